Background: an optimization exercise with open tools, aiming at small area. Do not read the settings as production practice. Only simulation tests tie the RTL to the original design; equivalence was not proved. Runs are listed by start time; runs that overlapped did not see each other's results, and the first one shown may already differ from the original design. Not every run is shown, and edits may drop behaviour that the tests do not exercise. Power is estimated from default activity; no workload was simulated. No driver is modelled on the clock port, so clocking that relies on it looks cheaper here than on a real chip.

**design/flow/config.mk**
```make
export PLATFORM = sky130hd
export DESIGN_NAME = sobel
export DESIGN_NICKNAME = sobel
export VERILOG_FILES = /design/flow/design.v
export SDC_FILE = /design/flow/constraint.sdc
export NUM_CORES = 4
export LEC_CHECK = 0
export CAP_MARGIN = 20
export CORE_MARGIN = 2
export CORE_UTILIZATION = 45
export SLEW_MARGIN = 20
```
**design/flow/constraint.sdc**
```tcl
create_clock -name core_clock -period 8.0 [get_ports {clk}]
set_input_delay 1.6000 -clock core_clock [delete_from_list [all_inputs] [get_ports {clk}]]
set_output_delay 1.6000 -clock core_clock [all_outputs]
set_load 0.01 [all_outputs]
```
**design/flow/design.v**
```verilog
module line_chain
#(
parameter N = 259
)
(
	input              clk,
	input              en,
	input  [7:0]       din,
	output [8*N-1:0]   q
);
reg [8*N-1:0] sr;
always @(posedge clk)
	if(en)
		sr <= {sr[8*N-9:0], din};
assign q = sr;
endmodule
module matrix_3x3
(
	input clk,
	input rst_n,
	input v0,               
	input v1,               
	input v2,               
	input [7:0] din,
	output [7:0] ta, output [7:0] tb, output [7:0] tc,
	output [7:0] ua, output [7:0] ub, output [7:0] uc,
	output [7:0] ra, output [7:0] rb, output [7:0] rc
);
reg [7:0] yr, y1, y2;
always @(posedge clk) begin
	yr <= din;
	y1 <= yr;
	y2 <= y1;
end
wire [8*256-1:0] l;
line_chain #(.N(256)) u_chain (
	.clk (clk),
	.en  (v2),
	.din (y2),
	.q   (l)
);
reg [6:0] col;
reg [3:0] row;
always @(posedge clk or negedge rst_n)
	if(!rst_n) begin
		col <= 7'd0;
		row <= 4'd0;
	end
	else if(v0) begin
		col <= col + 1'b1;
		if(col == 7'h7f)
			row <= row + 1'b1;
	end
wire c0 = (col == 7'd0);
wire c1 = (col == 7'd1);
wire r0 = (row == 4'd0);
wire r1 = (row == 4'd1);
wire [7:0] l125 = l[8*125 +: 8];
wire [7:0] l126 = l[8*126 +: 8];
wire [7:0] l127 = l[8*127 +: 8];
wire [7:0] l253 = l[8*253 +: 8];
wire [7:0] l254 = l[8*254 +: 8];
wire [7:0] l255 = l[8*255 +: 8];
wire [7:0] hu_c = v1 ? (v2 ? l125 : l126) : (v2 ? l126 : l127);
wire [7:0] hu_b = v2 ? l126 : l127;
wire [7:0] hu_a = l127;
wire [7:0] ht_c = v1 ? (v2 ? l253 : l254) : (v2 ? l254 : l255);
wire [7:0] ht_b = v2 ? l254 : l255;
wire [7:0] ht_a = l255;
wire [7:0] su_c = r0 ? yr : hu_c;
wire [7:0] su_b = r0 ? y1 : hu_b;
wire [7:0] su_a = r0 ? y2 : hu_a;
wire [7:0] st_c = r0 ? yr : r1 ? hu_c : ht_c;
wire [7:0] st_b = r0 ? y1 : r1 ? hu_b : ht_b;
wire [7:0] st_a = r0 ? y2 : r1 ? hu_a : ht_a;
wire ka = c0 | (c1 & v1);
assign rc = yr;
assign rb = c0 ? yr : y1;
assign ra = ka ? rb : y2;
assign uc = su_c;
assign ub = c0 ? su_c : su_b;
assign ua = ka ? ub : su_a;
assign tc = st_c;
assign tb = c0 ? st_c : st_b;
assign ta = ka ? tb : st_a;
endmodule
module rgb_to_ycbcr(
	input  [15:0] rgb565,
	output [7:0]  o_y_8b
);
wire [7:0] R0 = {rgb565[15:11], rgb565[13:11]};
wire [7:0] G0 = {rgb565[10: 5], rgb565[ 6: 5]};
wire [7:0] B0 = {rgb565[ 4: 0], rgb565[ 2: 0]};
wire [15:0] Y = R0 * 16'd77 + G0 * 16'd150 + B0 * 16'd29;
assign o_y_8b = Y[15:8];
endmodule
module sobel
#(
parameter U_COL = 128,
parameter U_ROW = 16,
parameter value = 120
)
(
	input clk,
	input rst_n,
	input cmos_frame_vsync,
	input cmos_frame_hsync,
	input cmos_frame_valid,
	input [15:0]cmos_frame_data,
	output sobel_vsync,
	output sobel_hsync,
	output sobel_de,
	output [15:0] sobel_data
);
wire [7:0] y;
rgb_to_ycbcr u0_rgb_to_ycbcr (
	.rgb565 (cmos_frame_data),
	.o_y_8b (y)
);
reg [6:0] de_r, hs_r, vs_r;
always @(posedge clk or negedge rst_n)
	if(!rst_n) begin
		de_r <= 7'd0;
		hs_r <= 7'd0;
		vs_r <= 7'd0;
	end
	else begin
		de_r <= {de_r[5:0], cmos_frame_valid};
		hs_r <= {hs_r[5:0], cmos_frame_hsync};
		vs_r <= {vs_r[5:0], cmos_frame_vsync};
	end
wire [7:0] ta, tb, tc, ua, ub, uc, ra, rb, rc;
matrix_3x3 u_matrix_3x3 (
	.clk   (clk),
	.rst_n (rst_n),
	.v0    (de_r[0]),
	.v1    (de_r[1]),
	.v2    (de_r[2]),
	.din   (y),
	.ta(ta), .tb(tb), .tc(tc),
	.ua(ua), .ub(ub), .uc(uc),
	.ra(ra), .rb(rb), .rc(rc)
);
wire [9:0] Gx1 = ta + {ua, 1'b0} + ra;
wire [9:0] Gx3 = tc + {uc, 1'b0} + rc;
wire [9:0] Gy1 = ta + {tb, 1'b0} + tc;
wire [9:0] Gy3 = ra + {rb, 1'b0} + rc;
wire [9:0] Gx = (Gx1 > Gx3) ? (Gx1 - Gx3) : (Gx3 - Gx1);
wire [9:0] Gy = (Gy1 > Gy3) ? (Gy1 - Gy3) : (Gy3 - Gy1);
wire [10:0] G = Gx + Gy;
wire edge_bit = (G > value);
reg [6:1] e_r;
always @(posedge clk)
	e_r <= {e_r[5:1], edge_bit};
assign sobel_de    = de_r[6];
assign sobel_hsync = hs_r[6];
assign sobel_vsync = vs_r[6];
assign sobel_data  = e_r[6] ? 16'h0000 : 16'hffff;
endmodule
```
**design/flow/run.sh**
```bash
#!/bin/bash
# synth_recipe.tcl (not shown) runs the flow's synth.tcl, then flattens the netlist and writes it again
# the make line also repeats each setting of config.mk as NAME=value (left out here)
make -C /OpenROAD-flow-scripts/flow DESIGN_CONFIG=/design/flow/config.mk WORK_HOME=/design/flow/orfs CLKGATE_MAP_FILE= SYNTH_SCRIPT=/design/flow/synth_recipe.tcl finish
```
==> flow_summary.rst, run 1 <==
.. list-table::
   :header-rows: 1

   * - Metric
     - Value
   * - Result of the run
     - complete, no violations
   * - Die span in y
     - about 400 µm
   * - First-pass GRT wire length
     - between 150 and 200 mm
   * - Largest driver fanout on the critical path
     - 29
   * - Routability-driven placement congestion ratio
     - 0.824
   * - Maximum number of pins on one net before global-route repair
     - 200
   * - Post-CTS Setup Bufs
     - 0
   * - Die Span X
     - between 400 and 500 µm
   * - Required time at the worst-slack endpoint
     - around 8.7 ns
   * - Number of H-tree levels
     - 4
   * - Vias
     - 27,955
   * - Data arrival, critical path
     - around 8.0 ns
   * - Gate count of the mapped netlist
     - approximately 3,300
   * - Total half-perimeter wirelength after legalization and detailed placement
     - 51.4 mm
   * - Clock transition at the registers of the reported paths
     - 0.07 ns
   * - Synth Register Bits
     - roughly 2,100
   * - Top Ports
     - 40
   * - Portion of synthesized cell area occupied by the leading cell type
     - approximately 85%
   * - Root Driver
     - sky130_fd_sc_hd__clkbuf_16
   * - Hold buffer count at cts
     - 0
   * - Overall Global Routing Usage
     - approximately an eighth
   * - Setup violators final
     - 0
   * - Count of pins over their slew limit
     - 0
   * - Worst-Margin Slew
     - 1.04 ns
   * - Post-synth top cells
     - 2,048 x sky130_fd_sc_hd__edfxtp_1, 206 x sky130_fd_sc_hd__inv_1, 197 x sky130_fd_sc_hd__ha_1
   * - Floorplan Core Area
     - 0.160 mm²
   * - Post-DR vias/cell
     - between 4 and 5
   * - Worst clock skew
     - approximately 0.03 ns
   * - Buffers plus inverters on the worst setup path
     - 4
   * - Share of cells above drive strength 1
     - just over 9%
   * - Worst Slack Setup Final
     - approximately 0.66 ns
   * - Portion of the clock cycle consumed by the worst path in the final layout
     - a little over 90%
   * - Cell taking the most area after synthesis
     - sky130_fd_sc_hd__edfxtp_1
   * - Crit path max-delay cell type
     - sky130_fd_sc_hd__dfrtp_1
   * - Max transition margin
     - a little under a third
   * - Most common cell in the netlist
     - sky130_fd_sc_hd__edfxtp_1
   * - Antenna violations before repair
     - 2
   * - Cell variety after synth
     - 65
   * - Netlist area before placement
     - a little over 0.07 mm²
   * - Sequential element share of the synthesized area
     - roughly 87%
   * - Post-Place Worst Slack
     - between 0.6 and 0.7 ns
   * - Setup TNS
     - 0 ns
   * - Min-delay worst type
     - reg -> reg
   * - Maximum clock rate
     - around 0.14 GHz
   * - Leading register cell type out of synthesis
     - sky130_fd_sc_hd__edfxtp_1
   * - Family with the most delay on the worst path
     - compound AO/OA/AOI/OAI gates
   * - Via count of the first global-routing pass
     - around 28,000
   * - Latest clock arrival within the worst-skew pair
     - roughly 0.8 ns
   * - Final routed DRC violation total
     - 0
   * - Top cells by area, synth
     - sky130_fd_sc_hd__edfxtp_1 85%, sky130_fd_sc_hd__ha_1 3.4%, sky130_fd_sc_hd__fa_1 1.8%, sky130_fd_sc_hd__dfrtp_1 1.1%, sky130_fd_sc_hd__inv_1 1.1%
   * - Detailed router's first-iteration violation count
     - approximately 2,600
   * - Max capacitance violation total
     - 0
   * - Startpoint type of the worst setup path
     - register
   * - Die outline area
     - roughly 0.16 mm²
   * - Nets
     - between 3,000 and 4,000
   * - Syn-to-layout area delta
     - 12.9%
   * - Number of buffers on the longest clock path
     - 3
   * - Fraction of registers with async set or reset after synthesis
     - under 10%
   * - Final critical-path required period
     - between 7 and 8 ns
   * - Number of nets produced by synthesis
     - 3,592
   * - Setup repair after global routing missed its margin
     - false
   * - Total iterations of the first detailed-routing run
     - 5
   * - Number of cells upsized or downsized after cts
     - 0
   * - Quantity of I/O buffers inserted on ports
     - 39
   * - Slowest cell delay on critical path
     - 0.41 ns
   * - Final Hold Viols
     - 0
   * - Antenna violation net count after detailed routing
     - 0
   * - Synth Area per Inst
     - ~22 µm²
   * - Average wire length per cell after detail routing
     - roughly 17 µm
   * - Number of flops mapped to enable cells by yosys
     - approximately 2,000
   * - Number of clock buffers inserted by TritonCTS
     - about 200
   * - Critical Path Most Common Cell
     - sky130_fd_sc_hd__ha_1
   * - Rows
     - ~150
   * - Initial core utilization
     - 45.2%
   * - Crit path capture type
     - register
   * - Yosys warning total
     - 3
   * - Wire length reported by the detailed router
     - slightly below 100 mm
   * - Number of clock sinks
     - about 2,100
   * - Total overflow reported by the global router
     - 0
   * - Critical path start-end classification
     - reg -> reg
   * - CTS tree
     - built
[metal layers]
metal / GRT usage, % / vias up / wire length [µm]
li1: - / 13101 / -
met1: 19.2 / 14311 / 51200
met2: 15.4 / 367 / 39100
met3: 2.67 / 176 / 3960
met4: 3.89 / 0 / 2060
met5: 0 / - / 0
[cells in the final DEF, fill, tap and decap left out, drive strengths merged, types with 4 or more instances in the layout]
| cell | synthesis | final |
|---|---|---|
| a31oi | 9 | 9 |
| or3 | 5 | 5 |
| xor2 | 38 | 38 |
| o21a | 8 | 8 |
| nand2b | 8 | 8 |
| ha | 197 | 197 |
| nand4 | 9 | 9 |
| dfxtp | 30 | 30 |
| clkdlybuf4s50 | 0 | 38 |
| mux4 | 4 | 4 |
| dfrtp | 32 | 32 |
| mux2i | 74 | 74 |
| clkbuf | 13 | 248 |
| edfxtp | 2048 | 2048 |
| nor2b | 20 | 20 |
| o21bai | 17 | 17 |
| a211oi | 28 | 28 |
| nand3 | 10 | 10 |
| clkinv | 0 | 92 |
| xnor2 | 56 | 56 |
| inv | 207 | 214 |
| and3 | 10 | 10 |
| buf | 38 | 39 |
| a21o | 45 | 45 |
| nor3 | 11 | 11 |
| fa | 66 | 66 |
| nor2 | 61 | 61 |
| bufinv | 0 | 10 |
| mux2 | 6 | 6 |
| nand2 | 70 | 70 |
| o21ai | 37 | 37 |
| a21boi | 4 | 4 |
| clkinvlp | 0 | 5 |
| a21oi | 108 | 108 |
| and2 | 5 | 5 |
[metrics by stage]
stage / hold slack (ns) / utilization (%) / instance area (µm²) / std cells
2_1_floorplan: 0.310 / - / 72400 / 3308
3_3_place_gp: 0.313 / 47.1 / 75300 / 5420
3_5_place_dp: 0.313 / 47.1 / 75300 / 5420
4_1_cts: 0.327 / 51.0 / 81600 / 5782
5_1_grt: 0.330 / 51.0 / 81600 / 5782
6_report: 0.327 / 51.0 / 81700 / 5783
[flip-flops by register name, summed over array words and instances (netlist names)]
| signal | cells |
|---|---|
| u_matrix_3x3.u_chain.sr | 2048 |
| u_matrix_3x3.y1 | 8 |
| u_matrix_3x3.y2 | 8 |
| u_matrix_3x3.yr | 8 |
| de_r | 7 |
| hs_r | 7 |
| u_matrix_3x3.col | 7 |
| vs_r | 7 |
| e_r | 6 |
| u_matrix_3x3.row | 4 |
[worst reg2reg max path, delay by kind of cell, from the launching register on]
family | cells | cell delay [ns]
AO/OA/AOI/OAI | 11 | 1.96
adder cells (fa/ha/maj) | 6 | 1.76
AND/OR/NAND/NOR | 7 | 1.04
multiplexers | 4 | 0.82
XOR/XNOR | 3 | 0.69
buffers and inverters | 4 | 0.55
flip-flops | 1 | 0.41
[path summary, 6_finish.rpt]
path / from / end / cells past startpoint / slack, ns
max: u_matrix_3x3.row[1] / e_r[1] / 35 / 0.66
min: e_r[3] / e_r[4] / 0 / 0.33
max reg2reg: u_matrix_3x3.row[1] / e_r[1] / 35 / 0.66
min reg2reg: e_r[3] / e_r[4] / 0 / 0.33
max in group asynchronous: rst_n / de_r[2] / 1 / 6.52
min in group asynchronous: rst_n / hs_r[6] / 1 / 0.87
[final cells by class]
class	instances	area [µm²]
diodes	1	2.50
clock buffers	248	5170
clock inverters	114	1120
fillers	12418	78400
inverters	207	777
multi-input cells	940	8350
flip-flops and latches	2110	62900
well taps	2086	2610
repair buffers	77	719
[kinds of logic (layout without fill, tap and decap cells)]
logic type               after synthesis  after routing  synth area share (%)
flip-flops                          2110           2110                  87.0
AO/OA/AOI/OAI                        281            281                  2.45
adder cells (fa/ha/maj)              263            263                  5.24
buffers and inverters                258            646                  1.50
AND/OR/NAND/NOR                      218            218                  1.42
XOR/XNOR                              94             94                  1.14
multiplexers                          84             84                  1.25
other                                  0              1                     0
Power of run 1 is not shown: default switching activity piles up to over one toggle a cycle in this logic, so the estimate is an artifact.
==> run 2: changes to the inputs <==
--- a/design/flow/config.mk
+++ b/design/flow/config.mk
@@ -7,5 +7,7 @@
 export LEC_CHECK = 0
 export CAP_MARGIN = 20
 export CORE_MARGIN = 2
-export CORE_UTILIZATION = 45
+export CORE_UTILIZATION = 55
+export CTS_BUF_LIST = sky130_fd_sc_hd__clkbuf_4 sky130_fd_sc_hd__clkbuf_8
+export CTS_CLUSTER_SIZE = 16
 export SLEW_MARGIN = 20
==> run 2 against run 1 <==
Net effect:
- still clean
- synthesized area unchanged
- cell count shrank 1.9%
- clock-buffer cell count up 206
- fmax down 3.3%
- final area down 0.37%
- highest routed layer unchanged
- sequential share of layout area is 0.28 points higher
- synthesized cell count stayed put
- global-route usage rose by 4.2 points
- clock skew is 0.049 ns higher
==> flow_summary.rst, run 2 <==
.. list-table::
   :header-rows: 1

   * - Metric
     - Value
   * - Die span in y
     - 367 µm
   * - Antenna violation net count after detailed routing
     - 0
   * - Number of nets produced by synthesis
     - 3,592
   * - Routability-driven placement congestion ratio
     - 0.836
   * - Syn-to-layout area delta
     - 12.5%
   * - Proportion of synthesized area in mux cells
     - between 1 and 1.5%
   * - Final routed DRC violation total
     - 0
   * - Latest clock arrival within the worst-skew pair
     - roughly 0.99 ns
   * - Post-DR vias/cell
     - approximately 5
   * - Critical Path Most Common Cell
     - sky130_fd_sc_hd__a21oi_2
   * - Worst-Margin Slew
     - between 1 and 1.5 ns
   * - Number of H-tree levels
     - 5
   * - Max capacitance violation total
     - 0
   * - Average wire length per cell after detail routing
     - 18.8 µm
   * - Setup violators final
     - 0
   * - Total half-perimeter wirelength after legalization and detailed placement
     - 56.9 mm
   * - FF/Latch Area
     - approximately 0.063 mm²
   * - Reg2Reg Setup Slack
     - a little over 0.4 ns
   * - Fraction of registers with async set or reset after synthesis
     - 1.52%
   * - Top Ports
     - 40
   * - Multi-input logic area
     - 0.00835 mm²
   * - Synth Register Bits
     - 2,110
   * - Post-layout instance count excluding filler cells
     - roughly 5,700
   * - Adder and majority gate portion of the synthesized area
     - under 10%
   * - Depth of the worst hold-timing path
     - 0
   * - Max transition margin
     - 29.5%
   * - Quantity of I/O buffers inserted on ports
     - 39
   * - R2R Path Start
     - u_matrix_3x3.row[1]
   * - Worst Slack Setup Final
     - between 0.4 and 0.5 ns
   * - Setup repair after global routing missed its margin
     - false
   * - Min-delay worst type
     - reg -> reg
   * - Largest family of logic cells by synthesized area
     - adder cells
   * - Most common cell in the netlist
     - sky130_fd_sc_hd__edfxtp_1
   * - Count of placed standard cells including taps
     - between 5,000 and 6,000
   * - Hold path start
     - e_r[2]
   * - R2R cell count
     - 34
   * - Crit path max-delay cell type
     - sky130_fd_sc_hd__fa_1
   * - Count of pins over their slew limit
     - 0
   * - Simple-Gate Fraction of Synth Area
     - 1.42%
   * - First-pass GRT wire length
     - ~170 mm
   * - Leading register cell type out of synthesis
     - sky130_fd_sc_hd__edfxtp_1
   * - Result of the run
     - complete, no violations
   * - Sequential element share of the synthesized area
     - a little under 90%
   * - Antenna violations before repair
     - 5
   * - Startpoint type of the worst setup path
     - register
   * - CTS tree
     - built
   * - Worst clock skew
     - between 0.07 and 0.08 ns
   * - Top cells by area, synth
     - sky130_fd_sc_hd__edfxtp_1 85%, sky130_fd_sc_hd__ha_1 3.4%, sky130_fd_sc_hd__fa_1 1.8%, sky130_fd_sc_hd__dfrtp_1 1.1%, sky130_fd_sc_hd__inv_1 1.1%
   * - Crit path capture type
     - register
   * - Critical path start-end classification
     - reg -> reg
   * - Via count of the first global-routing pass
     - 30,095
   * - Gate count of the mapped netlist
     - about 3,300
   * - Clock transition at the registers of the reported paths
     - approximately 0.08 ns
   * - Final Hold Viols
     - 0
   * - Commonest non-fill, non-tap cells in the layout
     - 2,048 x sky130_fd_sc_hd__edfxtp_1, 354 x sky130_fd_sc_hd__clkbuf_8, 206 x sky130_fd_sc_hd__inv_1, 196 x sky130_fd_sc_hd__ha_1, 102 x sky130_fd_sc_hd__a21oi_1
   * - Data arrival, critical path
     - between 8 and 9 ns
   * - Post-Place Worst Slack
     - 0.439 ns
   * - Max reg flops
     - roughly 2,000
   * - Die Span X
     - around 370 µm
   * - Required time at the worst-slack endpoint
     - 8.82 ns
   * - End-of-flow core utilization
     - between 60% and 70%
   * - Rows
     - 133
   * - Share of cells above drive strength 1
     - approximately 15%
   * - Setup TNS
     - 0 ns
   * - Synthesized-area fraction occupied by xor and xnor cells
     - 1.14%
   * - Overall Global Routing Usage
     - between 10% and 20%
   * - Initial core utilization
     - between 50% and 60%
   * - Netlist area before placement
     - slightly above 0.07 mm²
   * - Post-synthesis compound-gate area fraction
     - 2.45%
   * - Vias
     - just under 30,000
   * - Total overflow reported by the global router
     - 0
   * - Number of clock sinks
     - 2,110
   * - Die outline area
     - 0.134 mm²
   * - Number of buffers on the longest clock path
     - 4
   * - Wire length reported by the detailed router
     - between 100 and 150 mm
   * - Slowest cell delay on critical path
     - between 0.5 and 0.6 ns
   * - Number of flops mapped to enable cells by yosys
     - between 2,000 and 2,500
   * - Nets
     - approximately 4,000
   * - Cell variety after synth
     - 65
   * - Root Driver
     - sky130_fd_sc_hd__clkbuf_8
   * - Commonest non-fill, non-tap cell in the layout
     - sky130_fd_sc_hd__edfxtp_1
   * - Total iterations of the first detailed-routing run
     - 5
   * - Post-synth top cells
     - 2,048 x sky130_fd_sc_hd__edfxtp_1, 206 x sky130_fd_sc_hd__inv_1, 197 x sky130_fd_sc_hd__ha_1
   * - Maximum number of pins on one net before global-route repair
     - 204
   * - Largest driver fanout on the critical path
     - 29
   * - Cell taking the most area after synthesis
     - sky130_fd_sc_hd__edfxtp_1
   * - Maximum clock rate
     - 0.132 GHz
   * - Detailed router's first-iteration violation count
     - ~2,300
   * - Portion of the clock cycle consumed by the worst path in the final layout
     - a little over nine tenths
   * - Floorplan Core Area
     - between 0.1 and 0.15 mm²
   * - Reg-to-reg endpoint
     - e_r[1]
   * - Synth Area per Inst
     - 21.9 µm²
   * - Hold Path Sink
     - e_r[3]
   * - Register with the most flip-flops
     - u_matrix_3x3.u_chain.sr
   * - Yosys warning total
     - 3
   * - Number of clock buffers inserted by TritonCTS
     - between 300 and 400
   * - Portion of synthesized cell area occupied by the leading cell type
     - a little under nine tenths
   * - # fillers
     - roughly 9,000
   * - Final critical-path required period
     - between 7 and 8 ns
## run 2: cell types whose count changed in the layout (fill, tap and decap cells not counted), sizes merged
| cell | before | now |
|---|---|---|
| diode | 1 | 4 |
| bufinv | 10 | 5 |
| inv | 214 | 209 |
| buf | 39 | 40 |
| clkinv | 92 | 116 |
| clkinvlp | 5 | 4 |
| clkbuf | 248 | 454 |
## run 2: how the worst max path moves through the flow
| stage | slack (ns) | startpoint | cells after the start | to |
|---|---|---|---|---|
| 3_3_place_gp | 0.61 | u_matrix_3x3.row[1] | 32 | e_r[1] |
| 4_1_cts | 0.38 | u_matrix_3x3.row[0] | 31 | e_r[1] |
| 2_1_floorplan | -13.04 | de_r[2] | 33 | e_r[1] |
| 3_5_place_dp | 0.44 | de_r[2] | 30 | e_r[1] |
| 6_report | 0.41 | u_matrix_3x3.row[1] | 34 | e_r[1] |
| 5_1_grt | 0.03 | u_matrix_3x3.row[1] | 36 | e_r[1] |
## run 2: per-stage QoR
stage                     hold WS [ns]  instance area [µm²]
final                            0.342                81400
after global routing             0.335                81400
after CTS                        0.332                81300
after detailed placement         0.336                75000
after global placement           0.329                75000
after floorplan                  0.310                72400
## run 2: repair_timing
action / 4_1_cts / 5_1_grt
resized for setup: 0 / 3
setup buffers: 0 / 1
setup endpoints to repair: 0 / 1
hold buffers: 0 / 0
## run 2: per-layer routing
| layer | GRT usage [%] | share of wire [%] | up-vias |
|---|---|---|---|
| met2 | 22.1 | 43 | 577 |
| met3 | 3.39 | 3.8 | 237 |
| li1 | - | - | 13445 |
| met4 | 6.90 | 3.0 | 0 |
| met1 | 24.7 | 50 | 14875 |
| met5 | 0 | 0 | - |
## run 2: final cells by class
cell class | count | area share, %
Clock buffer | 454 | 6.91
Multi-Input combinational cell | 940 | 10.3
Timing Repair Buffer | 78 | 0.984
Antenna cell | 4 | 0.0123
Tap cell | 1755 | 2.70
Sequential cell | 2110 | 77.3
Inverter | 207 | 0.955
Clock inverter | 127 | 0.844
## run 2: worst max-delay path: cells and delay by family, from the launching register on
| family | cells | cell delay [ns] |
|---|---|---|
| AO/OA/AOI/OAI | 12 | 2.32 |
| XOR/XNOR | 3 | 0.71 |
| adder cells (fa/ha/maj) | 6 | 1.93 |
| buffers and inverters | 4 | 0.70 |
| flip-flops | 1 | 0.40 |
| multiplexers | 2 | 0.51 |
| AND/OR/NAND/NOR | 7 | 0.86 |
## run 2: kinds of logic (layout without fill, tap and decap cells)
kind of cell | count (synthesis) | after routing
muxes | 84 | 84
DFF | 2110 | 2110
and+or+nand+nor | 218 | 218
xor gates and xnor gates | 94 | 94
buffers and inverters | 258 | 866
AOI/OAI and AO/OA | 281 | 281
adders and majority gates | 263 | 263
other | 0 | 4
Power of run 2 is left out for the same reason.
==> run 3: changes to the inputs <==
==> design/flow/config.mk (replaced) <==
export PLATFORM = sky130hd
export DESIGN_NAME = sobel
export DESIGN_NICKNAME = sobel
export VERILOG_FILES = /design/flow/design.v
export SDC_FILE = /design/flow/constraint.sdc
export NUM_CORES = 4
export LEC_CHECK = 0
export CAP_MARGIN = 20
export CORE_MARGIN = 2
export CORE_UTILIZATION = 45
export CTS_BUF_LIST = sky130_fd_sc_hd__clkbuf_8
export CTS_CLUSTER_SIZE = 24
export SLEW_MARGIN = 20
==> run 3 against run 2 <==
Net effect:
- cell count grew 5.5%
- critical path depth grew 2
- utilization shrank 11 points
- synthesized cell count is the same
- final area is essentially flat
- first-iteration DRC count grew 5.0%
- global-route usage shrank 3.9 points
- largest cell class unchanged
==> flow_summary.rst, run 3 <==
.. list-table::
   :header-rows: 1

   * - Metric
     - Value
   * - Final routed DRC violation total
     - 0
   * - Post-synthesis compound-gate area fraction
     - under 10%
   * - Number of flops mapped to enable cells by yosys
     - approximately 2,000
   * - Post-route standard cell area excluding fillers
     - approximately 0.081 mm²
   * - Dpl cell area
     - between 0.07 and 0.08 mm²
   * - Netlist area before placement
     - ~0.072 mm²
   * - Synth Register Bits
     - 2,110
   * - Cell variety after synth
     - between 60 and 70
   * - Depth of the worst hold-timing path
     - 0
   * - Synthesized-area fraction occupied by xor and xnor cells
     - ~1.1%
   * - Result of the run
     - complete, no violations
   * - Post-DR vias/cell
     - roughly 4.8
   * - Syn-to-layout area delta
     - 12.4%
   * - Maximum number of pins on one net before global-route repair
     - 200
   * - CTS tree
     - built
   * - Average wire length per cell after detail routing
     - 16.5 µm
   * - Routability-driven placement congestion ratio
     - roughly 0.82
   * - Die span in y
     - a little over 400 µm
   * - Largest family of logic cells by synthesized area
     - adder cells
   * - Count of pins over their slew limit
     - 0
   * - Wire length reported by the detailed router
     - around 99 mm
   * - Sequential element share of the synthesized area
     - 87.0%
   * - Worst clock skew
     - about 0.07 ns
   * - Final critical-path required period
     - roughly 7.4 ns
   * - Register with the most flip-flops
     - u_matrix_3x3.u_chain.sr
   * - First-pass GRT wire length
     - between 150 and 200 mm
   * - # fillers
     - 12,579
   * - Yosys warning total
     - 3
   * - Overall Global Routing Usage
     - roughly 12%
   * - Top cells by area, synth
     - sky130_fd_sc_hd__edfxtp_1 85%, sky130_fd_sc_hd__ha_1 3.4%, sky130_fd_sc_hd__fa_1 1.8%, sky130_fd_sc_hd__dfrtp_1 1.1%, sky130_fd_sc_hd__inv_1 1.1%
   * - R2R Path Start
     - u_matrix_3x3.row[1]
   * - Total iterations of the first detailed-routing run
     - 6
   * - Commonest non-fill, non-tap cells in the layout
     - 2,048 x sky130_fd_sc_hd__edfxtp_1, 355 x sky130_fd_sc_hd__clkbuf_8, 313 x sky130_fd_sc_hd__inv_1, 196 x sky130_fd_sc_hd__ha_1, 102 x sky130_fd_sc_hd__a21oi_1
   * - Simple-Gate Fraction of Synth Area
     - about 1.4%
   * - Nets
     - slightly below 4,000
   * - Setup violators final
     - 0
   * - Root Driver
     - sky130_fd_sc_hd__clkbuf_8
   * - Setup repair after global routing missed its margin
     - false
   * - Reg2Reg Setup Slack
     - 0.64 ns
   * - Latest clock arrival within the worst-skew pair
     - approximately 0.95 ns
   * - Via count of the first global-routing pass
     - 28,764
   * - Clock transition at the registers of the reported paths
     - ~0.070 ns
   * - Total half-perimeter wirelength after legalization and detailed placement
     - around 51 mm
   * - Synth Area per Inst
     - 21.9 µm²
   * - Number of buffers on the longest clock path
     - 4
   * - Maximum clock rate
     - roughly 0.14 GHz
   * - Tightest hold margin
     - just over 0.3 ns
   * - Gate count of the mapped netlist
     - approximately 3,300
   * - Setup TNS
     - 0 ns
   * - Number of nets produced by synthesis
     - 3,592
   * - Required time at the worst-slack endpoint
     - between 8 and 9 ns
   * - Initial core utilization
     - 45.2%
   * - Worst-Margin Slew
     - 1.03 ns
   * - Largest driver fanout on the critical path
     - 29
   * - Data arrival, critical path
     - around 8 ns
   * - Detailed router's first-iteration violation count
     - ~2,400
   * - Floorplan Core Area
     - roughly 0.16 mm²
   * - Adder and majority gate portion of the synthesized area
     - about 5.2%
   * - Multi-input logic area
     - roughly 0.0083 mm²
   * - Slowest cell delay on critical path
     - between 0.4 and 0.5 ns
   * - Die outline area
     - approximately 0.16 mm²
   * - Total overflow reported by the global router
     - 0
   * - Critical Path Most Common Cell
     - sky130_fd_sc_hd__ha_1
   * - Leading register cell type out of synthesis
     - sky130_fd_sc_hd__edfxtp_1
   * - Hold Path Sink
     - e_r[5]
   * - Max capacitance violation total
     - 0
   * - Vias
     - approximately 29,000
   * - Top Ports
     - 40
   * - Portion of the clock cycle consumed by the worst path in the final layout
     - 92.0%
   * - Number of H-tree levels
     - 5
   * - FF/Latch Area
     - between 0.06 and 0.07 mm²
   * - Most common cell in the netlist
     - sky130_fd_sc_hd__edfxtp_1
   * - Stages on the worst setup path
     - 36
   * - Rows
     - between 100 and 150
   * - Critical path start-end classification
     - reg -> reg
   * - Final Hold Viols
     - 0
   * - Reg-to-reg endpoint
     - e_r[1]
   * - Hold path start
     - e_r[4]
   * - Fraction of registers with async set or reset after synthesis
     - under 10%
   * - Antenna violation net count after detailed routing
     - 0
   * - Antenna violations before repair
     - 2
   * - Post-synth top cells
     - 2,048 x sky130_fd_sc_hd__edfxtp_1, 206 x sky130_fd_sc_hd__inv_1, 197 x sky130_fd_sc_hd__ha_1
   * - Die Span X
     - 405 µm
   * - Cell taking the most area after synthesis
     - sky130_fd_sc_hd__edfxtp_1
   * - Quantity of I/O buffers inserted on ports
     - 39
   * - Startpoint type of the worst setup path
     - register
   * - Max reg flops
     - a little over 2,000
   * - Family with the most delay on the worst path
     - compound AO/OA/AOI/OAI gates
   * - Number of clock sinks
     - about 2,100
   * - R2R cell count
     - 36
   * - Portion of synthesized cell area occupied by the leading cell type
     - between 80% and 90%
   * - Proportion of synthesized area in mux cells
     - under 10%
   * - Max transition margin
     - between 30% and 40%
   * - Min-delay worst type
     - reg -> reg
   * - Share of cells above drive strength 1
     - 11.8%
   * - Buffers plus inverters on the worst setup path
     - 4
   * - Crit path capture type
     - register
   * - Commonest non-fill, non-tap cell in the layout
     - sky130_fd_sc_hd__edfxtp_1
   * - Number of clock buffers inserted by TritonCTS
     - between 300 and 400
   * - Crit path max-delay cell type
     - sky130_fd_sc_hd__fa_1
==> run 3: cell types whose count changed in the layout (fill, tap and decap cells not counted), sizes merged <==
| cell | change |
|---|---|
| buf | -1 |
| bufinv | +2 |
| clkbuf | -99 |
| clkinv | -28 |
| diode | -2 |
| inv | +108 |
==> run 3: metal layers <==
layer	GRT usage (%)	routed length, µm	vias to the layer above
li1	-	-	13413
met1	19.4	51900	14469
met2	15.4	40000	475
met3	2.96	4260	226
met4	5.08	2580	0
met5	0	0	-
==> run 3: logic make-up (layout without fill, tap and decap cells) <==
family	after synthesis	after routing
multiplexers	84	84
XOR/XNOR	94	94
buffers and inverters	258	848
other	0	2
flip-flops	2110	2110
adder cells (fa/ha/maj)	263	263
AND/OR/NAND/NOR	218	218
AO/OA/AOI/OAI	281	281
==> run 3: final cells by class <==
class | instances | area share [%]
diodes | 2 | 0.00616
clock buffers | 355 | 6.01
clock inverters | 209 | 1.27
inverters | 207 | 0.956
multi-input cells | 940 | 10.3
flip-flops and latches | 2110 | 77.4
well taps | 2086 | 3.21
repair buffers | 77 | 0.881
==> run 3: worst max-delay path by stage <==
stage                  end           startpoint
floorplan           e_r[1]              de_r[2]
global placement    e_r[1]  u_matrix_3x3.row[1]
detailed placement  e_r[1]  u_matrix_3x3.row[1]
CTS                 e_r[1]  u_matrix_3x3.row[1]
global route        e_r[1]              de_r[2]
finish              e_r[1]  u_matrix_3x3.row[1]
==> run 3: timing repair <==
action                                  4_1_cts  5_1_grt
resized for setup                             0        1
hold buffers                                  0        0
setup buffers                                 0        0
endpoints found under the setup margin        0        1
==> run 3: through the flow <==
step	setup WS, ns	util [%]	std cells
finish	0.640	50.8	5986
global route	0.0168	50.8	5985
CTS	0.652	50.8	5984
floorplan	-13.04	-	3308
global placement	0.802	47.1	5420
detailed placement	0.669	47.1	5420
Power of run 3 is left out for the same reason.
==> run 4: changes to the inputs <==
==> design/flow/design.v (replaced) <==
module line_chain
#(
parameter N = 259
)
(
	input              clk,
	input              en,
	input  [7:0]       din,
	output [8*N-1:0]   q
);
reg [8*N-1:0] sr;
always @(posedge clk)
	if(en)
		sr <= {sr[8*N-9:0], din};
assign q = sr;
endmodule
module matrix_3x3
(
	input clk,
	input rst_n,
	input valid,            
	input [7:0] din,
	output      col0,
	output [7:0] ta, output [7:0] tb, output [7:0] tc,
	output [7:0] ua, output [7:0] uc,
	output [7:0] ra, output [7:0] rb, output [7:0] rc
);
reg [7:0] yr;
always @(posedge clk)
	yr <= din;
wire [8*256-1:0] l;
line_chain #(.N(256)) u_chain (
	.clk (clk),
	.en  (valid),
	.din (yr),
	.q   (l)
);
reg [6:0] col_cnt;
reg [3:0] row_cnt;
always @(posedge clk or negedge rst_n)
	if(!rst_n) begin
		col_cnt <= 7'd0;
		row_cnt <= 4'd0;
	end
	else if(valid) begin
		col_cnt <= col_cnt + 1'b1;
		if(col_cnt == 7'h7f)
			row_cnt <= row_cnt + 1'b1;
	end
assign col0 = (col_cnt == 7'd0);
wire row0  = (row_cnt == 4'd0);
wire row01 = (row_cnt[3:1] == 3'd0);
wire [7:0] src_r = yr;
wire [7:0] src_u = row0  ? yr    : l[8*127 +: 8];
wire [7:0] src_t = row01 ? src_u : l[8*255 +: 8];
reg [7:0] b_r, a_r, b_u, a_u, b_t, a_t;
always @(posedge clk) begin
	b_r <= src_r;
	b_u <= src_u;
	b_t <= src_t;
	a_r <= col0 ? src_r : b_r;
	a_u <= col0 ? src_u : b_u;
	a_t <= col0 ? src_t : b_t;
end
assign rc = src_r;
assign rb = b_r;
assign ra = a_r;
assign uc = src_u;
assign ua = a_u;
assign tc = src_t;
assign tb = b_t;
assign ta = a_t;
endmodule
module rgb_to_ycbcr(
	input  [15:0] rgb565,
	output [7:0]  o_y_8b
);
wire n1 = rgb565[11] ^ rgb565[13];
wire n2 = rgb565[11] & rgb565[13];
wire n3 = rgb565[12] ^ rgb565[13] ^ rgb565[14];
wire n4 = (rgb565[12] & rgb565[13]) | (rgb565[12] & rgb565[14]) | (rgb565[13] & rgb565[14]);
wire n5 = rgb565[11] ^ rgb565[13] ^ rgb565[15];
wire n6 = (rgb565[11] & rgb565[13]) | (rgb565[11] & rgb565[15]) | (rgb565[13] & rgb565[15]);
wire n7 = rgb565[5] ^ rgb565[6];
wire n8 = rgb565[5] & rgb565[6];
wire n9 = rgb565[12] ^ rgb565[14] ^ rgb565[6];
wire n10 = (rgb565[12] & rgb565[14]) | (rgb565[12] & rgb565[6]) | (rgb565[14] & rgb565[6]);
wire n11 = rgb565[7] ^ rgb565[9] ^ rgb565[10];
wire n12 = (rgb565[7] & rgb565[9]) | (rgb565[7] & rgb565[10]) | (rgb565[9] & rgb565[10]);
wire n13 = rgb565[14] ^ rgb565[15] ^ rgb565[5];
wire n14 = (rgb565[14] & rgb565[15]) | (rgb565[14] & rgb565[5]) | (rgb565[15] & rgb565[5]);
wire n15 = rgb565[8] ^ rgb565[10] ^ rgb565[1];
wire n16 = (rgb565[8] & rgb565[10]) | (rgb565[8] & rgb565[1]) | (rgb565[10] & rgb565[1]);
wire n17 = rgb565[3] ^ rgb565[4];
wire n18 = rgb565[3] & rgb565[4];
wire n19 = rgb565[12] ^ rgb565[15] ^ rgb565[6];
wire n20 = (rgb565[12] & rgb565[15]) | (rgb565[12] & rgb565[6]) | (rgb565[15] & rgb565[6]);
wire n21 = rgb565[9] ^ rgb565[2] ^ rgb565[3];
wire n22 = (rgb565[9] & rgb565[2]) | (rgb565[9] & rgb565[3]) | (rgb565[2] & rgb565[3]);
wire n23 = rgb565[4] ^ n2;
wire n24 = rgb565[4] & n2;
wire n25 = rgb565[13] ^ rgb565[7];
wire n26 = rgb565[13] & rgb565[7];
wire n27 = rgb565[11] ^ rgb565[13] ^ rgb565[5];
wire n28 = (rgb565[11] & rgb565[13]) | (rgb565[11] & rgb565[5]) | (rgb565[13] & rgb565[5]);
wire n29 = rgb565[12] ^ rgb565[5];
wire n30 = rgb565[12] & rgb565[5];
wire n31 = rgb565[11] ^ rgb565[13];
wire n32 = rgb565[11] & rgb565[13];
wire n33 = rgb565[11] ^ rgb565[12];
wire n34 = rgb565[11] & rgb565[12];
wire n35 = rgb565[5] ^ rgb565[6] ^ rgb565[7];
wire n36 = (rgb565[5] & rgb565[6]) | (rgb565[5] & rgb565[7]) | (rgb565[6] & rgb565[7]);
wire n37 = rgb565[8] ^ rgb565[3];
wire n38 = rgb565[8] & rgb565[3];
wire n39 = rgb565[8] ^ rgb565[9] ^ rgb565[4];
wire n40 = (rgb565[8] & rgb565[9]) | (rgb565[8] & rgb565[4]) | (rgb565[9] & rgb565[4]);
wire n41 = n4 ^ n5 ^ n7;
wire n42 = (n4 & n5) | (n4 & n7) | (n5 & n7);
wire n43 = rgb565[0] ^ rgb565[3] ^ n6;
wire n44 = (rgb565[0] & rgb565[3]) | (rgb565[0] & n6) | (rgb565[3] & n6);
wire n45 = n8 ^ n9 ^ n11;
wire n46 = (n8 & n9) | (n8 & n11) | (n9 & n11);
wire n47 = n1 ^ n10 ^ n12;
wire n48 = (n1 & n10) | (n1 & n12) | (n10 & n12);
wire n49 = n13 ^ n15 ^ n17;
wire n50 = (n13 & n15) | (n13 & n17) | (n15 & n17);
wire n51 = n14 ^ n16 ^ n18;
wire n52 = (n14 & n16) | (n14 & n18) | (n16 & n18);
wire n53 = n19 ^ n21 ^ n23;
wire n54 = (n19 & n21) | (n19 & n23) | (n21 & n23);
wire n55 = rgb565[10] ^ rgb565[4] ^ n20;
wire n56 = (rgb565[10] & rgb565[4]) | (rgb565[10] & n20) | (rgb565[4] & n20);
wire n57 = n22 ^ n24 ^ n25;
wire n58 = (n22 & n24) | (n22 & n25) | (n24 & n25);
wire n59 = rgb565[14] ^ rgb565[8];
wire n60 = rgb565[14] & rgb565[8];
wire n61 = rgb565[6] ^ rgb565[0];
wire n62 = rgb565[6] & rgb565[0];
wire n63 = rgb565[6] ^ rgb565[1] ^ n28;
wire n64 = (rgb565[6] & rgb565[1]) | (rgb565[6] & n28) | (rgb565[1] & n28);
wire n65 = rgb565[6] ^ rgb565[2] ^ n30;
wire n66 = (rgb565[6] & rgb565[2]) | (rgb565[6] & n30) | (rgb565[2] & n30);
wire n67 = rgb565[5] ^ rgb565[7] ^ n32;
wire n68 = (rgb565[5] & rgb565[7]) | (rgb565[5] & n32) | (rgb565[7] & n32);
wire n69 = n3 ^ n34 ^ n35;
wire n70 = (n3 & n34) | (n3 & n35) | (n34 & n35);
wire n71 = n36 ^ n38 ^ n39;
wire n72 = (n36 & n38) | (n36 & n39) | (n38 & n39);
wire n73 = n40 ^ n42 ^ n43;
wire n74 = (n40 & n42) | (n40 & n43) | (n42 & n43);
wire n75 = n44 ^ n46 ^ n47;
wire n76 = (n44 & n46) | (n44 & n47) | (n46 & n47);
wire n77 = n48 ^ n50 ^ n51;
wire n78 = (n48 & n50) | (n48 & n51) | (n50 & n51);
wire n79 = n52 ^ n54 ^ n55;
wire n80 = (n52 & n54) | (n52 & n55) | (n54 & n55);
wire n81 = n26 ^ n56 ^ n58;
wire n82 = (n26 & n56) | (n26 & n58) | (n56 & n58);
wire n83 = rgb565[15] ^ rgb565[9];
wire n84 = rgb565[15] & rgb565[9];
wire n85 = rgb565[12] ^ rgb565[5];
wire n86 = rgb565[12] & rgb565[5];
wire n87 = rgb565[2] ^ n27 ^ n61;
wire n88 = (rgb565[2] & n27) | (rgb565[2] & n61) | (n27 & n61);
wire n89 = n29 ^ n62 ^ n63;
wire n90 = (n29 & n62) | (n29 & n63) | (n62 & n63);
wire n91 = n31 ^ n64 ^ n65;
wire n92 = (n31 & n64) | (n31 & n65) | (n64 & n65);
wire n93 = n33 ^ n66 ^ n67;
wire n94 = (n33 & n66) | (n33 & n67) | (n66 & n67);
wire n95 = n37 ^ n68 ^ n69;
wire n96 = (n37 & n68) | (n37 & n69) | (n68 & n69);
wire n97 = n41 ^ n70 ^ n71;
wire n98 = (n41 & n70) | (n41 & n71) | (n70 & n71);
wire n99 = n45 ^ n72 ^ n73;
wire n100 = (n45 & n72) | (n45 & n73) | (n72 & n73);
wire n101 = n49 ^ n74 ^ n75;
wire n102 = (n49 & n74) | (n49 & n75) | (n74 & n75);
wire n103 = n53 ^ n76 ^ n77;
wire n104 = (n53 & n76) | (n53 & n77) | (n76 & n77);
wire n105 = n57 ^ n78 ^ n79;
wire n106 = (n57 & n78) | (n57 & n79) | (n78 & n79);
wire n107 = n59 ^ n80 ^ n81;
wire n108 = (n59 & n80) | (n59 & n81) | (n80 & n81);
wire n109 = n60 ^ n82 ^ n83;
wire n110 = (n60 & n82) | (n60 & n83) | (n82 & n83);
wire n111 = rgb565[10] ^ n84;
wire n112 = rgb565[10] & n84;
wire n113 = rgb565[11] & rgb565[0];
wire n114 = (rgb565[1] & n85) | (rgb565[1] & n113) | (n85 & n113);
wire n115 = (n86 & n87) | (n86 & n114) | (n87 & n114);
wire n116 = (n88 & n89) | (n88 & n115) | (n89 & n115);
wire n117 = (n90 & n91) | (n90 & n116) | (n91 & n116);
wire n118 = (n92 & n93) | (n92 & n117) | (n93 & n117);
wire n119 = (n94 & n95) | (n94 & n118) | (n95 & n118);
wire n120 = (n96 & n97) | (n96 & n119) | (n97 & n119);
wire n121 = n98 ^ n99 ^ n120;
wire n122 = (n98 & n99) | (n98 & n120) | (n99 & n120);
wire n123 = n100 ^ n101 ^ n122;
wire n124 = (n100 & n101) | (n100 & n122) | (n101 & n122);
wire n125 = n102 ^ n103 ^ n124;
wire n126 = (n102 & n103) | (n102 & n124) | (n103 & n124);
wire n127 = n104 ^ n105 ^ n126;
wire n128 = (n104 & n105) | (n104 & n126) | (n105 & n126);
wire n129 = n106 ^ n107 ^ n128;
wire n130 = (n106 & n107) | (n106 & n128) | (n107 & n128);
wire n131 = n108 ^ n109 ^ n130;
wire n132 = (n108 & n109) | (n108 & n130) | (n109 & n130);
wire n133 = n110 ^ n111 ^ n132;
wire n134 = (n110 & n111) | (n110 & n132) | (n111 & n132);
wire n135 = n112 ^ n134;
wire n136 = n112 & n134;
assign o_y_8b = {n135, n133, n131, n129, n127, n125, n123, n121};
endmodule
module sobel
#(
parameter U_COL = 128,
parameter U_ROW = 16,
parameter value = 120
)
(
	input clk,
	input rst_n,
	input cmos_frame_vsync,
	input cmos_frame_hsync,
	input cmos_frame_valid,
	input [15:0]cmos_frame_data,
	output sobel_vsync,
	output sobel_hsync,
	output sobel_de,
	output [15:0] sobel_data
);
wire [7:0] y;
rgb_to_ycbcr u0_rgb_to_ycbcr (
	.rgb565 (cmos_frame_data),
	.o_y_8b (y)
);
reg [6:0] de_r, hs_r, vs_r;
always @(posedge clk or negedge rst_n)
	if(!rst_n) begin
		de_r <= 7'd0;
		hs_r <= 7'd0;
		vs_r <= 7'd0;
	end
	else begin
		de_r <= {de_r[5:0], cmos_frame_valid};
		hs_r <= {hs_r[5:0], cmos_frame_hsync};
		vs_r <= {vs_r[5:0], cmos_frame_vsync};
	end
wire [7:0] ta, tb, tc, ua, uc, ra, rb, rc;
wire       col0;
matrix_3x3 u_matrix_3x3 (
	.clk   (clk),
	.rst_n (rst_n),
	.valid (de_r[0]),
	.din   (y),
	.col0  (col0),
	.ta(ta), .tb(tb), .tc(tc),
	.ua(ua), .uc(uc),
	.ra(ra), .rb(rb), .rc(rc)
);
wire [8:0] dx, d1, e1, e2, f;
rca #(8) u_dx (.a(ua), .b(~uc), .ci(1'b1), .s(dx));
rca #(8) u_d1 (.a(tb), .b(~rb), .ci(1'b1), .s(d1));
rca #(8) u_e1 (.a(ta), .b(~rc), .ci(1'b1), .s(e1));
rca #(8) u_e2 (.a(ra), .b(~tc), .ci(1'b1), .s(e2));
rca #(8) u_f  (.a(tc), .b(~rc), .ci(1'b1), .s(f));
wire [9:0] w1, w2;
rca #(9) u_w1 (.a(dx), .b(d1),  .ci(1'b0), .s(w1));
rca #(9) u_w2 (.a(dx), .b(~d1), .ci(1'b0), .s(w2));
wire [10:0] p, q;
rca #(10) u_p (.a(w1), .b({1'b0, e1}), .ci(1'b0), .s(p));
rca #(10) u_q (.a(w2), .b({1'b0, e2}), .ci(1'b0), .s(q));
wire p_small = (p >= 11'd708) && (p <= 11'd828);
wire q_small = (q >= 11'd707) && (q <= 11'd827);
wire f_small = (f >= 9'd226) && (f <= 9'd286);
wire edge_bit = col0 ? ~f_small : ~(p_small & q_small);
reg [6:1] e_r;
always @(posedge clk)
	e_r <= {e_r[5:1], edge_bit};
assign sobel_de    = de_r[6];
assign sobel_hsync = hs_r[6];
assign sobel_vsync = vs_r[6];
assign sobel_data  = e_r[6] ? 16'h0000 : 16'hffff;
endmodule
module rca
#(
parameter N = 8
)
(
	input  [N-1:0] a,
	input  [N-1:0] b,
	input          ci,
	output [N:0]   s
);
wire [N:0] c;
assign c[0] = ci;
genvar i;
generate for (i = 0; i < N; i = i + 1) begin : g
	assign s[i]   = a[i] ^ b[i] ^ c[i];
	assign c[i+1] = (a[i] & b[i]) | (a[i] & c[i]) | (b[i] & c[i]);
end endgenerate
assign s[N] = c[N];
endmodule
--- a/design/flow/config.mk
+++ b/design/flow/config.mk
@@ -8,6 +8,4 @@
 export CAP_MARGIN = 20
 export CORE_MARGIN = 2
 export CORE_UTILIZATION = 45
-export CTS_BUF_LIST = sky130_fd_sc_hd__clkbuf_8
-export CTS_CLUSTER_SIZE = 24
 export SLEW_MARGIN = 20
==> run 4 against run 3 <==
Net effect:
- via count shrank 19%
- final area is 4.9% lower
- sequential cell count is 32 higher
- clock-buffer cell count decreased by 114
- non-clock buffer count shrank 16
- hold slack improved by 0.024 ns
- sequential share of layout area grew 4.8 points
- global-route usage down 1.1 points
==> flow_summary.rst, run 4 <==
.. list-table::
   :header-rows: 1

   * - Metric
     - Value
   * - Hold buffer count at cts
     - 0
   * - VDD IR max
     - between 0.0006 and 0.0007 V
   * - Clock transition at the registers of the reported paths
     - 0.06 ns
   * - Critical path start-end classification
     - reg -> reg
   * - Met3 Use GR
     - approximately 2.7%
   * - Setup TNS
     - 0 ns
   * - Number of cells upsized or downsized after cts
     - 0
   * - Netlist area before placement
     - slightly below 0.07 mm²
   * - Static leakage power
     - about 27 nW
   * - Total half-perimeter wirelength after legalization and detailed placement
     - between 30 and 40 mm
   * - Min-delay worst type
     - reg -> reg
   * - # fillers
     - ~11,000
   * - Synth Register Bits
     - approximately 2,100
   * - Vias
     - approximately 23,000
   * - Cell taking the most area after synthesis
     - sky130_fd_sc_hd__edfxtp_1
   * - Wire length reported by the detailed router
     - 84.0 mm
   * - Largest driver fanout on the critical path
     - 8
   * - Gate count of the mapped netlist
     - 2,599
   * - Total iterations of the first detailed-routing run
     - 5
   * - Top cells by area, synth
     - sky130_fd_sc_hd__edfxtp_1 91%, sky130_fd_sc_hd__fa_1 3.4%, sky130_fd_sc_hd__dfxtp_1 1.8%, sky130_fd_sc_hd__dfrtp_1 1.2%, sky130_fd_sc_hd__inv_1 0.85%
   * - Antenna violation net count after detailed routing
     - 0
   * - Cell variety after synth
     - 43
   * - Post-route standard cell area excluding fillers
     - 0.0773 mm²
   * - Dpl cell area
     - ~0.071 mm²
   * - Max transition margin
     - about a quarter
   * - Max capacitance violation total
     - 0
   * - Overall Global Routing Usage
     - a little over a tenth
   * - Routability-driven placement congestion ratio
     - approximately 0.73
   * - Busiest metal layer after global routing
     - met1
   * - Detailed router's first-iteration violation count
     - 1,767
   * - Number of H-tree levels
     - 4
   * - Nets
     - ~3,000
   * - Number of flops mapped to enable cells by yosys
     - between 2,000 and 2,500
   * - Synth Area per Inst
     - between 20 and 30 µm²
   * - Commonest non-fill, non-tap cell in the layout
     - sky130_fd_sc_hd__edfxtp_1
   * - Total power density per cell area
     - about 360 mW/mm²
   * - Quantity of I/O buffers inserted on ports
     - 39
   * - Rows
     - around 140
   * - R2R Path Start
     - u_matrix_3x3.row_cnt[1]
   * - Portion of synthesized cell area occupied by the leading cell type
     - between 90% and 100%
   * - Final critical-path required period
     - between 7 and 8 ns
   * - Final routed DRC violation total
     - 0
   * - Post-synth top cells
     - 2,048 x sky130_fd_sc_hd__edfxtp_1, 153 x sky130_fd_sc_hd__inv_1, 115 x sky130_fd_sc_hd__fa_1
   * - Maximum clock rate
     - 0.142 GHz
   * - Setup repair after global routing missed its margin
     - false
   * - Number of clock buffers inserted by TritonCTS
     - about 190
   * - Initial core utilization
     - a little under half
   * - Required time at the worst-slack endpoint
     - between 8 and 9 ns
   * - CTS tree
     - built
   * - Worst clock skew
     - between 0.03 and 0.04 ns
   * - Portion of the clock cycle consumed by the worst path in the final layout
     - between 80% and 90%
   * - Register with the most flip-flops
     - u_matrix_3x3.u_chain.sr
   * - Data arrival, critical path
     - between 7 and 8 ns
   * - First-pass GRT wire length
     - 133 mm
   * - Die span in y
     - 392 µm
   * - Max reg flops
     - 2,048
   * - Total overflow reported by the global router
     - 0
   * - Post-DR vias/cell
     - 4.61
   * - Number of clock sinks
     - 2,142
   * - Floorplan Core Area
     - between 0.1 and 0.15 mm²
   * - Number of nets produced by synthesis
     - 2,763
   * - Count of pins over their slew limit
     - 0
   * - Average wire length per cell after detail routing
     - between 15 and 20 µm
   * - Die Span X
     - ~390 µm
   * - Latest clock arrival within the worst-skew pair
     - approximately 0.80 ns
   * - Number of buffers on the longest clock path
     - 3
   * - Top Ports
     - 40
   * - Leading register cell type out of synthesis
     - sky130_fd_sc_hd__edfxtp_1
   * - Sequential element share of the synthesized area
     - between 90% and 100%
   * - Maximum number of pins on one net before global-route repair
     - around 210
   * - Post-CTS Setup Bufs
     - 0
   * - CP Launch Point
     - u_matrix_3x3.row_cnt[1]
   * - Syn-to-layout area delta
     - 13.9%
   * - Yosys warning total
     - 3
   * - Worst-Margin Slew
     - approximately 1.1 ns
   * - Inserted Diodes
     - 0
   * - Startpoint type of the worst setup path
     - register
   * - Via count of the first global-routing pass
     - between 20,000 and 25,000
   * - Most common cell in the netlist
     - sky130_fd_sc_hd__edfxtp_1
   * - Final Hold Viols
     - 0
   * - Share of cells above drive strength 1
     - a little over a tenth
   * - Global routing met2 resource utilization
     - 14.7%
   * - Die outline area
     - roughly 0.15 mm²
   * - Result of the run
     - complete, no violations
   * - Hold path start
     - e_r[2]
   * - Crit path capture type
     - register
   * - Antenna violations before repair
     - 5
   * - Fraction of registers with async set or reset after synthesis
     - under 10%
   * - Root Driver
     - sky130_fd_sc_hd__clkbuf_16
   * - GRT met1 Usage
     - ~17%
   * - Commonest non-fill, non-tap cells in the layout
     - 2,048 x sky130_fd_sc_hd__edfxtp_1, 194 x sky130_fd_sc_hd__clkbuf_16, 153 x sky130_fd_sc_hd__inv_1, 115 x sky130_fd_sc_hd__fa_1, 62 x sky130_fd_sc_hd__dfxtp_1
   * - Setup violators final
     - 0
## run 4: changes by cell type in the layout (fill, tap and decap cells not counted), sizes merged, moves of 45 or more
cell	delta
fa	+49
nor2	-54
a21oi	-105
ha	-169
xnor2	-49
inv	-154
clkbuf	-114
mux2i	-66
a21o	-45
## run 4: worst max-delay path: stages, from the launching register on
cell and delay [ns]:
sky130_fd_sc_hd__dfrtp_1 0.43, sky130_fd_sc_hd__inv_1 0.11, sky130_fd_sc_hd__ha_1 0.15, sky130_fd_sc_hd__nor3b_2 0.15
sky130_fd_sc_hd__buf_4 0.28, sky130_fd_sc_hd__mux2i_1 0.15, sky130_fd_sc_hd__inv_1 0.12, sky130_fd_sc_hd__ha_1 0.15
sky130_fd_sc_hd__inv_1 0.05, sky130_fd_sc_hd__fa_1 0.45, sky130_fd_sc_hd__fa_1 0.47, sky130_fd_sc_hd__fa_1 0.56
sky130_fd_sc_hd__fa_1 0.42, sky130_fd_sc_hd__inv_1 0.08, sky130_fd_sc_hd__fa_1 0.16, sky130_fd_sc_hd__inv_1 0.05
sky130_fd_sc_hd__fa_1 0.39, sky130_fd_sc_hd__fa_1 0.47, sky130_fd_sc_hd__fa_1 0.45, sky130_fd_sc_hd__fa_1 0.49
sky130_fd_sc_hd__fa_1 0.53, sky130_fd_sc_hd__or4b_1 0.52, sky130_fd_sc_hd__o21ai_0 0.10, sky130_fd_sc_hd__a41oi_1 0.15
## run 4: area by class of cell
class	instances	area, µm²	share of cell area (%)
flip-flops and latches	2142	63500	82.2
clock buffers	241	5110	6.61
multi-input cells	282	3590	4.64
well taps	2016	2520	3.26
clock inverters	116	1240	1.61
repair buffers	61	701	0.907
inverters	153	574	0.743
## run 4: power by group
| part | switching, W | internal [W] |
|---|---|---|
| clock | 0.00385 | 0.00520 |
| combinational | 0.00298 | 0.00241 |
| sequential | 0.000355 | 0.0132 |
| total | 0.00719 | 0.0208 |
## run 4: stage by stage
stage                     utilization, %  hold WS (ns)  power [W]  cells  worst slack, ns
after floorplan                        -         0.310     0.0179   2599            -7.94
after global placement              47.3         0.330     0.0190   4653            0.443
after detailed placement            47.3         0.330     0.0193   4653            0.486
after CTS                           51.6         0.344     0.0285   5010            0.862
after global routing                51.6         0.350     0.0298   5011            0.548
final                               51.6         0.335     0.0280   5011            0.942
## run 4: worst paths after layout
path	cells past startpoint	to	slack [ns]
worst min register to register	0	e_r[3]	0.34
worst max-delay path	23	e_r[1]	0.94
max in group asynchronous	2	de_r[0]	6.43
min in group asynchronous	2	hs_r[2]	1.22
worst min-delay path	0	e_r[3]	0.34
worst max register to register	23	e_r[1]	0.94
## run 4: logic make-up after synthesis
| logic type | count (synthesis) | synth area share (%) |
|---|---|---|
| AO/OA/AOI/OAI | 49 | 0.478 |
| XOR/XNOR | 11 | 0.142 |
| adder cells (fa/ha/maj) | 143 | 3.91 |
| buffers and inverters | 175 | 1.07 |
| flip-flops | 2142 | 93.6 |
| multiplexers | 9 | 0.214 |
| AND/OR/NAND/NOR | 70 | 0.546 |
## run 4: metal layers
metal	wire length [µm]	share of wire (%)
met1	43100	51
met5	0	0
met2	35400	42
met3	3540	4.2
met4	2010	2.4
==> run 5: changes to the inputs <==
--- a/design/flow/config.mk
+++ b/design/flow/config.mk
@@ -8,4 +8,7 @@
 export CAP_MARGIN = 20
 export CORE_MARGIN = 2
 export CORE_UTILIZATION = 45
+export CTS_BUF_LIST = sky130_fd_sc_hd__clkbuf_16
+export CTS_CLUSTER_DIAMETER = 100
+export CTS_CLUSTER_SIZE = 30
 export SLEW_MARGIN = 20
==> run 5 against run 4 <==
Net effect:
- wire length is 4.3% lower
- die area stayed put
- sequential power hardly changed
- sequential share of layout area is 4.4 points higher
- combinational power hardly changed
- synthesized area stayed put
- worst setup slack better by 0.064 ns
- final area is 5.1% lower
- cell count is 4.1% lower
- utilization is 2.6 points lower
- critical endpoint unchanged
- largest cell class unchanged
==> flow_summary.rst, run 5 <==
.. list-table::
   :header-rows: 1

   * - Metric
     - Value
   * - Die Span X
     - around 390 µm
   * - Total power density per cell area
     - between 300 and 400 mW/mm²
   * - Data arrival, critical path
     - around 7.6 ns
   * - Syn-to-layout area delta
     - 8.07%
   * - Wire length reported by the detailed router
     - 80.4 mm
   * - Final Hold Viols
     - 0
   * - Root Driver
     - sky130_fd_sc_hd__clkbuf_16
   * - Total iterations of the first detailed-routing run
     - 5
   * - Critical Path Most Common Cell
     - sky130_fd_sc_hd__fa_1
   * - Largest driver fanout on the critical path
     - 8
   * - Antenna violations before repair
     - 4
   * - Post-CTS Setup Bufs
     - 0
   * - Setup violators final
     - 0
   * - Number of H-tree levels
     - 3
   * - Max reg flops
     - just over 2,000
   * - Crit path max-delay cell type
     - sky130_fd_sc_hd__fa_1
   * - Inserted Diodes
     - 0
   * - Floorplan Core Area
     - roughly 0.15 mm²
   * - Total overflow reported by the global router
     - 0
   * - Antenna violation net count after detailed routing
     - 0
   * - Number of flops mapped to enable cells by yosys
     - 2,048
   * - Die span in y
     - ~390 µm
   * - Post-DR vias/cell
     - approximately 4.6
   * - Portion of the clock cycle consumed by the worst path in the final layout
     - 87.4%
   * - Clock transition at the registers of the reported paths
     - ~0.11 ns
   * - Top Ports
     - 40
   * - Routability-driven placement congestion ratio
     - between 0.7 and 0.8
   * - Commonest non-fill, non-tap cells in the layout
     - 2,048 x sky130_fd_sc_hd__edfxtp_1, 215 x sky130_fd_sc_hd__inv_1, 115 x sky130_fd_sc_hd__fa_1, 83 x sky130_fd_sc_hd__clkbuf_16, 62 x sky130_fd_sc_hd__dfxtp_1
   * - Netlist area before placement
     - slightly below 0.07 mm²
   * - Most common cell in the netlist
     - sky130_fd_sc_hd__edfxtp_1
   * - Overall Global Routing Usage
     - roughly a tenth
   * - Detailed router's first-iteration violation count
     - roughly 1,900
   * - Total half-perimeter wirelength after legalization and detailed placement
     - around 40 mm
   * - Register with the most flip-flops
     - u_matrix_3x3.u_chain.sr
   * - Maximum clock rate
     - between 0.1 and 0.15 GHz
   * - Final critical-path required period
     - 6.99 ns
   * - CTS tree
     - built
   * - Commonest non-fill, non-tap cell in the layout
     - sky130_fd_sc_hd__edfxtp_1
   * - Setup TNS
     - 0 ns
   * - Synth Register Bits
     - 2,142
   * - Required time at the worst-slack endpoint
     - ~8.6 ns
   * - Synth Area per Inst
     - around 26 µm²
   * - Setup repair after global routing missed its margin
     - false
   * - Via count of the first global-routing pass
     - about 22,000
   * - Maximum number of pins on one net before global-route repair
     - between 200 and 250
   * - Share of cells above drive strength 1
     - 4.84%
   * - Startpoint type of the worst setup path
     - register
   * - Critical Path, Cell by Cell
     - inv_1 > ha_1 > nor3b_2 > buf_4 > mux2i_1 > inv_1 > ha_1 > inv_1 > fa_1 > fa_1 > fa_1 > fa_1 > inv_1 > fa_1 > inv_1 > fa_1 > fa_1 > fa_1 > fa_1 > fa_1 > or4b_1 > o21ai_0 > a41oi_1
   * - Number of cells upsized or downsized after cts
     - 0
   * - Rows
     - ~140
   * - # fillers
     - ~12,000
   * - Number of clock sinks
     - 2,142
   * - Die outline area
     - around 0.15 mm²
   * - Dpl cell area
     - ~0.071 mm²
   * - Average wire length per cell after detail routing
     - 16.7 µm
   * - Cell taking the most area after synthesis
     - sky130_fd_sc_hd__edfxtp_1
   * - Initial core utilization
     - 45.3%
   * - Count of pins over their slew limit
     - 0
   * - Vias
     - between 20,000 and 25,000
   * - Worst-Margin Slew
     - around 1.1 ns
   * - Portion of synthesized cell area occupied by the leading cell type
     - 90.6%
   * - Crit path capture type
     - register
   * - Quantity of I/O buffers inserted on ports
     - 39
   * - Static leakage power
     - 24.9 nW
   * - Worst clock skew
     - 0.0453 ns
   * - Sequential element share of the synthesized area
     - 93.6%
   * - Result of the run
     - complete, no violations
   * - Leading register cell type out of synthesis
     - sky130_fd_sc_hd__edfxtp_1
   * - Latest clock arrival within the worst-skew pair
     - between 0.7 and 0.8 ns
   * - VDD IR max
     - ~0.00068 V
   * - Max capacitance violation total
     - 0
   * - End-of-flow core utilization
     - about half
   * - Final routed DRC violation total
     - 0
   * - Max transition margin
     - a little over a quarter
   * - Slowest cell delay on critical path
     - approximately 0.56 ns
   * - Fraction of registers with async set or reset after synthesis
     - under 10%
   * - Min-delay worst type
     - reg -> reg
   * - Post-synth top cells
     - 2,048 x sky130_fd_sc_hd__edfxtp_1, 153 x sky130_fd_sc_hd__inv_1, 115 x sky130_fd_sc_hd__fa_1
   * - Top cells by area, synth
     - sky130_fd_sc_hd__edfxtp_1 91%, sky130_fd_sc_hd__fa_1 3.4%, sky130_fd_sc_hd__dfxtp_1 1.8%, sky130_fd_sc_hd__dfrtp_1 1.2%, sky130_fd_sc_hd__inv_1 0.85%
   * - Critical path start-end classification
     - reg -> reg
   * - Nets
     - roughly 2,900
   * - Number of nets produced by synthesis
     - 2,763
   * - First-pass GRT wire length
     - 126 mm
   * - Post-route standard cell area excluding fillers
     - about 0.073 mm²
   * - Yosys warning total
     - 3
   * - Cell variety after synth
     - 43
   * - Number of clock buffers inserted by TritonCTS
     - between 80 and 90
   * - Gate count of the mapped netlist
     - 2,599
   * - Number of buffers on the longest clock path
     - 3
   * - Hold buffer count at cts
     - 0
==> run 5: cell counts after synthesis <==
No cell type changed its count.
==> run 5: where the power goes <==
| part | total (W) | internal, W | switching, W | leakage, nW |
|---|---|---|---|---|
| logic | 0.00538 | 0.00241 | 0.00298 | 2.53 |
| clock network | 0.00495 | 0.00194 | 0.00301 | 1.40 |
| registers | 0.0135 | 0.0132 | 0.000352 | 21.0 |
| total | 0.0238 | 0.0175 | 0.00634 | 24.9 |
==> run 5: layout make-up <==
class	instances	area [µm²]	area share, %
clock buffer	83	2080	2.83
clock inverter	68	328	0.447
inverter	153	574	0.783
multi-input combinational	282	3590	4.89
sequential	2142	63500	86.6
tap	2016	2520	3.44
timing repair buffer	61	701	0.955
==> run 5: metrics by stage <==
step / hold slack, ns / setup WS [ns] / power [W] / cells
5_1_grt: 0.326 / 0.600 / 0.0256 / 4805
3_3_place_gp: 0.330 / 0.443 / 0.0190 / 4653
2_1_floorplan: 0.310 / -7.94 / 0.0179 / 2599
4_1_cts: 0.333 / 0.909 / 0.0243 / 4804
6_report: 0.330 / 1.01 / 0.0238 / 4805
3_5_place_dp: 0.330 / 0.486 / 0.0193 / 4653
==> run 5: cells by family after synthesis <==
logic type | synth area share (%)
compound gates | 0.478
fa+ha+maj | 3.91
buf+inv | 1.07
flops | 93.6
xor+xnor | 0.142
mux | 0.214
simple gates | 0.546
==> run 5: layer usage <==
metal / track usage, % / vias to the layer above / wire length (µm) / part of all wire (%)
met4: 2.80 / 0 / 1820 / 2.3
li1: - / 10173 / - / -
met5: 0 / - / 0 / 0
met2: 14.3 / 205 / 34200 / 42
met1: 16.6 / 11712 / 42200 / 52
met3: 1.96 / 107 / 2290 / 2.8
==> run 5: final timing paths <==
| path | start | endpoint | slack (ns) | cells after the start |
|---|---|---|---|---|
| max in group asynchronous | rst_n | de_r[0] | 6.36 | 2 |
| min in group asynchronous | rst_n | u_matrix_3x3.col_cnt[5] | 1.30 | 2 |
| worst max-delay path | u_matrix_3x3.row_cnt[1] | e_r[1] | 1.01 | 23 |
| worst min-delay path | e_r[2] | e_r[3] | 0.33 | 0 |
| worst max register to register | u_matrix_3x3.row_cnt[1] | e_r[1] | 1.01 | 23 |
| worst min register to register | e_r[2] | e_r[3] | 0.33 | 0 |
==> run 5: critical path: cells and delay by family (launching register included) <==
family	cells	cell delay [ns]
buffers and inverters	6	0.67
AO/OA/AOI/OAI	2	0.25
flip-flops	1	0.45
adder cells (fa/ha/maj)	12	4.68
AND/OR/NAND/NOR	2	0.66
multiplexers	1	0.15
==> run 6: changes to the inputs <==
--- a/design/flow/config.mk
+++ b/design/flow/config.mk
@@ -7,7 +7,7 @@
 export LEC_CHECK = 0
 export CAP_MARGIN = 20
 export CORE_MARGIN = 2
-export CORE_UTILIZATION = 45
+export CORE_UTILIZATION = 60
 export CTS_BUF_LIST = sky130_fd_sc_hd__clkbuf_16
 export CTS_CLUSTER_DIAMETER = 100
 export CTS_CLUSTER_SIZE = 30
==> run 6 against run 5 <==
Net effect:
- critical path type unchanged
- wire length decreased by 3.7%
- register-to-register slack got worse by 0.09 ns
- synthesized area unchanged
- still clean
- global-route usage increased by 3.1 points
- sequential share of layout area increased by 0.97 points
==> flow_summary.rst, run 6 <==
.. list-table::
   :header-rows: 1

   * - Metric
     - Value
   * - Result of the run
     - complete, no violations
   * - VDD IR max
     - 0.000611 V
   * - Synth Register Bits
     - about 2,100
   * - Crit path capture type
     - register
   * - Gate count of the mapped netlist
     - 2,599
   * - Total iterations of the first detailed-routing run
     - 5
   * - Routability-driven placement congestion ratio
     - 0.736
   * - Maximum clock rate
     - ~0.14 GHz
   * - Hold Path Sink
     - e_r[6]
   * - Max transition margin
     - 25.6%
   * - Static leakage power
     - 24.6 nW
   * - Final critical-path required period
     - between 7 and 8 ns
   * - R2R Path Start
     - u_matrix_3x3.row_cnt[1]
   * - Floorplan Core Area
     - approximately 0.11 mm²
   * - Final Hold Viols
     - 0
   * - Sequential element share of the synthesized area
     - between 90% and 100%
   * - Reg-to-reg endpoint
     - e_r[1]
   * - Count of pins over their slew limit
     - 0
   * - Antenna violation net count after detailed routing
     - 0
   * - Inserted Diodes
     - 0
   * - FF/Latch Area
     - ~0.064 mm²
   * - Worst Slack Setup Final
     - 0.918 ns
   * - Most common cell in the netlist
     - sky130_fd_sc_hd__edfxtp_1
   * - Post-DR vias/cell
     - 5.18
   * - R2R cell count
     - 25
   * - Number of buffers on the longest clock path
     - 3
   * - Hold path start
     - e_r[5]
   * - Portion of the clock cycle consumed by the worst path in the final layout
     - approximately 89%
   * - Leading register cell type out of synthesis
     - sky130_fd_sc_hd__edfxtp_1
   * - Die outline area
     - about 0.12 mm²
   * - Multi-input logic area
     - between 0.003 and 0.004 mm²
   * - Quantity of I/O buffers inserted on ports
     - 39
   * - Via count of the first global-routing pass
     - 21,584
   * - Register with the most flip-flops
     - u_matrix_3x3.u_chain.sr
   * - Number of cells upsized or downsized after cts
     - 0
   * - Overall Global Routing Usage
     - around 13%
   * - Detailed router's first-iteration violation count
     - approximately 2,100
   * - Top Ports
     - 40
   * - CTS tree
     - built
   * - Post-route standard cell area excluding fillers
     - 0.0725 mm²
   * - Die span in y
     - 340 µm
   * - Critical path start-end classification
     - reg -> reg
   * - Total half-perimeter wirelength after legalization and detailed placement
     - roughly 37 mm
   * - Worst clock skew
     - around 0.043 ns
   * - Setup repair after global routing missed its margin
     - false
   * - Final routed DRC violation total
     - 0
   * - Max reg flops
     - approximately 2,000
   * - Yosys warning total
     - 3
   * - # fillers
     - approximately 7,300
   * - Portion of synthesized cell area occupied by the leading cell type
     - between 90% and 100%
   * - Power consumption
     - about 0.024 W
   * - Hold buffer count at cts
     - 0
   * - End-of-flow core utilization
     - between 60 and 70%
   * - Largest driver fanout on the critical path
     - 8
   * - Cell variety after synth
     - 43
   * - Initial core utilization
     - 60.4%
   * - Netlist area before placement
     - 0.0679 mm²
   * - Max capacitance violation total
     - 0
   * - Commonest non-fill, non-tap cell in the layout
     - sky130_fd_sc_hd__edfxtp_1
   * - Clock transition at the registers of the reported paths
     - around 0.12 ns
   * - Root Driver
     - sky130_fd_sc_hd__clkbuf_16
   * - Number of H-tree levels
     - 3
   * - Cell taking the most area after synthesis
     - sky130_fd_sc_hd__edfxtp_1
   * - Nets
     - between 2,000 and 3,000
   * - Setup violators final
     - 0
   * - Startpoint type of the worst setup path
     - register
   * - Data arrival, critical path
     - ~7.6 ns
   * - Wire length reported by the detailed router
     - a little under 80 mm
   * - Post-synth top cells
     - 2,048 x sky130_fd_sc_hd__edfxtp_1, 153 x sky130_fd_sc_hd__inv_1, 115 x sky130_fd_sc_hd__fa_1
   * - Total overflow reported by the global router
     - 0
   * - First-pass GRT wire length
     - 123 mm
   * - Reg2Reg Setup Slack
     - a little over 0.9 ns
   * - Number of clock buffers inserted by TritonCTS
     - 81
   * - Post-Place Worst Slack
     - approximately 0.46 ns
   * - Fraction of registers with async set or reset after synthesis
     - around 1.5%
   * - Worst-Margin Slew
     - 1.12 ns
   * - Min-delay worst type
     - reg -> reg
   * - Rows
     - about 120
   * - Dpl cell area
     - roughly 0.07 mm²
   * - Average wire length per cell after detail routing
     - roughly 18 µm
   * - Number of flops mapped to enable cells by yosys
     - a little over 2,000
   * - Latest clock arrival within the worst-skew pair
     - ~0.7 ns
   * - Commonest non-fill, non-tap cells in the layout
     - 2,048 x sky130_fd_sc_hd__edfxtp_1, 171 x sky130_fd_sc_hd__inv_1, 115 x sky130_fd_sc_hd__fa_1, 84 x sky130_fd_sc_hd__clkbuf_16, 62 x sky130_fd_sc_hd__dfxtp_1
   * - Top cells by area, synth
     - sky130_fd_sc_hd__edfxtp_1 91%, sky130_fd_sc_hd__fa_1 3.4%, sky130_fd_sc_hd__dfxtp_1 1.8%, sky130_fd_sc_hd__dfrtp_1 1.2%, sky130_fd_sc_hd__inv_1 0.85%
   * - Number of clock sinks
     - approximately 2,100
   * - Maximum number of pins on one net before global-route repair
     - 223
   * - Required time at the worst-slack endpoint
     - roughly 8.5 ns
   * - Number of nets produced by synthesis
     - about 2,800
   * - Share of cells above drive strength 1
     - around 5%
   * - Synth Area per Inst
     - roughly 26 µm²
   * - Setup TNS
     - 0 ns
   * - Post-CTS Setup Bufs
     - 0
   * - Antenna violations before repair
     - 2
   * - Syn-to-layout area delta
     - 6.88%
   * - Total power density per cell area
     - 325 mW/mm²
   * - Vias
     - about 22,000
   * - Depth of the worst hold-timing path
     - 0
   * - Die Span X
     - 340 µm
==> run 6: how the worst max path moves through the flow <==
stage,to,start,depth (start not counted)
6_report,e_r[1],u_matrix_3x3.row_cnt[1],25
5_1_grt,e_r[1],u_matrix_3x3.row_cnt[1],25
4_1_cts,e_r[1],u_matrix_3x3.row_cnt[1],25
3_5_place_dp,u_matrix_3x3.yr[6],cmos_frame_data[5],18
3_3_place_gp,u_matrix_3x3.yr[6],cmos_frame_data[5],18
2_1_floorplan,u_matrix_3x3.row_cnt[3],de_r[0],5
==> run 6: through the flow <==
step / instances / hold WS (ns)
3_3_place_gp: 4138 / 0.320
3_5_place_dp: 4138 / 0.320
6_report: 4248 / 0.342
4_1_cts: 4247 / 0.347
2_1_floorplan: 2599 / 0.310
5_1_grt: 4248 / 0.356
==> run 6: where the power goes <==
| part | internal, W | switching [W] | total (W) |
|---|---|---|---|
| clock | 0.00193 | 0.00294 | 0.00487 |
| sequential | 0.0132 | 0.000327 | 0.0135 |
| combinational | 0.00236 | 0.00289 | 0.00524 |
==> run 6: kinds of logic (layout without fill, tap and decap cells) <==
group / count (synthesis) / in the layout / share of synthesized area (%)
buffers and inverters: 175 / 324 / 1.07
AOI/OAI and AO/OA: 49 / 49 / 0.478
and+or+nand+nor: 70 / 70 / 0.546
muxes: 9 / 9 / 0.214
adders and majority gates: 143 / 143 / 3.91
DFF: 2142 / 2142 / 93.6
xor gates and xnor gates: 11 / 11 / 0.142
==> run 6: cell type report <==
type                       count  area share, %
inverter                     153          0.792
tap                         1500           2.59
multi-input combinational    282           4.95
sequential                  2142           87.6
timing repair buffer          62          0.942
clock inverter                25          0.214
clock buffer                  84           2.90
==> run 6: critical path: stages (launching register included) <==
cell	delay, ns
sky130_fd_sc_hd__dfrtp_1	0.45
sky130_fd_sc_hd__inv_1	0.10
sky130_fd_sc_hd__ha_1	0.13
sky130_fd_sc_hd__nor3b_2	0.16
sky130_fd_sc_hd__buf_4	0.28
sky130_fd_sc_hd__mux2i_1	0.16
sky130_fd_sc_hd__inv_1	0.11
sky130_fd_sc_hd__ha_1	0.15
sky130_fd_sc_hd__inv_1	0.06
sky130_fd_sc_hd__fa_1	0.46
sky130_fd_sc_hd__fa_1	0.59
sky130_fd_sc_hd__inv_1	0.07
sky130_fd_sc_hd__fa_1	0.54
sky130_fd_sc_hd__inv_1	0.05
sky130_fd_sc_hd__fa_1	0.44
sky130_fd_sc_hd__fa_1	0.45
sky130_fd_sc_hd__fa_1	0.39
sky130_fd_sc_hd__fa_1	0.38
sky130_fd_sc_hd__inv_1	0.08
sky130_fd_sc_hd__fa_1	0.16
sky130_fd_sc_hd__inv_1	0.05
sky130_fd_sc_hd__fa_1	0.43
sky130_fd_sc_hd__fa_1	0.37
sky130_fd_sc_hd__ha_1	0.27
sky130_fd_sc_hd__nor4bb_1	0.40
sky130_fd_sc_hd__a41oi_1	0.17
==> run 6: layer usage <==
metal  global-route usage, %  share of wire, %
met2                    18.1                42
met1                    23.0                53
met4                    3.57               2.3
met3                    2.30               2.6
met5                       0                 0
==> run 7: changes to the inputs <==
==> design/flow/flow/run.sh (new file) <==
#!/bin/bash
# The standard layout, with two changes: the clock tree is built without
# dummy loads, and the port buffers are the smallest buffer cell.
set -euo pipefail
export CTS_ARGS="-sink_clustering_enable -repair_clock_nets -sink_clustering_size 30 -sink_clustering_max_diameter 100 -buf_list sky130_fd_sc_hd__clkbuf_16 -dont_use_dummy_load"
export BUFFER_PORTS_ARGS="-buffer_cell sky130_fd_sc_hd__buf_1"
bash standard.sh > standard_make.log 2>&1
==> design/flow/standard.sh (new file) <==
#!/bin/bash
# synth_recipe.tcl (not shown) runs the flow's synth.tcl, then flattens the netlist and writes it again
# the make line also repeats each setting of config.mk as NAME=value (left out here)
make -C /OpenROAD-flow-scripts/flow DESIGN_CONFIG=/design/flow/config.mk WORK_HOME=/design/flow/orfs CLKGATE_MAP_FILE= SYNTH_SCRIPT=/design/flow/synth_recipe.tcl "${@:-finish}"
removed: design/flow/run.sh
==> run 7 against run 6 <==
Net effect:
- synthesized cell count unchanged
- first-iteration DRC count increased by 3.2%
- utilization decreased by 0.40 points
- non-clock buffer count increased by 1
- power decreased by 0.37%
- via count increased by 0.41%
- highest routed layer unchanged
- clock-buffer cell count decreased by 2
- synthesized area unchanged
- register-to-register slack about the same
- sequential share of layout area increased by 0.55 points
- wire length increased by 0.21%
==> flow_summary.rst, run 7 <==
.. list-table::
   :header-rows: 1

   * - Metric
     - Value
   * - Result of the run
     - complete, no violations
   * - Total overflow reported by the global router
     - 0
   * - Min-delay worst type
     - reg -> reg
   * - Top Ports
     - 40
   * - Gate count of the mapped netlist
     - 2,599
   * - Total half-perimeter wirelength after legalization and detailed placement
     - approximately 37 mm
   * - Startpoint type of the worst setup path
     - register
   * - Max capacitance violation total
     - 0
   * - Antenna violation net count after detailed routing
     - 0
   * - Worst clock skew
     - about 0.056 ns
   * - Fraction of registers with async set or reset after synthesis
     - under 10%
   * - Synthesized-area fraction occupied by xor and xnor cells
     - less than 1%
   * - Total iterations of the first detailed-routing run
     - 5
   * - Die Span X
     - approximately 340 µm
   * - Number of buffers on the longest clock path
     - 3
   * - Leading register cell type out of synthesis
     - sky130_fd_sc_hd__edfxtp_1
   * - Total power density per cell area
     - between 300 and 400 mW/mm²
   * - Die outline area
     - between 0.1 and 0.15 mm²
   * - Final critical-path required period
     - 7.09 ns
   * - Synth Area per Inst
     - ~26 µm²
   * - Wire length reported by the detailed router
     - 77.7 mm
   * - Portion of the clock cycle consumed by the worst path in the final layout
     - 88.6%
   * - Detailed router's first-iteration violation count
     - around 2,100
   * - FF/Latch Area
     - between 0.06 and 0.07 mm²
   * - Multi-input logic area
     - 0.00359 mm²
   * - Overall Global Routing Usage
     - 13.4%
   * - Max transition margin
     - between 20% and 30%
   * - Commonest non-fill, non-tap cell in the layout
     - sky130_fd_sc_hd__edfxtp_1
   * - Floorplan Core Area
     - between 0.1 and 0.15 mm²
   * - Largest family of logic cells by synthesized area
     - adder cells
   * - Via count of the first global-routing pass
     - between 20,000 and 25,000
   * - # fillers
     - 7,271
   * - Post-Place Worst Slack
     - 0.826 ns
   * - Post-CTS Setup Bufs
     - 0
   * - Required time at the worst-slack endpoint
     - between 8 and 9 ns
   * - Setup repair after global routing missed its margin
     - false
   * - Rows
     - about 120
   * - Largest driver fanout on the critical path
     - 8
   * - Proportion of synthesized area in mux cells
     - less than 1%
   * - Worst-Margin Slew
     - between 1 and 1.5 ns
   * - Worst Slack Setup Final
     - 0.911 ns
   * - Final Hold Viols
     - 0
   * - Post-synth top cells
     - 2,048 x sky130_fd_sc_hd__edfxtp_1, 153 x sky130_fd_sc_hd__inv_1, 115 x sky130_fd_sc_hd__fa_1
   * - Inserted Diodes
     - 0
   * - Nets
     - between 2,000 and 3,000
   * - Die span in y
     - about 340 µm
   * - Setup TNS
     - 0 ns
   * - Cell variety after synth
     - 43
   * - Latest clock arrival within the worst-skew pair
     - about 0.67 ns
   * - Simple-Gate Fraction of Synth Area
     - less than 1%
   * - Antenna violations before repair
     - 7
   * - Post-synthesis compound-gate area fraction
     - less than 1%
   * - Share of cells above drive strength 1
     - ~4.8%
   * - Portion of synthesized cell area occupied by the leading cell type
     - approximately 91%
   * - Number of cells upsized or downsized after cts
     - 0
   * - Commonest non-fill, non-tap cells in the layout
     - 2,048 x sky130_fd_sc_hd__edfxtp_1, 153 x sky130_fd_sc_hd__inv_1, 115 x sky130_fd_sc_hd__fa_1, 82 x sky130_fd_sc_hd__clkbuf_16, 62 x sky130_fd_sc_hd__dfxtp_1
   * - Critical path start-end classification
     - reg -> reg
   * - Adder and majority gate portion of the synthesized area
     - under 10%
   * - Clock transition at the registers of the reported paths
     - roughly 0.11 ns
   * - Maximum number of pins on one net before global-route repair
     - ~210
   * - Crit path capture type
     - register
   * - Average wire length per cell after detail routing
     - ~18 µm
   * - Max reg flops
     - 2,048
   * - Number of flops mapped to enable cells by yosys
     - between 2,000 and 2,500
   * - Cell taking the most area after synthesis
     - sky130_fd_sc_hd__edfxtp_1
   * - Vias
     - between 20,000 and 25,000
   * - Count of pins over their slew limit
     - 0
   * - First-pass GRT wire length
     - between 100 and 150 mm
   * - Number of clock buffers inserted by TritonCTS
     - around 80
   * - Netlist area before placement
     - slightly below 0.07 mm²
   * - Sequential element share of the synthesized area
     - a little over nine tenths
   * - Number of nets produced by synthesis
     - about 2,800
   * - Initial core utilization
     - between 60% and 70%
   * - Most common cell in the netlist
     - sky130_fd_sc_hd__edfxtp_1
   * - VDD IR max
     - 0.000909 V
   * - Number of H-tree levels
     - 3
   * - Number of clock sinks
     - 2,142
   * - CTS tree
     - built
   * - Top cells by area, synth
     - sky130_fd_sc_hd__edfxtp_1 91%, sky130_fd_sc_hd__fa_1 3.4%, sky130_fd_sc_hd__dfxtp_1 1.8%, sky130_fd_sc_hd__dfrtp_1 1.2%, sky130_fd_sc_hd__inv_1 0.85%
   * - Register with the most flip-flops
     - u_matrix_3x3.u_chain.sr
   * - Setup violators final
     - 0
   * - Routability-driven placement congestion ratio
     - around 0.73
   * - Maximum clock rate
     - 0.141 GHz
   * - Final routed DRC violation total
     - 0
   * - Post-DR vias/cell
     - 5.24
   * - Static leakage power
     - approximately 24 nW
   * - Data arrival, critical path
     - between 7 and 8 ns
   * - Syn-to-layout area delta
     - 6.21%
   * - Hold buffer count at cts
     - 0
   * - Synth Register Bits
     - between 2,000 and 2,500
   * - Root Driver
     - sky130_fd_sc_hd__clkbuf_16
   * - Quantity of I/O buffers inserted on ports
     - 39
   * - Yosys warning total
     - 3
==> run 7: cell counts after synthesis <==
No cell type changed its count.
==> run 7: final timing paths <==
| kind | startpoint | end | slack [ns] | depth (start not counted) |
|---|---|---|---|---|
| max in group asynchronous | rst_n | de_r[0] | 6.46 | 1 |
| min in group asynchronous | rst_n | vs_r[1] | 0.99 | 1 |
| hold reg to reg | e_r[3] | e_r[4] | 0.29 | 0 |
| setup / recovery | u_matrix_3x3.row_cnt[1] | e_r[1] | 0.91 | 23 |
| hold / removal | e_r[3] | e_r[4] | 0.29 | 0 |
| setup reg to reg | u_matrix_3x3.row_cnt[1] | e_r[1] | 0.91 | 23 |
==> run 7: critical path, cell delays in order (launching register included) <==
cell	delay, ns
sky130_fd_sc_hd__dfrtp_1	0.45
sky130_fd_sc_hd__inv_1	0.10
sky130_fd_sc_hd__ha_1	0.15
sky130_fd_sc_hd__nor3b_2	0.23
sky130_fd_sc_hd__buf_4	0.29
sky130_fd_sc_hd__mux2i_1	0.14
sky130_fd_sc_hd__inv_1	0.11
sky130_fd_sc_hd__ha_1	0.14
sky130_fd_sc_hd__inv_1	0.05
sky130_fd_sc_hd__fa_1	0.45
sky130_fd_sc_hd__fa_1	0.47
sky130_fd_sc_hd__fa_1	0.57
sky130_fd_sc_hd__fa_1	0.42
sky130_fd_sc_hd__inv_1	0.07
sky130_fd_sc_hd__fa_1	0.16
sky130_fd_sc_hd__inv_1	0.05
sky130_fd_sc_hd__fa_1	0.39
sky130_fd_sc_hd__fa_1	0.48
sky130_fd_sc_hd__fa_1	0.46
sky130_fd_sc_hd__fa_1	0.49
sky130_fd_sc_hd__fa_1	0.51
sky130_fd_sc_hd__or4b_1	0.52
sky130_fd_sc_hd__o21ai_0	0.10
sky130_fd_sc_hd__a41oi_1	0.13
==> run 7: cell families after synthesis <==
logic type               count (synthesis)
AND/OR/NAND/NOR                         70
XOR/XNOR                                11
AO/OA/AOI/OAI                           49
flip-flops                            2142
buffers and inverters                  175
adder cells (fa/ha/maj)                143
multiplexers                             9
==> run 7: layout make-up <==
class / instances / area share, %
Tap cell: 1500 / 2.60
Sequential cell: 2142 / 88.2
Multi-Input combinational cell: 282 / 4.98
Inverter: 153 / 0.797
Timing Repair Buffer: 63 / 0.604
Clock buffer: 82 / 2.85
==> run 7: power breakdown <==
group	internal, W	leakage (nW)	switching (W)
clock	0.00185	1.01	0.00287
combinational	0.00235	2.43	0.00295
sequential	0.0132	21.0	0.000326
==> run 7: layer usage <==
layer / track usage [%] / up-vias / wire [µm]
met2: 17.9 / 187 / 32400
met5: 0 / - / 0
li1: - / 10123 / -
met4: 3.75 / 0 / 1830
met1: 23.1 / 11679 / 41100
met3: 2.39 / 114 / 2350
==> run 7: stage by stage <==
stage,hold WS [ns],util [%],area [µm²],total power [W],cells
CTS,0.296,64.1,72000,0.0239,4221
finish,0.294,64.2,72100,0.0235,4222
floorplan,0.310,-,67900,0.0179,2599
detailed placement,0.314,62.3,70000,0.0191,4139
global placement,0.320,62.3,70000,0.0188,4139
global route,0.303,64.2,72100,0.0252,4222
==> run 8: changes to the inputs <==
==> design/flow/run.sh (new file) <==
#!/bin/bash
# synth_recipe.tcl (not shown) runs the flow's synth.tcl, then flattens the netlist and writes it again
# the make line also repeats each setting of config.mk as NAME=value (left out here)
make -C /OpenROAD-flow-scripts/flow DESIGN_CONFIG=/design/flow/config.mk WORK_HOME=/design/flow/orfs CLKGATE_MAP_FILE= SYNTH_SCRIPT=/design/flow/synth_recipe.tcl finish
--- a/design/flow/config.mk
+++ b/design/flow/config.mk
@@ -9,6 +9,6 @@
 export CORE_MARGIN = 2
 export CORE_UTILIZATION = 60
 export CTS_BUF_LIST = sky130_fd_sc_hd__clkbuf_16
-export CTS_CLUSTER_DIAMETER = 100
-export CTS_CLUSTER_SIZE = 30
+export CTS_CLUSTER_DIAMETER = 60
+export CTS_CLUSTER_SIZE = 40
 export SLEW_MARGIN = 20
removed: design/flow/flow/run.sh
removed: design/flow/standard.sh
==> run 8 against run 7 <==
Net effect:
- via count is 2.0% higher
- sequential share of layout area shrank 3.2 points
- clock power increased by 51%
- highest routed layer unchanged
- still clean on timing, DRC and antenna
- synthesized area is the same
- first-iteration DRC count shrank 6.3%
- global-route usage increased by 0.56 points
==> flow_summary.rst, run 8 <==
.. list-table::
   :header-rows: 1

   * - Metric
     - Value
   * - Result of the run
     - complete, no violations
   * - Top Ports
     - 40
   * - FF/Latch Area
     - 0.0635 mm²
   * - Setup repair after global routing missed its margin
     - false
   * - Floorplan Core Area
     - around 0.11 mm²
   * - Post-synth top cells
     - 2,048 x sky130_fd_sc_hd__edfxtp_1, 153 x sky130_fd_sc_hd__inv_1, 115 x sky130_fd_sc_hd__fa_1
   * - Count of pins over their slew limit
     - 0
   * - Max capacitance violation total
     - 0
   * - Number of nets produced by synthesis
     - around 2,800
   * - Simple-Gate Fraction of Synth Area
     - less than 1%
   * - Hold path start
     - e_r[3]
   * - Max reg flops
     - 2,048
   * - Required time at the worst-slack endpoint
     - around 8.6 ns
   * - Worst-Margin Slew
     - between 1 and 1.5 ns
   * - Number of cells upsized or downsized after cts
     - 0
   * - Average wire length per cell after detail routing
     - between 15 and 20 µm
   * - Final critical-path required period
     - 7.04 ns
   * - Commonest non-fill, non-tap cell in the layout
     - sky130_fd_sc_hd__edfxtp_1
   * - Antenna violation net count after detailed routing
     - 0
   * - Post-DR vias/cell
     - 5.14
   * - Detailed router's first-iteration violation count
     - between 2,000 and 2,500
   * - Portion of the clock cycle consumed by the worst path in the final layout
     - 88.0%
   * - Maximum clock rate
     - about 0.14 GHz
   * - Inserted Diodes
     - 0
   * - Total power density per cell area
     - 346 mW/mm²
   * - Number of clock buffers inserted by TritonCTS
     - roughly 130
   * - First-pass GRT wire length
     - roughly 130 mm
   * - Nets
     - 2,939
   * - Register with the most flip-flops
     - u_matrix_3x3.u_chain.sr
   * - Total half-perimeter wirelength after legalization and detailed placement
     - 37.1 mm
   * - Most common cell in the netlist
     - sky130_fd_sc_hd__edfxtp_1
   * - Maximum number of pins on one net before global-route repair
     - 223
   * - Number of H-tree levels
     - 4
   * - Largest driver fanout on the critical path
     - 8
   * - Hold buffer count at cts
     - 0
   * - Crit path capture type
     - register
   * - Static leakage power
     - roughly 26 nW
   * - Wire length reported by the detailed router
     - between 70 and 80 mm
   * - Family with the most delay on the worst path
     - adder cells
   * - Top cells by area, synth
     - sky130_fd_sc_hd__edfxtp_1 91%, sky130_fd_sc_hd__fa_1 3.4%, sky130_fd_sc_hd__dfxtp_1 1.8%, sky130_fd_sc_hd__dfrtp_1 1.2%, sky130_fd_sc_hd__inv_1 0.85%
   * - Busiest metal layer after global routing
     - met1
   * - GRT met1 Usage
     - about a quarter
   * - Data arrival, critical path
     - 7.60 ns
   * - Root Driver
     - sky130_fd_sc_hd__clkbuf_16
   * - Setup TNS
     - 0 ns
   * - Crit path max-delay cell type
     - sky130_fd_sc_hd__fa_1
   * - Setup violators final
     - 0
   * - Synthesized-area fraction occupied by xor and xnor cells
     - less than 1%
   * - Post-CTS Setup Bufs
     - 0
   * - Die outline area
     - roughly 0.12 mm²
   * - Cell variety after synth
     - 43
   * - Met3 Use GR
     - slightly below 3%
   * - Syn-to-layout area delta
     - 10.2%
   * - Yosys warning total
     - 3
   * - R2R Path Start
     - u_matrix_3x3.row_cnt[1]
   * - Tightest hold margin
     - approximately 0.33 ns
   * - Antenna violations before repair
     - 2
   * - Post-Place Worst Slack
     - between 0.4 and 0.5 ns
   * - Number of buffers on the longest clock path
     - 3
   * - Critical path start-end classification
     - reg -> reg
   * - Routability-driven placement congestion ratio
     - about 0.74
   * - Total iterations of the first detailed-routing run
     - 5
   * - Total overflow reported by the global router
     - 0
   * - Gate count of the mapped netlist
     - roughly 2,600
   * - Quantity of I/O buffers inserted on ports
     - 39
   * - Portion of synthesized cell area occupied by the leading cell type
     - 90.6%
   * - Worst Slack Setup Final
     - 0.960 ns
   * - Min-delay worst type
     - reg -> reg
   * - Share of cells above drive strength 1
     - 9.29%
   * - Vias
     - between 20,000 and 25,000
   * - Netlist area before placement
     - slightly below 0.07 mm²
   * - Final Hold Viols
     - 0
   * - Number of clock sinks
     - about 2,100
   * - Commonest non-fill, non-tap cells in the layout
     - 2,048 x sky130_fd_sc_hd__edfxtp_1, 166 x sky130_fd_sc_hd__inv_1, 140 x sky130_fd_sc_hd__clkbuf_16, 115 x sky130_fd_sc_hd__fa_1, 62 x sky130_fd_sc_hd__dfxtp_1
   * - Rows
     - ~120
   * - Die span in y
     - around 340 µm
   * - Cell taking the most area after synthesis
     - sky130_fd_sc_hd__edfxtp_1
   * - Overall Global Routing Usage
     - ~14%
   * - Global routing met2 resource utilization
     - 18.8%
   * - Final routed DRC violation total
     - 0
   * - Startpoint type of the worst setup path
     - register
   * - Largest family of logic cells by synthesized area
     - adder cells
   * - Latest clock arrival within the worst-skew pair
     - 0.74 ns
   * - Fraction of registers with async set or reset after synthesis
     - 1.49%
   * - Max transition margin
     - around 30%
   * - VDD IR max
     - a little over 0.0006 V
   * - CTS tree
     - built
   * - Synth Register Bits
     - 2,142
   * - Proportion of synthesized area in mux cells
     - 0.214%
   * - # fillers
     - between 7,000 and 8,000
   * - Buffers plus inverters on the worst setup path
     - 8
   * - Clock transition at the registers of the reported paths
     - approximately 0.08 ns
   * - Leading register cell type out of synthesis
     - sky130_fd_sc_hd__edfxtp_1
   * - Slowest cell delay on critical path
     - around 0.60 ns
   * - Critical Path Most Common Cell
     - sky130_fd_sc_hd__fa_1
   * - Via count of the first global-routing pass
     - 22,405
   * - Synth Area per Inst
     - between 20 and 30 µm²
   * - Post-synthesis compound-gate area fraction
     - less than 1%
   * - Number of flops mapped to enable cells by yosys
     - 2,048
   * - Die Span X
     - 340 µm
   * - Initial core utilization
     - 60.4%
   * - Worst clock skew
     - between 0.03 and 0.04 ns
   * - Multi-input logic area
     - 0.00359 mm²
   * - CP Launch Point
     - u_matrix_3x3.row_cnt[1]
   * - Adder and majority gate portion of the synthesized area
     - 3.91%
   * - Sequential element share of the synthesized area
     - a little over nine tenths
run 8: cell count changes in the layout (fill, tap and decap cells not counted), moves of 8 or more:
cell	delta
sky130_fd_sc_hd__inv_1	+13
sky130_fd_sc_hd__clkinv_2	+19
sky130_fd_sc_hd__clkinv_1	+11
sky130_fd_sc_hd__buf_1	-38
sky130_fd_sc_hd__bufinv_16	+8
sky130_fd_sc_hd__clkdlybuf4s50_1	+39
sky130_fd_sc_hd__clkinv_8	+11
sky130_fd_sc_hd__clkinvlp_4	+13
sky130_fd_sc_hd__inv_6	+16
sky130_fd_sc_hd__clkbuf_16	+58
run 8: layout make-up:
cell class / count / area share [%]
Sequential cell: 2142 / 85.0
Multi-Input combinational cell: 282 / 4.80
Clock buffer: 140 / 4.69
Tap cell: 1500 / 2.51
Clock inverter: 105 / 1.34
Timing Repair Buffer: 62 / 0.914
Inverter: 153 / 0.768
run 8: logic make-up after synthesis:
logic type	Yosys count
flip-flops	2142
buffers and inverters	175
multiplexers	9
XOR/XNOR	11
adder cells (fa/ha/maj)	143
AND/OR/NAND/NOR	70
AO/OA/AOI/OAI	49
run 8: stage by stage:
stage	power (W)	utilization (%)	area (µm²)	std cells
3_3_place_gp	0.0191	62.5	70200	4138
6_report	0.0259	66.6	74800	4384
4_1_cts	0.0264	66.5	74700	4383
2_1_floorplan	0.0179	-	67900	2599
5_1_grt	0.0278	66.6	74800	4384
3_5_place_dp	0.0191	62.5	70200	4138
run 8: where the power goes:
part	internal, W	switching (W)
registers	0.0132	0.000332
logic	0.00237	0.00290
clock network	0.00356	0.00355
run 8: routing by layer:
layer	wire length, µm	share of wire [%]
met5	0	0
met4	1670	2.1
met3	2850	3.6
met2	33900	43
met1	41300	52
run 8: worst paths after layout:
path	endpoint	slack [ns]	depth (start not counted)
worst min register to register	e_r[4]	0.33	0
min in group asynchronous	vs_r[0]	1.26	2
max in group asynchronous	de_r[0]	6.42	2
worst min-delay path	e_r[4]	0.33	0
worst max-delay path	e_r[1]	0.96	25
worst max register to register	e_r[1]	0.96	25
==> run 9: changes to the inputs <==
==> design/flow/design.v (replaced) <==
module line_chain
#(
parameter N = 259
)
(
	input              clk,
	input              en,
	input  [7:0]       din,
	output [8*N-1:0]   q
);
reg [8*N-1:0] sr;
always @(posedge clk)
	if(en)
		sr <= {sr[8*N-9:0], din};
assign q = sr;
endmodule
module matrix_3x3
(
	input clk,
	input rst_n,
	input valid,            
	input [7:0] din,
	output      col0,
	output [7:0] ta_n, output [7:0] tb_n, output [7:0] tc,
	output [7:0] ua_n, output [7:0] uc,
	output [7:0] ra, output [7:0] rb, output [7:0] rc
);
reg [7:0] yr;
always @(posedge clk)
	yr <= din;
wire [8*256-1:0] l;
line_chain #(.N(256)) u_chain (
	.clk (clk),
	.en  (valid),
	.din (yr),
	.q   (l)
);
reg [6:0] col_cnt;
reg [3:0] row_cnt;
always @(posedge clk or negedge rst_n)
	if(!rst_n) begin
		col_cnt <= 7'd0;
		row_cnt <= 4'd0;
	end
	else if(valid) begin
		col_cnt <= col_cnt + 1'b1;
		if(col_cnt == 7'h7f)
			row_cnt <= row_cnt + 1'b1;
	end
assign col0 = (col_cnt == 7'd0);
wire row0  = (row_cnt == 4'd0);
wire row01 = (row_cnt[3:1] == 3'd0);
wire [7:0] src_r = yr;
wire [7:0] src_u = row0  ? yr    : l[8*127 +: 8];
wire [7:0] src_t = row01 ? src_u : l[8*255 +: 8];
reg [7:0] b_r, a_r, b_u, a_u_n, b_t_n, a_t_n;
always @(posedge clk) begin
	b_r   <= src_r;
	b_u   <= src_u;
	b_t_n <= ~src_t;
	a_r   <= col0 ? src_r : b_r;
	a_u_n <= col0 ? ~src_u : ~b_u;
	a_t_n <= col0 ? ~src_t : b_t_n;
end
assign rc   = src_r;
assign rb   = b_r;
assign ra   = a_r;
assign uc   = src_u;
assign ua_n = a_u_n;
assign tc   = src_t;
assign tb_n = b_t_n;
assign ta_n = a_t_n;
endmodule
module rgb_to_ycbcr(
	input  [15:0] rgb565,
	output [7:0]  o_y_8b
);
wire n1 = ~rgb565[11] ^ ~rgb565[13] ^ ~rgb565[14];
wire n2 = (~rgb565[11] & ~rgb565[13]) | (~rgb565[11] & ~rgb565[14]) | (~rgb565[13] & ~rgb565[14]);
wire n3 = ~rgb565[12] ^ ~rgb565[15] ^ ~rgb565[6];
wire n4 = (~rgb565[12] & ~rgb565[15]) | (~rgb565[12] & ~rgb565[6]) | (~rgb565[15] & ~rgb565[6]);
wire n5 = rgb565[11] ^ ~rgb565[13] ^ rgb565[14];
wire n6 = (rgb565[11] & ~rgb565[13]) | (rgb565[11] & rgb565[14]) | (~rgb565[13] & rgb565[14]);
wire n7 = rgb565[5] ^ rgb565[8];
wire n8 = rgb565[5] & rgb565[8];
wire n9 = rgb565[12] ^ rgb565[15] ^ rgb565[6];
wire n10 = (rgb565[12] & rgb565[15]) | (rgb565[12] & rgb565[6]) | (rgb565[15] & rgb565[6]);
wire n11 = rgb565[11] ^ rgb565[13];
wire n12 = rgb565[11] & rgb565[13];
wire n13 = ~rgb565[11] ^ rgb565[13];
wire n14 = ~rgb565[11] & rgb565[13];
wire n15 = ~rgb565[12] ^ ~rgb565[6];
wire n16 = ~rgb565[12] & ~rgb565[6];
wire n17 = ~rgb565[11] ^ ~rgb565[13] ^ rgb565[14];
wire n18 = (~rgb565[11] & ~rgb565[13]) | (~rgb565[11] & rgb565[14]) | (~rgb565[13] & rgb565[14]);
wire n19 = ~rgb565[12] ^ rgb565[15] ^ ~rgb565[7];
wire n20 = (~rgb565[12] & rgb565[15]) | (~rgb565[12] & ~rgb565[7]) | (rgb565[15] & ~rgb565[7]);
wire n21 = ~rgb565[5] ^ ~rgb565[8] ^ ~rgb565[10];
wire n22 = (~rgb565[5] & ~rgb565[8]) | (~rgb565[5] & ~rgb565[10]) | (~rgb565[8] & ~rgb565[10]);
wire n23 = rgb565[0] ^ ~rgb565[3];
wire n24 = rgb565[0] & ~rgb565[3];
wire n25 = rgb565[7] ^ ~rgb565[9] ^ rgb565[1];
wire n26 = (rgb565[7] & ~rgb565[9]) | (rgb565[7] & rgb565[1]) | (~rgb565[9] & rgb565[1]);
wire n27 = ~rgb565[4] ^ n2 ^ n3;
wire n28 = (~rgb565[4] & n2) | (~rgb565[4] & n3) | (n2 & n3);
wire n29 = ~(~rgb565[10] ^ rgb565[2]);
wire n30 = ~rgb565[10] | rgb565[2];
wire n31 = n4 ^ n5 ^ n7;
wire n32 = (n4 & n5) | (n4 & n7) | (n5 & n7);
wire n33 = rgb565[7] ^ rgb565[9] ^ rgb565[3];
wire n34 = (rgb565[7] & rgb565[9]) | (rgb565[7] & rgb565[3]) | (rgb565[9] & rgb565[3]);
wire n35 = n6 ^ n8 ^ n9;
wire n36 = (n6 & n8) | (n6 & n9) | (n8 & n9);
wire n37 = rgb565[13] ^ rgb565[14] ^ rgb565[8];
wire n38 = (rgb565[13] & rgb565[14]) | (rgb565[13] & rgb565[8]) | (rgb565[14] & rgb565[8]);
wire n39 = rgb565[10] ^ rgb565[4] ^ n10;
wire n40 = (rgb565[10] & rgb565[4]) | (rgb565[10] & n10) | (rgb565[4] & n10);
wire n41 = rgb565[15] ^ rgb565[9];
wire n42 = rgb565[15] & rgb565[9];
wire n43 = rgb565[12] ^ ~rgb565[5];
wire n44 = rgb565[12] & ~rgb565[5];
wire n45 = ~rgb565[6] ^ rgb565[0] ^ rgb565[2];
wire n46 = (~rgb565[6] & rgb565[0]) | (~rgb565[6] & rgb565[2]) | (rgb565[0] & rgb565[2]);
wire n47 = ~(rgb565[12] ^ rgb565[1]);
wire n48 = rgb565[12] | rgb565[1];
wire n49 = ~(~rgb565[5] ^ rgb565[2]);
wire n50 = ~rgb565[5] | rgb565[2];
wire n51 = ~(~rgb565[7] ^ n14);
wire n52 = ~rgb565[7] | n14;
wire n53 = ~rgb565[8] ^ rgb565[3] ^ n16;
wire n54 = (~rgb565[8] & rgb565[3]) | (~rgb565[8] & n16) | (rgb565[3] & n16);
wire n55 = ~rgb565[9] ^ rgb565[4] ^ n18;
wire n56 = (~rgb565[9] & rgb565[4]) | (~rgb565[9] & n18) | (rgb565[4] & n18);
wire n57 = n1 ^ n20 ^ n21;
wire n58 = (n1 & n20) | (n1 & n21) | (n20 & n21);
wire n59 = n22 ^ n24 ^ n25;
wire n60 = (n22 & n24) | (n22 & n25) | (n24 & n25);
wire n61 = n26 ^ n28 ^ n29;
wire n62 = (n26 & n28) | (n26 & n29) | (n28 & n29);
wire n63 = n30 ^ n32 ^ n33;
wire n64 = (n30 & n32) | (n30 & n33) | (n32 & n33);
wire n65 = n34 ^ n36 ^ n37;
wire n66 = (n34 & n36) | (n34 & n37) | (n36 & n37);
wire n67 = ~(n38 ^ n40);
wire n68 = n38 | n40;
wire n69 = ~rgb565[10];
wire n70 = ~rgb565[1];
wire n71 = n11 ^ n44 ^ n45;
wire n72 = (n11 & n44) | (n11 & n45) | (n44 & n45);
wire n73 = n12 ^ n46 ^ n47;
wire n74 = (n12 & n46) | (n12 & n47) | (n46 & n47);
wire n75 = n13 ^ n48 ^ n49;
wire n76 = (n13 & n48) | (n13 & n49) | (n48 & n49);
wire n77 = n15 ^ n50 ^ n51;
wire n78 = (n15 & n50) | (n15 & n51) | (n50 & n51);
wire n79 = n17 ^ n52 ^ n53;
wire n80 = (n17 & n52) | (n17 & n53) | (n52 & n53);
wire n81 = n19 ^ n54 ^ n55;
wire n82 = (n19 & n54) | (n19 & n55) | (n54 & n55);
wire n83 = n23 ^ n56 ^ n57;
wire n84 = (n23 & n56) | (n23 & n57) | (n56 & n57);
wire n85 = n27 ^ n58 ^ n59;
wire n86 = (n27 & n58) | (n27 & n59) | (n58 & n59);
wire n87 = n31 ^ n60 ^ n61;
wire n88 = (n31 & n60) | (n31 & n61) | (n60 & n61);
wire n89 = n35 ^ n62 ^ n63;
wire n90 = (n35 & n62) | (n35 & n63) | (n62 & n63);
wire n91 = n39 ^ n64 ^ n65;
wire n92 = (n39 & n64) | (n39 & n65) | (n64 & n65);
wire n93 = n41 ^ n66 ^ n67;
wire n94 = (n41 & n66) | (n41 & n67) | (n66 & n67);
wire n95 = n42 ^ n68 ^ n69;
wire n96 = (n42 & n68) | (n42 & n69) | (n68 & n69);
wire n97 = ~rgb565[10];
wire n98 = rgb565[11] & rgb565[0];
wire n99 = (n43 & n70) | (n43 & n98) | (n70 & n98);
wire n100 = (rgb565[1] & n71) | (rgb565[1] & n99) | (n71 & n99);
wire n101 = (n72 & n73) | (n72 & n100) | (n73 & n100);
wire n102 = (n74 & n75) | (n74 & n101) | (n75 & n101);
wire n103 = (n76 & n77) | (n76 & n102) | (n77 & n102);
wire n104 = (n78 & n79) | (n78 & n103) | (n79 & n103);
wire n105 = (n80 & n81) | (n80 & n104) | (n81 & n104);
wire n106 = n82 ^ n83 ^ n105;
wire n107 = (n82 & n83) | (n82 & n105) | (n83 & n105);
wire n108 = n84 ^ n85 ^ n107;
wire n109 = (n84 & n85) | (n84 & n107) | (n85 & n107);
wire n110 = n86 ^ n87 ^ n109;
wire n111 = (n86 & n87) | (n86 & n109) | (n87 & n109);
wire n112 = n88 ^ n89 ^ n111;
wire n113 = (n88 & n89) | (n88 & n111) | (n89 & n111);
wire n114 = n90 ^ n91 ^ n113;
wire n115 = (n90 & n91) | (n90 & n113) | (n91 & n113);
wire n116 = n92 ^ n93 ^ n115;
wire n117 = (n92 & n93) | (n92 & n115) | (n93 & n115);
wire n118 = n94 ^ n95 ^ n117;
wire n119 = (n94 & n95) | (n94 & n117) | (n95 & n117);
wire n120 = n96 ^ n97 ^ n119;
assign o_y_8b = {n120, n118, n116, n114, n112, n110, n108, n106};
endmodule
module sobel
#(
parameter U_COL = 128,
parameter U_ROW = 16,
parameter value = 120
)
(
	input clk,
	input rst_n,
	input cmos_frame_vsync,
	input cmos_frame_hsync,
	input cmos_frame_valid,
	input [15:0]cmos_frame_data,
	output sobel_vsync,
	output sobel_hsync,
	output sobel_de,
	output [15:0] sobel_data
);
wire [7:0] y;
rgb_to_ycbcr u0_rgb_to_ycbcr (
	.rgb565 (cmos_frame_data),
	.o_y_8b (y)
);
reg [6:0] de_r, hs_r, vs_r;
always @(posedge clk or negedge rst_n)
	if(!rst_n) begin
		de_r <= 7'd0;
		hs_r <= 7'd0;
		vs_r <= 7'd0;
	end
	else begin
		de_r <= {de_r[5:0], cmos_frame_valid};
		hs_r <= {hs_r[5:0], cmos_frame_hsync};
		vs_r <= {vs_r[5:0], cmos_frame_vsync};
	end
wire [7:0] ta_n, tb_n, tc, ua_n, uc, ra, rb, rc;
wire       col0;
matrix_3x3 u_matrix_3x3 (
	.clk   (clk),
	.rst_n (rst_n),
	.valid (de_r[0]),
	.din   (y),
	.col0  (col0),
	.ta_n(ta_n), .tb_n(tb_n), .tc(tc),
	.ua_n(ua_n), .uc(uc),
	.ra(ra), .rb(rb), .rc(rc)
);
wire [8:0] dx, d1, e1, e2;
rca #(8) u_dx (.a(uc), .b(ua_n), .ci(1'b1), .s(dx));
rca #(8) u_d1 (.a(rb), .b(tb_n), .ci(1'b1), .s(d1));
rca #(8) u_e1 (.a(rc), .b(col0 ? ~tc : ta_n), .ci(1'b1), .s(e1));
rca #(8) u_e2 (.a(ra), .b(~tc), .ci(1'b1), .s(e2));
wire [9:0] w1, w2;
rca #(9) u_w1 (.a(d1), .b(dx),  .ci(1'b0), .s(w1));
rca #(9) u_w2 (.a(d1), .b(~dx), .ci(1'b0), .s(w2));
wire [10:0] p, q;
rca #(10) u_p (.a(w1), .b({1'b0, e1}), .ci(1'b0), .s(p));
rca #(10) u_q (.a(w2), .b({1'b0, e2}), .ci(1'b0), .s(q));
wire p_small = (p >= 11'd708) && (p <= 11'd828);
wire q_small = (q >= 11'd707) && (q <= 11'd827);
wire c_small = (e1 >= 9'd226) && (e1 <= 9'd286);
wire edge_bit = col0 ? ~c_small : ~(p_small & q_small);
reg [6:1] e_r;
always @(posedge clk)
	e_r <= {e_r[5:1], edge_bit};
assign sobel_de    = de_r[6];
assign sobel_hsync = hs_r[6];
assign sobel_vsync = vs_r[6];
assign sobel_data  = e_r[6] ? 16'h0000 : 16'hffff;
endmodule
module rca
#(
parameter N = 8
)
(
	input  [N-1:0] a,
	input  [N-1:0] b,
	input          ci,
	output [N:0]   s
);
wire [N:0] c;
assign c[0] = ci;
genvar i;
generate for (i = 0; i < N; i = i + 1) begin : g
	assign s[i]   = a[i] ^ b[i] ^ c[i];
	assign c[i+1] = (a[i] & b[i]) | (a[i] & c[i]) | (b[i] & c[i]);
end endgenerate
assign s[N] = c[N];
endmodule
--- a/design/flow/config.mk
+++ b/design/flow/config.mk
@@ -9,6 +9,6 @@
 export CORE_MARGIN = 2
 export CORE_UTILIZATION = 60
 export CTS_BUF_LIST = sky130_fd_sc_hd__clkbuf_16
-export CTS_CLUSTER_DIAMETER = 60
-export CTS_CLUSTER_SIZE = 40
+export CTS_CLUSTER_DIAMETER = 100
+export CTS_CLUSTER_SIZE = 30
 export SLEW_MARGIN = 20
==> run 9 against run 8 <==
Net effect:
- die area shrank 0.51%
- worst setup slack got worse by 0.20 ns
- sequential share of layout area rose by 3.0 points
- via count fell by 2.6%
- hold slack improved by 0.0093 ns
- synthesized area down 0.52%
- sequential cell count did not move
- global-route usage shrank 0.56 points
==> flow_summary.rst, run 9 <==
.. list-table::
   :header-rows: 1

   * - Metric
     - Value
   * - Result of the run
     - complete, no violations
   * - Post-route standard cell area excluding fillers
     - 0.0723 mm²
   * - Count of pins over their slew limit
     - 0
   * - Rows
     - between 100 and 150
   * - Average wire length per cell after detail routing
     - 18.4 µm
   * - Via count of the first global-routing pass
     - 21,240
   * - Slowest cell delay on critical path
     - 0.61 ns
   * - Detailed router's first-iteration violation count
     - between 1,500 and 2,000
   * - Share of cells above drive strength 1
     - about 5.3%
   * - Startpoint type of the worst setup path
     - register
   * - Critical path start-end classification
     - reg -> reg
   * - VDD IR max
     - roughly 0.00065 V
   * - Gate count of the mapped netlist
     - approximately 2,500
   * - Initial core utilization
     - 60.3%
   * - Total power density per cell area
     - approximately 330 mW/mm²
   * - Crit path capture type
     - register
   * - Number of clock buffers inserted by TritonCTS
     - about 80
   * - Required time at the worst-slack endpoint
     - 8.56 ns
   * - Die outline area
     - roughly 0.12 mm²
   * - Synth Area per Inst
     - approximately 26 µm²
   * - Fraction of registers with async set or reset after synthesis
     - roughly 1.5%
   * - Synth Register Bits
     - 2,142
   * - Sequential element share of the synthesized area
     - a little over nine tenths
   * - Die Span X
     - roughly 340 µm
   * - Static leakage power
     - between 20 and 25 nW
   * - Buffers plus inverters on the worst setup path
     - 3
   * - Final Hold Viols
     - 0
   * - First-pass GRT wire length
     - roughly 120 mm
   * - Maximum number of pins on one net before global-route repair
     - approximately 210
   * - Clock transition at the registers of the reported paths
     - approximately 0.11 ns
   * - Syn-to-layout area delta
     - 7.03%
   * - CTS tree
     - built
   * - Final routed DRC violation total
     - 0
   * - Post-DR vias/cell
     - 5.21
   * - Die span in y
     - 339 µm
   * - Dpl cell area
     - ~0.070 mm²
   * - Register with the most flip-flops
     - u_matrix_3x3.u_chain.sr
   * - Antenna violations before repair
     - 1
   * - Critical Path Most Common Cell
     - sky130_fd_sc_hd__fa_1
   * - Post-synth top cells
     - 2,048 x sky130_fd_sc_hd__edfxtp_1, 133 x sky130_fd_sc_hd__inv_1, 101 x sky130_fd_sc_hd__fa_1
   * - Commonest non-fill, non-tap cells in the layout
     - 2,048 x sky130_fd_sc_hd__edfxtp_1, 170 x sky130_fd_sc_hd__inv_1, 101 x sky130_fd_sc_hd__fa_1, 82 x sky130_fd_sc_hd__clkbuf_16, 62 x sky130_fd_sc_hd__dfxtp_1
   * - Inserted Diodes
     - 0
   * - Worst-Margin Slew
     - roughly 1.1 ns
   * - Cell variety after synth
     - 39
   * - Max capacitance violation total
     - 0
   * - Quantity of I/O buffers inserted on ports
     - 39
   * - Number of cells upsized or downsized after cts
     - 0
   * - Overall Global Routing Usage
     - about 13%
   * - Wire length reported by the detailed router
     - between 70 and 80 mm
   * - Total half-perimeter wirelength after legalization and detailed placement
     - roughly 37 mm
   * - Final critical-path required period
     - ~7.2 ns
   * - Data arrival, critical path
     - between 7 and 8 ns
   * - Setup repair after global routing missed its margin
     - false
   * - Number of flops mapped to enable cells by yosys
     - roughly 2,000
   * - Post-Place Worst Slack
     - 0.621 ns
   * - Cell taking the most area after synthesis
     - sky130_fd_sc_hd__edfxtp_1
   * - Max transition margin
     - around 27%
   * - Setup violators final
     - 0
   * - Total iterations of the first detailed-routing run
     - 5
   * - Number of H-tree levels
     - 3
   * - Yosys warning total
     - 3
   * - Hold buffer count at cts
     - 0
   * - Largest driver fanout on the critical path
     - 8
   * - Netlist area before placement
     - just under 0.07 mm²
   * - Max reg flops
     - around 2,000
   * - Worst Slack Setup Final
     - 0.761 ns
   * - Number of nets produced by synthesis
     - around 2,700
   * - Post-CTS Setup Bufs
     - 0
   * - Routability-driven placement congestion ratio
     - approximately 0.75
   * - Total overflow reported by the global router
     - 0
   * - Most common cell in the netlist
     - sky130_fd_sc_hd__edfxtp_1
   * - Nets
     - between 2,000 and 3,000
   * - Top cells by area, synth
     - sky130_fd_sc_hd__edfxtp_1 91%, sky130_fd_sc_hd__fa_1 3.0%, sky130_fd_sc_hd__dfxtp_1 1.8%, sky130_fd_sc_hd__dfrtp_1 1.2%, sky130_fd_sc_hd__inv_1 0.74%
   * - Maximum clock rate
     - ~0.14 GHz
   * - Worst clock skew
     - 0.0272 ns
   * - Family with the most delay on the worst path
     - adder cells
   * - Floorplan Core Area
     - approximately 0.11 mm²
   * - Top Ports
     - 40
   * - Portion of the clock cycle consumed by the worst path in the final layout
     - between 90% and 100%
   * - Setup TNS
     - 0 ns
   * - Number of buffers on the longest clock path
     - 3
   * - Number of clock sinks
     - approximately 2,100
   * - Min-delay worst type
     - reg -> reg
   * - Root Driver
     - sky130_fd_sc_hd__clkbuf_16
   * - Portion of synthesized cell area occupied by the leading cell type
     - 91.1%
   * - Latest clock arrival within the worst-skew pair
     - between 0.6 and 0.7 ns
   * - Leading register cell type out of synthesis
     - sky130_fd_sc_hd__edfxtp_1
   * - Crit path max-delay cell type
     - sky130_fd_sc_hd__fa_1
   * - Antenna violation net count after detailed routing
     - 0
   * - Vias
     - roughly 22,000
   * - Critical Path, Cell by Cell
     - inv_1 > ha_1 > nor3b_4 > buf_4 > mux2_2 > inv_1 > ha_1 > fa_1 > fa_1 > fa_1 > fa_1 > fa_1 > fa_1 > fa_1 > fa_1 > fa_1 > fa_1 > ha_1 > nor4bb_1 > o21a_1 > a31oi_1
   * - Commonest non-fill, non-tap cell in the layout
     - sky130_fd_sc_hd__edfxtp_1
## run 9: cell type report
| type | count | area (µm²) |
|---|---|---|
| clock buffers | 82 | 2050 |
| clock inverters | 45 | 284 |
| fillers | 7227 | 39800 |
| inverters | 133 | 499 |
| multi-input cells | 254 | 3330 |
| flip-flops and latches | 2142 | 63500 |
| well taps | 1500 | 1880 |
| repair buffers | 60 | 661 |
## run 9: power breakdown
group	total, W	switching [W]	internal (W)
clock network	0.00492	0.00295	0.00197
registers	0.0135	0.000318	0.0132
logic	0.00528	0.00292	0.00236
total	0.0237	0.00619	0.0175
## run 9: per-layer routing
metal  up-vias  GRT usage (%)  share of wire, %
li1      10023              -                 -
met1     11622           22.9                53
met2       213           18.1                42
met3       109           2.39               2.9
met4         0           3.71               2.4
met5         -              0                 0
## run 9: logic make-up after synthesis
group | count (synthesis) | synth area share (%)
XOR/XNOR | 11 | 0.143
multiplexers | 39 | 0.636
AO/OA/AOI/OAI | 28 | 0.248
adder cells (fa/ha/maj) | 129 | 3.51
buffers and inverters | 152 | 0.932
AND/OR/NAND/NOR | 47 | 0.397
flip-flops | 2142 | 94.1
## run 9: worst paths after layout
path                                          from  endpoint  slack [ns]  cells after the start
setup / recovery           u_matrix_3x3.row_cnt[1]    e_r[1]        0.76                     21
hold / removal                              e_r[4]    e_r[5]        0.34                      0
setup reg to reg           u_matrix_3x3.row_cnt[1]    e_r[1]        0.76                     21
hold reg to reg                             e_r[4]    e_r[5]        0.34                      0
max in group asynchronous                    rst_n   de_r[0]        6.34                      2
min in group asynchronous                    rst_n   hs_r[1]        1.32                      2
## run 9: metrics by stage
step / power, W / instances / hold WS [ns] / utilization (%)
3_5_place_dp: 0.0191 / 4089 / 0.312 / 62.4
2_1_floorplan: 0.0178 / 2548 / 0.310 / -
6_report: 0.0237 / 4216 / 0.337 / 64.5
5_1_grt: 0.0254 / 4216 / 0.341 / 64.5
4_1_cts: 0.0241 / 4216 / 0.337 / 64.5
3_3_place_gp: 0.0190 / 4089 / 0.317 / 62.4
==> run 10: changes to the inputs <==
==> design/flow/flow/run.sh (new file) <==
#!/bin/bash
# The standard layout, with two changes: the clock tree is built without
# dummy loads, and the port buffers are the smallest buffer cell.
set -euo pipefail
export CTS_ARGS="-sink_clustering_enable -repair_clock_nets -sink_clustering_size 30 -sink_clustering_max_diameter 100 -buf_list sky130_fd_sc_hd__clkbuf_16 -dont_use_dummy_load"
export BUFFER_PORTS_ARGS="-buffer_cell sky130_fd_sc_hd__buf_1"
bash standard.sh > standard_make.log 2>&1
==> design/flow/standard.sh (new file) <==
#!/bin/bash
# synth_recipe.tcl (not shown) runs the flow's synth.tcl, then flattens the netlist and writes it again
# the make line also repeats each setting of config.mk as NAME=value (left out here)
make -C /OpenROAD-flow-scripts/flow DESIGN_CONFIG=/design/flow/config.mk WORK_HOME=/design/flow/orfs CLKGATE_MAP_FILE= SYNTH_SCRIPT=/design/flow/synth_recipe.tcl "${@:-finish}"
removed: design/flow/run.sh
==> run 10 against run 9 <==
Net effect:
- still clean on timing, DRC and antenna
- via count shrank 0.22%
- fmax up 0.47%
- combinational power is 0.8% higher
- final area down 0.72%
- clock skew up 0.027 ns
- utilization decreased by 0.46 points
- worst setup slack gained 0.034 ns
- largest power group unchanged
==> flow_summary.rst, run 10 <==
.. list-table::
   :header-rows: 1

   * - Metric
     - Value
   * - R2R Path Start
     - u_matrix_3x3.row_cnt[1]
   * - Setup violators final
     - 0
   * - Latest clock arrival within the worst-skew pair
     - 0.67 ns
   * - Result of the run
     - complete, no violations
   * - Commonest non-fill, non-tap cells in the layout
     - 2,048 x sky130_fd_sc_hd__edfxtp_1, 133 x sky130_fd_sc_hd__inv_1, 101 x sky130_fd_sc_hd__fa_1, 82 x sky130_fd_sc_hd__clkbuf_16, 62 x sky130_fd_sc_hd__dfxtp_1
   * - Reg2Reg Setup Slack
     - about 0.79 ns
   * - Startpoint type of the worst setup path
     - register
   * - Number of H-tree levels
     - 3
   * - Floorplan Core Area
     - about 0.11 mm²
   * - Gate count of the mapped netlist
     - about 2,500
   * - Final routed DRC violation total
     - 0
   * - CP Launch Point
     - u_matrix_3x3.row_cnt[1]
   * - Data arrival, critical path
     - 7.69 ns
   * - Static leakage power
     - ~24 nW
   * - Synth Area per Inst
     - 26.5 µm²
   * - Overall Global Routing Usage
     - a little over an eighth
   * - Post-CTS Setup Bufs
     - 0
   * - Maximum clock rate
     - around 0.14 GHz
   * - Number of flops mapped to enable cells by yosys
     - slightly above 2,000
   * - Portion of synthesized cell area occupied by the leading cell type
     - 91.1%
   * - Synth Register Bits
     - ~2,100
   * - Largest driver fanout on the critical path
     - 8
   * - Rows
     - ~120
   * - Die span in y
     - approximately 340 µm
   * - Total iterations of the first detailed-routing run
     - 5
   * - Post-DR vias/cell
     - between 5 and 6
   * - Die Span X
     - between 300 and 400 µm
   * - Number of buffers on the longest clock path
     - 3
   * - Fraction of registers with async set or reset after synthesis
     - roughly 1.5%
   * - Worst-Margin Slew
     - approximately 1.1 ns
   * - Top Ports
     - 40
   * - First-pass GRT wire length
     - ~120 mm
   * - Worst clock skew
     - between 0.05 and 0.06 ns
   * - Reg-to-reg endpoint
     - e_r[1]
   * - Antenna violation net count after detailed routing
     - 0
   * - Most common cell in the netlist
     - sky130_fd_sc_hd__edfxtp_1
   * - FF/Latch Area
     - 0.0635 mm²
   * - Nets
     - around 2,800
   * - # fillers
     - approximately 7,300
   * - Average wire length per cell after detail routing
     - between 15 and 20 µm
   * - Root Driver
     - sky130_fd_sc_hd__clkbuf_16
   * - Netlist area before placement
     - 0.0675 mm²
   * - R2R cell count
     - 21
   * - Min-delay worst type
     - reg -> reg
   * - Total power density per cell area
     - around 330 mW/mm²
   * - Wire length reported by the detailed router
     - about 80 mm
   * - Critical path start-end classification
     - reg -> reg
   * - Syn-to-layout area delta
     - 6.26%
   * - Routability-driven placement congestion ratio
     - about 0.73
   * - VDD IR max
     - around 0.00053 V
   * - Total half-perimeter wirelength after legalization and detailed placement
     - 38.2 mm
   * - Max capacitance violation total
     - 0
   * - Number of clock sinks
     - 2,142
   * - Max transition margin
     - about a quarter
   * - Setup TNS
     - 0 ns
   * - Cell variety after synth
     - 39
   * - Tightest hold margin
     - 0.336 ns
   * - Multi-input logic area
     - approximately 0.0033 mm²
   * - Sequential element share of the synthesized area
     - ~94%
   * - CP endpoint
     - e_r[1]
   * - Count of pins over their slew limit
     - 0
   * - Final critical-path required period
     - roughly 7 ns
   * - Inserted Diodes
     - 0
   * - Critical Path Most Common Cell
     - sky130_fd_sc_hd__fa_1
   * - Number of clock buffers inserted by TritonCTS
     - between 80 and 90
   * - Slowest cell delay on critical path
     - 0.61 ns
   * - Initial core utilization
     - around three fifths
   * - Detailed router's first-iteration violation count
     - approximately 2,000
   * - Portion of the clock cycle consumed by the worst path in the final layout
     - 90.1%
   * - Maximum number of pins on one net before global-route repair
     - roughly 210
   * - Antenna violations before repair
     - 2
   * - CTS tree
     - built
   * - Commonest non-fill, non-tap cell in the layout
     - sky130_fd_sc_hd__edfxtp_1
   * - Family with the most delay on the worst path
     - adder cells
   * - Setup repair after global routing missed its margin
     - false
   * - Critical Path, Cell by Cell
     - inv_1 > ha_1 > nor3b_4 > buf_4 > mux2_2 > inv_1 > ha_1 > fa_1 > fa_1 > fa_1 > fa_1 > fa_1 > fa_1 > fa_1 > fa_1 > fa_1 > fa_1 > ha_1 > nor4bb_1 > o21a_1 > a31oi_1
   * - Required time at the worst-slack endpoint
     - approximately 8.5 ns
   * - Top cells by area, synth
     - sky130_fd_sc_hd__edfxtp_1 91%, sky130_fd_sc_hd__fa_1 3.0%, sky130_fd_sc_hd__dfxtp_1 1.8%, sky130_fd_sc_hd__dfrtp_1 1.2%, sky130_fd_sc_hd__inv_1 0.74%
   * - Number of nets produced by synthesis
     - ~2,700
   * - Hold buffer count at cts
     - 0
   * - Share of cells above drive strength 1
     - 5.09%
   * - Yosys warning total
     - 3
   * - Via count of the first global-routing pass
     - 21,340
   * - Register with the most flip-flops
     - u_matrix_3x3.u_chain.sr
   * - Total overflow reported by the global router
     - 0
   * - Leading register cell type out of synthesis
     - sky130_fd_sc_hd__edfxtp_1
   * - Buffers plus inverters on the worst setup path
     - 3
   * - End-of-flow core utilization
     - 64.0%
   * - Quantity of I/O buffers inserted on ports
     - 39
   * - Crit path capture type
     - register
   * - Stages on the worst setup path
     - 21
   * - Vias
     - about 22,000
   * - Crit path max-delay cell type
     - sky130_fd_sc_hd__fa_1
   * - Number of cells upsized or downsized after cts
     - 0
   * - Cell taking the most area after synthesis
     - sky130_fd_sc_hd__edfxtp_1
   * - Clock transition at the registers of the reported paths
     - around 0.11 ns
   * - Final Hold Viols
     - 0
   * - Max reg flops
     - ~2,000
   * - Post-synth top cells
     - 2,048 x sky130_fd_sc_hd__edfxtp_1, 133 x sky130_fd_sc_hd__inv_1, 101 x sky130_fd_sc_hd__fa_1
   * - Die outline area
     - between 0.1 and 0.15 mm²
-- run 10: changes by cell type in the layout (fill, tap and decap cells not counted), sizes merged --
cell | previous run | this run
clkinv | 1 | 0
bufinv | 2 | 0
clkbuf | 82 | 83
inv | 175 | 133
clkdlybuf4s50 | 39 | 0
buf | 21 | 59
-- run 10: worst reg2reg max path, delay by kind of cell (launching register included) --
| family | cells | cell delay (ns) |
|---|---|---|
| AO/OA/AOI/OAI | 2 | 0.24 |
| AND/OR/NAND/NOR | 2 | 0.46 |
| multiplexers | 1 | 0.26 |
| adder cells (fa/ha/maj) | 13 | 5.30 |
| buffers and inverters | 3 | 0.31 |
| flip-flops | 1 | 0.46 |
-- run 10: kinds of logic (layout without fill, tap and decap cells) --
kind of cell	Yosys count	after routing	share of synthesized area (%)
compound gates	28	28	0.248
xor+xnor	11	11	0.143
fa+ha+maj	129	129	3.51
buf+inv	152	275	0.932
flops	2142	2142	94.1
mux	39	39	0.636
simple gates	47	47	0.397
-- run 10: how the worst min path moves through the flow --
stage | start | to | cells past startpoint
after floorplan | e_r[1] | e_r[2] | 0
after global placement | e_r[5] | e_r[6] | 0
after detailed placement | e_r[4] | e_r[5] | 0
after CTS | e_r[5] | e_r[6] | 0
after global routing | e_r[4] | e_r[5] | 0
final | e_r[5] | e_r[6] | 0
-- run 10: layout make-up --
| class | count | area share, % |
|---|---|---|
| Sequential cell | 2142 | 88.6 |
| Timing Repair Buffer | 60 | 0.593 |
| Clock buffer | 82 | 2.86 |
| Multi-Input combinational cell | 254 | 4.65 |
| Tap cell | 1500 | 2.62 |
| Inverter | 133 | 0.696 |
-- run 10: layer usage --
metal	vias up	track usage [%]	wire [µm]
li1	9984	-	-
met1	11613	23.3	41900
met2	219	18.6	33200
met3	103	2.29	2250
met4	0	3.61	1730
met5	-	0	0
-- run 10: power breakdown --
group,switching (W),leakage (nW),total (W),internal [W]
logic,0.00297,2.24,0.00532,0.00234
clock network,0.00287,1.01,0.00472,0.00185
registers,0.000319,21.0,0.0135,0.0132
-- run 10: per-stage QoR --
step	cell area, µm²	cells	total power [W]	setup WS (ns)
after floorplan	67500	2548	0.0178	-7.99
after global placement	69700	4088	0.0192	0.875
after detailed placement	69700	4088	0.0192	0.778
after CTS	71700	4170	0.0240	0.696
after global routing	71700	4171	0.0253	0.337
final	71700	4171	0.0235	0.795
==> run 11: changes to the inputs <==
==> design/flow/flow/run.sh (replaced) <==
#!/bin/bash
# The standard layout, with two changes: the clock tree is built without
# dummy loads, and the port buffers are the smallest buffer cell.
set -euo pipefail
export CTS_ARGS="-sink_clustering_enable -repair_clock_nets -sink_clustering_size 32 -sink_clustering_max_diameter 130 -buf_list sky130_fd_sc_hd__clkbuf_16 -dont_use_dummy_load"
export BUFFER_PORTS_ARGS="-buffer_cell sky130_fd_sc_hd__buf_1"
bash standard.sh > standard_make.log 2>&1
==> run 11 against run 10 <==
Net effect:
- still clean on timing, DRC and antenna
- synthesized area unchanged
- die area unchanged
- utilization decreased by 0.11 points
- final area decreased by 0.17%
- non-clock buffer count did not move
- clock power decreased by 3%
- power fell by 0.62%
- clock-buffer cell count fell by 5
- largest power group unchanged
==> flow_summary.rst, run 11 <==
.. list-table::
   :header-rows: 1

   * - Metric
     - Value
   * - Gate count of the mapped netlist
     - 2,548
   * - Total overflow reported by the global router
     - 0
   * - Rows
     - 123
   * - Synth Register Bits
     - around 2,100
   * - Power consumption
     - about 0.023 W
   * - End-of-flow core utilization
     - 63.9%
   * - Number of buffers on the longest clock path
     - 3
   * - Hold buffer count at cts
     - 0
   * - Commonest non-fill, non-tap cell in the layout
     - sky130_fd_sc_hd__edfxtp_1
   * - FF/Latch Area
     - ~0.064 mm²
   * - First-pass GRT wire length
     - 123 mm
   * - Critical path start-end classification
     - reg -> reg
   * - Max transition margin
     - around 22%
   * - Cell variety after synth
     - 39
   * - Via count of the first global-routing pass
     - about 21,000
   * - Quantity of I/O buffers inserted on ports
     - 39
   * - Worst Slack Setup Final
     - 0.809 ns
   * - Fraction of registers with async set or reset after synthesis
     - 1.49%
   * - Final critical-path required period
     - between 7 and 8 ns
   * - Vias
     - about 22,000
   * - Antenna violation net count after detailed routing
     - 0
   * - Leading register cell type out of synthesis
     - sky130_fd_sc_hd__edfxtp_1
   * - Net switching component of the power
     - approximately 0.006 W
   * - Hold Path Sink
     - e_r[6]
   * - Setup violators final
     - 0
   * - Share of cells above drive strength 1
     - between 4 and 5%
   * - Nets
     - about 2,800
   * - Latest clock arrival within the worst-skew pair
     - between 0.6 and 0.7 ns
   * - Most common cell in the netlist
     - sky130_fd_sc_hd__edfxtp_1
   * - Initial core utilization
     - around 60%
   * - Busiest metal layer after global routing
     - met1
   * - Max capacitance violation total
     - 0
   * - Number of flops mapped to enable cells by yosys
     - between 2,000 and 2,500
   * - Multi-input logic area
     - 0.00333 mm²
   * - Maximum clock rate
     - between 0.1 and 0.15 GHz
   * - Static leakage power
     - ~24 nW
   * - Count of pins over their slew limit
     - 0
   * - Detailed router's first-iteration violation count
     - just over 2,000
   * - Proportion of power drawn by flip-flops and latches
     - between 50 and 60%
   * - Root Driver
     - sky130_fd_sc_hd__clkbuf_16
   * - Post-synth top cells
     - 2,048 x sky130_fd_sc_hd__edfxtp_1, 133 x sky130_fd_sc_hd__inv_1, 101 x sky130_fd_sc_hd__fa_1
   * - Post-Place Worst Slack
     - ~0.8 ns
   * - Total power density per cell area
     - 326 mW/mm²
   * - Number of clock sinks
     - ~2,100
   * - Worst-Margin Slew
     - ~1.2 ns
   * - Top cells by area, synth
     - sky130_fd_sc_hd__edfxtp_1 91%, sky130_fd_sc_hd__fa_1 3.0%, sky130_fd_sc_hd__dfxtp_1 1.8%, sky130_fd_sc_hd__dfrtp_1 1.2%, sky130_fd_sc_hd__inv_1 0.74%
   * - Data arrival, critical path
     - between 7 and 8 ns
   * - Total half-perimeter wirelength after legalization and detailed placement
     - approximately 38 mm
   * - Number of clock buffers inserted by TritonCTS
     - 77
   * - Combinational share of power
     - 22.8%
   * - Reg-to-reg endpoint
     - e_r[1]
   * - Startpoint type of the worst setup path
     - register
   * - Maximum number of pins on one net before global-route repair
     - 212
   * - Total iterations of the first detailed-routing run
     - 5
   * - Dpl cell area
     - ~0.07 mm²
   * - Switching share of total power
     - a little over a quarter
   * - Cell taking the most area after synthesis
     - sky130_fd_sc_hd__edfxtp_1
   * - Die Span X
     - approximately 340 µm
   * - Floorplan Core Area
     - between 0.1 and 0.15 mm²
   * - # fillers
     - ~7,300
   * - Portion of the clock cycle consumed by the worst path in the final layout
     - ~90%
   * - R2R Path Start
     - u_matrix_3x3.row_cnt[1]
   * - Number of H-tree levels
     - 3
   * - Number of cells upsized or downsized after cts
     - 0
   * - Clock transition at the registers of the reported paths
     - 0.12 ns
   * - Setup TNS
     - 0 ns
   * - Clock Power Share
     - around a fifth
   * - Final routed DRC violation total
     - 0
   * - Post-DR vias/cell
     - between 5 and 6
   * - Routability-driven placement congestion ratio
     - around 0.73
   * - Largest driver fanout on the critical path
     - 8
   * - Syn-to-layout area delta
     - 6.08%
   * - Worst clock skew
     - ~0.055 ns
   * - Average wire length per cell after detail routing
     - 18.9 µm
   * - Cell internal power dissipation
     - approximately 0.017 W
   * - Yosys warning total
     - 3
   * - Final Hold Viols
     - 0
   * - Setup repair after global routing missed its margin
     - false
   * - Die outline area
     - roughly 0.12 mm²
   * - Min-delay worst type
     - reg -> reg
   * - Met3 Use GR
     - under 10%
   * - Result of the run
     - complete, no violations
   * - Global routing met2 resource utilization
     - a little under a fifth
   * - Netlist area before placement
     - about 0.068 mm²
   * - Required time at the worst-slack endpoint
     - between 8 and 9 ns
   * - Die span in y
     - ~340 µm
   * - Number of nets produced by synthesis
     - between 2,000 and 3,000
   * - GRT met1 Usage
     - 23.3%
   * - Max reg flops
     - ~2,000
   * - Synth Area per Inst
     - 26.5 µm²
   * - CTS tree
     - built
   * - Crit path capture type
     - register
   * - Depth of the worst hold-timing path
     - 0
   * - Hold path start
     - e_r[5]
   * - Register with the most flip-flops
     - u_matrix_3x3.u_chain.sr
   * - Wire length reported by the detailed router
     - 78.8 mm
   * - Sequential element share of the synthesized area
     - 94.1%
   * - Antenna violations before repair
     - 2
   * - Post-route standard cell area excluding fillers
     - 0.0716 mm²
   * - R2R cell count
     - 21
   * - Overall Global Routing Usage
     - around 14%
   * - Commonest non-fill, non-tap cells in the layout
     - 2,048 x sky130_fd_sc_hd__edfxtp_1, 133 x sky130_fd_sc_hd__inv_1, 101 x sky130_fd_sc_hd__fa_1, 77 x sky130_fd_sc_hd__clkbuf_16, 62 x sky130_fd_sc_hd__dfxtp_1
   * - VDD IR max
     - 0.000527 V
   * - Top Ports
     - 40
   * - Portion of synthesized cell area occupied by the leading cell type
     - between 90% and 100%
   * - Reg2Reg Setup Slack
     - 0.81 ns
   * - Post-CTS Setup Bufs
     - 0
[run 11: worst max path at each step]
stage	slack (ns)	depth (start not counted)	start	endpoint
5_1_grt	0.38	21	u_matrix_3x3.row_cnt[1]	e_r[1]
2_1_floorplan	-7.99	4	de_r[0]	u_matrix_3x3.row_cnt[1]
3_5_place_dp	0.78	21	u_matrix_3x3.row_cnt[1]	e_r[1]
6_report	0.81	21	u_matrix_3x3.row_cnt[1]	e_r[1]
3_3_place_gp	0.88	21	u_matrix_3x3.row_cnt[1]	e_r[1]
4_1_cts	0.72	21	u_matrix_3x3.row_cnt[1]	e_r[1]
[run 11: kinds of logic after synthesis]
family                     share of synthesized area [%]
adders and majority gates                           3.51
xor gates and xnor gates                           0.143
and+or+nand+nor                                    0.397
muxes                                              0.636
DFF                                                 94.1
AOI/OAI and AO/OA                                  0.248
buffers and inverters                              0.932
[run 11: area by class of cell]
cell class                      count  area share (%)
Clock buffer                       77            2.69
Tap cell                         1500            2.62
Timing Repair Buffer               60           0.594
Inverter                          133           0.697
Multi-Input combinational cell    254            4.65
Antenna cell                        1         0.00349
Sequential cell                  2142            88.7
[run 11: power groups by stage]
stage / registers, W / logic [W] / clock network [W]
after global routing: 0.0136 / 0.00639 / 0.00518
after detailed placement: 0.0137 / 0.00546 / 0
after CTS: 0.0135 / 0.00551 / 0.00483
final: 0.0135 / 0.00532 / 0.00457
after global placement: 0.0137 / 0.00547 / 0
after floorplan: 0.0140 / 0.00387 / 0
[run 11: metal layers]
layer	up-vias	share of wire (%)
met1	11589	54
li1	9967	-
met2	206	42
met4	0	2.1
met5	-	0
met3	105	2.7
[run 11: stage by stage]
stage / std cells / hold slack (ns)
final: 4167 / 0.337
after global routing: 4166 / 0.343
after CTS: 4165 / 0.340
after detailed placement: 4088 / 0.314
after global placement: 4088 / 0.314
after floorplan: 2548 / 0.310
[run 11: critical path, stage by stage, from the launching register on]
cell                       delay [ns]
sky130_fd_sc_hd__dfrtp_1         0.46
sky130_fd_sc_hd__inv_1           0.06
sky130_fd_sc_hd__ha_1            0.18
sky130_fd_sc_hd__nor3b_4         0.15
sky130_fd_sc_hd__buf_4           0.18
sky130_fd_sc_hd__mux2_2          0.26
sky130_fd_sc_hd__inv_1           0.06
sky130_fd_sc_hd__ha_1            0.20
sky130_fd_sc_hd__fa_1            0.46
sky130_fd_sc_hd__fa_1            0.46
sky130_fd_sc_hd__fa_1            0.46
sky130_fd_sc_hd__fa_1            0.46
sky130_fd_sc_hd__fa_1            0.47
sky130_fd_sc_hd__fa_1            0.46
sky130_fd_sc_hd__fa_1            0.61
sky130_fd_sc_hd__fa_1            0.45
sky130_fd_sc_hd__fa_1            0.42
sky130_fd_sc_hd__fa_1            0.37
sky130_fd_sc_hd__ha_1            0.28
sky130_fd_sc_hd__nor4bb_1        0.31
sky130_fd_sc_hd__o21a_1          0.17
sky130_fd_sc_hd__a31oi_1         0.08
==> run 12: changes to the inputs <==
==> design/flow/flow/run.sh (replaced) <==
#!/bin/bash
# The standard layout, with three changes:
#  - after the standard synthesis, flow/fa_polarity.py picks the polarity of
#    each full-adder cell so that fewer inverters are needed between them
#    (registers and every other cell are left as synthesis made them);
#  - the clock tree is built without dummy loads, from clkbuf_16 cells
#    driving clusters of up to 32 flip-flops;
#  - the port buffers are the smallest buffer cell.
set -euo pipefail
export CTS_ARGS="-sink_clustering_enable -repair_clock_nets -sink_clustering_size 32 -sink_clustering_max_diameter 130 -buf_list sky130_fd_sc_hd__clkbuf_16 -dont_use_dummy_load"
export BUFFER_PORTS_ARGS="-buffer_cell sky130_fd_sc_hd__buf_1"
R=orfs/results/${FLOW_PLATFORM}/sobel/base
bash standard.sh synth > synth_make.log 2>&1
cp $R/1_2_yosys.v yosys_standard.v
python3 flow/fa_polarity.py yosys_standard.v $R/1_2_yosys.v > fa_polarity.log 2>&1
rm -f $R/1_synth.odb $R/1_synth.sdc
bash standard.sh > layout_make.log 2>&1
==> design/flow/flow/fa_polarity.py (new file) <==
#!/usr/bin/env python3
"""Remove inverters around full-adder cells of a Yosys netlist.

A full adder is self-dual: fa(~a, ~b, ~c) = (~cout, ~sum). Yosys's adder
extraction leaves inverters between fa cells whose polarity it picks cell by
cell. This script gives every fa cell a polarity (as is, or with all its
inputs and outputs complemented) so that the fewest inverters remain, then
rewrites the netlist: all inv cells are removed and one inverter is added per
net that some load needs complemented. The logic function is unchanged; only
inv and fa cells are touched.

usage: fa_polarity.py in.v out.v
"""
import re, sys, random

src = open(sys.argv[1]).read()
m = re.search(r'^(module .*?;\n)(.*?)^endmodule', src, re.S | re.M)
head, body = m.group(1), m.group(2)

ident = r'(?:\\\S+\s|[A-Za-z_][A-Za-z0-9_$]*(?:\s*\[\d+\])?)'
cell_re = re.compile(r'^\s*(sky130_fd_sc_hd__\w+)\s+(' + ident + r')\s*\((.*?)\);\s*$', re.S | re.M)
pin_re = re.compile(r'\.(\w+)\(\s*(.*?)\s*\)(?=\s*,|\s*$)', re.S)

decls = []
cells = []
pos = 0
for cm in cell_re.finditer(body):
    decls.append(body[pos:cm.start()])
    pos = cm.end()
    pins = {}
    for pm in pin_re.finditer(cm.group(3)):
        pins[pm.group(1)] = pm.group(2).strip()
    cells.append([cm.group(1), cm.group(2).strip(), pins])
tail = body[pos:]
other = "".join(decls) + tail
if re.search(r'\bassign\b', other):
    sys.exit("netlist has assign statements; not handled")

OUTPINS = {'X', 'Y', 'Q', 'Q_N', 'SUM', 'COUT', 'HI', 'LO'}
def is_inv(t): return re.match(r'sky130_fd_sc_hd__inv_\d+$', t) is not None
def is_fa(t): return t == 'sky130_fd_sc_hd__fa_1'

# inverter output net -> input net
inv_of = {}
for t, n, p in cells:
    if is_inv(t):
        inv_of[p['Y']] = p['A']

ports = set()
for line in head.splitlines() + other.splitlines():
    mm = re.match(r'\s*(input|output)\s*(\[\d+:\d+\])?\s*(.*);', line)
    if mm:
        for nm in mm.group(3).split(','):
            nm = nm.strip()
            if mm.group(2):
                hi, lo = map(int, mm.group(2)[1:-1].split(':'))
                for i in range(min(hi, lo), max(hi, lo) + 1):
                    ports.add(f"{nm}[{i}]")
            else:
                ports.add(nm)

def root(net):
    par = 0
    seen = 0
    while net in inv_of and seen < 100:
        net = inv_of[net]; par ^= 1; seen += 1
    return net, par

# loads: list of (cell index, pin, root, parity)
fa_idx = [i for i, c in enumerate(cells) if is_fa(c[0])]
fa_set = set(fa_idx)
drv_fa = {}
for i in fa_idx:
    for pin in ('SUM', 'COUT'):
        if pin in cells[i][2]:
            drv_fa[cells[i][2][pin]] = i
loads = {}   # root -> list of (cell idx or None, pin, parity)
for i, (t, n, p) in enumerate(cells):
    if is_inv(t):
        continue
    for pin, net in p.items():
        if pin in OUTPINS or net == '' or net.startswith("1'b"):
            continue
        r, par = root(net)
        loads.setdefault(r, []).append((i, pin, par))
# inverter outputs that reach ports must stay as they are
for pnet in ports:
    if pnet in inv_of:
        r, par = root(pnet)
        loads.setdefault(r, []).append((None, pnet, par))

x = {i: 0 for i in fa_idx}
for i in fa_idx:
    for pin in ('SUM', 'COUT'):
        if cells[i][2].get(pin) in ports:
            fa_idx.remove(i); fa_set.discard(i); del x[i]
            break
def cost_root(r):
    xd = x.get(drv_fa.get(r, -1), 0)
    need = False
    for i, pin, par in loads.get(r, []):
        q = par ^ xd ^ (x[i] if i in fa_set else 0)
        if q:
            need = True
            break
    return 1 if need else 0
roots = list(loads.keys())
def total():
    return sum(cost_root(r) for r in roots)
# roots touched by each fa
touch = {i: set() for i in fa_idx}
for r in roots:
    if r in drv_fa:
        touch[drv_fa[r]].add(r)
    for i, pin, par in loads[r]:
        if i in fa_set:
            touch[i].add(r)

before = total()
best = dict(x); best_cost = before
random.seed(1)
for restart in range(30):
    if restart:
        for i in fa_idx:
            x[i] = random.randint(0, 1)
    improved = True
    while improved:
        improved = False
        for i in fa_idx:
            c0 = sum(cost_root(r) for r in touch[i])
            x[i] ^= 1
            c1 = sum(cost_root(r) for r in touch[i])
            if c1 < c0:
                improved = True
            else:
                x[i] ^= 1
    c = total()
    if c < best_cost:
        best_cost = c; best = dict(x)
x = best
after = total()
old_inv = sum(1 for c in cells if is_inv(c[0]))
print(f"fa cells {len(fa_idx)}, flipped {sum(x.values())}, inverters {old_inv} -> {after}", file=sys.stderr)
if after >= old_inv:
    open(sys.argv[2], 'w').write(src)
    sys.exit(0)

# rewrite
newcells = []
newwires = []
k = 0
invnet = {}
def inv_net(r):
    global k
    if r not in invnet:
        k += 1
        nn = f"fapol_n{k}"
        invnet[r] = nn
        newwires.append(nn)
        newcells.append(('sky130_fd_sc_hd__inv_1', f"fapol_inv{k}", {'A': r, 'Y': nn}))
    return invnet[r]
for i, (t, n, p) in enumerate(cells):
    if is_inv(t):
        continue
    np_ = dict(p)
    for pin, net in p.items():
        if pin in OUTPINS or net == '' or net.startswith("1'b"):
            continue
        r, par = root(net)
        xd = x.get(drv_fa.get(r, -1), 0)
        q = par ^ xd ^ (x[i] if i in fa_set else 0)
        np_[pin] = inv_net(r) if q else r
    newcells.append((t, n, np_))
# ports driven through inverters
for pnet in sorted(ports):
    if pnet in inv_of:
        r, par = root(pnet)
        xd = x.get(drv_fa.get(r, -1), 0)
        q = par ^ xd
        k += 1
        if q:
            newcells.append(('sky130_fd_sc_hd__inv_1', f"fapol_inv{k}", {'A': r, 'Y': pnet}))
        else:
            newcells.append(('sky130_fd_sc_hd__buf_1', f"fapol_buf{k}", {'A': r, 'X': pnet}))

def fmt(t, n, p):
    pins = ",\n".join(f"    .{a}({b}{' ' if b.startswith(chr(92)) else ''})" for a, b in p.items())
    return f"  {t} {n} (\n{pins}\n  );\n"
out = head
out += "".join(f"  wire {w};\n" for w in newwires)
out += "".join(decls)  # declarations (wire lists) in original order
out += "".join(fmt(*c) for c in newcells)
out += tail + "endmodule\n"
open(sys.argv[2], 'w').write(out)
==> run 12 against run 11 <==
Net effect:
- first-iteration DRC count grew 7.9%
- clock power about the same
- non-clock buffer count rose by 1
- power fell by 0.82%
- utilization up 0.41 points
- wire length is 1.5% lower
- sequential power is essentially flat
- critical endpoint unchanged
==> flow_summary.rst, run 12 <==
.. list-table::
   :header-rows: 1

   * - Metric
     - Value
   * - Result of the run
     - complete, no violations
   * - Worst clock skew
     - around 0.032 ns
   * - Portion of the clock cycle consumed by the worst path in the final layout
     - approximately nine tenths
   * - Total half-perimeter wirelength after legalization and detailed placement
     - 37.1 mm
   * - Die span in y
     - 339 µm
   * - Final critical-path required period
     - just over 7 ns
   * - Total power density per cell area
     - roughly 320 mW/mm²
   * - Required time at the worst-slack endpoint
     - between 8 and 9 ns
   * - Post-CTS Setup Bufs
     - 0
   * - Commonest non-fill, non-tap cell in the layout
     - sky130_fd_sc_hd__edfxtp_1
   * - Root Driver
     - sky130_fd_sc_hd__clkbuf_16
   * - Yosys warning total
     - 3
   * - Data arrival, critical path
     - between 7 and 8 ns
   * - Overall Global Routing Usage
     - a little over an eighth
   * - Inserted Diodes
     - 0
   * - CTS tree
     - built
   * - Number of clock sinks
     - ~2,100
   * - Startpoint type of the worst setup path
     - register
   * - Antenna violation net count after detailed routing
     - 0
   * - Post-DR vias/cell
     - approximately 5.3
   * - Max transition margin
     - between 30% and 40%
   * - Hold buffer count at cts
     - 0
   * - Max reg flops
     - around 2,000
   * - Number of H-tree levels
     - 3
   * - Clock transition at the registers of the reported paths
     - around 0.11 ns
   * - Floorplan Core Area
     - between 0.1 and 0.15 mm²
   * - Largest driver fanout on the critical path
     - 4
   * - Number of clock buffers inserted by TritonCTS
     - 76
   * - Average wire length per cell after detail routing
     - between 15 and 20 µm
   * - Quantity of I/O buffers inserted on ports
     - 39
   * - Rows
     - 122
   * - Nets
     - 2,762
   * - Worst-Margin Slew
     - roughly 0.92 ns
   * - FF/Latch Area
     - 0.0635 mm²
   * - Maximum clock rate
     - approximately 0.14 GHz
   * - Via count of the first global-routing pass
     - about 21,000
   * - VDD IR max
     - about 0.00083 V
   * - Detailed router's first-iteration violation count
     - 2,179
   * - Gate count of the mapped netlist
     - between 2,000 and 2,500
   * - Hold path start
     - e_r[4]
   * - R2R Path Start
     - u_matrix_3x3.row_cnt[0]
   * - Critical path start-end classification
     - reg -> reg
   * - Antenna violations before repair
     - 2
   * - Setup violators final
     - 0
   * - First-pass GRT wire length
     - 121 mm
   * - Routability-driven placement congestion ratio
     - about 0.77
   * - Total overflow reported by the global router
     - 0
   * - Crit path capture type
     - register
   * - Final Hold Viols
     - 0
   * - Number of buffers on the longest clock path
     - 3
   * - Commonest non-fill, non-tap cells in the layout
     - 2,048 x sky130_fd_sc_hd__edfxtp_1, 101 x sky130_fd_sc_hd__fa_1, 77 x sky130_fd_sc_hd__inv_1, 76 x sky130_fd_sc_hd__clkbuf_16, 62 x sky130_fd_sc_hd__dfxtp_1
   * - Latest clock arrival within the worst-skew pair
     - between 0.6 and 0.7 ns
   * - Static leakage power
     - about 24 nW
   * - Setup TNS
     - 0 ns
   * - Vias
     - between 20,000 and 25,000
   * - Final routed DRC violation total
     - 0
   * - Min-delay worst type
     - reg -> reg
   * - Die Span X
     - between 300 and 400 µm
   * - Count of pins over their slew limit
     - 0
   * - Netlist area before placement
     - 0.0673 mm²
   * - # fillers
     - ~7,100
   * - Top Ports
     - 40
   * - CP Launch Point
     - u_matrix_3x3.row_cnt[0]
   * - Number of cells upsized or downsized after cts
     - 0
   * - Setup repair after global routing missed its margin
     - false
   * - Register with the most flip-flops
     - u_matrix_3x3.u_chain.sr
   * - Total iterations of the first detailed-routing run
     - 4
   * - End-of-flow core utilization
     - between 60% and 70%
   * - Die outline area
     - 0.115 mm²
   * - Share of cells above drive strength 1
     - 5.02%
   * - Maximum number of pins on one net before global-route repair
     - roughly 230
   * - Initial core utilization
     - 60.6%
   * - Max capacitance violation total
     - 0
   * - Multi-input logic area
     - 0.00333 mm²
   * - Wire length reported by the detailed router
     - just under 80 mm
   * - Synth Area per Inst
     - ~27 µm²
   * - Syn-to-layout area delta
     - 6.08%
   * - Number of nets produced by synthesis
     - 2,642
[run 12: final cells by class]
class                           instances  share of cell area (%)
Clock buffer                           76                    2.66
Sequential cell                      2142                    89.0
Timing Repair Buffer                   61                   0.635
Multi-Input combinational cell        254                    4.67
Tap cell                             1488                    2.61
Inverter                               77                   0.405
[run 12: per-layer routing]
metal  global-route usage, %  vias up  wire (µm)
li1                        -     9851          -
met1                    22.9    11391      41100
met2                    18.1      226      32500
met3                    2.14      100       2190
met4                    3.60        0       1820
met5                       0        -          0
[run 12: worst max-delay path, stage by stage (launching register included)]
cell and delay (ns):
sky130_fd_sc_hd__dfrtp_1 0.44, sky130_fd_sc_hd__inv_1 0.09, sky130_fd_sc_hd__ha_1 0.16, sky130_fd_sc_hd__nor3b_4 0.21, sky130_fd_sc_hd__mux2_2 0.39, sky130_fd_sc_hd__inv_1 0.08, sky130_fd_sc_hd__ha_1 0.14, sky130_fd_sc_hd__inv_1 0.05
sky130_fd_sc_hd__fa_1 0.44, sky130_fd_sc_hd__fa_1 0.46, sky130_fd_sc_hd__fa_1 0.46, sky130_fd_sc_hd__fa_1 0.46, sky130_fd_sc_hd__fa_1 0.46, sky130_fd_sc_hd__fa_1 0.47, sky130_fd_sc_hd__fa_1 0.59, sky130_fd_sc_hd__inv_1 0.07
sky130_fd_sc_hd__fa_1 0.40, sky130_fd_sc_hd__fa_1 0.47, sky130_fd_sc_hd__fa_1 0.44, sky130_fd_sc_hd__ha_1 0.28, sky130_fd_sc_hd__nor4bb_1 0.34, sky130_fd_sc_hd__o21a_1 0.17, sky130_fd_sc_hd__a31oi_1 0.07
[run 12: report_power, final]
group	leakage (nW)	switching, W	internal, W
registers	21.0	0.000341	0.0132
logic	1.96	0.00280	0.00233
clock network	0.937	0.00283	0.00173
[run 12: through the flow]
stage | setup slack, ns | hold slack [ns] | cells | power [W] | instance area (µm²)
4_1_cts | 0.631 | 0.350 | 4096 | 0.0236 | 71300
5_1_grt | 0.331 | 0.353 | 4098 | 0.0248 | 71400
3_3_place_gp | 0.748 | 0.328 | 4020 | 0.0189 | 69400
3_5_place_dp | 0.648 | 0.324 | 4020 | 0.0189 | 69400
2_1_floorplan | -7.99 | 0.310 | 2492 | 0.0178 | 67300
6_report | 0.725 | 0.346 | 4098 | 0.0232 | 71400
[run 12: final timing paths]
path	end	slack [ns]	depth (start not counted)
max	e_r[1]	0.73	22
min	e_r[5]	0.35	0
max reg2reg	e_r[1]	0.73	22
min reg2reg	e_r[5]	0.35	0
max in group asynchronous	de_r[0]	6.32	1
min in group asynchronous	vs_r[6]	1.04	1
==> run 13: changes to the inputs <==
--- a/design/flow/flow/run.sh
+++ b/design/flow/flow/run.sh
@@ -7,7 +7,7 @@
 #    driving clusters of up to 32 flip-flops;
 #  - the port buffers are the smallest buffer cell.
 set -euo pipefail
-export CTS_ARGS="-sink_clustering_enable -repair_clock_nets -sink_clustering_size 32 -sink_clustering_max_diameter 130 -buf_list sky130_fd_sc_hd__clkbuf_16 -dont_use_dummy_load"
+export CTS_ARGS="-sink_clustering_enable -repair_clock_nets -sink_clustering_size 28 -sink_clustering_max_diameter 160 -buf_list sky130_fd_sc_hd__clkbuf_16 -dont_use_dummy_load"
 export BUFFER_PORTS_ARGS="-buffer_cell sky130_fd_sc_hd__buf_1"
 R=orfs/results/${FLOW_PLATFORM}/sobel/base
 bash standard.sh synth > synth_make.log 2>&1
==> run 13 against run 12 <==
Net effect:
- critical path type unchanged
- global-route usage increased by 0.15 points
- utilization up 0.23 points
- worst setup slack gained 0.014 ns
- clock power rose by 6.2%
- critical endpoint unchanged
- first-iteration DRC count rose by 1.6%
- hold slack worse by 0.0023 ns
- final area up 0.35%
- wire length up 0.52%
- fmax is 0.19% higher
- still clean
- sequential power hardly changed
- clock-buffer cell count rose by 10
- sequential share of layout area decreased by 0.31 points
==> flow_summary.rst, run 13 <==
.. list-table::
   :header-rows: 1

   * - Metric
     - Value
   * - Number of clock buffers inserted by TritonCTS
     - 86
   * - Root Driver
     - sky130_fd_sc_hd__clkbuf_16
   * - Number of buffers on the longest clock path
     - 3
   * - Count of pins over their slew limit
     - 0
   * - Detailed router's first-iteration violation count
     - about 2,200
   * - Antenna violation net count after detailed routing
     - 0
   * - Floorplan Core Area
     - between 0.1 and 0.15 mm²
   * - Die Span X
     - 339 µm
   * - Total overflow reported by the global router
     - 0
   * - Dpl cell area
     - a little under 0.07 mm²
   * - Crit path capture type
     - register
   * - Nets
     - 2,772
   * - Setup violators final
     - 0
   * - Latest clock arrival within the worst-skew pair
     - between 0.6 and 0.7 ns
   * - Top Ports
     - 40
   * - R2R Path Start
     - u_matrix_3x3.row_cnt[1]
   * - Setup TNS
     - 0 ns
   * - Yosys warning total
     - 3
   * - CTS tree
     - built
   * - Busiest metal layer after global routing
     - met1
   * - Hold buffer count at cts
     - 0
   * - Final routed DRC violation total
     - 0
   * - Total power density per cell area
     - roughly 330 mW/mm²
   * - Static leakage power
     - roughly 24 nW
   * - Commonest non-fill, non-tap cells in the layout
     - 2,048 x sky130_fd_sc_hd__edfxtp_1, 101 x sky130_fd_sc_hd__fa_1, 86 x sky130_fd_sc_hd__clkbuf_16, 77 x sky130_fd_sc_hd__inv_1, 62 x sky130_fd_sc_hd__dfxtp_1
   * - Result of the run
     - complete, no violations
   * - Max transition margin
     - 38.3%
   * - Required time at the worst-slack endpoint
     - around 8.5 ns
   * - Number of cells upsized or downsized after cts
     - 0
   * - Number of H-tree levels
     - 3
   * - Overall Global Routing Usage
     - a little over an eighth
   * - Hold path start
     - e_r[5]
   * - Post-route standard cell area excluding fillers
     - roughly 0.072 mm²
   * - Clock transition at the registers of the reported paths
     - 0.11 ns
   * - Worst-Margin Slew
     - between 0.9 and 1 ns
   * - VDD IR max
     - about 0.00084 V
   * - Critical path start-end classification
     - reg -> reg
   * - Reg-to-reg endpoint
     - e_r[1]
   * - Die outline area
     - between 0.1 and 0.15 mm²
   * - Hold Path Sink
     - e_r[6]
   * - Reg2Reg Setup Slack
     - between 0.7 and 0.8 ns
   * - Share of cells above drive strength 1
     - 5.38%
   * - Worst clock skew
     - roughly 0.063 ns
   * - Total half-perimeter wirelength after legalization and detailed placement
     - 37.1 mm
   * - Quantity of I/O buffers inserted on ports
     - 39
   * - Final critical-path required period
     - 7.26 ns
   * - Setup repair after global routing missed its margin
     - false
   * - Average wire length per cell after detail routing
     - between 15 and 20 µm
   * - Vias
     - between 20,000 and 25,000
   * - Register with the most flip-flops
     - u_matrix_3x3.u_chain.sr
   * - Maximum number of pins on one net before global-route repair
     - around 230
   * - Total iterations of the first detailed-routing run
     - 5
   * - Syn-to-layout area delta
     - 6.45%
   * - Post-CTS Setup Bufs
     - 0
   * - First-pass GRT wire length
     - approximately 120 mm
   * - Post-DR vias/cell
     - approximately 5.3
   * - Max capacitance violation total
     - 0
   * - Initial core utilization
     - 60.6%
   * - Antenna violations before repair
     - 2
   * - Routability-driven placement congestion ratio
     - about 0.77
   * - Rows
     - around 120
   * - Startpoint type of the worst setup path
     - register
   * - Met3 Use GR
     - under 10%
   * - Number of nets produced by synthesis
     - approximately 2,600
   * - Synth Area per Inst
     - between 20 and 30 µm²
   * - Wire length reported by the detailed router
     - around 80 mm
   * - Commonest non-fill, non-tap cell in the layout
     - sky130_fd_sc_hd__edfxtp_1
   * - Tightest hold margin
     - ~0.34 ns
   * - Gate count of the mapped netlist
     - approximately 2,500
   * - Via count of the first global-routing pass
     - around 21,000
   * - Post-layout instance count excluding filler cells
     - between 4,000 and 5,000
   * - # fillers
     - ~7,100
   * - Number of clock sinks
     - about 2,100
   * - Max reg flops
     - around 2,000
   * - Count of placed standard cells including taps
     - around 4,000
   * - Depth of the worst hold-timing path
     - 0
   * - Maximum clock rate
     - 0.138 GHz
   * - R2R cell count
     - 22
   * - Data arrival, critical path
     - slightly below 8 ns
   * - Min-delay worst type
     - reg -> reg
   * - End-of-flow core utilization
     - ~65%
   * - GRT met1 Usage
     - roughly a quarter
   * - Netlist area before placement
     - slightly below 0.07 mm²
   * - Largest driver fanout on the critical path
     - 5
   * - Die span in y
     - 339 µm
   * - Portion of the clock cycle consumed by the worst path in the final layout
     - between 90% and 100%
   * - Global routing met2 resource utilization
     - 18.1%
   * - Final Hold Viols
     - 0
-- run 13: layer usage --
layer	part of all wire, %	vias up	wire length [µm]
met5	0	-	0
met1	53	11531	41000
met3	3.4	96	2640
met2	42	270	32600
met4	2.2	0	1740
li1	-	9877	-
-- run 13: how the worst max path moves through the flow --
stage,from,end,cells past startpoint
3_5_place_dp,u_matrix_3x3.row_cnt[1],e_r[1],22
5_1_grt,u_matrix_3x3.row_cnt[0],e_r[1],22
3_3_place_gp,u_matrix_3x3.row_cnt[1],e_r[1],22
2_1_floorplan,de_r[0],u_matrix_3x3.row_cnt[1],4
6_report,u_matrix_3x3.row_cnt[1],e_r[1],22
4_1_cts,u_matrix_3x3.row_cnt[1],e_r[1],22
-- run 13: worst max-delay path: stages (launching register included) --
cell and delay [ns]:
sky130_fd_sc_hd__dfrtp_1 0.46, sky130_fd_sc_hd__inv_1 0.08, sky130_fd_sc_hd__ha_1 0.15, sky130_fd_sc_hd__nor3b_4 0.21, sky130_fd_sc_hd__mux2_2 0.39, sky130_fd_sc_hd__inv_1 0.08, sky130_fd_sc_hd__ha_1 0.14, sky130_fd_sc_hd__inv_1 0.05
sky130_fd_sc_hd__fa_1 0.44, sky130_fd_sc_hd__fa_1 0.46, sky130_fd_sc_hd__fa_1 0.46, sky130_fd_sc_hd__fa_1 0.46, sky130_fd_sc_hd__fa_1 0.46, sky130_fd_sc_hd__fa_1 0.47, sky130_fd_sc_hd__fa_1 0.59, sky130_fd_sc_hd__inv_1 0.07
sky130_fd_sc_hd__fa_1 0.40, sky130_fd_sc_hd__fa_1 0.47, sky130_fd_sc_hd__fa_1 0.44, sky130_fd_sc_hd__ha_1 0.28, sky130_fd_sc_hd__nor4bb_1 0.33, sky130_fd_sc_hd__o21a_1 0.17, sky130_fd_sc_hd__a31oi_1 0.07
-- run 13: final cells by class --
class	count	area, µm²	area share [%]
flip-flops and latches	2142	63500	88.7
clock buffers	86	2150	3.00
repair buffers	61	453	0.632
well taps	1488	1860	2.60
multi-input cells	254	3330	4.65
inverters	77	289	0.403
diodes	1	2.50	0.00349
-- run 13: stage by stage --
| step | power, W | worst slack [ns] |
|---|---|---|
| 2_1_floorplan | 0.0178 | -7.99 |
| 6_report | 0.0235 | 0.739 |
| 3_5_place_dp | 0.0189 | 0.648 |
| 5_1_grt | 0.0251 | 0.334 |
| 4_1_cts | 0.0239 | 0.639 |
| 3_3_place_gp | 0.0189 | 0.748 |
-- run 13: where the power goes --
part | switching (W) | leakage, nW | internal [W]
clock | 0.00289 | 1.06 | 0.00194
sequential | 0.000341 | 21.0 | 0.0132
combinational | 0.00282 | 1.96 | 0.00234
total | 0.00605 | 24.0 | 0.0174
==> run 14: changes to the inputs <==
--- a/design/flow/flow/run.sh
+++ b/design/flow/flow/run.sh
@@ -7,7 +7,7 @@
 #    driving clusters of up to 32 flip-flops;
 #  - the port buffers are the smallest buffer cell.
 set -euo pipefail
-export CTS_ARGS="-sink_clustering_enable -repair_clock_nets -sink_clustering_size 28 -sink_clustering_max_diameter 160 -buf_list sky130_fd_sc_hd__clkbuf_16 -dont_use_dummy_load"
+export CTS_ARGS="-sink_clustering_enable -repair_clock_nets -sink_clustering_size 16 -sink_clustering_max_diameter 60 -buf_list sky130_fd_sc_hd__clkbuf_8 -dont_use_dummy_load"
 export BUFFER_PORTS_ARGS="-buffer_cell sky130_fd_sc_hd__buf_1"
 R=orfs/results/${FLOW_PLATFORM}/sobel/base
 bash standard.sh synth > synth_make.log 2>&1
==> run 14 against run 13 <==
Net effect:
- cell count up 1.7%
- still clean on timing, DRC and antenna
- clock power down 3%
- register-to-register slack worse by 0.05 ns
- sequential cell count unchanged
- sequential power about the same
- clock skew up 0.021 ns
- global-route usage up 0.36 points
- fmax down 0.75%
==> flow_summary.rst, run 14 <==
.. list-table::
   :header-rows: 1

   * - Metric
     - Value
   * - Portion of the clock cycle consumed by the worst path in the final layout
     - between 90% and 100%
   * - Total power density per cell area
     - approximately 330 mW/mm²
   * - Post-route standard cell area excluding fillers
     - about 0.072 mm²
   * - Hold path start
     - u_matrix_3x3.yr[0]
   * - Hold buffer count at cts
     - 0
   * - Critical path start-end classification
     - reg -> reg
   * - CP Launch Point
     - u_matrix_3x3.row_cnt[1]
   * - Post-CTS Setup Bufs
     - 0
   * - Final routed DRC violation total
     - 0
   * - Maximum clock rate
     - approximately 0.14 GHz
   * - Total half-perimeter wirelength after legalization and detailed placement
     - approximately 37 mm
   * - Die span in y
     - 339 µm
   * - Max reg flops
     - 2,048
   * - Max capacitance violation total
     - 0
   * - Final Hold Viols
     - 0
   * - First-pass GRT wire length
     - about 120 mm
   * - Required time at the worst-slack endpoint
     - 8.64 ns
   * - Cell internal power dissipation
     - 0.0172 W
   * - Startpoint type of the worst setup path
     - register
   * - Post-Place Worst Slack
     - around 0.65 ns
   * - Clock transition at the registers of the reported paths
     - 0.09 ns
   * - Quantity of I/O buffers inserted on ports
     - 39
   * - Total overflow reported by the global router
     - 0
   * - # fillers
     - between 7,000 and 8,000
   * - Register with the most flip-flops
     - u_matrix_3x3.u_chain.sr
   * - Proportion of power drawn by flip-flops and latches
     - about 58%
   * - Wire length reported by the detailed router
     - around 80 mm
   * - Total iterations of the first detailed-routing run
     - 4
   * - Via count of the first global-routing pass
     - 21,895
   * - Switching share of total power
     - 26.2%
   * - Share of cells above drive strength 1
     - a little under 8%
   * - Vias
     - between 20,000 and 25,000
   * - Syn-to-layout area delta
     - 6.43%
   * - Clock Power Share
     - between 20% and 30%
   * - CTS tree
     - built
   * - Post-DR vias/cell
     - 5.28
   * - Combinational share of power
     - between 20% and 30%
   * - Setup violators final
     - 0
   * - Root Driver
     - sky130_fd_sc_hd__clkbuf_8
   * - Yosys warning total
     - 3
   * - Setup repair after global routing missed its margin
     - false
   * - CP endpoint
     - e_r[1]
   * - Result of the run
     - complete, no violations
   * - Data arrival, critical path
     - about 8.0 ns
   * - Die Span X
     - roughly 340 µm
   * - Worst clock skew
     - approximately 0.084 ns
   * - Commonest non-fill, non-tap cell in the layout
     - sky130_fd_sc_hd__edfxtp_1
   * - Worst-Margin Slew
     - between 0.9 and 1 ns
   * - Floorplan Core Area
     - around 0.11 mm²
   * - R2R cell count
     - 22
   * - Worst Slack Setup Final
     - 0.684 ns
   * - Gate count of the mapped netlist
     - ~2,500
   * - Dpl cell area
     - about 0.07 mm²
   * - Number of H-tree levels
     - 4
   * - Synth Area per Inst
     - about 27 µm²
   * - Reg-to-reg endpoint
     - e_r[1]
   * - Maximum number of pins on one net before global-route repair
     - between 200 and 250
   * - Tightest hold margin
     - around 0.31 ns
   * - End-of-flow core utilization
     - between 60% and 70%
   * - Initial core utilization
     - 60.6%
   * - Commonest non-fill, non-tap cells in the layout
     - 2,048 x sky130_fd_sc_hd__edfxtp_1, 155 x sky130_fd_sc_hd__clkbuf_8, 101 x sky130_fd_sc_hd__fa_1, 77 x sky130_fd_sc_hd__inv_1, 62 x sky130_fd_sc_hd__dfxtp_1
   * - Latest clock arrival within the worst-skew pair
     - around 0.83 ns
   * - Largest driver fanout on the critical path
     - 5
   * - Setup TNS
     - 0 ns
   * - Number of nets produced by synthesis
     - between 2,000 and 3,000
   * - Number of cells upsized or downsized after cts
     - 0
   * - Net switching component of the power
     - around 0.006 W
   * - Rows
     - about 120
   * - Number of buffers on the longest clock path
     - 3
   * - Antenna violation net count after detailed routing
     - 0
   * - Nets
     - about 2,800
   * - Number of clock sinks
     - about 2,100
   * - Overall Global Routing Usage
     - between 10% and 20%
   * - Top Ports
     - 40
   * - Routability-driven placement congestion ratio
     - 0.775
   * - Antenna violations before repair
     - 3
   * - Static leakage power
     - between 20 and 25 nW
   * - Die outline area
     - 0.115 mm²
   * - Number of clock buffers inserted by TritonCTS
     - 155
   * - Detailed router's first-iteration violation count
     - 2,084
   * - Crit path capture type
     - register
   * - Average wire length per cell after detail routing
     - roughly 19 µm
   * - VDD IR max
     - about 0.00084 V
   * - Reg2Reg Setup Slack
     - ~0.68 ns
   * - Count of pins over their slew limit
     - 0
   * - Netlist area before placement
     - approximately 0.067 mm²
   * - Min-delay worst type
     - reg -> reg
   * - Final critical-path required period
     - 7.32 ns
   * - R2R Path Start
     - u_matrix_3x3.row_cnt[1]
   * - Max transition margin
     - between 30% and 40%
==> run 14: worst min-delay path by stage <==
stage,end,slack (ns),depth (start not counted)
floorplan,e_r[2],0.31,0
global placement,e_r[6],0.33,0
detailed placement,e_r[5],0.32,0
CTS,u_matrix_3x3.b_r[0],0.30,0
global route,u_matrix_3x3.b_r[0],0.31,0
finish,u_matrix_3x3.b_r[0],0.31,0
==> run 14: routing by layer <==
layer  vias up  share of wire [%]  track usage, %  routed length (µm)
li1       9993                  -               -                   -
met1     11565                 52            23.2               41700
met2       345                 41            18.3               32700
met3       155                3.9            2.65                3110
met4         0                2.6            5.19                2110
met5         -                  0               0                   0
==> run 14: cell type report <==
type / count / area (µm²) / share of cell area [%]
antenna: 1 / 2.50 / 0.00349
clock buffer: 155 / 2130 / 2.98
inverter: 77 / 289 / 0.404
multi-input combinational: 254 / 3330 / 4.65
sequential: 2142 / 63500 / 88.7
tap: 1488 / 1860 / 2.60
timing repair buffer: 61 / 453 / 0.632
==> run 14: critical path: stages (launching register included) <==
cell and delay, ns:
sky130_fd_sc_hd__dfrtp_1 0.45, sky130_fd_sc_hd__inv_1 0.08, sky130_fd_sc_hd__ha_1 0.15, sky130_fd_sc_hd__nor3b_4 0.21
sky130_fd_sc_hd__mux2_2 0.39, sky130_fd_sc_hd__inv_1 0.08, sky130_fd_sc_hd__ha_1 0.14, sky130_fd_sc_hd__inv_1 0.05
sky130_fd_sc_hd__fa_1 0.44, sky130_fd_sc_hd__fa_1 0.46, sky130_fd_sc_hd__fa_1 0.46, sky130_fd_sc_hd__fa_1 0.46
sky130_fd_sc_hd__fa_1 0.46, sky130_fd_sc_hd__fa_1 0.47, sky130_fd_sc_hd__fa_1 0.59, sky130_fd_sc_hd__inv_1 0.07
sky130_fd_sc_hd__fa_1 0.40, sky130_fd_sc_hd__fa_1 0.47, sky130_fd_sc_hd__fa_1 0.44, sky130_fd_sc_hd__ha_1 0.28
sky130_fd_sc_hd__nor4bb_1 0.34, sky130_fd_sc_hd__o21a_1 0.17, sky130_fd_sc_hd__a31oi_1 0.07
==> run 14: stage by stage <==
stage          instances  power [W]
5_1_grt             4178     0.0250
2_1_floorplan       2492     0.0178
6_report            4178     0.0233
4_1_cts             4175     0.0238
3_5_place_dp        4020     0.0189
3_3_place_gp        4020     0.0189
==> run 14: power groups by stage <==
stage | Clock, W | Combinational, W | Sequential (W)
2_1_floorplan | 0 | 0.00382 | 0.0140
3_3_place_gp | 0 | 0.00517 | 0.0137
3_5_place_dp | 0 | 0.00520 | 0.0137
4_1_cts | 0.00499 | 0.00526 | 0.0135
5_1_grt | 0.00535 | 0.00608 | 0.0136
6_report | 0.00470 | 0.00515 | 0.0135
==> run 15: changes to the inputs <==
--- a/design/flow/flow/run.sh
+++ b/design/flow/flow/run.sh
@@ -7,7 +7,7 @@
 #    driving clusters of up to 32 flip-flops;
 #  - the port buffers are the smallest buffer cell.
 set -euo pipefail
-export CTS_ARGS="-sink_clustering_enable -repair_clock_nets -sink_clustering_size 16 -sink_clustering_max_diameter 60 -buf_list sky130_fd_sc_hd__clkbuf_8 -dont_use_dummy_load"
+export CTS_ARGS="-sink_clustering_enable -repair_clock_nets -sink_clustering_size 32 -sink_clustering_max_diameter 130 -buf_list \"sky130_fd_sc_hd__clkbuf_8 sky130_fd_sc_hd__clkbuf_16\" -root_buf sky130_fd_sc_hd__clkbuf_16 -dont_use_dummy_load"
 export BUFFER_PORTS_ARGS="-buffer_cell sky130_fd_sc_hd__buf_1"
 R=orfs/results/${FLOW_PLATFORM}/sobel/base
 bash standard.sh synth > synth_make.log 2>&1
==> run 15 against run 14 <==
Net effect:
- cell count down 1.9%
- combinational power about the same
- synthesized area unchanged
- synthesized cell count unchanged
- wire length down 2.6%
- sequential power about the same
- utilization down 0.21 points
- clock skew down 0.052 ns
- register-to-register slack better by 0.04 ns
- critical path depth unchanged
- global-route usage down 0.50 points
- final area down 0.33%
- highest routed layer unchanged
==> flow_summary.rst, run 15 <==
.. list-table::
   :header-rows: 1

   * - Metric
     - Value
   * - Top Ports
     - 40
   * - Commonest non-fill, non-tap cells in the layout
     - 2,048 x sky130_fd_sc_hd__edfxtp_1, 101 x sky130_fd_sc_hd__fa_1, 77 x sky130_fd_sc_hd__inv_1, 76 x sky130_fd_sc_hd__clkbuf_16, 62 x sky130_fd_sc_hd__dfxtp_1
   * - CP Launch Point
     - u_matrix_3x3.row_cnt[0]
   * - Post-DR vias/cell
     - ~5.3
   * - Rows
     - ~120
   * - Average wire length per cell after detail routing
     - ~19 µm
   * - Synth Area per Inst
     - between 20 and 30 µm²
   * - First-pass GRT wire length
     - roughly 120 mm
   * - Reg-to-reg endpoint
     - e_r[1]
   * - Floorplan Core Area
     - about 0.11 mm²
   * - Number of nets produced by synthesis
     - around 2,600
   * - Latest clock arrival within the worst-skew pair
     - approximately 0.65 ns
   * - R2R cell count
     - 22
   * - Syn-to-layout area delta
     - 6.08%
   * - Number of clock buffers inserted by TritonCTS
     - between 70 and 80
   * - Post-CTS Setup Bufs
     - 0
   * - Crit path capture type
     - register
   * - Stages on the worst setup path
     - 22
   * - Count of pins over their slew limit
     - 0
   * - Worst-Margin Slew
     - between 0.9 and 1 ns
   * - Initial core utilization
     - 60.6%
   * - Netlist area before placement
     - 0.0673 mm²
   * - CP endpoint
     - e_r[1]
   * - Result of the run
     - complete, no violations
   * - Number of H-tree levels
     - 3
   * - Crit path max-delay cell type
     - sky130_fd_sc_hd__fa_1
   * - Clock transition at the registers of the reported paths
     - around 0.11 ns
   * - Die outline area
     - ~0.11 mm²
   * - Static leakage power
     - ~24 nW
   * - Yosys warning total
     - 3
   * - CTS tree
     - built
   * - Detailed router's first-iteration violation count
     - around 2,200
   * - Number of clock sinks
     - between 2,000 and 2,500
   * - Critical path start-end classification
     - reg -> reg
   * - End-of-flow core utilization
     - around 64%
   * - Wire length reported by the detailed router
     - between 70 and 80 mm
   * - Worst clock skew
     - approximately 0.032 ns
   * - Vias
     - roughly 22,000
   * - Setup violators final
     - 0
   * - Critical Path Most Common Cell
     - sky130_fd_sc_hd__fa_1
   * - Routability-driven placement congestion ratio
     - between 0.7 and 0.8
   * - Overall Global Routing Usage
     - between 10% and 20%
   * - Total power density per cell area
     - about 320 mW/mm²
   * - Die Span X
     - 339 µm
   * - Clock Power Share
     - roughly a fifth
   * - Critical Path, Cell by Cell
     - inv_1 > ha_1 > nor3b_4 > mux2_2 > inv_1 > ha_1 > inv_1 > fa_1 > fa_1 > fa_1 > fa_1 > fa_1 > fa_1 > fa_1 > inv_1 > fa_1 > fa_1 > fa_1 > ha_1 > nor4bb_1 > o21a_1 > a31oi_1
   * - Die span in y
     - ~340 µm
   * - Family with the most delay on the worst path
     - adder cells
   * - Buffers plus inverters on the worst setup path
     - 4
   * - Slowest cell delay on critical path
     - a little under 0.6 ns
   * - Inserted Diodes
     - 0
   * - Multi-input logic area
     - 0.00333 mm²
   * - Combinational share of power
     - 22.1%
   * - Gate count of the mapped netlist
     - between 2,000 and 2,500
   * - Final critical-path required period
     - 7.27 ns
   * - Required time at the worst-slack endpoint
     - 8.51 ns
   * - Share of cells above drive strength 1
     - 5.02%
   * - Final Hold Viols
     - 0
   * - Tightest hold margin
     - 0.346 ns
   * - Max capacitance violation total
     - 0
   * - Setup TNS
     - 0 ns
   * - Register with the most flip-flops
     - u_matrix_3x3.u_chain.sr
   * - Root Driver
     - sky130_fd_sc_hd__clkbuf_16
   * - Net switching component of the power
     - roughly 0.0060 W
   * - Via count of the first global-routing pass
     - 20,964
   * - Proportion of power drawn by flip-flops and latches
     - a little under 60%
   * - Nets
     - ~2,800
   * - Max reg flops
     - approximately 2,000
   * - Reg2Reg Setup Slack
     - around 0.73 ns
   * - Startpoint type of the worst setup path
     - register
   * - Antenna violations before repair
     - 2
   * - FF/Latch Area
     - ~0.064 mm²
   * - # fillers
     - just over 7,000
   * - Total iterations of the first detailed-routing run
     - 4
   * - R2R Path Start
     - u_matrix_3x3.row_cnt[0]
   * - Portion of the clock cycle consumed by the worst path in the final layout
     - approximately nine tenths
   * - Max transition margin
     - just under 40%
   * - Min-delay worst type
     - reg -> reg
   * - Total overflow reported by the global router
     - 0
   * - Data arrival, critical path
     - just under 8 ns
   * - Hold buffer count at cts
     - 0
   * - Quantity of I/O buffers inserted on ports
     - 39
   * - Maximum clock rate
     - 0.137 GHz
   * - Total half-perimeter wirelength after legalization and detailed placement
     - 37.1 mm
   * - Largest driver fanout on the critical path
     - 4
   * - VDD IR max
     - around 0.00083 V
   * - Final routed DRC violation total
     - 0
   * - Setup repair after global routing missed its margin
     - false
   * - Number of cells upsized or downsized after cts
     - 0
   * - Worst Slack Setup Final
     - slightly above 0.7 ns
   * - Commonest non-fill, non-tap cell in the layout
     - sky130_fd_sc_hd__edfxtp_1
   * - Cell internal power dissipation
     - roughly 0.017 W
   * - Number of buffers on the longest clock path
     - 3
   * - Maximum number of pins on one net before global-route repair
     - 231
   * - Switching share of total power
     - 25.7%
   * - Post-Place Worst Slack
     - about 0.65 ns
   * - Antenna violation net count after detailed routing
     - 0
## run 15: through the flow
| stage | area [µm²] | power, W | cells |
|---|---|---|---|
| finish | 71400 | 0.0232 | 4098 |
| global route | 71400 | 0.0248 | 4098 |
| CTS | 71300 | 0.0236 | 4096 |
| detailed placement | 69400 | 0.0189 | 4020 |
| global placement | 69400 | 0.0189 | 4020 |
| floorplan | 67300 | 0.0178 | 2492 |
## run 15: how the worst min path moves through the flow
stage	startpoint	endpoint	cells after the start
floorplan	e_r[1]	e_r[2]	0
global route	e_r[3]	e_r[4]	0
detailed placement	e_r[4]	e_r[5]	0
CTS	e_r[4]	e_r[5]	0
finish	e_r[4]	e_r[5]	0
global placement	e_r[5]	e_r[6]	0
## run 15: routing by layer
layer  vias to the layer above  global-route usage, %  routed length, µm
met5                         -                      0                  0
met4                         0                   3.60               1820
met3                       100                   2.14               2190
met2                       226                   18.1              32500
met1                     11391                   22.9              41100
li1                       9851                      -                  -
## run 15: cell type report
| type | instances | area share (%) |
|---|---|---|
| tap | 1488 | 2.61 |
| timing repair buffer | 61 | 0.635 |
| clock buffer | 76 | 2.66 |
| multi-input combinational | 254 | 4.67 |
| sequential | 2142 | 89.0 |
| inverter | 77 | 0.405 |
## run 15: worst register-to-register path, delay by kind of cell, from the launching register on
family,cells,cell delay [ns]
and+or+nand+nor,2,0.55
DFF,1,0.44
buffers and inverters,4,0.29
muxes,1,0.39
adders and majority gates,13,5.23
AOI/OAI and AO/OA,2,0.24
## run 15: power by group through the flow
stage | clock network, W | registers [W] | logic, W
4_1_cts | 0.00481 | 0.0135 | 0.00526
3_3_place_gp | 0 | 0.0137 | 0.00517
3_5_place_dp | 0 | 0.0137 | 0.00520
5_1_grt | 0.00514 | 0.0136 | 0.00608
6_report | 0.00455 | 0.0135 | 0.00513
2_1_floorplan | 0 | 0.0140 | 0.00382
==> run 16: changes to the inputs <==
--- a/design/flow/flow/run.sh
+++ b/design/flow/flow/run.sh
@@ -7,7 +7,7 @@
 #    driving clusters of up to 32 flip-flops;
 #  - the port buffers are the smallest buffer cell.
 set -euo pipefail
-export CTS_ARGS="-sink_clustering_enable -repair_clock_nets -sink_clustering_size 32 -sink_clustering_max_diameter 130 -buf_list \"sky130_fd_sc_hd__clkbuf_8 sky130_fd_sc_hd__clkbuf_16\" -root_buf sky130_fd_sc_hd__clkbuf_16 -dont_use_dummy_load"
+export CTS_ARGS="-sink_clustering_enable -repair_clock_nets -sink_clustering_size 20 -sink_clustering_max_diameter 80 -buf_list sky130_fd_sc_hd__clkbuf_8 -dont_use_dummy_load"
 export BUFFER_PORTS_ARGS="-buffer_cell sky130_fd_sc_hd__buf_1"
 R=orfs/results/${FLOW_PLATFORM}/sobel/base
 bash standard.sh synth > synth_make.log 2>&1
==> run 16 against run 15 <==
Net effect:
- still clean
- hold slack got worse by 0.0083 ns
- first-iteration DRC count decreased by 5.7%
- synthesized cell count unchanged
- clock-buffer cell count increased by 42
- synthesized area unchanged
- highest routed layer unchanged
==> flow_summary.rst, run 16 <==
.. list-table::
   :header-rows: 1

   * - Metric
     - Value
   * - Result of the run
     - complete, no violations
   * - Crit path max-delay cell type
     - sky130_fd_sc_hd__fa_1
   * - Reg2Reg Setup Slack
     - a little under 0.7 ns
   * - Root Driver
     - sky130_fd_sc_hd__clkbuf_8
   * - Worst clock skew
     - ~0.12 ns
   * - Floorplan Core Area
     - approximately 0.11 mm²
   * - Die span in y
     - roughly 340 µm
   * - Detailed router's first-iteration violation count
     - 2,054
   * - Critical Path, Cell by Cell
     - inv_1 > ha_1 > nor3b_4 > mux2_2 > inv_1 > ha_1 > inv_1 > fa_1 > fa_1 > fa_1 > fa_1 > fa_1 > fa_1 > fa_1 > inv_1 > fa_1 > fa_1 > fa_1 > ha_1 > nor4bb_1 > o21a_1 > a31oi_1
   * - Top Ports
     - 40
   * - Number of buffers on the longest clock path
     - 3
   * - Crit path capture type
     - register
   * - Number of nets produced by synthesis
     - 2,642
   * - Cell internal power dissipation
     - 0.0168 W
   * - Total iterations of the first detailed-routing run
     - 5
   * - Post-layout instance count excluding filler cells
     - between 4,000 and 5,000
   * - Die outline area
     - around 0.11 mm²
   * - Routability-driven placement congestion ratio
     - between 0.7 and 0.8
   * - Proportion of power drawn by flip-flops and latches
     - 59.1%
   * - Max capacitance violation total
     - 0
   * - Average wire length per cell after detail routing
     - around 19 µm
   * - Switching share of total power
     - between 20% and 30%
   * - Initial core utilization
     - 60.6%
   * - Vias
     - roughly 22,000
   * - Setup TNS
     - 0 ns
   * - Net switching component of the power
     - about 0.006 W
   * - Number of cells upsized or downsized after cts
     - 0
   * - Netlist area before placement
     - 0.0673 mm²
   * - Antenna violation net count after detailed routing
     - 0
   * - Syn-to-layout area delta
     - 5.67%
   * - Die Span X
     - about 340 µm
   * - Share of cells above drive strength 1
     - 6.52%
   * - Max reg flops
     - 2,048
   * - Max transition margin
     - about two fifths
   * - Maximum number of pins on one net before global-route repair
     - 231
   * - Total power density per cell area
     - approximately 320 mW/mm²
   * - Commonest non-fill, non-tap cell in the layout
     - sky130_fd_sc_hd__edfxtp_1
   * - Startpoint type of the worst setup path
     - register
   * - Number of clock buffers inserted by TritonCTS
     - ~120
   * - FF/Latch Area
     - roughly 0.064 mm²
   * - Clock transition at the registers of the reported paths
     - between 0.1 and 0.15 ns
   * - Setup repair after global routing missed its margin
     - false
   * - Clock Power Share
     - 18.3%
   * - Final routed DRC violation total
     - 0
   * - Buffers plus inverters on the worst setup path
     - 4
   * - Rows
     - 122
   * - Count of pins over their slew limit
     - 0
   * - Slowest cell delay on critical path
     - 0.59 ns
   * - Overall Global Routing Usage
     - 13.6%
   * - Final critical-path required period
     - approximately 7.3 ns
   * - Total half-perimeter wirelength after legalization and detailed placement
     - approximately 37 mm
   * - Via count of the first global-routing pass
     - 21,522
   * - Latest clock arrival within the worst-skew pair
     - roughly 0.79 ns
   * - # fillers
     - ~7,100
   * - First-pass GRT wire length
     - about 120 mm
   * - Gate count of the mapped netlist
     - 2,492
   * - Data arrival, critical path
     - around 8 ns
   * - Number of clock sinks
     - 2,142
   * - Nets
     - 2,804
   * - Synth Area per Inst
     - around 27 µm²
   * - Critical path start-end classification
     - reg -> reg
   * - Hold buffer count at cts
     - 0
   * - Quantity of I/O buffers inserted on ports
     - 39
   * - Maximum clock rate
     - between 0.1 and 0.15 GHz
   * - Largest driver fanout on the critical path
     - 4
   * - Wire length reported by the detailed router
     - between 70 and 80 mm
   * - Total overflow reported by the global router
     - 0
   * - Yosys warning total
     - 3
   * - Portion of the clock cycle consumed by the worst path in the final layout
     - 91.5%
   * - VDD IR max
     - ~0.00084 V
   * - Final Hold Viols
     - 0
   * - Count of placed standard cells including taps
     - about 4,000
   * - Min-delay worst type
     - reg -> reg
   * - Post-CTS Setup Bufs
     - 0
   * - Critical Path Most Common Cell
     - sky130_fd_sc_hd__fa_1
   * - CTS tree
     - built
   * - Static leakage power
     - 23.8 nW
   * - Combinational share of power
     - 22.6%
   * - Post-DR vias/cell
     - ~5.3
   * - Multi-input logic area
     - 0.00333 mm²
   * - Number of H-tree levels
     - 3
   * - Antenna violations before repair
     - 2
   * - Commonest non-fill, non-tap cells in the layout
     - 2,048 x sky130_fd_sc_hd__edfxtp_1, 118 x sky130_fd_sc_hd__clkbuf_8, 101 x sky130_fd_sc_hd__fa_1, 77 x sky130_fd_sc_hd__inv_1, 62 x sky130_fd_sc_hd__dfxtp_1
   * - Setup violators final
     - 0
   * - Family with the most delay on the worst path
     - adder cells
   * - Required time at the worst-slack endpoint
     - 8.58 ns
   * - Worst-Margin Slew
     - slightly above 0.9 ns
   * - Register with the most flip-flops
     - u_matrix_3x3.u_chain.sr
-- run 16: cell types whose count changed in the layout (fill, tap and decap cells not counted) --
| cell | before | now |
|---|---|---|
| sky130_fd_sc_hd__clkbuf_16 | 76 | 0 |
| sky130_fd_sc_hd__clkbuf_8 | 0 | 118 |
| sky130_fd_sc_hd__diode_2 | 0 | 1 |
-- run 16: power groups by stage --
stage               sequential [W]  clock [W]  combinational (W)
CTS                         0.0135    0.00445            0.00526
global placement            0.0137          0            0.00517
detailed placement          0.0137          0            0.00520
finish                      0.0135    0.00417            0.00516
global route                0.0136    0.00479            0.00608
floorplan                   0.0140          0            0.00382
-- run 16: area by class of cell --
cell class                      instances  share of cell area [%]
Antenna cell                            1                 0.00352
Clock buffer                          118                    2.28
Inverter                               77                   0.406
Multi-Input combinational cell        254                    4.69
Sequential cell                      2142                    89.4
Tap cell                             1488                    2.62
Timing Repair Buffer                   61                   0.637
-- run 16: metal layers --
metal  routed length [µm]  track usage [%]  vias to the layer above
met5                    0                0                        -
met4                 1950             3.99                        0
met3                 2730             2.46                      134
met2                32600             18.1                      288
met1                41200             23.3                    11455
li1                     -                -                     9917
-- run 16: through the flow --
step	setup slack [ns]	instance area, µm²	power, W	utilization [%]	hold slack, ns
final	0.678	71100	0.0228	64.1	0.338
after global routing	0.272	71100	0.0245	64.1	0.343
after CTS	0.574	71100	0.0232	64.0	0.342
after detailed placement	0.648	69400	0.0189	62.6	0.324
after global placement	0.748	69400	0.0189	62.6	0.328
after floorplan	-7.99	67300	0.0178	-	0.310
-- run 16: final timing paths --
kind,start,endpoint,cells past startpoint
min reg2reg,e_r[4],e_r[5],0
max reg2reg,u_matrix_3x3.row_cnt[0],e_r[1],22
max in group asynchronous,rst_n,de_r[0],1
max,u_matrix_3x3.row_cnt[0],e_r[1],22
min,e_r[4],e_r[5],0
min in group asynchronous,rst_n,de_r[6],1
==> run 17: changes to the inputs <==
--- a/design/flow/flow/run.sh
+++ b/design/flow/flow/run.sh
@@ -7,7 +7,7 @@
 #    driving clusters of up to 32 flip-flops;
 #  - the port buffers are the smallest buffer cell.
 set -euo pipefail
-export CTS_ARGS="-sink_clustering_enable -repair_clock_nets -sink_clustering_size 20 -sink_clustering_max_diameter 80 -buf_list sky130_fd_sc_hd__clkbuf_8 -dont_use_dummy_load"
+export CTS_ARGS="-sink_clustering_enable -repair_clock_nets -sink_clustering_size 12 -sink_clustering_max_diameter 50 -buf_list sky130_fd_sc_hd__clkbuf_4 -dont_use_dummy_load"
 export BUFFER_PORTS_ARGS="-buffer_cell sky130_fd_sc_hd__buf_1"
 R=orfs/results/${FLOW_PLATFORM}/sobel/base
 bash standard.sh synth > synth_make.log 2>&1
==> run 17 against run 16 <==
Net effect:
- power shrank 0.44%
- critical endpoint unchanged
- register-to-register slack is essentially flat
- fmax is essentially flat
- synthesized area is the same
- sequential share of layout area grew 0.12 points
- largest cell class unchanged
- first-iteration DRC count shrank 1.7%
- utilization shrank 0.086 points
- largest power group unchanged
- worst setup slack lost 0.0072 ns
- cell count grew 2.2%
==> flow_summary.rst, run 17 <==
.. list-table::
   :header-rows: 1

   * - Metric
     - Value
   * - Die outline area
     - between 0.1 and 0.15 mm²
   * - Total power density per cell area
     - about 320 mW/mm²
   * - Setup TNS
     - 0 ns
   * - Final Hold Viols
     - 0
   * - Antenna violation net count after detailed routing
     - 0
   * - Wire length reported by the detailed router
     - 79.9 mm
   * - Synth Area per Inst
     - around 27 µm²
   * - Worst-Margin Slew
     - 0.917 ns
   * - Post-CTS Setup Bufs
     - 0
   * - Post-Place Worst Slack
     - roughly 0.65 ns
   * - Number of buffers on the longest clock path
     - 3
   * - Worst Slack Setup Final
     - ~0.67 ns
   * - VDD IR max
     - 0.000829 V
   * - Post-DR vias/cell
     - around 5.3
   * - Total overflow reported by the global router
     - 0
   * - Number of cells upsized or downsized after cts
     - 0
   * - Detailed router's first-iteration violation count
     - slightly above 2,000
   * - Worst clock skew
     - around 0.13 ns
   * - Commonest non-fill, non-tap cell in the layout
     - sky130_fd_sc_hd__edfxtp_1
   * - Count of placed standard cells including taps
     - about 4,000
   * - Commonest non-fill, non-tap cells in the layout
     - 2,048 x sky130_fd_sc_hd__edfxtp_1, 201 x sky130_fd_sc_hd__clkbuf_4, 101 x sky130_fd_sc_hd__fa_1, 77 x sky130_fd_sc_hd__inv_1, 62 x sky130_fd_sc_hd__dfxtp_1
   * - Dpl cell area
     - ~0.07 mm²
   * - Critical Path Most Common Cell
     - sky130_fd_sc_hd__fa_1
   * - Reg2Reg Setup Slack
     - roughly 0.67 ns
   * - Data arrival, critical path
     - 8.20 ns
   * - Critical Path, Cell by Cell
     - inv_1 > ha_1 > nor3b_4 > mux2_2 > inv_1 > ha_1 > inv_1 > fa_1 > fa_1 > fa_1 > fa_1 > fa_1 > fa_1 > fa_1 > inv_1 > fa_1 > fa_1 > fa_1 > ha_1 > nor4bb_1 > o21a_1 > a31oi_1
   * - Via count of the first global-routing pass
     - roughly 22,000
   * - Register with the most flip-flops
     - u_matrix_3x3.u_chain.sr
   * - Rows
     - roughly 120
   * - Final critical-path required period
     - between 7 and 8 ns
   * - Gate count of the mapped netlist
     - around 2,500
   * - Die Span X
     - roughly 340 µm
   * - Routability-driven placement congestion ratio
     - between 0.7 and 0.8
   * - First-pass GRT wire length
     - approximately 130 mm
   * - Startpoint type of the worst setup path
     - register
   * - Family with the most delay on the worst path
     - adder cells
   * - Antenna violations before repair
     - 3
   * - Critical path start-end classification
     - reg -> reg
   * - Largest driver fanout on the critical path
     - 4
   * - Die span in y
     - between 300 and 400 µm
   * - Static leakage power
     - approximately 24 nW
   * - Required time at the worst-slack endpoint
     - roughly 8.9 ns
   * - Setup violators final
     - 0
   * - Result of the run
     - complete, no violations
   * - Number of clock sinks
     - approximately 2,100
   * - Initial core utilization
     - 60.6%
   * - Floorplan Core Area
     - 0.111 mm²
   * - Number of H-tree levels
     - 4
   * - Top Ports
     - 40
   * - Total iterations of the first detailed-routing run
     - 5
   * - Overall Global Routing Usage
     - 14.1%
   * - Vias
     - 22,343
   * - Maximum number of pins on one net before global-route repair
     - 231
   * - Nets
     - between 2,000 and 3,000
   * - Final routed DRC violation total
     - 0
   * - Count of pins over their slew limit
     - 0
   * - Slowest cell delay on critical path
     - about 0.59 ns
   * - Max capacitance violation total
     - 0
   * - Clock transition at the registers of the reported paths
     - roughly 0.12 ns
   * - Buffers plus inverters on the worst setup path
     - 4
   * - Root Driver
     - sky130_fd_sc_hd__clkbuf_4
   * - Hold buffer count at cts
     - 0
   * - Maximum clock rate
     - roughly 0.14 GHz
   * - Setup repair after global routing missed its margin
     - false
   * - Quantity of I/O buffers inserted on ports
     - 39
   * - Portion of the clock cycle consumed by the worst path in the final layout
     - 91.6%
   * - Number of nets produced by synthesis
     - 2,642
   * - Yosys warning total
     - 3
   * - Latest clock arrival within the worst-skew pair
     - ~1.1 ns
   * - Syn-to-layout area delta
     - 5.53%
   * - # fillers
     - between 7,000 and 8,000
   * - Post-layout instance count excluding filler cells
     - between 4,000 and 5,000
   * - CTS tree
     - built
   * - Crit path capture type
     - register
   * - Netlist area before placement
     - between 0.06 and 0.07 mm²
   * - Share of cells above drive strength 1
     - under 10%
   * - Post-route standard cell area excluding fillers
     - approximately 0.071 mm²
   * - Total half-perimeter wirelength after legalization and detailed placement
     - approximately 37 mm
   * - Number of clock buffers inserted by TritonCTS
     - between 200 and 250
   * - Average wire length per cell after detail routing
     - 18.9 µm
   * - Min-delay worst type
     - reg -> reg
   * - Max reg flops
     - between 2,000 and 2,500
   * - Max transition margin
     - between 30% and 40%
   * - Crit path max-delay cell type
     - sky130_fd_sc_hd__fa_1
-- run 17: changes by cell type in the layout (fill, tap and decap cells not counted) --
| cell | change |
|---|---|
| sky130_fd_sc_hd__diode_2 | +8 |
| sky130_fd_sc_hd__clkbuf_8 | -118 |
| sky130_fd_sc_hd__clkbuf_4 | +201 |
-- run 17: cell type report --
type	instances	area, µm²	area share (%)
repair buffers	61	453	0.638
inverters	77	289	0.407
multi-input cells	254	3330	4.69
flip-flops and latches	2142	63500	89.5
clock buffers	201	1510	2.12
diodes	9	22.5	0.0317
well taps	1488	1860	2.62
-- run 17: layer usage --
layer	vias to the layer above	share of wire [%]	global-route usage, %
met1	11626	52	23.7
met4	0	2.3	4.94
met2	375	41	18.1
met5	-	0	0
li1	10170	-	-
met3	172	4.4	3.27
-- run 17: worst paths after layout --
check / startpoint / endpoint / cells past startpoint
setup / recovery: u_matrix_3x3.row_cnt[0] / e_r[1] / 22
hold / removal: e_r[3] / e_r[4] / 0
setup reg to reg: u_matrix_3x3.row_cnt[0] / e_r[1] / 22
hold reg to reg: e_r[3] / e_r[4] / 0
max in group asynchronous: rst_n / de_r[0] / 1
min in group asynchronous: rst_n / vs_r[2] / 1
-- run 17: where the power goes --
group / total, W / switching [W] / internal, W / leakage [nW]
logic: 0.00514 / 0.00280 / 0.00233 / 1.96
clock network: 0.00409 / 0.00293 / 0.00116 / 0.925
registers: 0.0135 / 0.000341 / 0.0132 / 21.0
-- run 17: per-stage QoR --
stage	power [W]	utilization [%]	hold slack (ns)
2_1_floorplan	0.0178	-	0.310
3_3_place_gp	0.0189	62.6	0.328
3_5_place_dp	0.0189	62.6	0.324
4_1_cts	0.0232	63.9	0.306
5_1_grt	0.0245	64.0	0.294
6_report	0.0227	64.0	0.294
==> run 18: changes to the inputs <==
--- a/design/flow/flow/run.sh
+++ b/design/flow/flow/run.sh
@@ -7,7 +7,7 @@
 #    driving clusters of up to 32 flip-flops;
 #  - the port buffers are the smallest buffer cell.
 set -euo pipefail
-export CTS_ARGS="-sink_clustering_enable -repair_clock_nets -sink_clustering_size 12 -sink_clustering_max_diameter 50 -buf_list sky130_fd_sc_hd__clkbuf_4 -dont_use_dummy_load"
+export CTS_ARGS="-sink_clustering_enable -repair_clock_nets -sink_clustering_size 11 -sink_clustering_max_diameter 45 -buf_list sky130_fd_sc_hd__clkbuf_4 -dont_use_dummy_load"
 export BUFFER_PORTS_ARGS="-buffer_cell sky130_fd_sc_hd__buf_1"
 R=orfs/results/${FLOW_PLATFORM}/sobel/base
 bash standard.sh synth > synth_make.log 2>&1
==> run 18 against run 17 <==
Net effect:
- still clean
- wire length grew 0.37%
- clock power grew 3%
- register-to-register slack worse by 0.04 ns
- first-iteration DRC count increased by 0.40%
==> flow_summary.rst, run 18 <==
.. list-table::
   :header-rows: 1

   * - Metric
     - Value
   * - Slowest cell delay on critical path
     - roughly 0.59 ns
   * - Result of the run
     - complete, no violations
   * - Setup repair after global routing missed its margin
     - false
   * - Dpl cell area
     - 0.0694 mm²
   * - Detailed router's first-iteration violation count
     - slightly above 2,000
   * - Initial core utilization
     - approximately three fifths
   * - Die outline area
     - about 0.11 mm²
   * - Antenna violation net count after detailed routing
     - 0
   * - Worst-Margin Slew
     - 0.924 ns
   * - Top Ports
     - 40
   * - Hold path start
     - u_matrix_3x3.yr[0]
   * - Post-DR vias/cell
     - between 5 and 6
   * - First-pass GRT wire length
     - between 100 and 150 mm
   * - Commonest non-fill, non-tap cells in the layout
     - 2,048 x sky130_fd_sc_hd__edfxtp_1, 219 x sky130_fd_sc_hd__clkbuf_4, 101 x sky130_fd_sc_hd__fa_1, 77 x sky130_fd_sc_hd__inv_1, 62 x sky130_fd_sc_hd__dfxtp_1
   * - Maximum number of pins on one net before global-route repair
     - about 230
   * - Number of H-tree levels
     - 4
   * - Root Driver
     - sky130_fd_sc_hd__clkbuf_4
   * - Number of clock buffers inserted by TritonCTS
     - around 220
   * - Number of buffers on the longest clock path
     - 3
   * - R2R Path Start
     - u_matrix_3x3.row_cnt[0]
   * - Critical path start-end classification
     - reg -> reg
   * - Die Span X
     - approximately 340 µm
   * - VDD IR max
     - approximately 0.00082 V
   * - Overall Global Routing Usage
     - 14.1%
   * - Crit path capture type
     - register
   * - Number of nets produced by synthesis
     - 2,642
   * - Critical Path Most Common Cell
     - sky130_fd_sc_hd__fa_1
   * - Family with the most delay on the worst path
     - adder cells
   * - Multi-input logic area
     - 0.00333 mm²
   * - Final routed DRC violation total
     - 0
   * - Gate count of the mapped netlist
     - around 2,500
   * - Count of pins over their slew limit
     - 0
   * - Largest driver fanout on the critical path
     - 4
   * - Rows
     - roughly 120
   * - Static leakage power
     - 23.9 nW
   * - Max reg flops
     - 2,048
   * - Register with the most flip-flops
     - u_matrix_3x3.u_chain.sr
   * - Final Hold Viols
     - 0
   * - Floorplan Core Area
     - around 0.11 mm²
   * - Antenna violations before repair
     - 3
   * - Required time at the worst-slack endpoint
     - slightly below 9 ns
   * - FF/Latch Area
     - ~0.064 mm²
   * - Wire length on met3
     - 3.66 mm
   * - Vias
     - around 22,000
   * - Routed length on met2
     - ~33 mm
   * - Worst clock skew
     - 0.117 ns
   * - Latest clock arrival within the worst-skew pair
     - around 1.1 ns
   * - CTS tree
     - built
   * - Number of cells upsized or downsized after cts
     - 0
   * - Portion of the clock cycle consumed by the worst path in the final layout
     - ~92%
   * - Yosys warning total
     - 3
   * - Share of cells above drive strength 1
     - roughly a tenth
   * - CP Launch Point
     - u_matrix_3x3.row_cnt[0]
   * - # fillers
     - a little over 7,000
   * - Total iterations of the first detailed-routing run
     - 5
   * - Setup TNS
     - 0 ns
   * - Data arrival, critical path
     - ~8.2 ns
   * - Total half-perimeter wirelength after legalization and detailed placement
     - between 30 and 40 mm
   * - Number of clock sinks
     - approximately 2,100
   * - Clock transition at the registers of the reported paths
     - approximately 0.11 ns
   * - Max transition margin
     - approximately two fifths
   * - Syn-to-layout area delta
     - 5.73%
   * - Final critical-path required period
     - approximately 7.4 ns
   * - Hold buffer count at cts
     - 0
   * - End-of-flow core utilization
     - ~64%
   * - Max capacitance violation total
     - 0
   * - Top Layer Used
     - met4
   * - Commonest non-fill, non-tap cell in the layout
     - sky130_fd_sc_hd__edfxtp_1
   * - Wire length on met1
     - ~42 mm
   * - Post-route standard cell area excluding fillers
     - roughly 0.07 mm²
   * - Nets
     - 2,905
   * - Netlist area before placement
     - just under 0.07 mm²
   * - Die span in y
     - 339 µm
   * - Setup violators final
     - 0
   * - Critical Path, Cell by Cell
     - inv_1 > ha_1 > nor3b_4 > mux2_2 > inv_1 > ha_1 > inv_1 > fa_1 > fa_1 > fa_1 > fa_1 > fa_1 > fa_1 > fa_1 > inv_1 > fa_1 > fa_1 > fa_1 > ha_1 > nor4bb_1 > o21a_1 > a31oi_1
   * - Buffers plus inverters on the worst setup path
     - 4
   * - Average wire length per cell after detail routing
     - between 15 and 20 µm
   * - Wire length reported by the detailed router
     - 80.2 mm
   * - Total overflow reported by the global router
     - 0
   * - Post-CTS Setup Bufs
     - 0
   * - Synth Area per Inst
     - 27.0 µm²
   * - Quantity of I/O buffers inserted on ports
     - 39
   * - Via count of the first global-routing pass
     - 22,392
   * - Total power density per cell area
     - between 300 and 400 mW/mm²
   * - Crit path max-delay cell type
     - sky130_fd_sc_hd__fa_1
   * - Routability-driven placement congestion ratio
     - 0.775
   * - Startpoint type of the worst setup path
     - register
   * - Min-delay worst type
     - reg -> reg
   * - Maximum clock rate
     - 0.136 GHz
run 18: cell count changes in the layout (fill, tap and decap cells not counted), sizes merged:
cell	delta
clkbuf	+18
run 18: layout make-up:
| cell class | instances | share of cell area [%] |
|---|---|---|
| inverter | 77 | 0.406 |
| sequential | 2142 | 89.3 |
| antenna | 9 | 0.0317 |
| tap | 1488 | 2.62 |
| multi-input combinational | 254 | 4.68 |
| clock buffer | 219 | 2.31 |
| timing repair buffer | 61 | 0.637 |
run 18: where the power goes:
part | internal [W] | leakage (nW) | switching [W]
Sequential | 0.0132 | 21.0 | 0.000343
Combinational | 0.00234 | 1.96 | 0.00281
Clock | 0.00125 | 1.01 | 0.00296
run 18: metal layers:
metal	up-vias	GRT usage, %
met1	11645	23.7
met4	0	5.33
met2	429	18.2
met3	193	3.19
met5	-	0
li1	10216	-
run 18: through the flow:
stage,hold WS (ns),setup slack [ns],instances,total power [W]
floorplan,0.310,-7.99,2492,0.0178
global placement,0.328,0.748,4020,0.0189
detailed placement,0.324,0.648,4020,0.0189
CTS,0.253,0.513,4239,0.0233
global route,0.256,0.193,4246,0.0246
finish,0.274,0.630,4250,0.0229
run 18: worst paths after layout:
| path | end | slack [ns] | depth (start not counted) |
|---|---|---|---|
| min reg2reg | u_matrix_3x3.b_r[0] | 0.27 | 0 |
| max reg2reg | e_r[1] | 0.63 | 22 |
| min in group asynchronous | vs_r[1] | 0.60 | 1 |
| max | e_r[1] | 0.63 | 22 |
| min | u_matrix_3x3.b_r[0] | 0.27 | 0 |
| max in group asynchronous | de_r[0] | 6.76 | 1 |
==> run 19: changes to the inputs <==
==> design/flow/flow/run.sh (replaced) <==
#!/bin/bash
# The standard layout, with three changes:
#  - after the standard synthesis, flow/fa_polarity.py picks the polarity of
#    each full-adder cell so that fewer inverters are needed between them
#    (registers and every other cell are left as synthesis made them);
#  - the clock tree is built without dummy loads, from clkbuf_4 cells
#    driving clusters of up to 12 flip-flops;
#  - the port buffers are the smallest buffer cell.
set -euo pipefail
export CTS_ARGS="-sink_clustering_enable -repair_clock_nets -sink_clustering_size 12 -sink_clustering_max_diameter 50 -buf_list sky130_fd_sc_hd__clkbuf_4 -dont_use_dummy_load"
export BUFFER_PORTS_ARGS="-buffer_cell sky130_fd_sc_hd__buf_1"
R=orfs/results/${FLOW_PLATFORM}/sobel/base
bash standard.sh synth > synth_make.log 2>&1
cp $R/1_2_yosys.v yosys_standard.v
python3 flow/fa_polarity.py yosys_standard.v $R/1_2_yosys.v > fa_polarity.log 2>&1
rm -f $R/1_synth.odb $R/1_synth.sdc
bash standard.sh > layout_make.log 2>&1
==> run 19 against run 18 <==
Net effect:
- critical path depth is the same
- critical endpoint unchanged
- largest cell class unchanged
- clock power shrank 3%
- register-to-register slack gained 0.04 ns
==> flow_summary.rst, run 19 <==
.. list-table::
   :header-rows: 1

   * - Metric
     - Value
   * - Result of the run
     - complete, no violations
   * - CP endpoint
     - e_r[1]
   * - Final routed DRC violation total
     - 0
   * - Hold buffer count at cts
     - 0
   * - Root Driver
     - sky130_fd_sc_hd__clkbuf_4
   * - Largest driver fanout on the critical path
     - 4
   * - VDD IR max
     - between 0.0008 and 0.0009 V
   * - Number of cells upsized or downsized after cts
     - 0
   * - Routability-driven placement congestion ratio
     - ~0.77
   * - Post-CTS Setup Bufs
     - 0
   * - Commonest non-fill, non-tap cells in the layout
     - 2,048 x sky130_fd_sc_hd__edfxtp_1, 201 x sky130_fd_sc_hd__clkbuf_4, 101 x sky130_fd_sc_hd__fa_1, 77 x sky130_fd_sc_hd__inv_1, 62 x sky130_fd_sc_hd__dfxtp_1
   * - Reg2Reg Setup Slack
     - about 0.67 ns
   * - Critical Path, Cell by Cell
     - inv_1 > ha_1 > nor3b_4 > mux2_2 > inv_1 > ha_1 > inv_1 > fa_1 > fa_1 > fa_1 > fa_1 > fa_1 > fa_1 > fa_1 > inv_1 > fa_1 > fa_1 > fa_1 > ha_1 > nor4bb_1 > o21a_1 > a31oi_1
   * - Slowest cell delay on critical path
     - between 0.5 and 0.6 ns
   * - R2R Path Start
     - u_matrix_3x3.row_cnt[0]
   * - Number of clock sinks
     - 2,142
   * - Clock transition at the registers of the reported paths
     - 0.12 ns
   * - Top Ports
     - 40
   * - Netlist area before placement
     - between 0.06 and 0.07 mm²
   * - Crit path max-delay cell type
     - sky130_fd_sc_hd__fa_1
   * - Crit path capture type
     - register
   * - Maximum clock rate
     - 0.136 GHz
   * - Syn-to-layout area delta
     - 5.53%
   * - Min-delay worst type
     - reg -> reg
   * - Post-DR vias/cell
     - about 5.3
   * - Routed length on met2
     - between 30 and 40 mm
   * - Data arrival, critical path
     - a little over 8 ns
   * - Total power density per cell area
     - 320 mW/mm²
   * - Worst clock skew
     - 0.127 ns
   * - Antenna violation net count after detailed routing
     - 0
   * - Worst-Margin Slew
     - slightly above 0.9 ns
   * - Wire length on met3
     - 3.49 mm
   * - Wire length reported by the detailed router
     - 79.9 mm
   * - CTS tree
     - built
   * - Gate count of the mapped netlist
     - between 2,000 and 2,500
   * - Vias
     - 22,343
   * - Total overflow reported by the global router
     - 0
   * - Setup repair after global routing missed its margin
     - false
   * - Max capacitance violation total
     - 0
   * - Critical Path Most Common Cell
     - sky130_fd_sc_hd__fa_1
   * - Wire length on met1
     - between 40 and 50 mm
   * - Register with the most flip-flops
     - u_matrix_3x3.u_chain.sr
   * - Number of H-tree levels
     - 4
   * - Floorplan Core Area
     - 0.111 mm²
   * - Number of nets produced by synthesis
     - ~2,600
   * - Detailed router's first-iteration violation count
     - around 2,000
   * - Count of pins over their slew limit
     - 0
   * - CP Launch Point
     - u_matrix_3x3.row_cnt[0]
   * - Total half-perimeter wirelength after legalization and detailed placement
     - around 37 mm
   * - Number of buffers on the longest clock path
     - 3
   * - Antenna violations before repair
     - 3
   * - Die outline area
     - 0.115 mm²
   * - Required time at the worst-slack endpoint
     - between 8 and 9 ns
   * - R2R cell count
     - 22
   * - Synth Area per Inst
     - 27.0 µm²
   * - First-pass GRT wire length
     - 126 mm
   * - Reg-to-reg endpoint
     - e_r[1]
   * - Power consumption
     - approximately 0.023 W
   * - Commonest non-fill, non-tap cell in the layout
     - sky130_fd_sc_hd__edfxtp_1
   * - Yosys warning total
     - 3
   * - Final Hold Viols
     - 0
   * - Static leakage power
     - 23.8 nW
   * - Die span in y
     - around 340 µm
   * - Quantity of I/O buffers inserted on ports
     - 39
   * - End-of-flow core utilization
     - between 60 and 70%
   * - Rows
     - between 100 and 150
   * - Critical path start-end classification
     - reg -> reg
   * - Setup TNS
     - 0 ns
   * - Via count of the first global-routing pass
     - around 22,000
   * - Setup violators final
     - 0
   * - Count of placed standard cells including taps
     - 4,020
   * - Overall Global Routing Usage
     - between 10% and 20%
   * - Post-layout instance count excluding filler cells
     - between 4,000 and 5,000
   * - Portion of the clock cycle consumed by the worst path in the final layout
     - 91.6%
   * - Startpoint type of the worst setup path
     - register
   * - Max transition margin
     - between 30% and 40%
   * - Average wire length per cell after detail routing
     - about 19 µm
   * - Nets
     - ~2,900
   * - Max reg flops
     - between 2,000 and 2,500
   * - Share of cells above drive strength 1
     - under 10%
   * - Final critical-path required period
     - roughly 7.3 ns
   * - Top Layer Used
     - met4
   * - Total iterations of the first detailed-routing run
     - 5
   * - Number of clock buffers inserted by TritonCTS
     - about 200
   * - Maximum number of pins on one net before global-route repair
     - around 230
   * - Initial core utilization
     - 60.6%
   * - Die Span X
     - 339 µm
   * - Latest clock arrival within the worst-skew pair
     - 1.09 ns
## run 19: area by class of cell
| type | instances | area, µm² |
|---|---|---|
| sequential | 2142 | 63500 |
| fill | 7253 | 40000 |
| multi-input combinational | 254 | 3330 |
| tap | 1488 | 1860 |
| clock buffer | 201 | 1510 |
| timing repair buffer | 61 | 453 |
| inverter | 77 | 289 |
| antenna | 9 | 22.5 |
## run 19: through the flow
step,worst slack (ns),hold slack [ns],area [µm²]
floorplan,-7.99,0.310,67300
global placement,0.748,0.328,69400
detailed placement,0.648,0.324,69400
CTS,0.567,0.306,70900
global route,0.248,0.294,71000
finish,0.671,0.294,71000
## run 19: critical path: cells and delay by family, from the launching register on
| family | cells | cell delay (ns) |
|---|---|---|
| and+or+nand+nor | 2 | 0.55 |
| buffers and inverters | 4 | 0.28 |
| adders and majority gates | 13 | 5.23 |
| AOI/OAI and AO/OA | 2 | 0.24 |
| DFF | 1 | 0.44 |
| muxes | 1 | 0.39 |
## run 19: worst min-delay path by stage
stage	to	slack [ns]	start	depth (start not counted)
final	e_r[4]	0.29	e_r[3]	0
after global routing	e_r[4]	0.29	e_r[3]	0
after CTS	e_r[4]	0.31	e_r[3]	0
after detailed placement	e_r[5]	0.32	e_r[4]	0
after global placement	e_r[6]	0.33	e_r[5]	0
after floorplan	e_r[2]	0.31	e_r[1]	0
## run 19: power by group
| group | switching, W | internal [W] |
|---|---|---|
| Sequential | 0.000341 | 0.0132 |
| Clock | 0.00293 | 0.00116 |
| Combinational | 0.00280 | 0.00233 |
| Total | 0.00608 | 0.0166 |
## run 19: metal layers
layer  GRT usage (%)  vias to the layer above
met3            3.27                      172
met2            18.1                      375
met4            4.94                        0
met5               0                        -
li1                -                    10170
met1            23.7                    11626
==> run 20: changes to the inputs <==
==> design/flow/flow/run.sh (replaced) <==
#!/bin/bash
# The standard layout, with three changes:
#  - after the standard synthesis, flow/fa_polarity.py picks the polarity of
#    each full-adder cell so that fewer inverters are needed between them
#    (registers and every other cell are left as synthesis made them);
#  - the clock tree is built without dummy loads, from clkbuf_8 cells
#    driving clusters of up to 20 flip-flops;
#  - the port buffers are the smallest buffer cell.
set -euo pipefail
export CTS_ARGS="-sink_clustering_enable -repair_clock_nets -sink_clustering_size 20 -sink_clustering_max_diameter 80 -buf_list sky130_fd_sc_hd__clkbuf_8 -dont_use_dummy_load"
export BUFFER_PORTS_ARGS="-buffer_cell sky130_fd_sc_hd__buf_1"
R=orfs/results/${FLOW_PLATFORM}/sobel/base
bash standard.sh synth > synth_make.log 2>&1
cp $R/1_2_yosys.v yosys_standard.v
python3 flow/fa_polarity.py yosys_standard.v $R/1_2_yosys.v > fa_polarity.log 2>&1
rm -f $R/1_synth.odb $R/1_synth.sdc
bash standard.sh > layout_make.log 2>&1
==> run 20 against run 19 <==
Net effect:
- still clean on timing, DRC and antenna
- wire length fell by 1.7%
- utilization rose by 0.086 points
- hold slack improved by 0.043 ns
- first-iteration DRC count rose by 1.7%
- via count fell by 2.5%
- clock skew fell by 0.0076 ns
- clock power rose by 2%
- non-clock buffer count did not move
- power rose by 0.45%
- synthesized cell count did not move
- combinational power barely moved
- critical path depth did not move
==> flow_summary.rst, run 20 <==
.. list-table::
   :header-rows: 1

   * - Metric
     - Value
   * - Required time at the worst-slack endpoint
     - ~8.6 ns
   * - Initial core utilization
     - 60.6%
   * - Total half-perimeter wirelength after legalization and detailed placement
     - 37.1 mm
   * - Number of buffers on the longest clock path
     - 3
   * - Syn-to-layout area delta
     - 5.67%
   * - Static leakage power
     - around 24 nW
   * - Maximum clock rate
     - about 0.14 GHz
   * - VDD IR max
     - 0.000839 V
   * - Max reg flops
     - a little over 2,000
   * - Crit path max-delay cell type
     - sky130_fd_sc_hd__fa_1
   * - Top Ports
     - 40
   * - Setup repair after global routing missed its margin
     - false
   * - Worst clock skew
     - ~0.12 ns
   * - Total iterations of the first detailed-routing run
     - 5
   * - First-pass GRT wire length
     - around 120 mm
   * - Total power density per cell area
     - approximately 320 mW/mm²
   * - End-of-flow core utilization
     - 64.1%
   * - Clock transition at the registers of the reported paths
     - 0.11 ns
   * - Startpoint type of the worst setup path
     - register
   * - Die Span X
     - 339 µm
   * - Via count of the first global-routing pass
     - ~22,000
   * - Dpl cell area
     - just under 0.07 mm²
   * - Wire length reported by the detailed router
     - 78.5 mm
   * - Critical path start-end classification
     - reg -> reg
   * - Number of cells upsized or downsized after cts
     - 0
   * - Final routed DRC violation total
     - 0
   * - Number of nets produced by synthesis
     - 2,642
   * - Wire length on met3
     - ~2.7 mm
   * - Routed length on met2
     - about 33 mm
   * - Min-delay worst type
     - reg -> reg
   * - Wire length on met1
     - roughly 41 mm
   * - Setup TNS
     - 0 ns
   * - Worst-Margin Slew
     - 0.922 ns
   * - Antenna violations before repair
     - 2
   * - Total overflow reported by the global router
     - 0
   * - Slowest cell delay on critical path
     - 0.59 ns
   * - Worst Slack Setup Final
     - just under 0.7 ns
   * - Rows
     - 122
   * - Yosys warning total
     - 3
   * - Die span in y
     - about 340 µm
   * - Max transition margin
     - between 30% and 40%
   * - Average wire length per cell after detail routing
     - ~19 µm
   * - Number of clock sinks
     - about 2,100
   * - Data arrival, critical path
     - about 7.9 ns
   * - Commonest non-fill, non-tap cells in the layout
     - 2,048 x sky130_fd_sc_hd__edfxtp_1, 118 x sky130_fd_sc_hd__clkbuf_8, 101 x sky130_fd_sc_hd__fa_1, 77 x sky130_fd_sc_hd__inv_1, 62 x sky130_fd_sc_hd__dfxtp_1
   * - Overall Global Routing Usage
     - 13.6%
   * - Routability-driven placement congestion ratio
     - approximately 0.77
   * - Family with the most delay on the worst path
     - adder cells
   * - Final Hold Viols
     - 0
   * - Netlist area before placement
     - roughly 0.067 mm²
   * - Result of the run
     - complete, no violations
   * - Die outline area
     - 0.115 mm²
   * - Post-DR vias/cell
     - ~5.3
   * - Post-CTS Setup Bufs
     - 0
   * - Synth Area per Inst
     - between 20 and 30 µm²
   * - Portion of the clock cycle consumed by the worst path in the final layout
     - approximately 92%
   * - Top Layer Used
     - met4
   * - Number of clock buffers inserted by TritonCTS
     - approximately 120
   * - Maximum number of pins on one net before global-route repair
     - between 200 and 250
   * - Crit path capture type
     - register
   * - Final critical-path required period
     - between 7 and 8 ns
   * - Hold buffer count at cts
     - 0
   * - # fillers
     - about 7,100
   * - Vias
     - roughly 22,000
   * - Post-Place Worst Slack
     - 0.648 ns
   * - Floorplan Core Area
     - about 0.11 mm²
   * - Quantity of I/O buffers inserted on ports
     - 39
   * - Max capacitance violation total
     - 0
   * - Setup violators final
     - 0
   * - Largest driver fanout on the critical path
     - 4
   * - Post-route standard cell area excluding fillers
     - just over 0.07 mm²
   * - Root Driver
     - sky130_fd_sc_hd__clkbuf_8
   * - Share of cells above drive strength 1
     - about 6.5%
   * - Nets
     - roughly 2,800
   * - Number of H-tree levels
     - 3
   * - Register with the most flip-flops
     - u_matrix_3x3.u_chain.sr
   * - Critical Path Most Common Cell
     - sky130_fd_sc_hd__fa_1
   * - CTS tree
     - built
   * - Multi-input logic area
     - around 0.0033 mm²
   * - Latest clock arrival within the worst-skew pair
     - around 0.79 ns
   * - Gate count of the mapped netlist
     - between 2,000 and 2,500
   * - Critical Path, Cell by Cell
     - inv_1 > ha_1 > nor3b_4 > mux2_2 > inv_1 > ha_1 > inv_1 > fa_1 > fa_1 > fa_1 > fa_1 > fa_1 > fa_1 > fa_1 > inv_1 > fa_1 > fa_1 > fa_1 > ha_1 > nor4bb_1 > o21a_1 > a31oi_1
   * - Count of pins over their slew limit
     - 0
   * - Detailed router's first-iteration violation count
     - ~2,100
   * - Antenna violation net count after detailed routing
     - 0
   * - FF/Latch Area
     - 0.0635 mm²
   * - Buffers plus inverters on the worst setup path
     - 4
   * - Commonest non-fill, non-tap cell in the layout
     - sky130_fd_sc_hd__edfxtp_1
## run 20: cell count changes in the layout (fill, tap and decap cells not counted), sizes merged
cell    delta
clkbuf    -83
diode      -8
## run 20: cell type report
type / instances / share of cell area, %
Sequential cell: 2142 / 89.4
Multi-Input combinational cell: 254 / 4.69
Tap cell: 1488 / 2.62
Clock buffer: 118 / 2.28
Timing Repair Buffer: 61 / 0.637
Inverter: 77 / 0.406
Antenna cell: 1 / 0.00352
## run 20: path summary, 6_finish.rpt
kind	endpoint	start	slack, ns	cells past startpoint
setup / recovery	e_r[1]	u_matrix_3x3.row_cnt[0]	0.68	22
hold / removal	e_r[5]	e_r[4]	0.34	0
setup reg to reg	e_r[1]	u_matrix_3x3.row_cnt[0]	0.68	22
hold reg to reg	e_r[5]	e_r[4]	0.34	0
max in group asynchronous	de_r[0]	rst_n	6.47	1
min in group asynchronous	de_r[6]	rst_n	0.90	1
## run 20: per-stage QoR
step	instances	power, W	hold WS [ns]
final	4141	0.0228	0.338
after global routing	4141	0.0245	0.343
after CTS	4138	0.0232	0.342
after detailed placement	4020	0.0189	0.324
after global placement	4020	0.0189	0.328
after floorplan	2492	0.0178	0.310
## run 20: per-layer routing
metal  GRT usage, %  vias to the layer above
met5              0                        -
met4           3.99                        0
met3           2.46                      134
met2           18.1                      288
met1           23.3                    11455
li1               -                     9917
## run 20: power by group
part           internal, W  leakage [nW]  switching (W)
logic              0.00234          1.96        0.00282
clock network      0.00132         0.848        0.00285
registers           0.0132          21.0       0.000343
total               0.0168          23.8        0.00601
==> run 21: changes to the inputs <==
--- a/design/flow/config.mk
+++ b/design/flow/config.mk
@@ -7,7 +7,7 @@
 export LEC_CHECK = 0
 export CAP_MARGIN = 20
 export CORE_MARGIN = 2
-export CORE_UTILIZATION = 60
+export CORE_UTILIZATION = 70
 export CTS_BUF_LIST = sky130_fd_sc_hd__clkbuf_16
 export CTS_CLUSTER_DIAMETER = 100
 export CTS_CLUSTER_SIZE = 30
==> run 21 against run 20 <==
Net effect:
- cell count is 5.4% lower
- clock-buffer cell count is the same
- first-iteration DRC count up 6.5%
- non-clock buffer count down 3
- largest power group unchanged
- sequential share of layout area grew 0.42 points
- critical path type unchanged
- register-to-register slack lost 0.04 ns
==> flow_summary.rst, run 21 <==
.. list-table::
   :header-rows: 1

   * - Metric
     - Value
   * - Result of the run
     - complete, no violations
   * - Largest driver fanout on the critical path
     - 5
   * - Quantity of I/O buffers inserted on ports
     - 39
   * - Yosys warning total
     - 3
   * - Die Span X
     - between 300 and 400 µm
   * - Met3 Use GR
     - between 2 and 3%
   * - Busiest metal layer after global routing
     - met1
   * - Total half-perimeter wirelength after legalization and detailed placement
     - between 40 and 50 mm
   * - Critical path start-end classification
     - reg -> reg
   * - Global routing met2 resource utilization
     - 23.1%
   * - Antenna violations before repair
     - 2
   * - Crit path capture type
     - register
   * - Count of placed standard cells including taps
     - approximately 3,800
   * - Number of H-tree levels
     - 3
   * - Via count of the first global-routing pass
     - 21,293
   * - Register with the most flip-flops
     - u_matrix_3x3.u_chain.sr
   * - Number of clock buffers inserted by TritonCTS
     - 118
   * - CTS tree
     - built
   * - Critical Path, Cell by Cell
     - inv_1 > ha_1 > nor3b_4 > mux2_2 > inv_1 > ha_1 > inv_1 > fa_1 > fa_1 > fa_1 > fa_1 > fa_1 > fa_1 > fa_1 > inv_1 > fa_1 > fa_1 > fa_1 > ha_1 > nor4bb_1 > o21a_1 > a31oi_1
   * - Top Ports
     - 40
   * - Setup repair after global routing missed its margin
     - false
   * - Netlist area before placement
     - just under 0.07 mm²
   * - Total power density per cell area
     - between 300 and 400 mW/mm²
   * - Crit path max-delay cell type
     - sky130_fd_sc_hd__fa_1
   * - Final Hold Viols
     - 0
   * - Buffers plus inverters on the worst setup path
     - 4
   * - Final critical-path required period
     - 7.36 ns
   * - Share of cells above drive strength 1
     - ~6.4%
   * - Maximum clock rate
     - between 0.1 and 0.15 GHz
   * - Min-delay worst type
     - reg -> reg
   * - Number of buffers on the longest clock path
     - 3
   * - Synth Area per Inst
     - ~27 µm²
   * - Count of pins over their slew limit
     - 0
   * - Critical Path Most Common Cell
     - sky130_fd_sc_hd__fa_1
   * - Data arrival, critical path
     - between 7 and 8 ns
   * - Nets
     - ~2,800
   * - Hold buffer count at cts
     - 0
   * - Vias
     - 21,858
   * - Setup TNS
     - 0 ns
   * - # fillers
     - 4,749
   * - Rows
     - ~110
   * - Post-CTS Setup Bufs
     - 0
   * - Antenna violation net count after detailed routing
     - 0
   * - Max capacitance violation total
     - 0
   * - Family with the most delay on the worst path
     - adder cells
   * - Average wire length per cell after detail routing
     - 20.6 µm
   * - Clock transition at the registers of the reported paths
     - approximately 0.11 ns
   * - Total iterations of the first detailed-routing run
     - 5
   * - Dpl cell area
     - between 0.06 and 0.07 mm²
   * - Portion of the clock cycle consumed by the worst path in the final layout
     - 92.1%
   * - Post-route standard cell area excluding fillers
     - slightly above 0.07 mm²
   * - Latest clock arrival within the worst-skew pair
     - 0.80 ns
   * - Max transition margin
     - between 20% and 30%
   * - Setup violators final
     - 0
   * - Post-layout instance count excluding filler cells
     - between 3,000 and 4,000
   * - Wire length reported by the detailed router
     - roughly 81 mm
   * - Root Driver
     - sky130_fd_sc_hd__clkbuf_8
   * - GRT met1 Usage
     - between 20% and 30%
   * - Number of cells upsized or downsized after cts
     - 0
   * - Total overflow reported by the global router
     - 0
   * - Initial core utilization
     - ~70%
   * - Final routed DRC violation total
     - 0
   * - Syn-to-layout area delta
     - 5.17%
   * - Die span in y
     - about 310 µm
   * - Static leakage power
     - 23.7 nW
   * - Die outline area
     - ~0.1 mm²
   * - Worst clock skew
     - ~0.10 ns
   * - Commonest non-fill, non-tap cells in the layout
     - 2,048 x sky130_fd_sc_hd__edfxtp_1, 118 x sky130_fd_sc_hd__clkbuf_8, 101 x sky130_fd_sc_hd__fa_1, 77 x sky130_fd_sc_hd__inv_1, 62 x sky130_fd_sc_hd__dfxtp_1
   * - VDD IR max
     - ~0.00074 V
   * - Gate count of the mapped netlist
     - between 2,000 and 2,500
   * - First-pass GRT wire length
     - ~120 mm
   * - Routability-driven placement congestion ratio
     - 0.756
   * - Post-DR vias/cell
     - ~5.6
   * - Worst-Margin Slew
     - 1.12 ns
   * - Number of nets produced by synthesis
     - 2,642
   * - Slowest cell delay on critical path
     - approximately 0.6 ns
   * - Number of clock sinks
     - about 2,100
   * - Maximum number of pins on one net before global-route repair
     - ~210
   * - Detailed router's first-iteration violation count
     - 2,187
   * - Required time at the worst-slack endpoint
     - 8.58 ns
   * - Floorplan Core Area
     - between 0.09 and 0.1 mm²
   * - Overall Global Routing Usage
     - ~16%
   * - Commonest non-fill, non-tap cell in the layout
     - sky130_fd_sc_hd__edfxtp_1
   * - Startpoint type of the worst setup path
     - register
   * - Max reg flops
     - roughly 2,000
==> run 21: cell count changes in the layout (fill, tap and decap cells not counted), sizes merged <==
cell and change:
diode +1, buf -3
==> run 21: cell type report <==
class | instances | area (µm²) | share of cell area [%]
clock buffer | 118 | 1620 | 2.29
multi-input combinational | 254 | 3330 | 4.71
inverter | 77 | 289 | 0.408
timing repair buffer | 58 | 394 | 0.557
sequential | 2142 | 63500 | 89.8
antenna | 2 | 5.00 | 0.00707
tap | 1265 | 1580 | 2.24
==> run 21: report_power, final <==
part           total [W]  internal [W]  switching, W
logic            0.00516       0.00231       0.00285
registers         0.0135        0.0132      0.000354
clock network    0.00410       0.00132       0.00278
==> run 21: layer usage <==
layer | up-vias | routed length, µm
met5 | - | 0
met4 | 0 | 1640
met3 | 122 | 3330
met2 | 445 | 35400
met1 | 11380 | 40200
li1 | 9911 | -
==> run 21: worst register-to-register path, delay by kind of cell, from the launching register on <==
family / cells / cell delay (ns)
mux: 1 / 0.39
simple gates: 2 / 0.54
fa+ha+maj: 13 / 5.25
flops: 1 / 0.47
compound gates: 2 / 0.26
buf+inv: 4 / 0.29
==> run 21: stage by stage <==
stage | hold WS (ns) | setup WS, ns | power (W) | utilization [%]
2_1_floorplan | 0.310 | -7.99 | 0.0178 | -
3_3_place_gp | 0.320 | 0.709 | 0.0190 | 72.7
3_5_place_dp | 0.314 | 0.573 | 0.0191 | 72.7
4_1_cts | 0.320 | 0.548 | 0.0232 | 74.4
5_1_grt | 0.327 | 0.233 | 0.0244 | 74.4
6_report | 0.317 | 0.635 | 0.0228 | 74.4
==> run 21: final timing paths <==
kind | from | endpoint | slack (ns) | depth (start not counted)
setup / recovery | u_matrix_3x3.row_cnt[1] | e_r[1] | 0.64 | 22
hold / removal | e_r[3] | e_r[4] | 0.32 | 0
setup reg to reg | u_matrix_3x3.row_cnt[1] | e_r[1] | 0.64 | 22
hold reg to reg | e_r[3] | e_r[4] | 0.32 | 0
max in group asynchronous | rst_n | de_r[0] | 6.50 | 1
min in group asynchronous | rst_n | hs_r[1] | 0.88 | 1
==> run 22: changes to the inputs <==
--- a/design/flow/config.mk
+++ b/design/flow/config.mk
@@ -7,7 +7,7 @@
 export LEC_CHECK = 0
 export CAP_MARGIN = 20
 export CORE_MARGIN = 2
-export CORE_UTILIZATION = 70
+export CORE_UTILIZATION = 80
 export CTS_BUF_LIST = sky130_fd_sc_hd__clkbuf_16
 export CTS_CLUSTER_DIAMETER = 100
 export CTS_CLUSTER_SIZE = 30
==> run 22 against run 21 <==
Net effect:
- the flow now stops in 3_5_place_dp
- synthesized area did not move
- synthesized cell count did not move
==> flow_summary.rst, run 22 <==
.. list-table::
   :header-rows: 1

   * - Metric
     - Value
   * - Result of the run
     - did not finish
   * - Last stage
     - 3_5_place_dp
   * - Run-stopping error
     - [ERROR DPL-0033] detailed placement checks failed during check placement.
   * - Synth Area per Inst
     - between 20 and 30 µm²
   * - Top Ports
     - 40
   * - Number of nets produced by synthesis
     - approximately 2,600
   * - Initial core utilization
     - roughly four fifths
   * - Gate count of the mapped netlist
     - between 2,000 and 2,500
   * - Quantity of I/O buffers inserted on ports
     - 39
   * - Routability-driven placement congestion ratio
     - between 0.7 and 0.8
   * - Total half-perimeter wirelength after legalization and detailed placement
     - slightly above 60 mm
   * - Rows
     - around 110
   * - Die Span X
     - 294 µm
   * - Netlist area before placement
     - about 0.067 mm²
   * - Die span in y
     - around 290 µm
   * - Yosys warning total
     - 3
==> run 22: worst min-delay path by stage <==
| stage | start | to | slack [ns] | depth (start not counted) |
|---|---|---|---|---|
| 2_1_floorplan | e_r[1] | e_r[2] | 0.31 | 0 |
| 3_3_place_gp | e_r[2] | e_r[3] | 0.32 | 0 |
==> run 22: metrics by stage <==
stage	cells	hold WS, ns	setup slack (ns)
3_3_place_gp	3610	0.321	0.788
2_1_floorplan	2492	0.310	-7.99

==> port drivers added, routing unchanged <==
How much do the figures lean on ideal ports? The routed layouts below were timed once more, with nothing changed but the port constraints. Step 1 (the two cells are an assumption about what drives the block):
set clk [get_ports {clk}]
set_driving_cell -lib_cell sky130_fd_sc_hd__clkbuf_16 $clk
set_driving_cell -lib_cell sky130_fd_sc_hd__buf_2 [delete_from_list [all_inputs] $clk]
Step 2 also shifts input and output timing later by t, the mid clock arrival at the registers, as if the neighbouring blocks saw the same clock. Three values: no drivers, after step 1, after step 2; two values: the first two.
| run | t (ns) | slack for setup (ns) | worst setup path after step 2 | clock arrival spread, ns | slew at the worst register clock pin (ns) |
|---|---|---|---|---|---|
| run 1 | 0.859 | 0.659 / 0.659 / 0.659 | register to register | 0.037 / 0.037 | 0.07 / 0.07 |
| run 2 | 1.010 | 0.407 / 0.407 / 0.407 | register to register | 0.106 / 0.106 | 0.08 / 0.08 |
| run 3 | 0.991 | 0.640 / 0.640 / 0.640 | register to register | 0.092 / 0.092 | 0.07 / 0.07 |
| run 4 | 0.853 | 0.942 / 0.942 / 0.529 | input to register | 0.043 / 0.043 | 0.07 / 0.07 |
| run 5 | 0.768 | 1.006 / 1.006 / 0.544 | input to register | 0.048 / 0.047 | 0.12 / 0.12 |
| run 6 | 0.735 | 0.918 / 0.918 / 0.560 | input to register | 0.052 / 0.052 | 0.12 / 0.12 |
| run 7 | 0.716 | 0.911 / 0.911 / 0.894 | input to register | 0.064 / 0.064 | 0.11 / 0.11 |
| run 8 | 0.794 | 0.960 / 0.960 / 0.526 | input to register | 0.043 / 0.043 | 0.09 / 0.09 |
| run 9 | 0.750 | 0.761 / 0.761 / 0.563 | input to register | 0.030 / 0.029 | 0.11 / 0.11 |
| run 10 | 0.718 | 0.795 / 0.795 / 0.795 | register to register | 0.059 / 0.059 | 0.11 / 0.11 |
| run 11 | 0.726 | 0.809 / 0.809 / 0.809 | register to register | 0.062 / 0.062 | 0.12 / 0.12 |
| run 12 | 0.718 | 0.725 / 0.725 / 0.725 | register to register | 0.058 / 0.058 | 0.12 / 0.12 |
| run 13 | 0.713 | 0.739 / 0.739 / 0.739 | register to register | 0.072 / 0.072 | 0.11 / 0.11 |
| run 14 | 0.850 | 0.684 / 0.684 / 0.684 | register to register | 0.088 / 0.087 | 0.10 / 0.10 |
| run 15 | 0.718 | 0.725 / 0.725 / 0.725 | register to register | 0.058 / 0.058 | 0.12 / 0.12 |
| run 16 | 0.799 | 0.678 / 0.678 / 0.678 | register to register | 0.125 / 0.125 | 0.12 / 0.12 |
| run 17 | 1.089 | 0.671 / 0.671 / 0.671 | register to register | 0.138 / 0.138 | 0.12 / 0.12 |
| run 18 | 1.099 | 0.630 / 0.630 / 0.630 | register to register | 0.139 / 0.139 | 0.12 / 0.12 |
| run 19 | 1.089 | 0.671 / 0.671 / 0.671 | register to register | 0.138 / 0.138 | 0.12 / 0.12 |
| run 20 | 0.799 | 0.678 / 0.678 / 0.678 | register to register | 0.125 / 0.125 | 0.12 / 0.12 |
| run 21 | 0.819 | 0.635 / 0.635 / 0.635 | register to register | 0.107 / 0.107 | 0.12 / 0.12 |
After both steps every run listed still meets setup and hold. For run 5, which loses most, drivers alone change the setup slack by 0.000 ns; drivers and shift together by -0.462 ns.
